Source: an optimization exercise on an open RTL-to-GDS flow (aim: small area). Production flows keep margins and buffers that such runs may drop.
RTL that was checked went through simulation tests only; none was proved equivalent to the original.
Order is by start time. A run may have started before the one above it ended, and the first run may already hold edits.
Some runs may be left out. An edit can pass the tests and still lose a function that they never use.
No functional check of the RTL was part of runs 2, 4, 7, 9, 15, 18 and 22.
Power and IR drop assume default switching activity.

==> flow/design.v <==
module alu(OPA, OPB, CIN,INP_VALID, CLK, RST, CMD, CE, MODE, COUT, OFLOW, RES, G, E, L, ERR);
    input ['d8-1:0] OPA, OPB;
    input CLK, RST, CE, MODE, CIN;
    input [1:0] INP_VALID;
    input ['d4-1:0] CMD;
    output reg ['d16-1:0] RES;
    output reg COUT;
    output reg OFLOW;
    output reg G;
    output reg E;
    output reg L;
    output reg ERR;
    reg ['d16-1:0] RES_next;
    reg COUT_next, OFLOW_next, G_next, E_next, L_next, ERR_next;
    reg ['d16-1:0] res_t;
    reg cout_t, oflow_t, g_t, e_t, l_t, err_t;
    always @(posedge CLK or posedge RST) begin
        if (RST) begin
            RES <= {'d16{1'b0}};
            COUT <= 1'b0;
            OFLOW <= 1'b0;
            G <= 1'b0;
            E <= 1'b0;
            L <= 1'b0;
            ERR <= 1'b0;
        end
        else begin
                RES <= RES_next;
                COUT <= COUT_next;
                OFLOW <= OFLOW_next;
                G <= G_next;
                E <= E_next;
                L <= L_next;
                ERR <= ERR_next;
        end
    end
    always @(posedge CLK) begin
        res_t = {'d16{1'b0}};
        cout_t = 1'b0;
        oflow_t = 1'b0;
        g_t = 1'b0;
        e_t = 1'b0;
        l_t = 1'b0;
        err_t = 1'b0;
        if (CE) begin
            if (MODE) begin
                case (CMD)
                   'd0: begin
                        if (INP_VALID == 'b11) begin
                            res_t = OPA+ OPB;
                            cout_t = res_t[8]; 
                        end
                   end
                   'd1: begin
                        if (INP_VALID == 'b11) begin
                            oflow_t = (OPA < OPB);
                            res_t = OPA - OPB;
                        end
                   end
                   'd2: begin
                        if (INP_VALID == 'b11) begin
                            res_t = OPA + OPB + CIN;
                            cout_t = res_t[8];
                        end
                   end
                   'd3: begin
                        if (INP_VALID == 'b11) begin
                            oflow_t = (OPA < (OPB + CIN));
                            res_t = OPA - OPB - CIN;
                        end
                   end
                   'd4:  begin
                        if (INP_VALID[0] == 'b1) begin
                            res_t = OPA + 1;
                        end
                   end
                   'd5: begin
                        if (INP_VALID[0] == 'b1) begin
                            res_t = OPA - 1;
                            if (OPA == {'d8{1'b0}}) oflow_t = 1;
                        end
                   end
                   'd6: begin
                        if (INP_VALID[1] == 'b1) begin
                            res_t = OPB + 1;
                        end
                   end
                   'd7: begin
                        if (INP_VALID[1] == 'b1) begin
                            res_t = OPB - 1;
                            if (OPB == {'d8{1'b0}}) oflow_t = 1;
                        end
                   end
                   'd8: begin
                        if (INP_VALID == 'b11) begin
                            if (OPA == OPB) begin
                                e_t = 1'b1;
                                g_t = 1'b0;
                                l_t = 1'b0;
                            end
                            else if (OPA > OPB) begin
                                e_t = 1'b0;
                                g_t = 1'b1;
                                l_t = 1'b0;
                            end
                            else begin
                                e_t = 1'b0;
                                g_t = 1'b0;
                                l_t = 1'b1;
                            end
                        end
                   end
                   'd9: begin
                        if (INP_VALID == 'b11) begin
                            res_t = (OPA + 1) * (OPB + 1);
                        end
                   end
                   'd10: begin
                        if (INP_VALID == 'b11) begin
                            res_t = (OPA << 1) * (OPB);
                        end
                   end
                   'd11: begin
                        if (INP_VALID == 'b11) begin
                            res_t = $signed(OPA) + $signed(OPB);
                            oflow_t =((OPA[7] == OPB[7]) && (res_t[7] != OPA[7]));
                            cout_t = res_t[8];
                            if ($signed(res_t) < 0) l_t = 1'b1;
                            else if ($signed(res_t) > 0) g_t = 1'b1;
                            else e_t = 1'b1;
                        end
                   end
                   'd12: begin
                        if (INP_VALID == 'b11) begin
                            res_t = $signed(OPA) - $signed(OPB);
                            oflow_t = ((OPA[7] != OPB[7]) && (res_t[7] != OPA[7]));
                            cout_t = res_t[8];
                            if ($signed(res_t) < 0) l_t = 1'b1;
                            else if ($signed(res_t) > 0) g_t = 1'b1;
                            else e_t = 1'b1;
                        end
                   end
                   default:;
               endcase
            end
            else begin
                case (CMD)
                    'd0:begin
                        if (INP_VALID == 'b11) res_t = {1'b0, OPA & OPB};
                    end
                    'd1:begin
                        if (INP_VALID == 'b11) res_t = {1'b0, ~(OPA & OPB)};
                    end
                    'd2:begin
                        if (INP_VALID == 'b11)res_t = {1'b0, OPA | OPB};
                    end
                    'd3:begin
                        if (INP_VALID == 'b11)res_t = {1'b0, ~(OPA | OPB)};
                    end
                    'd4:begin
                        if (INP_VALID == 'b11) res_t = {1'b0, OPA ^ OPB};
                    end
                    'd5:begin
                        if (INP_VALID == 'b11) res_t = {1'b0, ~(OPA ^ OPB)};
                    end
                    'd6:begin
                        if (INP_VALID[0] == 'b1)
                            res_t = ~OPA &{'d8 {1'b1}};
                    end
                    'd7:begin
                        if (INP_VALID[1] == 'b1)
                            res_t =  ~OPB&{'d8{1'b1}};
                    end
                    'd8:begin
                        if (INP_VALID[0] == 'b1)
                            res_t = (OPA >> 1) &{'d8{1'b1}} ;
                    end
                    'd9:begin
                        if (INP_VALID[0] == 'b1)
                            res_t = (OPA << 1)&{'d8{1'b1}};
                    end
                    'd10:begin
                        if (INP_VALID[1] == 'b1)
                            res_t = (OPB >> 1)&{'d8{1'b1}};
                    end
                    'd11:begin
                        if (INP_VALID[1] == 'b1)
                            res_t = (OPB << 1)&{'d8{1'b1}};
                    end
                    'd12:begin
                        if (INP_VALID == 'b11) begin
                            if (!(|OPB['d8-1:'d2+1])) begin
                                res_t = ((OPA <<  OPB['d2:0]) | (OPA >> ('d8 -  OPB['d2:0])))&{'d8{1'b1}};
                            end
                            else err_t = 1'b1;
                        end
                    end
                    'd13:begin
                        if (INP_VALID == 'b11) begin
                            if (!(|OPB['d8-1:'d2+1])) begin
                                res_t = ((OPA >> OPB['d2:0]) | (OPA << ('d8 - OPB['d2:0]))) &{'d8{1'b1}};
                            end
                            else err_t = 1'b1;
                        end
                    end
                    default: ;
                endcase
            end
            if(!(MODE == 1 && (CMD == 'd10 || CMD == 'd9 || CMD == 'd12 || CMD == 'd11)))
                res_t = res_t & {'d8{1'b1}};
        end
        RES_next <= res_t;
        COUT_next <= cout_t;
        OFLOW_next <= oflow_t;
        G_next <= g_t;
        E_next <= e_t;
        L_next <= l_t;
        ERR_next <= err_t;
    end
endmodule
==> flow/run.sh <==
#!/bin/bash
# synth_recipe.tcl (not shown) runs the flow's synth.tcl, then flattens the netlist and writes it again
# the make line also repeats each setting of config.mk as NAME=value (left out here)
make -C /OpenROAD-flow-scripts/flow DESIGN_CONFIG=/design/flow/config.mk WORK_HOME=/design/flow/orfs CLKGATE_MAP_FILE= SYNTH_SCRIPT=/design/flow/synth_recipe.tcl finish
==> flow/config.mk <==
export PLATFORM = sky130hd
export DESIGN_NAME = alu
export DESIGN_NICKNAME = alu
export VERILOG_FILES = /design/flow/design.v
export SDC_FILE = /design/flow/constraint.sdc
export NUM_CORES = 4
export LEC_CHECK = 0
export CAP_MARGIN = 20
export CORE_MARGIN = 2
export CORE_UTILIZATION = 40
export SLEW_MARGIN = 20
==> flow/constraint.sdc <==
create_clock -name core_clock -period 8.0 [get_ports {CLK}]
set_input_delay 1.6000 -clock core_clock [delete_from_list [all_inputs] [get_ports {CLK}]]
set_output_delay 1.6000 -clock core_clock [all_outputs]
set_load 0.01 [all_outputs]
==> run_results.csv, run 1 <==
group,metric,value,unit
synth,synth_ff_type,"dfxtp_1",
synth,syn_area,10200,µm²
floorplan,start_util,0.407,
critical_path,critical_path_class,"in2reg",
finish,fin_nets,1537,
synth,netlist_top_cells_count,"150 x inv_1, 143 x nor2_1, 108 x ha_1",
critical_path,crit_chain,"clkdlybuf4s50_1, ha_1, xor2_1, nand2_1, fa_1, inv_1, ha_1, ha_1, inv_1, fa_1, inv_1, ha_1, fa_1, a21o_1, a211o_1, a2111oi_0, or3_1, o21ai_0, xor2_1, a22oi_1, a21oi_1",
synth,synth.avg_cell_area,7.97,µm²
power_and_ir_drop,leakagePower,0.00510,µW
clock_tree,clock-root-buffer,"clkbuf_16",
clock_tree,cts_inserted_buffers,5,
floorplan,fp.dieW,164,µm
placed_design,port_buffers,48,
detailed_routing,drt_pass1_iterations,8,
flow_run,maxCapViolations,0,
placed_design,place_congestion,1.01,
floorplan,die-area,26800,µm²
critical_path,crit_path_top_delay_cell,"clkdlybuf4s50_1",
global_routing,grt_usage,0.281,
synth,synthArstFlopShare,0.500,
sta,rsz0062_at_grt,"false",
finish,drive_above_1_share,0.0858,
critical_path,cp_max_fo,7,
power_and_ir_drop,ir_drop,0.000200,V
detailed_routing,drc,0,
sta,slew_headroom,0.238,
finish,areaGrowthSynthToFinish,10.7,%
placed_design,place_area,11100,µm²
global_routing,overflow,0,
floorplan,core,25100,µm²
sta,worstMarginPinSlew,1.13,ns
sta,maxSlewViolCount,0,
sta,fmax,0.137,GHz
critical_path,start_kind,"primary input",
floorplan,die_y,164,µm
detailed_routing,wl_per_cell,22.4,µm
clock_tree,cts_tree,"yes",
clock_tree,clk_pin_slew_worst_paths,0.05,ns
synth,synth-seq-cells,44,
sta,setup_violations,0,
clock_tree,clock_sinks,44,
synth,synth_edf_count,0,
detailed_routing,via_per_inst,6.03,
floorplan,rows,58,
critical_path,worst_ep_required_time,8.16,ns
finish,fin_area,11300,µm²
global_routing,grt_pass1_vias,9815,
detailed_routing,drt_iter0_drc,1015,
global_routing,grt_antenna_before_repair,1,
detailed_routing,wl,36.9,mm
synth,synth_warnings,1,
synth,syn_inst,1281,
sta,timing.final.crit_period,7.31,ns
synth,synth_top_area_frac,0.169,
clock_tree,hold_buffers,0,
clock_tree,post_cts_resized,0,
detailed_routing,ant_nets,0,
clock_tree,postCtsSetupRepairBufs,0,
floorplan,io_pins,49,
critical_path,cp_common_cell,"ha_1",
synth,ys_seq_area_frac,0.0970,
status,status,"complete, no violations",
global_routing,grt_pass1_wl,57.4,mm
synth,synth_top_cell_by_area,"fa_1",
detailed_routing,num_vias,9933,
clock_tree,cts_max_level,2,
critical_path,cp.arrival,7.46,ns
global_routing,grt_max_degree,40,
clock_tree,clock_path_buffers,2,
min_path,hold_class,"reg2reg",
placed_design,hpwl,29.7,mm
synth,synth_most_common_cell,"inv_1",
critical_path,end_kind,"flop",
sta,tns,0,ns
critical_path,cp_slowest_stage_delay,0.68,ns
sta,finalCritPeriodShare,0.913,
sta,finalHoldViolations,0,
finish,n_fill_cell,2586,
synth,ys_top_cells_by_area,"fa_1 17%, ha_1 13%, inv_1 5.5%, dfrtp_1 5.4%, nor2_1 5.3%",
power_and_ir_drop,cellPowerDensity,169,nW/µm²
sta,fin_worst_skew,0.00223,ns
synth,yosysUniqueCellTypes,94,
clock_tree,insertion_delay,0.27,ns
## worst max-delay path, delay by kind of cell
family,cells,cell delay [ns]
adder cells (fa/ha/maj),7,2.64
AO/OA/AOI/OAI,6,1.32
buffers and inverters,4,0.81
XOR/XNOR,2,0.69
AND/OR/NAND/NOR,2,0.38
## logic make-up (layout without fill, tap and decap cells)
group,Yosys count,count (layout),share of synthesized area
xor+xnor,99,99,0.0915
buf+inv,222,258,0.0894
mux,31,31,0.0357
flops,44,44,0.0970
other cells,0,1,0
simple gates,424,424,0.196
fa+ha+maj,194,194,0.301
compound gates,267,267,0.189
## metal layers
metal / vias to the layer above / track usage / share of wire
li1: 4503 / - / -
met1: 4804 / 0.382 / 0.42
met2: 519 / 0.447 / 0.44
met3: 107 / 0.0303 / 0.082
met4: 0 / 0.133 / 0.052
met5: - / 0 / 0
## flip-flops by register name, indices dropped and copies added (netlist names)
| name | count |
|---|---|
| COUT | 1 |
| L | 1 |
| ERR_next | 1 |
| COUT_next | 1 |
| RES_next | 16 |
| OFLOW | 1 |
| RES | 16 |
| OFLOW_next | 1 |
| L_next | 1 |
| E | 1 |
| E_next | 1 |
| G | 1 |
| ERR | 1 |
| G_next | 1 |
## metrics by stage
step | total power, µW | std cells | worst slack, ns | hold slack, ns | util
finish | 1910 | 1648 | 0.693 | 0.324 | 0.450
floorplan | 1250 | 1281 | 0.901 | 0.316 | -
global placement | 1660 | 1639 | 0.592 | 0.316 | 0.443
global route | 2090 | 1647 | 0.386 | 0.331 | 0.450
detailed placement | 1670 | 1639 | 0.465 | 0.320 | 0.443
CTS | 1910 | 1647 | 0.719 | 0.325 | 0.450
## final cells by class
cell class / instances / area, µm² / share of cell area
antenna: 1 / 2.50 / 0.000221
clock buffer: 7 / 153 / 0.0135
clock inverter: 1 / 30.0 / 0.00266
inverter: 158 / 596 / 0.0527
multi-input combinational: 1015 / 8310 / 0.735
sequential: 44 / 991 / 0.0877
tap: 330 / 413 / 0.0365
timing repair buffer: 92 / 811 / 0.0717
## layout by cell type, fill, tap and decap left out, types with 8 or more instances in the layout
cell type,n
inv_1,150
nor2_1,143
ha_1,108
nand2_1,106
fa_1,86
a21oi_1,61
xnor2_1,53
clkdlybuf4s50_1,48
buf_4,44
xor2_1,37
nor3_1,36
nand3_1,35
o22ai_1,30
o21ai_0,29
mux2i_1,24
dfrtp_1,22
dfxtp_1,22
nand2b_1,15
or2_2,14
a22oi_1,14
a31oi_1,13
nor4_1,11
a221oi_1,10
nand4_1,9
a21o_1,9
nor2b_1,8
a211oi_1,8
## worst paths after layout
| check | start | end | slack (ns) | cells past startpoint |
|---|---|---|---|---|
| min in group asynchronous | RST | RES[9] | 1.76 | 2 |
| worst max register to register | RES_next[15] | RES[15] | 7.58 | 0 |
| worst min register to register | RES_next[8] | RES[8] | 0.32 | 0 |
| max in group asynchronous | RST | ERR | 5.75 | 2 |
| worst max-delay path | OPB[0] | RES_next[14] | 0.69 | 21 |
| worst min-delay path | RES_next[8] | RES[8] | 0.32 | 0 |
## power breakdown
| part | internal (µW) | total (µW) | switching (µW) |
|---|---|---|---|
| combinational | 554 | 1450 | 898 |
| sequential | 226 | 227 | 1.08 |
| clock | 164 | 236 | 71.7 |
| total | 943 | 1910 | 971 |
==> inputs of run 2 (changes only) <==
==> flow/design.v (replaced) <==
module alu(OPA, OPB, CIN, INP_VALID, CLK, RST, CMD, CE, MODE, COUT, OFLOW, RES, G, E, L, ERR);
    input [7:0] OPA, OPB;
    input CLK, RST, CE, MODE, CIN;
    input [1:0] INP_VALID;
    input [3:0] CMD;
    output reg [15:0] RES;
    output reg COUT;
    output reg OFLOW;
    output reg G;
    output reg E;
    output reg L;
    output reg ERR;
    wire [3:0] fam_d;
    wire [7:0] xa_d, yb_d;
    wire       c_d;
    alu_dec u_dec (.OPA(OPA), .OPB(OPB), .CIN(CIN), .INP_VALID(INP_VALID), .CMD(CMD), .CE(CE), .MODE(MODE),
                   .fam_d(fam_d), .xa_d(xa_d), .yb_d(yb_d), .c_d(c_d));
    reg [3:0] fam;
    reg [7:0] xan, ybn;
    reg       cn;
    always @(posedge CLK) begin
        fam <= fam_d;
        xan <= ~xa_d;
        ybn <= ~yb_d;
        cn  <= ~c_d;
    end
    wire s_alu = ~fam[3] & ~fam[2];                  
    wire s_add = ~fam[3] & ~fam[2] & ~fam[1] & fam[0];
    wire s_sub = ~fam[3] & fam[1] & ~fam[0];
    wire s_sgn = ~fam[3] & fam[1] & fam[0];
    wire s_cmp = ~fam[3] & fam[2] & ~fam[0];
    wire s_err = ~fam[3] & fam[2] & fam[0];
    wire s_lo  = fam[3] & fam[1];                    
    wire s_hi  = fam[3] & fam[0];                    
    wire s_mul = fam[2] & fam[1];                    
    wire s_sft = fam[3] & fam[2] & ~fam[1];          
    wire [8:0] Sn;
    wire [8:0] cyn;
    assign cyn[0] = cn;
    genvar k;
    generate for (k = 0; k < 8; k = k + 1) begin : add
        alu_fa u_fa (.a(xan[k]), .b(ybn[k]), .c(cyn[k]), .s(Sn[k]), .co(cyn[k+1]));
    end endgenerate
    assign Sn[8] = cyn[8];
    wire [8:0] S = ~Sn;
    wire [15:0] P;
    alu_mul u_mul (.xa(~xan), .yb(~ybn), .sg(S & {9{s_mul}}), .P(P));
    wire xa7 = ~xan[7];
    wire yb7 = ~ybn[7];
    wire z8  = ~|S[7:0];
    wire r8  = xa7 ^ yb7 ^ S[8];
    wire neg = s_cmp ? ~S[8] : r8;
    wire gel = s_cmp | s_sgn;
    wire [15:0] res_d;
    assign res_d[7:0]  = ({8{s_alu}} & S[7:0]) | ({8{s_lo}} & P[7:0]) | ({8{s_hi}} & P[15:8]) |
                         ({8{s_sft}} & {P[6:0], 1'b0});
    assign res_d[15:8] = ({8{s_mul}} & P[15:8]) | ({8{s_sft}} & P[14:7]) | {8{s_sgn & r8}};
    wire cout_d  = (s_add & S[8]) | (s_sgn & r8);
    wire oflow_d = (s_sub & ~S[8]) | (s_sgn & ~(xa7 ^ yb7) & (S[7] ^ xa7));
    wire g_d     = gel & ~neg & ~z8;
    wire e_d     = gel & ~neg & z8;
    wire l_d     = gel & neg;
    always @(posedge CLK or posedge RST) begin
        if (RST) begin
            RES <= 16'd0;
            COUT <= 1'b0;
            OFLOW <= 1'b0;
            G <= 1'b0;
            E <= 1'b0;
            L <= 1'b0;
            ERR <= 1'b0;
        end else begin
            RES <= res_d;
            COUT <= cout_d;
            OFLOW <= oflow_d;
            G <= g_d;
            E <= e_d;
            L <= l_d;
            ERR <= s_err;
        end
    end
endmodule
module alu_dec(OPA, OPB, CIN, INP_VALID, CMD, CE, MODE, fam_d, xa_d, yb_d, c_d);
    input [7:0] OPA, OPB;
    input CE, MODE, CIN;
    input [1:0] INP_VALID;
    input [3:0] CMD;
    output reg [3:0] fam_d;
    output [7:0] xa_d, yb_d;
    output reg c_d;
    localparam F_PASS = 4'b0000,  
               F_ADD  = 4'b0001,  
               F_SUB  = 4'b0010,  
               F_SGN  = 4'b0011,  
               F_CMP  = 4'b0100,  
               F_ERR  = 4'b0101,  
               F_NULL = 4'b1000,  
               F_HI   = 4'b1001,  
               F_LO   = 4'b1010,  
               F_ROT  = 4'b1011,  
               F_SFT  = 4'b1100,  
               F_MUL  = 4'b1110;  
    localparam T_A = 4'b1100, T_B = 4'b1010;  
    wire vab = INP_VALID[0] & INP_VALID[1];
    wire va  = INP_VALID[0];
    wire vb  = INP_VALID[1];
    wire rot_err = |OPB[7:3];
    wire quirk = CIN & (&OPB);
    reg [3:0] t;        
    reg yinv, yen, yff, ohen;
    reg [1:0] rsel;     
    always @* begin
        fam_d = F_NULL; t = T_A; yinv = 1'b0; yen = 1'b1; yff = 1'b0; ohen = 1'b0;
        rsel = 2'd0; c_d = 1'b0;
        if (CE) begin
            if (MODE) begin
                case (CMD)
                    4'd0:  if (vab) fam_d = F_ADD;
                    4'd1:  if (vab) begin fam_d = F_SUB; yinv = 1'b1; c_d = 1'b1; end
                    4'd2:  if (vab) begin fam_d = F_ADD; c_d = CIN; end
                    4'd3:  if (vab) begin
                               yinv = 1'b1;
                               if (quirk) fam_d = F_ADD;       
                               else begin fam_d = F_SUB; c_d = ~CIN; end
                           end
                    4'd4:  if (va) begin fam_d = F_PASS; yen = 1'b0; c_d = 1'b1; end
                    4'd5:  if (va) begin fam_d = F_SUB; yen = 1'b0; yff = 1'b1; end
                    4'd6:  if (vb) begin fam_d = F_PASS; t = T_B; yen = 1'b0; c_d = 1'b1; end
                    4'd7:  if (vb) begin fam_d = F_SUB; t = T_B; yen = 1'b0; yff = 1'b1; end
                    4'd8:  if (vab) begin fam_d = F_CMP; yinv = 1'b1; c_d = 1'b1; end
                    4'd9:  if (vab) begin fam_d = F_MUL; c_d = 1'b1; end
                    4'd10: if (vab) fam_d = F_SFT;
                    4'd11: if (vab) fam_d = F_SGN;
                    4'd12: if (vab) begin fam_d = F_SGN; yinv = 1'b1; c_d = 1'b1; end
                    default: ;
                endcase
            end else begin
                case (CMD)
                    4'd0:  if (vab) begin fam_d = F_PASS; t = 4'b1000; yen = 1'b0; end
                    4'd1:  if (vab) begin fam_d = F_PASS; t = 4'b0111; yen = 1'b0; end
                    4'd2:  if (vab) begin fam_d = F_PASS; t = 4'b1110; yen = 1'b0; end
                    4'd3:  if (vab) begin fam_d = F_PASS; t = 4'b0001; yen = 1'b0; end
                    4'd4:  if (vab) begin fam_d = F_PASS; t = 4'b0110; yen = 1'b0; end
                    4'd5:  if (vab) begin fam_d = F_PASS; t = 4'b1001; yen = 1'b0; end
                    4'd6:  if (va)  begin fam_d = F_PASS; t = 4'b0011; yen = 1'b0; end
                    4'd7:  if (vb)  begin fam_d = F_PASS; t = 4'b0101; yen = 1'b0; end
                    4'd8:  if (va)  begin fam_d = F_HI; yen = 1'b0; ohen = 1'b1; rsel = 2'd3; end
                    4'd9:  if (va)  begin fam_d = F_LO; yen = 1'b0; ohen = 1'b1; rsel = 2'd2; end
                    4'd10: if (vb)  begin fam_d = F_HI; t = T_B; yen = 1'b0; ohen = 1'b1; rsel = 2'd3; end
                    4'd11: if (vb)  begin fam_d = F_LO; t = T_B; yen = 1'b0; ohen = 1'b1; rsel = 2'd2; end
                    4'd12: if (vab) begin
                               if (rot_err) fam_d = F_ERR;
                               else begin fam_d = F_ROT; yen = 1'b0; ohen = 1'b1; rsel = 2'd0; end
                           end
                    4'd13: if (vab) begin
                               if (rot_err) fam_d = F_ERR;
                               else begin fam_d = F_ROT; yen = 1'b0; ohen = 1'b1; rsel = 2'd1; end
                           end
                    default: ;
                endcase
            end
        end
    end
    wire [2:0] s = OPB[2:0];
    wire [2:0] r = (rsel == 2'd0) ? s : (rsel == 2'd1) ? (3'd0 - s) : (rsel == 2'd2) ? 3'd1 : 3'd7;
    wire [7:0] oh = 8'd1 << r;
    genvar k;
    generate for (k = 0; k < 8; k = k + 1) begin : bitk
        wire a = OPA[k];
        wire b = OPB[k];
        assign xa_d[k] = (a & b & t[3]) | (a & ~b & t[2]) | (~a & b & t[1]) | (~a & ~b & t[0]);
        assign yb_d[k] = ((b ^ yinv) & yen) | yff | (oh[k] & ohen);
    end endgenerate
endmodule
module alu_mul(xa, yb, sg, P);
    input [7:0] xa, yb;
    input [8:0] sg;
    output [15:0] P;
    wire [7:0] pp [0:7];
    genvar k;
    generate for (k = 0; k < 8; k = k + 1) begin : ppg
        assign pp[k] = {8{xa[k]}} & yb;
    end endgenerate
    wire hs1, hc2;
    wire fs3, fc4;
    wire hs5, hc6;
    wire fs7, fc8;
    wire fs9, fc10;
    wire hs11, hc12;
    wire fs13, fc14;
    wire fs15, fc16;
    wire hs17, hc18;
    wire fs19, fc20;
    wire hs21, hc22;
    wire hs23, hc24;
    wire hs25, hc26;
    wire fs27, fc28;
    wire hs29, hc30;
    wire fs31, fc32;
    wire fs33, fc34;
    wire fs35, fc36;
    wire fs37, fc38;
    wire fs39, fc40;
    wire fs41, fc42;
    wire fs43, fc44;
    wire fs45, fc46;
    wire fs47, fc48;
    wire fs49, fc50;
    wire fs51, fc52;
    wire fs53, fc54;
    wire fs55, fc56;
    wire hs57, hc58;
    wire hs59, hc60;
    wire hs61, hc62;
    wire fs63, fc64;
    wire fs65, fc66;
    wire fs67, fc68;
    wire fs69, fc70;
    wire fs71, fc72;
    wire fs73, fc74;
    wire fs75, fc76;
    wire fs77, fc78;
    wire fs79, fc80;
    wire fs81, fc82;
    wire hs83, hc84;
    wire hs85, hc86;
    wire fs87, fc88;
    wire fs89, fc90;
    wire fs91, fc92;
    wire fs93, fc94;
    wire fs95, fc96;
    wire fs97, fc98;
    wire fs99, fc100;
    wire fs101, fc102;
    wire fs103, fc104;
    wire fs105, fc106;
    wire fs107, fc108;
    wire fs109, fc110;
    wire hs111, hc112;
    wire hs113, hc114;
    wire fs115, fc116;
    wire fs117, fc118;
    wire fs119, fc120;
    wire fs121, fc122;
    wire fs123, fc124;
    wire fs125, fc126;
    wire fs127, fc128;
    wire fs129, fc130;
    wire fs131, fc132;
    wire fs133, fc134;
    wire fs135, fc136;
    wire fs137, fc138;
    wire fs139, fc140;
    wire fs141, fc142;
    wire xs143;
    alu_ha u_hs1 (.a(pp[0][5]), .b(pp[1][4]), .s(hs1), .co(hc2));
    alu_fa u_fs3 (.a(pp[0][6]), .b(pp[1][5]), .c(pp[2][4]), .s(fs3), .co(fc4));
    alu_ha u_hs5 (.a(pp[3][3]), .b(pp[4][2]), .s(hs5), .co(hc6));
    alu_fa u_fs7 (.a(pp[0][7]), .b(pp[1][6]), .c(pp[2][5]), .s(fs7), .co(fc8));
    alu_fa u_fs9 (.a(pp[3][4]), .b(pp[4][3]), .c(pp[5][2]), .s(fs9), .co(fc10));
    alu_ha u_hs11 (.a(pp[6][1]), .b(pp[7][0]), .s(hs11), .co(hc12));
    alu_fa u_fs13 (.a(pp[1][7]), .b(pp[2][6]), .c(pp[3][5]), .s(fs13), .co(fc14));
    alu_fa u_fs15 (.a(pp[4][4]), .b(pp[5][3]), .c(pp[6][2]), .s(fs15), .co(fc16));
    alu_ha u_hs17 (.a(pp[7][1]), .b(sg[8]), .s(hs17), .co(hc18));
    alu_fa u_fs19 (.a(pp[2][7]), .b(pp[3][6]), .c(pp[4][5]), .s(fs19), .co(fc20));
    alu_ha u_hs21 (.a(pp[5][4]), .b(pp[6][3]), .s(hs21), .co(hc22));
    alu_ha u_hs23 (.a(pp[3][7]), .b(pp[4][6]), .s(hs23), .co(hc24));
    alu_ha u_hs25 (.a(pp[0][3]), .b(pp[1][2]), .s(hs25), .co(hc26));
    alu_fa u_fs27 (.a(pp[0][4]), .b(pp[1][3]), .c(pp[2][2]), .s(fs27), .co(fc28));
    alu_ha u_hs29 (.a(pp[3][1]), .b(pp[4][0]), .s(hs29), .co(hc30));
    alu_fa u_fs31 (.a(hs1), .b(pp[2][3]), .c(pp[3][2]), .s(fs31), .co(fc32));
    alu_fa u_fs33 (.a(pp[4][1]), .b(pp[5][0]), .c(sg[5]), .s(fs33), .co(fc34));
    alu_fa u_fs35 (.a(hc2), .b(fs3), .c(hs5), .s(fs35), .co(fc36));
    alu_fa u_fs37 (.a(pp[5][1]), .b(pp[6][0]), .c(sg[6]), .s(fs37), .co(fc38));
    alu_fa u_fs39 (.a(fc4), .b(hc6), .c(fs7), .s(fs39), .co(fc40));
    alu_fa u_fs41 (.a(fs9), .b(hs11), .c(sg[7]), .s(fs41), .co(fc42));
    alu_fa u_fs43 (.a(fc8), .b(fc10), .c(hc12), .s(fs43), .co(fc44));
    alu_fa u_fs45 (.a(fs13), .b(fs15), .c(hs17), .s(fs45), .co(fc46));
    alu_fa u_fs47 (.a(fc14), .b(fc16), .c(hc18), .s(fs47), .co(fc48));
    alu_fa u_fs49 (.a(fs19), .b(hs21), .c(pp[7][2]), .s(fs49), .co(fc50));
    alu_fa u_fs51 (.a(fc20), .b(hc22), .c(hs23), .s(fs51), .co(fc52));
    alu_fa u_fs53 (.a(pp[5][5]), .b(pp[6][4]), .c(pp[7][3]), .s(fs53), .co(fc54));
    alu_fa u_fs55 (.a(hc24), .b(pp[4][7]), .c(pp[5][6]), .s(fs55), .co(fc56));
    alu_ha u_hs57 (.a(pp[6][5]), .b(pp[7][4]), .s(hs57), .co(hc58));
    alu_ha u_hs59 (.a(pp[5][7]), .b(pp[6][6]), .s(hs59), .co(hc60));
    alu_ha u_hs61 (.a(pp[0][2]), .b(pp[1][1]), .s(hs61), .co(hc62));
    alu_fa u_fs63 (.a(hs25), .b(pp[2][1]), .c(pp[3][0]), .s(fs63), .co(fc64));
    alu_fa u_fs65 (.a(hc26), .b(fs27), .c(hs29), .s(fs65), .co(fc66));
    alu_fa u_fs67 (.a(fc28), .b(hc30), .c(fs31), .s(fs67), .co(fc68));
    alu_fa u_fs69 (.a(fc32), .b(fc34), .c(fs35), .s(fs69), .co(fc70));
    alu_fa u_fs71 (.a(fc36), .b(fc38), .c(fs39), .s(fs71), .co(fc72));
    alu_fa u_fs73 (.a(fc40), .b(fc42), .c(fs43), .s(fs73), .co(fc74));
    alu_fa u_fs75 (.a(fc44), .b(fc46), .c(fs47), .s(fs75), .co(fc76));
    alu_fa u_fs77 (.a(fc48), .b(fc50), .c(fs51), .s(fs77), .co(fc78));
    alu_fa u_fs79 (.a(fc52), .b(fc54), .c(fs55), .s(fs79), .co(fc80));
    alu_fa u_fs81 (.a(fc56), .b(hc58), .c(hs59), .s(fs81), .co(fc82));
    alu_ha u_hs83 (.a(hc60), .b(pp[6][7]), .s(hs83), .co(hc84));
    alu_ha u_hs85 (.a(pp[0][1]), .b(pp[1][0]), .s(hs85), .co(hc86));
    alu_fa u_fs87 (.a(hs61), .b(pp[2][0]), .c(sg[2]), .s(fs87), .co(fc88));
    alu_fa u_fs89 (.a(hc62), .b(fs63), .c(sg[3]), .s(fs89), .co(fc90));
    alu_fa u_fs91 (.a(fc64), .b(fs65), .c(sg[4]), .s(fs91), .co(fc92));
    alu_fa u_fs93 (.a(fc66), .b(fs67), .c(fs33), .s(fs93), .co(fc94));
    alu_fa u_fs95 (.a(fc68), .b(fs69), .c(fs37), .s(fs95), .co(fc96));
    alu_fa u_fs97 (.a(fc70), .b(fs71), .c(fs41), .s(fs97), .co(fc98));
    alu_fa u_fs99 (.a(fc72), .b(fs73), .c(fs45), .s(fs99), .co(fc100));
    alu_fa u_fs101 (.a(fc74), .b(fs75), .c(fs49), .s(fs101), .co(fc102));
    alu_fa u_fs103 (.a(fc76), .b(fs77), .c(fs53), .s(fs103), .co(fc104));
    alu_fa u_fs105 (.a(fc78), .b(fs79), .c(hs57), .s(fs105), .co(fc106));
    alu_fa u_fs107 (.a(fc80), .b(fs81), .c(pp[7][5]), .s(fs107), .co(fc108));
    alu_fa u_fs109 (.a(fc82), .b(hs83), .c(pp[7][6]), .s(fs109), .co(fc110));
    alu_ha u_hs111 (.a(hc84), .b(pp[7][7]), .s(hs111), .co(hc112));
    alu_ha u_hs113 (.a(pp[0][0]), .b(sg[0]), .s(hs113), .co(hc114));
    alu_fa u_fs115 (.a(hs85), .b(sg[1]), .c(hc114), .s(fs115), .co(fc116));
    alu_fa u_fs117 (.a(hc86), .b(fs87), .c(fc116), .s(fs117), .co(fc118));
    alu_fa u_fs119 (.a(fc88), .b(fs89), .c(fc118), .s(fs119), .co(fc120));
    alu_fa u_fs121 (.a(fc90), .b(fs91), .c(fc120), .s(fs121), .co(fc122));
    alu_fa u_fs123 (.a(fc92), .b(fs93), .c(fc122), .s(fs123), .co(fc124));
    alu_fa u_fs125 (.a(fc94), .b(fs95), .c(fc124), .s(fs125), .co(fc126));
    alu_fa u_fs127 (.a(fc96), .b(fs97), .c(fc126), .s(fs127), .co(fc128));
    alu_fa u_fs129 (.a(fc98), .b(fs99), .c(fc128), .s(fs129), .co(fc130));
    alu_fa u_fs131 (.a(fc100), .b(fs101), .c(fc130), .s(fs131), .co(fc132));
    alu_fa u_fs133 (.a(fc102), .b(fs103), .c(fc132), .s(fs133), .co(fc134));
    alu_fa u_fs135 (.a(fc104), .b(fs105), .c(fc134), .s(fs135), .co(fc136));
    alu_fa u_fs137 (.a(fc106), .b(fs107), .c(fc136), .s(fs137), .co(fc138));
    alu_fa u_fs139 (.a(fc108), .b(fs109), .c(fc138), .s(fs139), .co(fc140));
    alu_fa u_fs141 (.a(fc110), .b(hs111), .c(fc140), .s(fs141), .co(fc142));
    assign xs143 = hc112 ^ fc142;
    assign P = {xs143, fs141, fs139, fs137, fs135, fs133, fs131, fs129, fs127, fs125, fs123, fs121, fs119, fs117, fs115, hs113};
endmodule
module alu_fa(a, b, c, s, co);
    input a, b, c;
    output s, co;
    assign s  = a ^ b ^ c;
    assign co = (a & b) | (a & c) | (b & c);
endmodule
module alu_ha(a, b, s, co);
    input a, b;
    output s, co;
    assign s  = a ^ b;
    assign co = a & b;
endmodule
--- a/flow/config.mk
+++ b/flow/config.mk
@@ -11 +11,2 @@
 export SLEW_MARGIN = 20
+export SYNTH_HIERARCHICAL = 1
==> run_results.csv, run 2 <==
group,metric,value,unit
critical_path,worst_ep_required_time,8.16,ns
synth,syn_inst,494,
detailed_routing,wl,11.6,mm
global_routing,grt_pass1_wl,19.3,mm
sta,setup_violations,0,
sta,finalCritPeriodShare,0.988,
critical_path,cp_slowest_stage_delay,0.56,ns
synth,synth-seq-cells,43,
critical_path,end_kind,"flop",
synth,synth_warnings,9,
power_and_ir_drop,leakagePower,0.00242,µW
synth,netlist_top_cells_count,"67 x and2_1, 64 x fa_1, 41 x inv_1",
clock_tree,clock_path_buffers,2,
sta,fin_ws,0.0947,ns
synth,yosysUniqueCellTypes,71,
floorplan,fp.dieW,115,µm
sta,fin_worst_skew,0.00393,ns
detailed_routing,wl_per_cell,16.8,µm
synth,synth_most_common_cell,"and2_1",
finish,largest_registers,"RES (16), xan (8), ybn (8)",
clock_tree,clock-root-buffer,"clkbuf_16",
synth,ys_top_cells_by_area,"fa_1 26%, dfrtp_1 11%, dfxtp_1 8.5%, and2_1 8.5%, ha_1 4.3%",
synth,synth_top_cell_by_area,"fa_1",
synth,synthArstFlopShare,0.512,
placed_design,place_congestion,0.911,
clock_tree,insertion_delay,0.28,ns
synth,synth.avg_cell_area,10.0,µm²
finish,largest_reg_flops,16,
finish,fin_nets,626,
placed_design,hpwl,9.24,mm
synth,synth_ff_type,"dfrtp_1",
power_and_ir_drop,ir_drop,0.000117,V
finish,multiInputGateArea,3610,µm²
critical_path,cp_common_cell,"fa_2",
critical_path,path_buf_inv,0,
finish,drive_above_1_share,0.116,
finish,layout.cells.non_filler,687,
floorplan,core,12100,µm²
detailed_routing,drc,0,
global_routing,overflow,0,
global_routing,grt_usage,0.185,
global_routing,grt_max_degree,30,
flow_run,maxCapViolations,0,
detailed_routing,ant_nets,0,
min_path,hold_class,"reg2reg",
critical_path,cp.arrival,8.07,ns
critical_path,crit_chain,"fa_2, fa_2, fa_2, fa_2, fa_2, fa_2, fa_2, nor2_2, fa_2, fa_1, fa_2, fa_2, fa_2, fa_2, fa_2, fa_2, fa_2, fa_2, fa_2, xor2_1, a22oi_1, o21ai_1, o2bb2ai_1",
finish,final_cell_mix,"67 x and2_1, 48 x clkdlybuf4s50_1, 44 x fa_1, 41 x inv_1, 25 x o21ai_0",
clock_tree,cts_tree,"yes",
sta,timing.final.crit_period,7.91,ns
floorplan,die_y,115,µm
power_and_ir_drop,cellPowerDensity,214,nW/µm²
global_routing,grt_antenna_before_repair,0,
synth,syn_area,4950,µm²
sta,slew_headroom,0.434,
sta,timing.hold.ws,0.688,ns
finish,regArea,972,µm²
critical_path,path_delay_family,"adder cells",
clock_tree,cts_inserted_buffers,5,
detailed_routing,via_per_inst,5.35,
finish,areaGrowthSynthToFinish,14.2,%
sta,fmax,0.126,GHz
global_routing,busiest_layer,"met2",
floorplan,rows,40,
critical_path,cp_max_fo,2,
sta,finalHoldViolations,0,
floorplan,io_pins,49,
global_routing,gr-usage-met3,0.0221,
placed_design,dp_slack,-0.114,ns
synth,synth_top_area_frac,0.259,
placed_design,dp_cells,677,
finish,n_fill_cell,1128,
critical_path,start_kind,"flop",
critical_path,critical_path_class,"reg2reg",
clock_tree,clk_pin_slew_worst_paths,0.06,ns
finish,n_antenna_cell,0,
floorplan,start_util,0.410,
synth,ys_seq_area_frac,0.196,
floorplan,die-area,13300,µm²
placed_design,port_buffers,48,
finish,layout_commonest_cell,"and2_1",
synth,synth_edf_count,0,
sta,rsz0062_at_grt,"true",
global_routing,met2_usage,0.326,
status,status,"complete, no violations",
detailed_routing,drt_iter0_drc,144,
global_routing,grt_pass1_vias,3694,
critical_path,crit_path_top_delay_cell,"fa_2",
detailed_routing,drt_pass1_iterations,5,
clock_tree,clock_sinks,43,
finish,largest_register,"RES",
clock_tree,cts_max_level,2,
detailed_routing,num_vias,3678,
sta,maxSlewViolCount,0,
global_routing,use_met1,0.250,
sta,worstMarginPinSlew,0.846,ns
## run 2: cell types whose count changed after synthesis, sizes merged, moves of 36 or more
| cell | change |
|---|---|
| nand2 | -85 |
| a21oi | -53 |
| inv | -114 |
| ha | -91 |
| and2 | +60 |
| xnor2 | -52 |
| nor2 | -124 |
| xor2 | -36 |
## run 2: final cells by class
type,count,area share
clock buffer,8,0.0316
inverter,41,0.0272
multi-input combinational,372,0.638
sequential,43,0.172
tap,168,0.0372
timing repair buffer,55,0.0943
## run 2: worst min-delay path, cell delays in order (launching register included)
cell and delay (ns):
dfxtp_1 0.46, nand2_1 0.10, o21ai_0 0.08
## run 2: where the power goes
part / internal [µW] / switching [µW]
logic: 342 / 378
registers: 240 / 15.7
clock network: 154 / 79.2
## run 2: logic make-up (layout without fill, tap and decap cells)
family	after synthesis	count (layout)	synth area share
simple gates	162	162	0.198
compound gates	108	108	0.150
fa+ha+maj	81	81	0.302
buf+inv	79	104	0.0882
flops	43	43	0.196
xor+xnor	12	12	0.0243
mux	9	9	0.0414
## run 2: what timing repair did
| item | 4_1_cts | 5_1_grt |
|---|---|---|
| setup buffers | 0 | 2 |
| hold buffers | 0 | 0 |
| resized for setup | 4 | 10 |
| pin swaps | 3 | 12 |
| hold endpoints to repair | 0 | 0 |
| setup endpoints to repair | 3 | 4 |
## run 2: per-module statistics from Yosys, one instance, submodules excluded
module   flip-flops and latches  times used  cell area, µm²  cells
alu_ha                        0          15            12.5      1
alu                          43           1            1680    167
alu_mul                       0           1             529     81
alu_fa                        0          64            20.0      1
alu_dec                       0           1            1270    167
## run 2: per-layer routing
layer	wire [µm]	part of all wire	up-vias
li1	-	-	1739
met1	5280	0.46	1826
met2	5770	0.50	104
met3	408	0.035	9
met4	100	0.0086	0
met5	0	0	-
## run 2: final timing paths
| check | start | endpoint | slack (ns) | cells after the start |
|---|---|---|---|---|
| worst max register to register | xan[0] | RES[7] | 0.09 | 23 |
| min in group asynchronous | RST | ERR | 1.77 | 2 |
| worst max-delay path | xan[0] | RES[7] | 0.09 | 23 |
| max in group asynchronous | RST | G | 5.75 | 2 |
| worst min register to register | fam[3] | RES[0] | 0.69 | 2 |
| worst min-delay path | fam[3] | RES[0] | 0.69 | 2 |
## run 2: per-stage QoR
step | utilization | setup TNS (ns) | instance area, µm² | power, µW
6_report | 0.469 | 0 | 5650 | 1210
4_1_cts | 0.466 | 0 | 5620 | 1210
3_3_place_gp | 0.450 | -0.0541 | 5430 | 954
5_1_grt | 0.469 | -0.291 | 5650 | 1300
2_1_floorplan | - | 0 | 4980 | 835
3_5_place_dp | 0.450 | -0.152 | 5430 | 966
==> inputs of run 3 (changes only) <==
--- a/flow/design.v
+++ b/flow/design.v
@@ -13,6 +13,6 @@
     wire [3:0] fam_d;
-    wire [7:0] xa_d, yb_d;
-    wire       c_d;
+    wire [7:0] xan_d, ybn_d;
+    wire       cn_d;
     alu_dec u_dec (.OPA(OPA), .OPB(OPB), .CIN(CIN), .INP_VALID(INP_VALID), .CMD(CMD), .CE(CE), .MODE(MODE),
-                   .fam_d(fam_d), .xa_d(xa_d), .yb_d(yb_d), .c_d(c_d));
+                   .fam_d(fam_d), .xan_d(xan_d), .ybn_d(ybn_d), .cn_d(cn_d));
     reg [3:0] fam;
@@ -22,5 +22,5 @@
         fam <= fam_d;
-        xan <= ~xa_d;
-        ybn <= ~yb_d;
-        cn  <= ~c_d;
+        xan <= xan_d;
+        ybn <= ybn_d;
+        cn  <= cn_d;
     end
@@ -46,3 +46,3 @@
     wire [15:0] P;
-    alu_mul u_mul (.xa(~xan), .yb(~ybn), .sg(S & {9{s_mul}}), .P(P));
+    alu_mul u_mul (.xan(xan), .ybn(ybn), .sg(S & {9{s_mul}}), .P(P));
     wire xa7 = ~xan[7];
@@ -82,3 +82,3 @@
 endmodule
-module alu_dec(OPA, OPB, CIN, INP_VALID, CMD, CE, MODE, fam_d, xa_d, yb_d, c_d);
+module alu_dec(OPA, OPB, CIN, INP_VALID, CMD, CE, MODE, fam_d, xan_d, ybn_d, cn_d);
     input [7:0] OPA, OPB;
@@ -87,5 +87,37 @@
     input [3:0] CMD;
+    output [3:0] fam_d;
+    output [7:0] xan_d, ybn_d;
+    output cn_d;
+    wire [3:0] t;
+    wire yinv, yen;
+    wire [7:0] oh;
+    alu_ctl u_ctl (.OPB(OPB), .CIN(CIN), .INP_VALID(INP_VALID), .CMD(CMD), .CE(CE), .MODE(MODE),
+                   .fam_d(fam_d), .t(t), .yinv(yinv), .yen(yen), .oh(oh), .cn_d(cn_d));
+    genvar k;
+    generate for (k = 0; k < 8; k = k + 1) begin : bitk
+        alu_xbit u_x (.a(OPA[k]), .b(OPB[k]), .t(t), .xn(xan_d[k]));
+        alu_ybit u_y (.b(OPB[k]), .yinv(yinv), .yen(yen), .oh(oh[k]), .yn(ybn_d[k]));
+    end endgenerate
+endmodule
+module alu_xbit(a, b, t, xn);
+    input a, b;
+    input [3:0] t;
+    output xn;
+    assign xn = ~(a ? (b ? t[3] : t[2]) : (b ? t[1] : t[0]));
+endmodule
+module alu_ybit(b, yinv, yen, oh, yn);
+    input b, yinv, yen, oh;
+    output yn;
+    assign yn = ~(((b ^ yinv) & yen) | oh);
+endmodule
+module alu_ctl(OPB, CIN, INP_VALID, CMD, CE, MODE, fam_d, t, yinv, yen, oh, cn_d);
+    input [7:0] OPB;
+    input CE, MODE, CIN;
+    input [1:0] INP_VALID;
+    input [3:0] CMD;
     output reg [3:0] fam_d;
-    output [7:0] xa_d, yb_d;
-    output reg c_d;
+    output reg [3:0] t;
+    output yinv, yen;
+    output [7:0] oh;
+    output cn_d;
     localparam F_PASS = 4'b0000,  
@@ -102,76 +134,75 @@
                F_MUL  = 4'b1110;  
-    localparam T_A = 4'b1100, T_B = 4'b1010;  
-    wire vab = INP_VALID[0] & INP_VALID[1];
-    wire va  = INP_VALID[0];
-    wire vb  = INP_VALID[1];
-    wire rot_err = |OPB[7:3];
+    wire [4:0] mc = {MODE, CMD};
+    wire M = MODE;
+    wire [3:0] C = CMD;
+    wire [2:0] s = OPB[2:0];
     wire quirk = CIN & (&OPB);
-    reg [3:0] t;        
-    reg yinv, yen, yff, ohen;
-    reg [1:0] rsel;     
+    wire rot_err = |OPB[7:3];
+    reg needa, needb, exists;
     always @* begin
-        fam_d = F_NULL; t = T_A; yinv = 1'b0; yen = 1'b1; yff = 1'b0; ohen = 1'b0;
-        rsel = 2'd0; c_d = 1'b0;
-        if (CE) begin
-            if (MODE) begin
-                case (CMD)
-                    4'd0:  if (vab) fam_d = F_ADD;
-                    4'd1:  if (vab) begin fam_d = F_SUB; yinv = 1'b1; c_d = 1'b1; end
-                    4'd2:  if (vab) begin fam_d = F_ADD; c_d = CIN; end
-                    4'd3:  if (vab) begin
-                               yinv = 1'b1;
-                               if (quirk) fam_d = F_ADD;       
-                               else begin fam_d = F_SUB; c_d = ~CIN; end
-                           end
-                    4'd4:  if (va) begin fam_d = F_PASS; yen = 1'b0; c_d = 1'b1; end
-                    4'd5:  if (va) begin fam_d = F_SUB; yen = 1'b0; yff = 1'b1; end
-                    4'd6:  if (vb) begin fam_d = F_PASS; t = T_B; yen = 1'b0; c_d = 1'b1; end
-                    4'd7:  if (vb) begin fam_d = F_SUB; t = T_B; yen = 1'b0; yff = 1'b1; end
-                    4'd8:  if (vab) begin fam_d = F_CMP; yinv = 1'b1; c_d = 1'b1; end
-                    4'd9:  if (vab) begin fam_d = F_MUL; c_d = 1'b1; end
-                    4'd10: if (vab) fam_d = F_SFT;
-                    4'd11: if (vab) fam_d = F_SGN;
-                    4'd12: if (vab) begin fam_d = F_SGN; yinv = 1'b1; c_d = 1'b1; end
-                    default: ;
-                endcase
-            end else begin
-                case (CMD)
-                    4'd0:  if (vab) begin fam_d = F_PASS; t = 4'b1000; yen = 1'b0; end
-                    4'd1:  if (vab) begin fam_d = F_PASS; t = 4'b0111; yen = 1'b0; end
-                    4'd2:  if (vab) begin fam_d = F_PASS; t = 4'b1110; yen = 1'b0; end
-                    4'd3:  if (vab) begin fam_d = F_PASS; t = 4'b0001; yen = 1'b0; end
-                    4'd4:  if (vab) begin fam_d = F_PASS; t = 4'b0110; yen = 1'b0; end
-                    4'd5:  if (vab) begin fam_d = F_PASS; t = 4'b1001; yen = 1'b0; end
-                    4'd6:  if (va)  begin fam_d = F_PASS; t = 4'b0011; yen = 1'b0; end
-                    4'd7:  if (vb)  begin fam_d = F_PASS; t = 4'b0101; yen = 1'b0; end
-                    4'd8:  if (va)  begin fam_d = F_HI; yen = 1'b0; ohen = 1'b1; rsel = 2'd3; end
-                    4'd9:  if (va)  begin fam_d = F_LO; yen = 1'b0; ohen = 1'b1; rsel = 2'd2; end
-                    4'd10: if (vb)  begin fam_d = F_HI; t = T_B; yen = 1'b0; ohen = 1'b1; rsel = 2'd3; end
-                    4'd11: if (vb)  begin fam_d = F_LO; t = T_B; yen = 1'b0; ohen = 1'b1; rsel = 2'd2; end
-                    4'd12: if (vab) begin
-                               if (rot_err) fam_d = F_ERR;
-                               else begin fam_d = F_ROT; yen = 1'b0; ohen = 1'b1; rsel = 2'd0; end
-                           end
-                    4'd13: if (vab) begin
-                               if (rot_err) fam_d = F_ERR;
-                               else begin fam_d = F_ROT; yen = 1'b0; ohen = 1'b1; rsel = 2'd1; end
-                           end
-                    default: ;
-                endcase
-            end
-        end
+        needa = 1'b1; needb = 1'b1; exists = 1'b1;
+        case (mc)
+            5'h14, 5'h15, 5'h06, 5'h08, 5'h09: needb = 1'b0;   
+            5'h16, 5'h17, 5'h07, 5'h0A, 5'h0B: needa = 1'b0;   
+            5'h1D, 5'h1E, 5'h1F, 5'h0E, 5'h0F: exists = 1'b0;
+            default: ;
+        endcase
     end
-    wire [2:0] s = OPB[2:0];
-    wire [2:0] r = (rsel == 2'd0) ? s : (rsel == 2'd1) ? (3'd0 - s) : (rsel == 2'd2) ? 3'd1 : 3'd7;
-    wire [7:0] oh = 8'd1 << r;
-    genvar k;
-    generate for (k = 0; k < 8; k = k + 1) begin : bitk
-        wire a = OPA[k];
-        wire b = OPB[k];
-        assign xa_d[k] = (a & b & t[3]) | (a & ~b & t[2]) | (~a & b & t[1]) | (~a & ~b & t[0]);
-        assign yb_d[k] = ((b ^ yinv) & yen) | yff | (oh[k] & ohen);
+    wire ok = CE & exists & (INP_VALID[0] | ~needa) & (INP_VALID[1] | ~needb);
+    reg [3:0] fam_t;
+    always @* begin
+        case (mc)
+            5'h10, 5'h12: fam_t = F_ADD;
+            5'h13:        fam_t = quirk ? F_ADD : F_SUB;
+            5'h11, 5'h15, 5'h17: fam_t = F_SUB;
+            5'h14, 5'h16: fam_t = F_PASS;
+            5'h18:        fam_t = F_CMP;
+            5'h19:        fam_t = F_MUL;
+            5'h1A:        fam_t = F_SFT;
+            5'h1B, 5'h1C: fam_t = F_SGN;
+            5'h08, 5'h0A: fam_t = F_HI;
+            5'h09, 5'h0B: fam_t = F_LO;
+            5'h0C, 5'h0D: fam_t = rot_err ? F_ERR : F_ROT;
+            default:      fam_t = F_PASS;    
+        endcase
+        fam_d = ok ? fam_t : F_NULL;
+    end
+    assign yen  = M & (C[3] | ~C[2]);
+    assign yinv = C[3] ? (~C[1] & ~C[0]) : C[0];
+    wire yff  = M & ~C[3] & C[2] & C[0];
+    wire ohen = ~M & C[3];
+    wire [2:0] u = {s[2] & C[2], s[1] & C[2], s[0] | ~C[2]};
+    wire dir = C[0] ^ ~C[2];
+    wire [7:0] d;
+    genvar j;
+    generate for (j = 0; j < 8; j = j + 1) begin : dec
+        assign d[j] = ohen & (u == j);
     end endgenerate
+    wire [7:0] dm = {d[1], d[2], d[3], d[4], d[5], d[6], d[7], d[0]};
+    assign oh = (dir ? dm : d) | {8{yff}};
+    reg c_d;
+    always @* begin
+        if (M) begin
+            if (~C[3]) c_d = C[2] ? ~C[0] : (C[1] ? (CIN ^ C[0]) : C[0]);
+            else       c_d = ~(C[1] & C[0]);
+        end else c_d = 1'b0;
+    end
+    assign cn_d = ~c_d;
+    always @* begin
+        case (mc)
+            5'h00: t = 4'b1000;   
+            5'h01: t = 4'b0111;   
+            5'h02: t = 4'b1110;   
+            5'h03: t = 4'b0001;   
+            5'h04: t = 4'b0110;   
+            5'h05: t = 4'b1001;   
+            5'h06: t = 4'b0011;   
+            5'h07: t = 4'b0101;   
+            5'h0A, 5'h0B, 5'h16, 5'h17: t = 4'b1010;  
+            default: t = 4'b1100;   
+        endcase
+    end
 endmodule
-module alu_mul(xa, yb, sg, P);
-    input [7:0] xa, yb;
+module alu_mul(xan, ybn, sg, P);
+    input [7:0] xan, ybn;
     input [8:0] sg;
@@ -181,3 +212,3 @@
     generate for (k = 0; k < 8; k = k + 1) begin : ppg
-        assign pp[k] = {8{xa[k]}} & yb;
+        assign pp[k] = ~({8{xan[k]}} | ybn);
     end endgenerate
==> run_results.csv, run 3 <==
group,metric,value,unit
detailed_routing,wl_per_cell,16.0,µm
clock_tree,clock_path_buffers,2,
detailed_routing,via_per_inst,5.36,
synth,synth_ff_type,"dfrtp_1",
finish,n_antenna_cell,0,
detailed_routing,drt_pass1_iterations,4,
status,status,"complete, no violations",
sta,finalHoldViolations,0,
synth,ys_seq_area_frac,0.208,
flow_run,maxCapViolations,0,
min_path,hold_class,"reg2reg",
finish,finalCoreUtilization,0.461,
detailed_routing,top_layer,"met4",
detailed_routing,num_vias,3358,
clock_tree,clock-root-buffer,"clkbuf_16",
synth,syn_inst,465,
global_routing,grt_usage,0.172,
sta,finalCritPeriodShare,0.987,
sta,tns,0,ns
synth,ys_top_cells_by_area,"fa_1 27%, dfrtp_1 12%, dfxtp_1 9.0%, nor2_1 6.5%, ha_1 5.3%",
critical_path,start_kind,"flop",
sta,worstMarginPinSlew,0.956,ns
finish,n_fill_cell,1101,
sta,timing.hold.ws,0.672,ns
synth,synth_warnings,9,
synth,synth.avg_cell_area,10.1,µm²
power_and_ir_drop,leakagePower,0.00228,µW
sta,timing.final.crit_period,7.90,ns
floorplan,fp.dieW,112,µm
synth,syn_area,4680,µm²
detailed_routing,drt-met1-wl,4.66,mm
clock_tree,clk_pin_slew_worst_paths,0.06,ns
critical_path,cp_max_fo,2,
min_path,min_from,"fam[3]",
critical_path,worst_ep_required_time,8.17,ns
critical_path,r2r_cells,23,
finish,multiInputGateArea,3310,µm²
synth,synth_top_area_frac,0.274,
power_and_ir_drop,cellPowerDensity,193,nW/µm²
synth,netlist_top_cells_count,"81 x nor2_1, 64 x fa_1, 24 x a21oi_1",
placed_design,port_buffers,48,
synth,synthArstFlopShare,0.512,
sta,setup_violations,0,
critical_path,end_kind,"flop",
detailed_routing,drt_iter0_drc,179,
detailed_routing,route.met3.wl,529,µm
critical_path,r2r_slack,0.10,ns
finish,layout_commonest_cell,"nor2_1",
detailed_routing,drc,0,
finish,fin_nets,594,
sta,slew_headroom,0.361,
clock_tree,cts_max_level,2,
sta,fin_ws,0.103,ns
clock_tree,cts_inserted_buffers,5,
critical_path,reg2reg_to,"RES[7]",
synth,synth-seq-cells,43,
min_path,holdPathEnd,"RES[5]",
finish,areaGrowthSynthToFinish,12.4,%
floorplan,io_pins,49,
finish,final_cell_mix,"80 x nor2_1, 48 x clkdlybuf4s50_1, 44 x fa_1, 24 x a21oi_1, 22 x dfrtp_1",
global_routing,grt_pass1_vias,3498,
global_routing,grt_max_degree,31,
critical_path,r2r-start,"xan[0]",
detailed_routing,ant_nets,0,
placed_design,dp_slack,-0.0752,ns
global_routing,grt_antenna_before_repair,0,
sta,fin_worst_skew,0.00446,ns
finish,drive_above_1_share,0.128,
critical_path,critical_path_class,"reg2reg",
synth,synth_most_common_cell,"nor2_1",
critical_path,cp.arrival,8.06,ns
synth,synth_edf_count,0,
synth,synth_top_cell_by_area,"fa_1",
floorplan,die-area,12600,µm²
finish,largest_registers,"RES (16), xan (8), ybn (8)",
placed_design,place_congestion,0.878,
sta,fmax,0.127,GHz
floorplan,start_util,0.410,
power_and_ir_drop,power.total,1020,µW
floorplan,core,11400,µm²
detailed_routing,wl,10.0,mm
clock_tree,clock_sinks,43,
clock_tree,hold_buffers,0,
clock_tree,insertion_delay,0.28,ns
floorplan,die_y,112,µm
finish,largest_reg_flops,16,
floorplan,rows,39,
placed_design,hpwl,8.14,mm
detailed_routing,met2_length,4.71,mm
finish,regArea,972,µm²
sta,rsz0062_at_grt,"true",
synth,yosysUniqueCellTypes,65,
finish,largest_register,"RES",
clock_tree,cts_tree,"yes",
global_routing,overflow,0,
global_routing,grt_pass1_wl,17.7,mm
sta,maxSlewViolCount,0,
min_path,whs_path_depth,1,
power_and_ir_drop,ir_drop,0.0000996,V
[run 3: modules after synthesis (local to each module, per instance), excerpt]
module,flip-flops and latches,cells inside,copies in the design,cell area (µm²)
alu_ybit,0,2,8,13.8
alu_ctl,0,122,1,778
alu_xbit,0,2,8,26.3
alu_mul,0,97,1,554
alu_ha,0,1,15,12.5
alu,43,135,1,1560
alu_fa,0,1,64,20.0
[run 3: cell families (layout without fill, tap and decap cells)]
family	Yosys count	count (layout)	synth area share
AND/OR/NAND/NOR	150	150	0.158
AO/OA/AOI/OAI	102	102	0.144
adder cells (fa/ha/maj)	84	84	0.327
buffers and inverters	64	83	0.0957
flip-flops	43	43	0.208
XOR/XNOR	13	13	0.0275
multiplexers	9	9	0.0407
[run 3: report_power, final]
group          switching, µW  internal (µW)  total [µW]
Clock                   80.2            155         235
Combinational            273            246         519
Sequential              30.7            231         262
[run 3: worst max path at each step]
stage / start / to / slack (ns) / depth (start not counted)
after global routing: xan[0] / RES[7] / -0.15 / 23
after global placement: xan[0] / RES[7] / 0.003 / 23
after floorplan: xan[0] / RES[7] / 0.004 / 24
after detailed placement: xan[0] / RES[7] / -0.08 / 23
final: xan[0] / RES[7] / 0.10 / 23
after CTS: xan[0] / RES[7] / 0.004 / 23
[run 3: final cells by class]
| cell class | count | share of cell area |
|---|---|---|
| Multi-Input combinational cell | 358 | 0.630 |
| Clock buffer | 6 | 0.0264 |
| Sequential cell | 43 | 0.185 |
| Inverter | 16 | 0.0114 |
| Timing Repair Buffer | 59 | 0.107 |
| Tap cell | 143 | 0.0340 |
| Clock inverter | 2 | 0.00666 |
[run 3: what timing repair did]
| action | in CTS | in global routing |
|---|---|---|
| buffers inserted | 1 | 0 |
| pin swaps | 3 | 6 |
| endpoints found under the setup margin | 2 | 4 |
| gates resized for setup | 3 | 5 |
[run 3: critical path, stage by stage, from the launching register on]
cell and delay, ns:
dfxtp_2 0.33, fa_2 0.38, fa_2 0.35, fa_2 0.35, fa_2 0.35, fa_2 0.34
fa_2 0.35, fa_2 0.35, fa_1 0.57, nor2_2 0.05, fa_2 0.54, fa_1 0.44
fa_2 0.37, fa_2 0.34, fa_2 0.35, fa_2 0.35, fa_2 0.35, fa_2 0.35
fa_2 0.35, fa_2 0.34, xor2_1 0.18, a22oi_1 0.17, o21ai_1 0.09, o2bb2ai_1 0.12
[run 3: through the flow]
stage	instance area [µm²]	std cells
floorplan	4720	465
global placement	5060	618
detailed placement	5060	618
CTS	5250	627
global route	5260	627
finish	5260	627
[run 3: layer usage]
metal,GRT usage,up-vias
met5,0,-
met4,0.0366,0
met3,0.0313,9
met2,0.275,94
met1,0.246,1648
li1,-,1607
==> inputs of run 4 (changes only) <==
--- a/flow/design.v
+++ b/flow/design.v
@@ -117,3 +117,3 @@
     input [3:0] CMD;
-    output reg [3:0] fam_d;
+    output [3:0] fam_d;
     output reg [3:0] t;
@@ -122,15 +122,2 @@
     output cn_d;
-    localparam F_PASS = 4'b0000,  
-               F_ADD  = 4'b0001,  
-               F_SUB  = 4'b0010,  
-               F_SGN  = 4'b0011,  
-               F_CMP  = 4'b0100,  
-               F_ERR  = 4'b0101,  
-               F_NULL = 4'b1000,  
-               F_HI   = 4'b1001,  
-               F_LO   = 4'b1010,  
-               F_ROT  = 4'b1011,  
-               F_SFT  = 4'b1100,  
-               F_MUL  = 4'b1110;  
-    wire [4:0] mc = {MODE, CMD};
     wire M = MODE;
@@ -138,46 +125,41 @@
     wire [2:0] s = OPB[2:0];
-    wire quirk = CIN & (&OPB);
-    wire rot_err = |OPB[7:3];
-    reg needa, needb, exists;
+    wire q = CIN & (&OPB);        
+    wire e = |OPB[7:3];           
+    wire unA1 = M & ~C[3] & C[2] & ~C[1];    
+    wire unB1 = M & ~C[3] & C[2] & C[1];     
+    wire unA0 = ~M & ((~C[3] & C[2] & C[1] & ~C[0]) | (C[3] & ~C[2] & ~C[1]));   
+    wire unB0 = ~M & ((~C[3] & C[2] & C[1] & C[0]) | (C[3] & ~C[2] & C[1]));     
+    wire exists = M ? ~(C[3] & C[2] & (C[1] | C[0])) : ~(C[3] & C[2] & C[1]);
+    wire vok = ((unA1 | unA0) & INP_VALID[0]) | ((unB1 | unB0) & INP_VALID[1]) |
+               (~(unA1 | unA0 | unB1 | unB0) & INP_VALID[0] & INP_VALID[1]);
+    wire ok = CE & exists & vok;
+    reg [3:0] f;
     always @* begin
-        needa = 1'b1; needb = 1'b1; exists = 1'b1;
-        case (mc)
-            5'h14, 5'h15, 5'h06, 5'h08, 5'h09: needb = 1'b0;   
-            5'h16, 5'h17, 5'h07, 5'h0A, 5'h0B: needa = 1'b0;   
-            5'h1D, 5'h1E, 5'h1F, 5'h0E, 5'h0F: exists = 1'b0;
-            default: ;
-        endcase
-    end
-    wire ok = CE & exists & (INP_VALID[0] | ~needa) & (INP_VALID[1] | ~needb);
-    reg [3:0] fam_t;
-    always @* begin
-        case (mc)
-            5'h10, 5'h12: fam_t = F_ADD;
-            5'h13:        fam_t = quirk ? F_ADD : F_SUB;
-            5'h11, 5'h15, 5'h17: fam_t = F_SUB;
-            5'h14, 5'h16: fam_t = F_PASS;
-            5'h18:        fam_t = F_CMP;
-            5'h19:        fam_t = F_MUL;
-            5'h1A:        fam_t = F_SFT;
-            5'h1B, 5'h1C: fam_t = F_SGN;
-            5'h08, 5'h0A: fam_t = F_HI;
-            5'h09, 5'h0B: fam_t = F_LO;
-            5'h0C, 5'h0D: fam_t = rot_err ? F_ERR : F_ROT;
-            default:      fam_t = F_PASS;    
-        endcase
-        fam_d = ok ? fam_t : F_NULL;
+        if (M) begin
+            if (~C[3]) f = {2'b00, C[0] & ~(C[1] & ~C[2] & q), ~C[2] & (~C[0] | (C[1] & q))};
+            else case (C[2:0])
+                3'd0: f = 4'b0100;
+                3'd1: f = 4'b1110;
+                3'd2: f = 4'b1100;
+                default: f = 4'b0011;
+            endcase
+        end else begin
+            if (~C[3]) f = 4'b0000;
+            else if (~C[2]) f = {2'b10, C[0], ~C[0]};
+            else f = e ? 4'b0101 : 4'b1011;
+        end
     end
-    assign yen  = M & (C[3] | ~C[2]);
-    assign yinv = C[3] ? (~C[1] & ~C[0]) : C[0];
-    wire yff  = M & ~C[3] & C[2] & C[0];
+    assign fam_d = ok ? f : 4'b1000;
+    assign yen  = M & ~(~C[3] & C[2] & ~C[1]);
+    assign yinv = C[3] ? (~C[1] & ~C[0]) : (C[0] & ~C[2]);
+    wire yff  = M & ~C[3] & C[2] & ~C[1] & C[0];    
     wire ohen = ~M & C[3];
-    wire [2:0] u = {s[2] & C[2], s[1] & C[2], s[0] | ~C[2]};
     wire dir = C[0] ^ ~C[2];
-    wire [7:0] d;
-    genvar j;
-    generate for (j = 0; j < 8; j = j + 1) begin : dec
-        assign d[j] = ohen & (u == j);
-    end endgenerate
-    wire [7:0] dm = {d[1], d[2], d[3], d[4], d[5], d[6], d[7], d[0]};
-    assign oh = (dir ? dm : d) | {8{yff}};
+    wire [2:0] r;
+    assign r[0] = s[0] | ~C[2];
+    assign r[1] = C[2] ? (s[1] ^ (dir & s[0])) : dir;
+    assign r[2] = C[2] ? (s[2] ^ (dir & (s[1] | s[0]))) : dir;
+    wire [3:0] lo = {r[1] & r[0], r[1] & ~r[0], ~r[1] & r[0], ~r[1] & ~r[0]} | {4{yff}};
+    wire [1:0] hi = ({r[2], ~r[2]} & {2{ohen}}) | {2{yff}};
+    assign oh = {lo & {4{hi[1]}}, lo & {4{hi[0]}}};
     reg c_d;
@@ -191,12 +173,13 @@
     always @* begin
-        case (mc)
-            5'h00: t = 4'b1000;   
-            5'h01: t = 4'b0111;   
-            5'h02: t = 4'b1110;   
-            5'h03: t = 4'b0001;   
-            5'h04: t = 4'b0110;   
-            5'h05: t = 4'b1001;   
-            5'h06: t = 4'b0011;   
-            5'h07: t = 4'b0101;   
-            5'h0A, 5'h0B, 5'h16, 5'h17: t = 4'b1010;  
+        if (M) t = C[3] ? 4'b1100 : (C[2] & C[1]) ? {4{C[0]}} : 4'b1100;
+        else case (C)
+            4'd0: t = 4'b1000;   
+            4'd1: t = 4'b0111;   
+            4'd2: t = 4'b1110;   
+            4'd3: t = 4'b0001;   
+            4'd4: t = 4'b0110;   
+            4'd5: t = 4'b1001;   
+            4'd6: t = 4'b0011;   
+            4'd7: t = 4'b0101;   
+            4'd10, 4'd11: t = 4'b1010;  
             default: t = 4'b1100;   
--- a/flow/config.mk
+++ b/flow/config.mk
@@ -10,2 +10,3 @@
 export CORE_UTILIZATION = 40
+export CTS_BUF_LIST = sky130_fd_sc_hd__clkbuf_4
 export SLEW_MARGIN = 20
==> run_results.csv, run 4 <==
group,metric,value,unit
detailed_routing,num_vias,3229,
placed_design,dp_slack,-0.0471,ns
finish,n_antenna_cell,0,
synth,netlist_top_cells_count,"91 x nor2_1, 64 x fa_1, 22 x dfrtp_1",
sta,fin_ws,0.105,ns
detailed_routing,drt_pass1_iterations,4,
flow_run,maxCapViolations,0,
critical_path,r2r-start,"xan[0]",
clock_tree,cts_tree,"yes",
sta,finalHoldViolations,0,
synth,synth.avg_cell_area,10.2,µm²
synth,ys_seq_area_frac,0.211,
sta,maxSlewViolCount,0,
critical_path,r2r_cells,23,
power_and_ir_drop,comb_power_share,0.578,
sta,fmax,0.127,GHz
min_path,min_from,"fam[3]",
critical_path,start_kind,"flop",
power_and_ir_drop,p_sw,357,µW
global_routing,grt_pass1_vias,3413,
sta,worstMarginPinSlew,0.958,ns
critical_path,end_kind,"flop",
detailed_routing,ant_nets,0,
critical_path,reg2reg_to,"RES[7]",
power_and_ir_drop,p_sw_frac,0.408,
finish,n_fill_cell,1095,
placed_design,port_buffers,48,
power_and_ir_drop,leakagePower,0.00223,µW
floorplan,core,11300,µm²
synth,syn_area,4600,µm²
synth,synth_top_area_frac,0.278,
clock_tree,clock_path_buffers,2,
clock_tree,clk_pin_slew_worst_paths,0.11,ns
finish,largest_reg_flops,16,
clock_tree,cts_inserted_buffers,5,
finish,largest_registers,"RES (16), xan (8), ybn (8)",
global_routing,grt_max_degree,29,
power_and_ir_drop,clkPwrFrac,0.118,
power_and_ir_drop,ir_drop,0.0000862,V
sta,rsz0062_at_grt,"true",
critical_path,cp.arrival,8.14,ns
placed_design,place_area,4990,µm²
floorplan,start_util,0.407,
sta,timing.final.crit_period,7.90,ns
global_routing,grt_usage,0.165,
global_routing,overflow,0,
global_routing,grt_antenna_before_repair,0,
power_and_ir_drop,seqPwrFrac,0.304,
floorplan,die-area,12400,µm²
synth,synth_most_common_cell,"nor2_1",
min_path,holdPathEnd,"RES[0]",
detailed_routing,drc,0,
floorplan,die_y,111,µm
sta,finalCritPeriodShare,0.987,
finish,regArea,972,µm²
status,status,"complete, no violations",
clock_tree,clock-root-buffer,"clkbuf_4",
sta,fin_worst_skew,0.00883,ns
finish,areaGrowthSynthToFinish,10.4,%
power_and_ir_drop,cellPowerDensity,172,nW/µm²
synth,synth_ff_type,"dfrtp_1",
sta,slew_headroom,0.356,
critical_path,critical_path_class,"reg2reg",
finish,multiInputGateArea,3250,µm²
sta,timing.hold.ws,0.672,ns
finish,final_cell_mix,"89 x nor2_1, 48 x clkdlybuf4s50_1, 44 x fa_1, 22 x dfrtp_1, 21 x ha_1",
synth,synth_top_cell_by_area,"fa_1",
finish,layout_commonest_cell,"nor2_1",
synth,synth_warnings,9,
clock_tree,insertion_delay,0.34,ns
sta,setup_violations,0,
finish,drive_above_1_share,0.140,
placed_design,place_congestion,0.854,
finish,largest_register,"RES",
finish,fin_area,5080,µm²
detailed_routing,via_per_inst,5.27,
synth,synth-seq-cells,43,
sta,tns,0,ns
floorplan,fp.dieW,111,µm
placed_design,dp_cells,604,
floorplan,rows,39,
synth,ys_top_cells_by_area,"fa_1 28%, dfrtp_1 12%, dfxtp_1 9.1%, nor2_1 7.4%, ha_1 5.7%",
clock_tree,clock_sinks,43,
critical_path,cp_max_fo,2,
finish,layout.cells.non_filler,613,
clock_tree,hold_buffers,0,
synth,synth_edf_count,0,
placed_design,hpwl,8.03,mm
detailed_routing,wl_per_cell,16.0,µm
critical_path,r2r_slack,0.10,ns
detailed_routing,drt_iter0_drc,147,
finish,fin_nets,581,
synth,syn_inst,450,
detailed_routing,wl,9.81,mm
min_path,whs_path_depth,2,
synth,yosysUniqueCellTypes,63,
floorplan,io_pins,49,
power_and_ir_drop,p_int,517,µW
synth,synthArstFlopShare,0.512,
min_path,hold_class,"reg2reg",
critical_path,worst_ep_required_time,8.24,ns
global_routing,grt_pass1_wl,16.8,mm
clock_tree,cts_max_level,2,
run 4: logic make-up after synthesis:
| family | synth area share |
|---|---|
| buf+inv | 0.0970 |
| flops | 0.211 |
| xor+xnor | 0.0299 |
| simple gates | 0.152 |
| fa+ha+maj | 0.335 |
| mux | 0.0435 |
| compound gates | 0.131 |
run 4: worst max path at each step:
stage,from,endpoint
after global placement,xan[0],RES[7]
after detailed placement,xan[0],RES[7]
final,xan[0],RES[7]
after floorplan,xan[0],RES[7]
after global routing,xan[0],RES[7]
after CTS,xan[0],RES[7]
run 4: final cells by class:
class	count	area share
tap	143	0.0352
sequential	43	0.191
clock inverter	1	0.000985
timing repair buffer	60	0.112
clock buffer	7	0.0103
multi-input combinational	344	0.639
inverter	15	0.0111
run 4: repair_timing:
item,CTS,global route
pin swaps,2,6
setup buffers,0,1
resized for setup,4,7
setup endpoints to repair,2,4
run 4: modules after synthesis (local to each module, per instance), excerpt:
module	copies in the design	cells	flip-flops and latches	cell area, µm²
alu	1	135	43	1560
alu_ctl	1	107	0	703
alu_mul	1	97	0	554
alu_xbit	8	2	0	26.3
alu_fa	64	1	0	20.0
alu_ybit	8	2	0	13.8
alu_ha	15	1	0	12.5
run 4: metrics by stage:
stage,power (µW),util
floorplan,680,-
global placement,747,0.441
detailed placement,762,0.441
CTS,868,0.447
global route,943,0.449
finish,874,0.449
run 4: critical path, stage by stage (launching register included):
cell       delay, ns
dfxtp_2         0.34
fa_2            0.38
fa_2            0.34
fa_2            0.36
fa_2            0.36
fa_2            0.34
fa_2            0.35
fa_2            0.55
nor2_1          0.07
fa_2            0.56
fa_1            0.44
fa_2            0.37
fa_2            0.35
fa_2            0.34
fa_2            0.35
fa_2            0.35
fa_2            0.35
fa_2            0.35
fa_2            0.35
fa_2            0.34
xor2_1          0.18
a22oi_1         0.17
o21ai_1         0.09
o2bb2ai_1       0.12
run 4: metal layers:
metal | track usage | part of all wire
met3 | 0.0224 | 0.033
met5 | 0 | 0
met1 | 0.224 | 0.47
met4 | 0.0461 | 0.017
met2 | 0.278 | 0.48
run 4: power by group through the flow:
| stage | combinational [µW] | clock [µW] | sequential [µW] |
|---|---|---|---|
| 5_1_grt | 558 | 116 | 269 |
| 3_5_place_dp | 492 | 0 | 270 |
| 4_1_cts | 494 | 108 | 266 |
| 6_report | 505 | 103 | 266 |
| 2_1_floorplan | 424 | 0 | 256 |
| 3_3_place_gp | 478 | 0 | 269 |
==> inputs of run 5 (changes only) <==
--- a/flow/design.v
+++ b/flow/design.v
@@ -197,17 +197,17 @@
     end endgenerate
-    wire hs1, hc2;
+    wire fs1, fc2;
     wire fs3, fc4;
-    wire hs5, hc6;
+    wire fs5, fc6;
     wire fs7, fc8;
     wire fs9, fc10;
-    wire hs11, hc12;
+    wire fs11, fc12;
     wire fs13, fc14;
     wire fs15, fc16;
-    wire hs17, hc18;
+    wire fs17, fc18;
     wire fs19, fc20;
-    wire hs21, hc22;
-    wire hs23, hc24;
-    wire hs25, hc26;
+    wire fs21, fc22;
+    wire fs23, fc24;
+    wire fs25, fc26;
     wire fs27, fc28;
-    wire hs29, hc30;
+    wire fs29, fc30;
     wire fs31, fc32;
@@ -225,5 +225,5 @@
     wire fs55, fc56;
-    wire hs57, hc58;
-    wire hs59, hc60;
-    wire hs61, hc62;
+    wire fs57, fc58;
+    wire fs59, fc60;
+    wire fs61, fc62;
     wire fs63, fc64;
@@ -238,4 +238,4 @@
     wire fs81, fc82;
-    wire hs83, hc84;
-    wire hs85, hc86;
+    wire fs83, fc84;
+    wire fs85, fc86;
     wire fs87, fc88;
@@ -252,92 +252,92 @@
     wire fs109, fc110;
-    wire hs111, hc112;
+    wire fs111, fc112;
     wire hs113, hc114;
-    wire fs115, fc116;
-    wire fs117, fc118;
-    wire fs119, fc120;
-    wire fs121, fc122;
-    wire fs123, fc124;
-    wire fs125, fc126;
-    wire fs127, fc128;
-    wire fs129, fc130;
-    wire fs131, fc132;
-    wire fs133, fc134;
-    wire fs135, fc136;
-    wire fs137, fc138;
-    wire fs139, fc140;
-    wire fs141, fc142;
+    wire hs115, hc116;
+    wire hs117, hc118;
+    wire hs119, hc120;
+    wire hs121, hc122;
+    wire hs123, hc124;
+    wire hs125, hc126;
+    wire hs127, hc128;
+    wire hs129, hc130;
+    wire hs131, hc132;
+    wire hs133, hc134;
+    wire hs135, hc136;
+    wire hs137, hc138;
+    wire hs139, hc140;
+    wire hs141, hc142;
     wire xs143;
-    alu_ha u_hs1 (.a(pp[0][5]), .b(pp[1][4]), .s(hs1), .co(hc2));
-    alu_fa u_fs3 (.a(pp[0][6]), .b(pp[1][5]), .c(pp[2][4]), .s(fs3), .co(fc4));
-    alu_ha u_hs5 (.a(pp[3][3]), .b(pp[4][2]), .s(hs5), .co(hc6));
-    alu_fa u_fs7 (.a(pp[0][7]), .b(pp[1][6]), .c(pp[2][5]), .s(fs7), .co(fc8));
-    alu_fa u_fs9 (.a(pp[3][4]), .b(pp[4][3]), .c(pp[5][2]), .s(fs9), .co(fc10));
-    alu_ha u_hs11 (.a(pp[6][1]), .b(pp[7][0]), .s(hs11), .co(hc12));
-    alu_fa u_fs13 (.a(pp[1][7]), .b(pp[2][6]), .c(pp[3][5]), .s(fs13), .co(fc14));
-    alu_fa u_fs15 (.a(pp[4][4]), .b(pp[5][3]), .c(pp[6][2]), .s(fs15), .co(fc16));
-    alu_ha u_hs17 (.a(pp[7][1]), .b(sg[8]), .s(hs17), .co(hc18));
-    alu_fa u_fs19 (.a(pp[2][7]), .b(pp[3][6]), .c(pp[4][5]), .s(fs19), .co(fc20));
-    alu_ha u_hs21 (.a(pp[5][4]), .b(pp[6][3]), .s(hs21), .co(hc22));
-    alu_ha u_hs23 (.a(pp[3][7]), .b(pp[4][6]), .s(hs23), .co(hc24));
-    alu_ha u_hs25 (.a(pp[0][3]), .b(pp[1][2]), .s(hs25), .co(hc26));
-    alu_fa u_fs27 (.a(pp[0][4]), .b(pp[1][3]), .c(pp[2][2]), .s(fs27), .co(fc28));
-    alu_ha u_hs29 (.a(pp[3][1]), .b(pp[4][0]), .s(hs29), .co(hc30));
-    alu_fa u_fs31 (.a(hs1), .b(pp[2][3]), .c(pp[3][2]), .s(fs31), .co(fc32));
-    alu_fa u_fs33 (.a(pp[4][1]), .b(pp[5][0]), .c(sg[5]), .s(fs33), .co(fc34));
-    alu_fa u_fs35 (.a(hc2), .b(fs3), .c(hs5), .s(fs35), .co(fc36));
-    alu_fa u_fs37 (.a(pp[5][1]), .b(pp[6][0]), .c(sg[6]), .s(fs37), .co(fc38));
-    alu_fa u_fs39 (.a(fc4), .b(hc6), .c(fs7), .s(fs39), .co(fc40));
-    alu_fa u_fs41 (.a(fs9), .b(hs11), .c(sg[7]), .s(fs41), .co(fc42));
-    alu_fa u_fs43 (.a(fc8), .b(fc10), .c(hc12), .s(fs43), .co(fc44));
-    alu_fa u_fs45 (.a(fs13), .b(fs15), .c(hs17), .s(fs45), .co(fc46));
-    alu_fa u_fs47 (.a(fc14), .b(fc16), .c(hc18), .s(fs47), .co(fc48));
-    alu_fa u_fs49 (.a(fs19), .b(hs21), .c(pp[7][2]), .s(fs49), .co(fc50));
-    alu_fa u_fs51 (.a(fc20), .b(hc22), .c(hs23), .s(fs51), .co(fc52));
-    alu_fa u_fs53 (.a(pp[5][5]), .b(pp[6][4]), .c(pp[7][3]), .s(fs53), .co(fc54));
-    alu_fa u_fs55 (.a(hc24), .b(pp[4][7]), .c(pp[5][6]), .s(fs55), .co(fc56));
-    alu_ha u_hs57 (.a(pp[6][5]), .b(pp[7][4]), .s(hs57), .co(hc58));
-    alu_ha u_hs59 (.a(pp[5][7]), .b(pp[6][6]), .s(hs59), .co(hc60));
-    alu_ha u_hs61 (.a(pp[0][2]), .b(pp[1][1]), .s(hs61), .co(hc62));
-    alu_fa u_fs63 (.a(hs25), .b(pp[2][1]), .c(pp[3][0]), .s(fs63), .co(fc64));
-    alu_fa u_fs65 (.a(hc26), .b(fs27), .c(hs29), .s(fs65), .co(fc66));
-    alu_fa u_fs67 (.a(fc28), .b(hc30), .c(fs31), .s(fs67), .co(fc68));
-    alu_fa u_fs69 (.a(fc32), .b(fc34), .c(fs35), .s(fs69), .co(fc70));
-    alu_fa u_fs71 (.a(fc36), .b(fc38), .c(fs39), .s(fs71), .co(fc72));
-    alu_fa u_fs73 (.a(fc40), .b(fc42), .c(fs43), .s(fs73), .co(fc74));
-    alu_fa u_fs75 (.a(fc44), .b(fc46), .c(fs47), .s(fs75), .co(fc76));
-    alu_fa u_fs77 (.a(fc48), .b(fc50), .c(fs51), .s(fs77), .co(fc78));
-    alu_fa u_fs79 (.a(fc52), .b(fc54), .c(fs55), .s(fs79), .co(fc80));
-    alu_fa u_fs81 (.a(fc56), .b(hc58), .c(hs59), .s(fs81), .co(fc82));
-    alu_ha u_hs83 (.a(hc60), .b(pp[6][7]), .s(hs83), .co(hc84));
-    alu_ha u_hs85 (.a(pp[0][1]), .b(pp[1][0]), .s(hs85), .co(hc86));
-    alu_fa u_fs87 (.a(hs61), .b(pp[2][0]), .c(sg[2]), .s(fs87), .co(fc88));
-    alu_fa u_fs89 (.a(hc62), .b(fs63), .c(sg[3]), .s(fs89), .co(fc90));
-    alu_fa u_fs91 (.a(fc64), .b(fs65), .c(sg[4]), .s(fs91), .co(fc92));
-    alu_fa u_fs93 (.a(fc66), .b(fs67), .c(fs33), .s(fs93), .co(fc94));
-    alu_fa u_fs95 (.a(fc68), .b(fs69), .c(fs37), .s(fs95), .co(fc96));
-    alu_fa u_fs97 (.a(fc70), .b(fs71), .c(fs41), .s(fs97), .co(fc98));
-    alu_fa u_fs99 (.a(fc72), .b(fs73), .c(fs45), .s(fs99), .co(fc100));
-    alu_fa u_fs101 (.a(fc74), .b(fs75), .c(fs49), .s(fs101), .co(fc102));
-    alu_fa u_fs103 (.a(fc76), .b(fs77), .c(fs53), .s(fs103), .co(fc104));
-    alu_fa u_fs105 (.a(fc78), .b(fs79), .c(hs57), .s(fs105), .co(fc106));
-    alu_fa u_fs107 (.a(fc80), .b(fs81), .c(pp[7][5]), .s(fs107), .co(fc108));
-    alu_fa u_fs109 (.a(fc82), .b(hs83), .c(pp[7][6]), .s(fs109), .co(fc110));
-    alu_ha u_hs111 (.a(hc84), .b(pp[7][7]), .s(hs111), .co(hc112));
+    alu_fa u_fs1 (.a(pp[0][1]), .b(pp[1][0]), .c(sg[1]), .s(fs1), .co(fc2));
+    alu_fa u_fs3 (.a(pp[0][2]), .b(pp[1][1]), .c(pp[2][0]), .s(fs3), .co(fc4));
+    alu_fa u_fs5 (.a(fs3), .b(fc2), .c(sg[2]), .s(fs5), .co(fc6));
+    alu_fa u_fs7 (.a(pp[0][3]), .b(pp[1][2]), .c(pp[2][1]), .s(fs7), .co(fc8));
+    alu_fa u_fs9 (.a(pp[3][0]), .b(fc4), .c(fs7), .s(fs9), .co(fc10));
+    alu_fa u_fs11 (.a(fs9), .b(sg[3]), .c(fc6), .s(fs11), .co(fc12));
+    alu_fa u_fs13 (.a(pp[0][4]), .b(pp[1][3]), .c(pp[2][2]), .s(fs13), .co(fc14));
+    alu_fa u_fs15 (.a(pp[3][1]), .b(pp[4][0]), .c(fc8), .s(fs15), .co(fc16));
+    alu_fa u_fs17 (.a(fs13), .b(fc10), .c(fs15), .s(fs17), .co(fc18));
+    alu_fa u_fs19 (.a(fs17), .b(sg[4]), .c(fc12), .s(fs19), .co(fc20));
+    alu_fa u_fs21 (.a(pp[0][5]), .b(pp[1][4]), .c(pp[2][3]), .s(fs21), .co(fc22));
+    alu_fa u_fs23 (.a(pp[3][2]), .b(pp[4][1]), .c(pp[5][0]), .s(fs23), .co(fc24));
+    alu_fa u_fs25 (.a(fc14), .b(fs21), .c(fs23), .s(fs25), .co(fc26));
+    alu_fa u_fs27 (.a(fc16), .b(fs25), .c(fc18), .s(fs27), .co(fc28));
+    alu_fa u_fs29 (.a(fs27), .b(fc20), .c(sg[5]), .s(fs29), .co(fc30));
+    alu_fa u_fs31 (.a(pp[0][6]), .b(pp[1][5]), .c(pp[2][4]), .s(fs31), .co(fc32));
+    alu_fa u_fs33 (.a(pp[3][3]), .b(pp[4][2]), .c(pp[5][1]), .s(fs33), .co(fc34));
+    alu_fa u_fs35 (.a(pp[6][0]), .b(fc22), .c(fc24), .s(fs35), .co(fc36));
+    alu_fa u_fs37 (.a(fs31), .b(fs33), .c(fc26), .s(fs37), .co(fc38));
+    alu_fa u_fs39 (.a(fs35), .b(fs37), .c(fc28), .s(fs39), .co(fc40));
+    alu_fa u_fs41 (.a(fs39), .b(sg[6]), .c(fc30), .s(fs41), .co(fc42));
+    alu_fa u_fs43 (.a(pp[0][7]), .b(pp[1][6]), .c(pp[2][5]), .s(fs43), .co(fc44));
+    alu_fa u_fs45 (.a(pp[3][4]), .b(pp[4][3]), .c(pp[5][2]), .s(fs45), .co(fc46));
+    alu_fa u_fs47 (.a(pp[6][1]), .b(pp[7][0]), .c(fc32), .s(fs47), .co(fc48));
+    alu_fa u_fs49 (.a(fc34), .b(fs43), .c(fs45), .s(fs49), .co(fc50));
+    alu_fa u_fs51 (.a(fc36), .b(fs47), .c(fs49), .s(fs51), .co(fc52));
+    alu_fa u_fs53 (.a(fc38), .b(fs51), .c(fc40), .s(fs53), .co(fc54));
+    alu_fa u_fs55 (.a(fs53), .b(sg[7]), .c(fc42), .s(fs55), .co(fc56));
+    alu_fa u_fs57 (.a(pp[1][7]), .b(pp[2][6]), .c(pp[3][5]), .s(fs57), .co(fc58));
+    alu_fa u_fs59 (.a(pp[4][4]), .b(pp[5][3]), .c(pp[6][2]), .s(fs59), .co(fc60));
+    alu_fa u_fs61 (.a(pp[7][1]), .b(fc44), .c(fc46), .s(fs61), .co(fc62));
+    alu_fa u_fs63 (.a(fs57), .b(fs59), .c(fc48), .s(fs63), .co(fc64));
+    alu_fa u_fs65 (.a(fc50), .b(fs61), .c(fs63), .s(fs65), .co(fc66));
+    alu_fa u_fs67 (.a(fc52), .b(fs65), .c(fc54), .s(fs67), .co(fc68));
+    alu_fa u_fs69 (.a(fs67), .b(sg[8]), .c(fc56), .s(fs69), .co(fc70));
+    alu_fa u_fs71 (.a(pp[2][7]), .b(pp[3][6]), .c(pp[4][5]), .s(fs71), .co(fc72));
+    alu_fa u_fs73 (.a(pp[5][4]), .b(pp[6][3]), .c(pp[7][2]), .s(fs73), .co(fc74));
+    alu_fa u_fs75 (.a(fc58), .b(fc60), .c(fs71), .s(fs75), .co(fc76));
+    alu_fa u_fs77 (.a(fs73), .b(fc62), .c(fs75), .s(fs77), .co(fc78));
+    alu_fa u_fs79 (.a(fc64), .b(fs77), .c(fc66), .s(fs79), .co(fc80));
+    alu_fa u_fs81 (.a(fs79), .b(fc68), .c(fc70), .s(fs81), .co(fc82));
+    alu_fa u_fs83 (.a(pp[3][7]), .b(pp[4][6]), .c(pp[5][5]), .s(fs83), .co(fc84));
+    alu_fa u_fs85 (.a(pp[6][4]), .b(pp[7][3]), .c(fc72), .s(fs85), .co(fc86));
+    alu_fa u_fs87 (.a(fc74), .b(fs83), .c(fc76), .s(fs87), .co(fc88));
+    alu_fa u_fs89 (.a(fs85), .b(fc78), .c(fs87), .s(fs89), .co(fc90));
+    alu_fa u_fs91 (.a(fs89), .b(fc80), .c(fc82), .s(fs91), .co(fc92));
+    alu_fa u_fs93 (.a(pp[4][7]), .b(pp[5][6]), .c(pp[6][5]), .s(fs93), .co(fc94));
+    alu_fa u_fs95 (.a(pp[7][4]), .b(fc84), .c(fs93), .s(fs95), .co(fc96));
+    alu_fa u_fs97 (.a(fc86), .b(fs95), .c(fc88), .s(fs97), .co(fc98));
+    alu_fa u_fs99 (.a(fc90), .b(fs97), .c(fc92), .s(fs99), .co(fc100));
+    alu_fa u_fs101 (.a(pp[5][7]), .b(pp[6][6]), .c(pp[7][5]), .s(fs101), .co(fc102));
+    alu_fa u_fs103 (.a(fc94), .b(fs101), .c(fc96), .s(fs103), .co(fc104));
+    alu_fa u_fs105 (.a(fs103), .b(fc98), .c(fc100), .s(fs105), .co(fc106));
+    alu_fa u_fs107 (.a(pp[6][7]), .b(pp[7][6]), .c(fc102), .s(fs107), .co(fc108));
+    alu_fa u_fs109 (.a(fs107), .b(fc104), .c(fc106), .s(fs109), .co(fc110));
+    alu_fa u_fs111 (.a(pp[7][7]), .b(fc108), .c(fc110), .s(fs111), .co(fc112));
     alu_ha u_hs113 (.a(pp[0][0]), .b(sg[0]), .s(hs113), .co(hc114));
-    alu_fa u_fs115 (.a(hs85), .b(sg[1]), .c(hc114), .s(fs115), .co(fc116));
-    alu_fa u_fs117 (.a(hc86), .b(fs87), .c(fc116), .s(fs117), .co(fc118));
-    alu_fa u_fs119 (.a(fc88), .b(fs89), .c(fc118), .s(fs119), .co(fc120));
-    alu_fa u_fs121 (.a(fc90), .b(fs91), .c(fc120), .s(fs121), .co(fc122));
-    alu_fa u_fs123 (.a(fc92), .b(fs93), .c(fc122), .s(fs123), .co(fc124));
-    alu_fa u_fs125 (.a(fc94), .b(fs95), .c(fc124), .s(fs125), .co(fc126));
-    alu_fa u_fs127 (.a(fc96), .b(fs97), .c(fc126), .s(fs127), .co(fc128));
-    alu_fa u_fs129 (.a(fc98), .b(fs99), .c(fc128), .s(fs129), .co(fc130));
-    alu_fa u_fs131 (.a(fc100), .b(fs101), .c(fc130), .s(fs131), .co(fc132));
-    alu_fa u_fs133 (.a(fc102), .b(fs103), .c(fc132), .s(fs133), .co(fc134));
-    alu_fa u_fs135 (.a(fc104), .b(fs105), .c(fc134), .s(fs135), .co(fc136));
-    alu_fa u_fs137 (.a(fc106), .b(fs107), .c(fc136), .s(fs137), .co(fc138));
-    alu_fa u_fs139 (.a(fc108), .b(fs109), .c(fc138), .s(fs139), .co(fc140));
-    alu_fa u_fs141 (.a(fc110), .b(hs111), .c(fc140), .s(fs141), .co(fc142));
-    assign xs143 = hc112 ^ fc142;
-    assign P = {xs143, fs141, fs139, fs137, fs135, fs133, fs131, fs129, fs127, fs125, fs123, fs121, fs119, fs117, fs115, hs113};
+    alu_ha u_hs115 (.a(fs1), .b(hc114), .s(hs115), .co(hc116));
+    alu_ha u_hs117 (.a(fs5), .b(hc116), .s(hs117), .co(hc118));
+    alu_ha u_hs119 (.a(fs11), .b(hc118), .s(hs119), .co(hc120));
+    alu_ha u_hs121 (.a(fs19), .b(hc120), .s(hs121), .co(hc122));
+    alu_ha u_hs123 (.a(fs29), .b(hc122), .s(hs123), .co(hc124));
+    alu_ha u_hs125 (.a(fs41), .b(hc124), .s(hs125), .co(hc126));
+    alu_ha u_hs127 (.a(fs55), .b(hc126), .s(hs127), .co(hc128));
+    alu_ha u_hs129 (.a(fs69), .b(hc128), .s(hs129), .co(hc130));
+    alu_ha u_hs131 (.a(fs81), .b(hc130), .s(hs131), .co(hc132));
+    alu_ha u_hs133 (.a(fs91), .b(hc132), .s(hs133), .co(hc134));
+    alu_ha u_hs135 (.a(fs99), .b(hc134), .s(hs135), .co(hc136));
+    alu_ha u_hs137 (.a(fs105), .b(hc136), .s(hs137), .co(hc138));
+    alu_ha u_hs139 (.a(fs109), .b(hc138), .s(hs139), .co(hc140));
+    alu_ha u_hs141 (.a(fs111), .b(hc140), .s(hs141), .co(hc142));
+    assign xs143 = fc112 ^ hc142;
+    assign P = {xs143, hs141, hs139, hs137, hs135, hs133, hs131, hs129, hs127, hs125, hs123, hs121, hs119, hs117, hs115, hs113};
 endmodule
==> flow/flow/run.sh (new file) <==
#!/bin/bash
# Standard ORFS flow, with the port buffers made from the smallest buffer cell
# and no dummy loads in the clock tree. make's full output goes to flow.log.
set -eo pipefail
export BUFFER_PORTS_ARGS="-buffer_cell sky130_fd_sc_hd__buf_1"
export CTS_ARGS="-sink_clustering_enable -repair_clock_nets -buf_list \"sky130_fd_sc_hd__clkbuf_4 sky130_fd_sc_hd__clkbuf_8\" -dont_use_dummy_load"
bash standard.sh > flow.log 2>&1
==> flow/standard.sh (new file) <==
#!/bin/bash
# synth_recipe.tcl (not shown) runs the flow's synth.tcl, then flattens the netlist and writes it again
# the make line also repeats each setting of config.mk as NAME=value (left out here)
make -C /OpenROAD-flow-scripts/flow DESIGN_CONFIG=/design/flow/config.mk WORK_HOME=/design/flow/orfs CLKGATE_MAP_FILE= SYNTH_SCRIPT=/design/flow/synth_recipe.tcl "${@:-finish}"
--- a/flow/config.mk
+++ b/flow/config.mk
@@ -10,3 +10,2 @@
 export CORE_UTILIZATION = 40
-export CTS_BUF_LIST = sky130_fd_sc_hd__clkbuf_4
 export SLEW_MARGIN = 20
removed: flow/run.sh
==> run_results.csv, run 5 <==
group,metric,value,unit
global_routing,grt_pass1_wl,16.5,mm
clock_tree,insertion_delay,0.30,ns
synth,synth.avg_cell_area,10.2,µm²
finish,final_cell_mix,"91 x nor2_1, 55 x fa_1, 48 x buf_1, 22 x dfrtp_1",
placed_design,hpwl,7.50,mm
placed_design,dp_slack,0.117,ns
power_and_ir_drop,ir_drop,0.000101,V
detailed_routing,wl,9.67,mm
clock_tree,clock_path_buffers,2,
synth,syn_inst,450,
critical_path,cp_max_fo,3,
placed_design,place_area,4630,µm²
synth,netlist_top_cells_count,"91 x nor2_1, 64 x fa_1, 22 x dfrtp_1",
power_and_ir_drop,cellPowerDensity,188,nW/µm²
clock_tree,clk_pin_slew_worst_paths,0.08,ns
synth,synth_top_area_frac,0.278,
detailed_routing,num_vias,3312,
synth,ys_seq_area_frac,0.211,
sta,maxSlewViolCount,0,
power_and_ir_drop,leakagePower,0.00211,µW
detailed_routing,drc,0,
sta,fin_ws,0.327,ns
synth,synth_ff_type,"dfrtp_1",
sta,finalCritPeriodShare,0.959,
synth,synthArstFlopShare,0.512,
finish,n_antenna_cell,0,
power_and_ir_drop,p_sw_frac,0.421,
clock_tree,cts_max_level,2,
sta,fmax,0.130,GHz
finish,largest_reg_flops,16,
clock_tree,cts_inserted_buffers,5,
critical_path,start_kind,"flop",
sta,slew_headroom,0.364,
critical_path,r2r_cells,22,
synth,syn_area,4600,µm²
detailed_routing,drt_iter0_drc,154,
critical_path,endpoint,"RES[7]",
synth,synth_edf_count,0,
power_and_ir_drop,p_int,516,µW
floorplan,core,11300,µm²
floorplan,die_y,111,µm
critical_path,startpoint,"xan[0]",
critical_path,end_kind,"flop",
clock_tree,cts_tree,"yes",
detailed_routing,drt_pass1_iterations,5,
critical_path,worst_ep_required_time,8.19,ns
synth,synth_most_common_cell,"nor2_1",
finish,largest_registers,"RES (16), xan (8), ybn (8)",
finish,finalCoreUtilization,0.419,
min_path,min_from,"fam[3]",
power_and_ir_drop,p_sw,374,µW
finish,fin_area,4740,µm²
critical_path,critical_path_class,"reg2reg",
clock_tree,clock_sinks,43,
detailed_routing,ant_nets,0,
detailed_routing,wl_per_cell,15.9,µm
power_and_ir_drop,seqPwrFrac,0.299,
finish,areaGrowthSynthToFinish,3.04,%
critical_path,r2r-start,"xan[0]",
floorplan,io_pins,49,
finish,drive_above_1_share,0.101,
sta,rsz0062_at_grt,"false",
flow_run,maxCapViolations,0,
placed_design,place_congestion,0.897,
floorplan,die-area,12400,µm²
floorplan,fp.dieW,111,µm
detailed_routing,via_per_inst,5.44,
floorplan,start_util,0.407,
synth,yosysUniqueCellTypes,63,
critical_path,r2r_slack,0.33,ns
global_routing,grt_pass1_vias,3385,
power_and_ir_drop,clkPwrFrac,0.135,
sta,setup_violations,0,
finish,layout_commonest_cell,"nor2_1",
sta,worstMarginPinSlew,0.955,ns
status,status,"complete, no violations",
finish,fin_nets,580,
sta,fin_worst_skew,0.0224,ns
sta,finalHoldViolations,0,
min_path,hold_class,"reg2reg",
global_routing,grt_max_degree,29,
sta,tns,0,ns
floorplan,rows,39,
finish,largest_register,"RES",
placed_design,port_buffers,48,
synth,synth-seq-cells,43,
synth,synth_top_cell_by_area,"fa_1",
global_routing,overflow,0,
sta,timing.final.crit_period,7.67,ns
synth,synth_warnings,9,
global_routing,grt_usage,0.162,
critical_path,cp.arrival,7.87,ns
clock_tree,clock-root-buffer,"clkbuf_8",
finish,n_fill_cell,1097,
global_routing,grt_antenna_before_repair,0,
critical_path,reg2reg_to,"RES[7]",
power_and_ir_drop,comb_power_share,0.566,
synth,ys_top_cells_by_area,"fa_1 28%, dfrtp_1 12%, dfxtp_1 9.1%, nor2_1 7.4%, ha_1 5.7%",
[run 5: cell counts after synthesis]
No cell type changed its count.
[run 5: worst min path at each step]
stage / end / slack, ns / cells past startpoint
2_1_floorplan: OFLOW / 0.53 / 3
3_3_place_gp: RES[7] / 0.68 / 1
3_5_place_dp: RES[7] / 0.69 / 1
4_1_cts: RES[7] / 0.67 / 1
5_1_grt: RES[5] / 0.72 / 1
6_report: RES[7] / 0.68 / 1
[run 5: cell families (layout without fill, tap and decap cells)]
| logic type | count (synthesis) | after routing | synth area share |
|---|---|---|---|
| adders and majority gates | 85 | 85 | 0.335 |
| AOI/OAI and AO/OA | 86 | 86 | 0.131 |
| muxes | 10 | 10 | 0.0435 |
| buffers and inverters | 63 | 79 | 0.0970 |
| xor gates and xnor gates | 14 | 14 | 0.0299 |
| DFF | 43 | 43 | 0.211 |
| and+or+nand+nor | 149 | 149 | 0.152 |
[run 5: repair_timing]
| action | 4_1_cts | 5_1_grt |
|---|---|---|
| hold buffers | 0 | 0 |
| gates resized for setup | 0 | 9 |
| buffers inserted | 0 | 2 |
| endpoints found under the setup margin | 0 | 4 |
[run 5: cell type report]
class | count | area, µm² | area share
multi-input combinational | 344 | 3210 | 0.676
inverter | 15 | 56.3 | 0.0119
clock buffer | 5 | 68.8 | 0.0145
sequential | 43 | 971 | 0.205
tap | 143 | 179 | 0.0377
timing repair buffer | 59 | 260 | 0.0549
[run 5: worst max-delay path: stages (launching register included)]
cell and delay (ns):
dfxtp_1 0.33, fa_2 0.40, fa_2 0.57, nor2_1 0.07, fa_1 0.41, fa_1 0.43, fa_2 0.36, fa_2 0.35
fa_2 0.38, fa_1 0.39, fa_1 0.39, fa_1 0.39, fa_2 0.35, fa_1 0.38, fa_1 0.41, fa_1 0.40
fa_1 0.39, fa_1 0.44, ha_1 0.21, xor2_1 0.18, a22oi_1 0.14, o21ai_0 0.11, o2bb2ai_1 0.13
[run 5: power groups by stage]
stage | logic, µW | registers (µW) | clock network (µW)
floorplan | 454 | 255 | 0
global placement | 484 | 270 | 0
detailed placement | 489 | 270 | 0
CTS | 495 | 265 | 126
global route | 569 | 270 | 134
finish | 504 | 266 | 120
[run 5: per-module statistics from Yosys, one instance, submodules excluded, a selection]
module,flops+latches,cells
alu_xbit,0,2
alu_ctl,0,107
alu_mul,0,97
alu,43,135
alu_fa,0,1
alu_ha,0,1
alu_ybit,0,2
[run 5: per-layer routing]
layer | part of all wire | GRT usage | vias to the layer above
li1 | - | - | 1544
met4 | 0.018 | 0.0486 | 0
met5 | 0 | 0 | -
met1 | 0.47 | 0.234 | 1638
met2 | 0.45 | 0.250 | 116
met3 | 0.059 | 0.0279 | 14
[run 5: metrics by stage]
step	power, µW	hold WS (ns)	std cells
after floorplan	709	0.533	450
after global routing	973	0.719	609
after global placement	754	0.683	601
after CTS	886	0.671	606
final	890	0.679	609
after detailed placement	759	0.687	601
==> inputs of run 6 (changes only) <==
==> flow/flow/run.sh (replaced) <==
#!/bin/bash
# Standard ORFS flow, with the port buffers made from the smallest buffer cell
# and no dummy loads in the clock tree. make's full output goes to flow.log.
set -eo pipefail
export BUFFER_PORTS_ARGS="-buffer_cell sky130_fd_sc_hd__buf_1"
export CTS_ARGS="-sink_clustering_enable -repair_clock_nets -buf_list sky130_fd_sc_hd__clkbuf_8 -dont_use_dummy_load"
bash standard.sh > flow.log 2>&1
==> run_results.csv, run 6 <==
group,metric,value,unit
synth,yosysUniqueCellTypes,63,
placed_design,place_area,4630,µm²
placed_design,place_congestion,0.897,
critical_path,end_kind,"flop",
clock_tree,cts_tree,"yes",
sta,rsz0062_at_grt,"false",
clock_tree,cts_inserted_buffers,5,
global_routing,grt_pass1_wl,16.5,mm
synth,syn_inst,450,
placed_design,dp_slack,0.117,ns
finish,areaGrowthSynthToFinish,3.04,%
synth,synth.avg_cell_area,10.2,µm²
status,status,"complete, no violations",
floorplan,die_y,111,µm
synth,synth_ff_type,"dfrtp_1",
clock_tree,clk_pin_slew_worst_paths,0.08,ns
synth,synth_edf_count,0,
synth,synthArstFlopShare,0.512,
finish,fin_nets,580,
sta,fin_ws,0.327,ns
synth,synth_top_family_by_area,"adder cells",
critical_path,critical_path_class,"reg2reg",
synth,synth_most_common_cell,"nor2_1",
critical_path,start_kind,"flop",
global_routing,grt_antenna_before_repair,0,
detailed_routing,drc,0,
floorplan,core,11300,µm²
synth,synth_adder_area_share,0.335,
sta,fin_worst_skew,0.0224,ns
detailed_routing,wl,9.67,mm
synth,synth_warnings,9,
clock_tree,clock-root-buffer,"clkbuf_8",
global_routing,grt_usage,0.162,
placed_design,port_buffers,48,
finish,fin_area,4740,µm²
finish,multiInputGateArea,3210,µm²
sta,tns,0,ns
sta,timing.final.crit_period,7.67,ns
synth,synth_top_area_frac,0.278,
detailed_routing,ant_nets,0,
synth,ys_seq_area_frac,0.211,
synth,synthSimpleGateAreaFrac,0.152,
finish,largest_reg_flops,16,
clock_tree,cts_max_level,2,
sta,worstMarginPinSlew,0.955,ns
finish,largest_register,"RES",
sta,setup_violations,0,
detailed_routing,via_per_inst,5.44,
min_path,hold_class,"reg2reg",
power_and_ir_drop,cellPowerDensity,188,nW/µm²
critical_path,cp_slowest_stage_delay,0.57,ns
synth,synth-seq-cells,43,
detailed_routing,num_vias,3312,
sta,fmax,0.130,GHz
floorplan,fp.dieW,111,µm
critical_path,crit_chain,"fa_2, fa_2, nor2_1, fa_1, fa_1, fa_2, fa_2, fa_2, fa_1, fa_1, fa_1, fa_2, fa_1, fa_1, fa_1, fa_1, fa_1, ha_1, xor2_1, a22oi_1, o21ai_0, o2bb2ai_1",
clock_tree,clock_sinks,43,
global_routing,overflow,0,
global_routing,grt_pass1_vias,3385,
synth,netlist_top_cells_count,"91 x nor2_1, 64 x fa_1, 22 x dfrtp_1",
synth,muxShareOfSynthArea,0.0435,
detailed_routing,drt_iter0_drc,154,
floorplan,start_util,0.407,
finish,layout_commonest_cell,"nor2_1",
floorplan,io_pins,49,
synth,ys_top_cells_by_area,"fa_1 28%, dfrtp_1 12%, dfxtp_1 9.1%, nor2_1 7.4%, ha_1 5.7%",
critical_path,crit_path_top_delay_cell,"fa_2",
finish,drive_above_1_share,0.101,
critical_path,cp_common_cell,"fa_1",
synth,synth_top_cell_by_area,"fa_1",
power_and_ir_drop,ir_drop,0.000101,V
finish,regArea,971,µm²
clock_tree,insertion_delay,0.30,ns
critical_path,cp.arrival,7.87,ns
flow_run,maxCapViolations,0,
synth,syn_area,4600,µm²
sta,finalHoldViolations,0,
sta,maxSlewViolCount,0,
finish,layout.cells.non_filler,609,
finish,n_antenna_cell,0,
sta,slew_headroom,0.364,
detailed_routing,wl_per_cell,15.9,µm
synth,synth_compound_area_frac,0.131,
synth,synth-xor-area-share,0.0299,
finish,largest_registers,"RES (16), xan (8), ybn (8)",
critical_path,worst_ep_required_time,8.19,ns
critical_path,cp_max_fo,3,
detailed_routing,drt_pass1_iterations,5,
power_and_ir_drop,leakagePower,0.00211,µW
floorplan,rows,39,
global_routing,grt_max_degree,29,
finish,final_cell_mix,"91 x nor2_1, 55 x fa_1, 48 x buf_1, 22 x dfrtp_1",
clock_tree,clock_path_buffers,2,
placed_design,dp_cells,601,
placed_design,hpwl,7.50,mm
finish,n_fill_cell,1097,
sta,finalCritPeriodShare,0.959,
floorplan,die-area,12400,µm²
-- run 6: area by class of cell --
cell class	instances	share of cell area
Multi-Input combinational cell	344	0.676
Clock buffer	5	0.0145
Inverter	15	0.0119
Sequential cell	43	0.205
Tap cell	143	0.0377
Timing Repair Buffer	59	0.0549
-- run 6: kinds of logic after synthesis --
kind of cell / after synthesis
compound gates: 86
mux: 10
simple gates: 149
flops: 43
fa+ha+maj: 85
buf+inv: 63
xor+xnor: 14
-- run 6: per-layer routing --
layer | wire (µm) | GRT usage
met1 | 4590 | 0.234
met2 | 4340 | 0.250
met3 | 572 | 0.0279
met4 | 173 | 0.0486
met5 | 0 | 0
-- run 6: what timing repair did --
item | CTS | global route
hold buffers | 0 | 0
gates resized for setup | 0 | 9
setup buffers | 0 | 2
setup endpoints to repair | 0 | 4
-- run 6: stage by stage --
step,hold WS (ns),utilization,total power [µW]
finish,0.679,0.419,890
floorplan,0.533,-,709
global placement,0.683,0.409,754
CTS,0.671,0.415,886
detailed placement,0.687,0.409,759
global route,0.719,0.419,973
-- run 6: Yosys stat by module, one instance, submodules excluded, excerpt --
module	flops+latches	cells	cell area [µm²]	copies in the design
alu_ybit	0	2	13.8	8
alu_ctl	0	107	703	1
alu_mul	0	97	554	1
alu_fa	0	1	20.0	64
alu	43	135	1560	1
alu_ha	0	1	12.5	15
alu_xbit	0	2	26.3	8
-- run 6: worst paths after layout --
path	start	end	slack [ns]	depth (start not counted)
max in group asynchronous	RST	RES[4]	6.08	2
min in group asynchronous	RST	RES[3]	1.41	2
worst min register to register	fam[3]	RES[7]	0.68	1
worst max-delay path	xan[0]	RES[7]	0.33	22
worst max register to register	xan[0]	RES[7]	0.33	22
worst min-delay path	fam[3]	RES[7]	0.68	1
-- run 6: report_power, final --
group / switching, µW / total (µW) / internal [µW]
Clock: 63.9 / 120 / 56.2
Sequential: 32.2 / 266 / 234
Combinational: 278 / 504 / 225
Total: 374 / 890 / 516
-- run 6: worst max-delay path, delay by kind of cell, from the launching register on --
kind | cells | cell delay [ns]
compound gates | 3 | 0.38
xor+xnor | 1 | 0.18
fa+ha+maj | 17 | 6.65
flops | 1 | 0.33
simple gates | 1 | 0.07
==> inputs of run 7 (changes only) <==
--- a/flow/design.v
+++ b/flow/design.v
@@ -26,12 +26,14 @@
     end
-    wire s_alu = ~fam[3] & ~fam[2];                  
+    wire s_pos = ~fam[3] & ~fam[2] & ~(fam[1] & fam[0]);   
+    wire s_neg = ~fam[3] & fam[2] & ~fam[0];              
     wire s_add = ~fam[3] & ~fam[2] & ~fam[1] & fam[0];
-    wire s_sub = ~fam[3] & fam[1] & ~fam[0];
-    wire s_sgn = ~fam[3] & fam[1] & fam[0];
-    wire s_cmp = ~fam[3] & fam[2] & ~fam[0];
-    wire s_err = ~fam[3] & fam[2] & fam[0];
-    wire s_lo  = fam[3] & fam[1];                    
-    wire s_hi  = fam[3] & fam[0];                    
-    wire s_mul = fam[2] & fam[1];                    
-    wire s_sft = fam[3] & fam[2] & ~fam[1];          
+    wire s_sub = ~fam[3] & fam[2] & ~fam[1] & ~fam[0];
+    wire s_sgn = ~fam[3] & fam[1] & ~fam[0];
+    wire s_cmp = ~fam[3] & fam[2] & fam[0];
+    wire s_err = ~fam[3] & ~fam[2] & fam[1] & fam[0];
+    wire s_inv = fam[2];                                  
+    wire s_lo  = fam[3] & fam[1];                         
+    wire s_hi  = fam[3] & fam[0];                         
+    wire s_mul = fam[2] & fam[1] & ~fam[0] & fam[3];      
+    wire s_sft = fam[3] & fam[2] & ~fam[1];               
     wire [8:0] Sn;
@@ -49,8 +51,10 @@
     wire yb7 = ~ybn[7];
-    wire z8  = ~|S[7:0];
-    wire r8  = xa7 ^ yb7 ^ S[8];
-    wire neg = s_cmp ? ~S[8] : r8;
+    wire zdet = s_inv ? (&S[7:0]) : ~|S[7:0];             
+    wire r8  = xa7 ^ yb7 ^ S[8] ^ s_inv;
+    wire ovf = ~(xa7 ^ yb7) & (S[7] ^ xa7);
+    wire neg = s_cmp ? S[8] : r8;
     wire gel = s_cmp | s_sgn;
     wire [15:0] res_d;
-    assign res_d[7:0]  = ({8{s_alu}} & S[7:0]) | ({8{s_lo}} & P[7:0]) | ({8{s_hi}} & P[15:8]) |
+    assign res_d[7:0]  = ({8{s_pos}} & S[7:0]) | ({8{s_neg}} & Sn[7:0]) |
+                         ({8{s_lo}} & P[7:0]) | ({8{s_hi}} & P[15:8]) |
                          ({8{s_sft}} & {P[6:0], 1'b0});
@@ -58,5 +62,5 @@
     wire cout_d  = (s_add & S[8]) | (s_sgn & r8);
-    wire oflow_d = (s_sub & ~S[8]) | (s_sgn & ~(xa7 ^ yb7) & (S[7] ^ xa7));
-    wire g_d     = gel & ~neg & ~z8;
-    wire e_d     = gel & ~neg & z8;
+    wire oflow_d = (s_sub & S[8]) | (s_sgn & ovf);
+    wire g_d     = gel & ~neg & ~zdet;
+    wire e_d     = gel & ~neg & zdet;
     wire l_d     = gel & neg;
@@ -91,6 +95,6 @@
     wire [3:0] t;
-    wire yinv, yen;
+    wire yen;
     wire [7:0] oh;
     alu_ctl u_ctl (.OPB(OPB), .CIN(CIN), .INP_VALID(INP_VALID), .CMD(CMD), .CE(CE), .MODE(MODE),
-                   .fam_d(fam_d), .t(t), .yinv(yinv), .yen(yen), .oh(oh), .cn_d(cn_d));
+                   .fam_d(fam_d), .t(t), .yen(yen), .oh(oh), .cn_d(cn_d));
     genvar k;
@@ -98,3 +102,3 @@
         alu_xbit u_x (.a(OPA[k]), .b(OPB[k]), .t(t), .xn(xan_d[k]));
-        alu_ybit u_y (.b(OPB[k]), .yinv(yinv), .yen(yen), .oh(oh[k]), .yn(ybn_d[k]));
+        alu_ybit u_y (.b(OPB[k]), .yen(yen), .oh(oh[k]), .yn(ybn_d[k]));
     end endgenerate
@@ -107,8 +111,8 @@
 endmodule
-module alu_ybit(b, yinv, yen, oh, yn);
-    input b, yinv, yen, oh;
+module alu_ybit(b, yen, oh, yn);
+    input b, yen, oh;
     output yn;
-    assign yn = ~(((b ^ yinv) & yen) | oh);
+    assign yn = ~((b & yen) | oh);
 endmodule
-module alu_ctl(OPB, CIN, INP_VALID, CMD, CE, MODE, fam_d, t, yinv, yen, oh, cn_d);
+module alu_ctl(OPB, CIN, INP_VALID, CMD, CE, MODE, fam_d, t, yen, oh, cn_d);
     input [7:0] OPB;
@@ -119,3 +123,3 @@
     output reg [3:0] t;
-    output yinv, yen;
+    output yen;
     output [7:0] oh;
@@ -138,8 +142,11 @@
         if (M) begin
-            if (~C[3]) f = {2'b00, C[0] & ~(C[1] & ~C[2] & q), ~C[2] & (~C[0] | (C[1] & q))};
-            else case (C[2:0])
-                3'd0: f = 4'b0100;
-                3'd1: f = 4'b1110;
-                3'd2: f = 4'b1100;
-                default: f = 4'b0011;
+            case (C)
+                4'd0, 4'd2:  f = 4'b0001;
+                4'd1, 4'd3, 4'd5, 4'd7: f = 4'b0100;
+                4'd4, 4'd6:  f = 4'b0000;
+                4'd8:        f = 4'b0101;
+                4'd9:        f = 4'b1110;
+                4'd10:       f = 4'b1100;
+                4'd11:       f = 4'b0010;
+                default:     f = 4'b0110;
             endcase
@@ -148,3 +155,3 @@
             else if (~C[2]) f = {2'b10, C[0], ~C[0]};
-            else f = e ? 4'b0101 : 4'b1011;
+            else f = e ? 4'b0011 : 4'b1011;
         end
@@ -152,5 +159,3 @@
     assign fam_d = ok ? f : 4'b1000;
-    assign yen  = M & ~(~C[3] & C[2] & ~C[1]);
-    assign yinv = C[3] ? (~C[1] & ~C[0]) : (C[0] & ~C[2]);
-    wire yff  = M & ~C[3] & C[2] & ~C[1] & C[0];    
+    assign yen = M & (C[3] | ~C[2]) & ~(~C[3] & ~C[2] & C[1] & C[0] & q);
     wire ohen = ~M & C[3];
@@ -161,15 +166,12 @@
     assign r[2] = C[2] ? (s[2] ^ (dir & (s[1] | s[0]))) : dir;
-    wire [3:0] lo = {r[1] & r[0], r[1] & ~r[0], ~r[1] & r[0], ~r[1] & ~r[0]} | {4{yff}};
-    wire [1:0] hi = ({r[2], ~r[2]} & {2{ohen}}) | {2{yff}};
+    wire [3:0] lo = {r[1] & r[0], r[1] & ~r[0], ~r[1] & r[0], ~r[1] & ~r[0]};
+    wire [1:0] hi = {r[2], ~r[2]} & {2{ohen}};
     assign oh = {lo & {4{hi[1]}}, lo & {4{hi[0]}}};
-    reg c_d;
-    always @* begin
-        if (M) begin
-            if (~C[3]) c_d = C[2] ? ~C[0] : (C[1] ? (CIN ^ C[0]) : C[0]);
-            else       c_d = ~(C[1] & C[0]);
-        end else c_d = 1'b0;
-    end
+    wire c_d = M & ((~C[3] & C[2]) | (~C[3] & ~C[2] & C[1] & CIN & ~(C[0] & q)) |
+                    (C[3] & ~C[2] & ~C[1] & C[0]));
     assign cn_d = ~c_d;
+    wire inv = C[3] ? (~C[1] & ~C[0]) : C[0];
+    wire opb = ~C[3] & C[2] & C[1];
     always @* begin
-        if (M) t = C[3] ? 4'b1100 : (C[2] & C[1]) ? {4{C[0]}} : 4'b1100;
+        if (M) t = opb ? (inv ? 4'b0101 : 4'b1010) : (inv ? 4'b0011 : 4'b1100);
         else case (C)
==> run_results.csv, run 7 <==
group,metric,value,unit
clock_tree,cts_inserted_buffers,5,
clock_tree,hold_buffers,0,
sta,finalHoldViolations,0,
sta,fin_worst_skew,0.0162,ns
finish,finalCoreUtilization,0.423,
clock_tree,clock-root-buffer,"clkbuf_8",
clock_tree,cts_tree,"yes",
synth,synth_top_area_frac,0.278,
sta,finalCritPeriodShare,0.973,
critical_path,critical_path_class,"reg2reg",
critical_path,crit_chain,"fa_1, fa_1, fa_1, fa_2, nor2_1, fa_1, fa_2, fa_2, fa_1, fa_1, fa_1, fa_1, fa_2, fa_2, fa_1, fa_2, fa_1, ha_4, xor2_1, a22o_1, a221o_1",
clock_tree,cts_max_level,2,
sta,worstMarginPinSlew,0.921,ns
detailed_routing,num_vias,3316,
finish,largest_registers,"RES (16), xan (8), ybn (8)",
detailed_routing,drc,0,
critical_path,cp.arrival,7.97,ns
floorplan,fp.dieW,111,µm
clock_tree,post_cts_resized,0,
detailed_routing,ant_nets,0,
critical_path,endpoint,"RES[7]",
synth,synth_most_common_cell,"nor2_1",
global_routing,grt_pass1_vias,3241,
power_and_ir_drop,ir_drop,0.0000961,V
critical_path,cp_max_fo,2,
placed_design,dp_cells,612,
finish,largest_register,"RES",
critical_path,r2r-start,"xan[0]",
finish,regArea,971,µm²
min_path,hold_class,"reg2reg",
synth,synth-seq-cells,43,
finish,layout.cells.non_filler,617,
critical_path,cp_slowest_stage_delay,0.55,ns
global_routing,grt_max_degree,24,
detailed_routing,wl,9.61,mm
power_and_ir_drop,power.total,856,µW
global_routing,grt_pass1_wl,16.1,mm
finish,largest_reg_flops,16,
global_routing,grt_usage,0.157,
clock_tree,postCtsSetupRepairBufs,0,
finish,fin_nets,589,
finish,layout_commonest_cell,"nor2_1",
sta,slew_headroom,0.386,
critical_path,r2r_cells,21,
synth,syn_area,4600,µm²
global_routing,grt_antenna_before_repair,0,
placed_design,place_congestion,0.847,
finish,areaGrowthSynthToFinish,4.11,%
sta,timing.final.crit_period,7.78,ns
synth,synth_ff_type,"dfrtp_1",
sta,maxSlewViolCount,0,
synth,synth_top_cell_by_area,"fa_1",
synth,synthArstFlopShare,0.512,
synth,netlist_top_cells_count,"103 x nor2_1, 64 x fa_1, 22 x dfrtp_1, 22 x ha_1, 21 x dfxtp_1",
placed_design,port_buffers,48,
power_and_ir_drop,leakagePower,0.00212,µW
finish,drive_above_1_share,0.108,
sta,rsz0062_at_grt,"false",
finish,n_antenna_cell,0,
sta,setup_violations,0,
placed_design,hpwl,7.60,mm
global_routing,busiest_layer,"met2",
floorplan,die-area,12400,µm²
detailed_routing,drt_pass1_iterations,4,
synth,ys_seq_area_frac,0.211,
clock_tree,clock_sinks,43,
global_routing,overflow,0,
finish,multiInputGateArea,3210,µm²
detailed_routing,drt_iter0_drc,177,
floorplan,rows,39,
synth,syn_inst,453,
global_routing,use_met1,0.229,
floorplan,start_util,0.406,
floorplan,die_y,111,µm
critical_path,startpoint,"xan[0]",
synth,yosysUniqueCellTypes,60,
critical_path,r2r_slack,0.22,ns
critical_path,crit_path_top_delay_cell,"fa_2",
clock_tree,insertion_delay,0.30,ns
critical_path,start_kind,"flop",
global_routing,gr-usage-met3,0.0301,
finish,final_cell_mix,"103 x nor2_1, 58 x fa_1, 48 x buf_1, 22 x dfrtp_1",
critical_path,worst_ep_required_time,8.19,ns
synth,synth_edf_count,0,
floorplan,core,11300,µm²
detailed_routing,wl_per_cell,15.6,µm
power_and_ir_drop,cellPowerDensity,179,nW/µm²
sta,tns,0,ns
synth,synth.avg_cell_area,10.2,µm²
status,status,"complete, no violations",
critical_path,reg2reg_to,"RES[7]",
critical_path,cp_common_cell,"fa_1",
clock_tree,clk_pin_slew_worst_paths,0.08,ns
sta,timing.hold.ws,0.632,ns
flow_run,maxCapViolations,0,
synth,ys_top_cells_by_area,"fa_1 28%, dfrtp_1 12%, dfxtp_1 9.1%, nor2_1 8.4%, ha_1 6.0%",
global_routing,met2_usage,0.241,
critical_path,end_kind,"flop",
floorplan,io_pins,49,
finish,n_fill_cell,1139,
synth,synth_warnings,9,
detailed_routing,via_per_inst,5.37,
sta,fmax,0.129,GHz
clock_tree,clock_path_buffers,2,
-- run 7: changes by cell type after synthesis, moves of 8 or more --
cell     before  now
o21ai_1      11    1
a22oi_1      15    1
nor2_1       91  103
a221o_1       0   15
a21oi_2       0    8
xor2_1       12    4
-- run 7: per-layer routing --
metal	wire length, µm	share of wire	up-vias
met5	0	0	-
met4	93	0.0097	0
met3	579	0.060	7
met2	4420	0.46	113
met1	4510	0.47	1624
li1	-	-	1572
-- run 7: logic make-up after synthesis --
group	Yosys count	synth area share
xor+xnor	7	0.0174
mux	10	0.0457
buf+inv	64	0.0971
fa+ha+maj	86	0.338
compound gates	76	0.126
simple gates	167	0.164
flops	43	0.211
-- run 7: report_power, final --
part,internal [µW],leakage (µW),total [µW],switching [µW]
Clock,56.2,0.0000359,120,63.7
Combinational,205,0.00162,457,252
Sequential,246,0.000471,279,33.2
-- run 7: stage by stage --
stage | worst slack, ns | instance area (µm²)
after CTS | 0.0392 | 4760
after global routing | 0.00858 | 4790
after floorplan | 0.137 | 4600
after global placement | 0.114 | 4690
after detailed placement | 0.0382 | 4690
final | 0.218 | 4790
-- run 7: modules after synthesis (local to each module, per instance), excerpt --
module / cells / copies in the design / area (µm²)
alu_fa: 1 / 64 / 20.0
alu_ctl: 98 / 1 / 614
alu_mul: 97 / 1 / 554
alu_xbit: 2 / 8 / 26.3
alu_ha: 1 / 15 / 12.5
alu: 155 / 1 / 1680
alu_ybit: 1 / 8 / 8.76
-- run 7: worst min path at each step --
stage,start,end,slack (ns),depth (start not counted)
finish,fam[0],L,0.63,3
global route,fam[0],L,0.66,3
CTS,fam[0],L,0.63,3
detailed placement,fam[0],L,0.63,3
global placement,fam[0],L,0.62,3
floorplan,fam[3],OFLOW,0.57,2
-- run 7: critical path: cells and delay by family, from the launching register on --
| kind | cells | cell delay, ns |
|---|---|---|
| fa+ha+maj | 17 | 6.69 |
| simple gates | 1 | 0.06 |
| compound gates | 2 | 0.46 |
| xor+xnor | 1 | 0.16 |
| flops | 1 | 0.32 |
-- run 7: cell type report --
cell class | count | share of cell area
timing repair buffer | 64 | 0.0627
inverter | 16 | 0.0125
tap | 143 | 0.0373
clock buffer | 5 | 0.0144
sequential | 43 | 0.203
multi-input combinational | 346 | 0.670
==> inputs of run 8 (changes only) <==
==> flow/design.v: back to that of run 5 <==
--- a/flow/flow/run.sh
+++ b/flow/flow/run.sh
@@ -5,2 +5,3 @@
 export BUFFER_PORTS_ARGS="-buffer_cell sky130_fd_sc_hd__buf_1"
+export REMOVE_ABC_BUFFERS=1
 export CTS_ARGS="-sink_clustering_enable -repair_clock_nets -buf_list sky130_fd_sc_hd__clkbuf_8 -dont_use_dummy_load"
--- a/flow/config.mk
+++ b/flow/config.mk
@@ -10,2 +10,3 @@
 export CORE_UTILIZATION = 40
+export GPL_TIMING_DRIVEN = 0
 export SLEW_MARGIN = 20
==> run_results.csv, run 8 <==
group,metric,value,unit
status,status,"complete, no violations",
floorplan,io_pins,49,
detailed_routing,drc,0,
sta,timing.hold.ws,0.710,ns
synth,synth-seq-cells,43,
floorplan,core,11300,µm²
sta,timing.final.crit_period,7.73,ns
critical_path,end_kind,"flop",
finish,largest_registers,"RES (16), xan (8), ybn (8)",
min_path,hold_class,"reg2reg",
critical_path,worst_ep_required_time,8.14,ns
synth,ys_seq_area_frac,0.211,
finish,layout_commonest_cell,"nor2_1",
detailed_routing,num_vias,3252,
synth,synthSimpleGateAreaFrac,0.152,
sta,slew_headroom,0.348,
critical_path,cp.arrival,7.87,ns
clock_tree,cts_max_level,2,
power_and_ir_drop,leakagePower,0.00209,µW
critical_path,critical_path_class,"reg2reg",
finish,n_fill_cell,1101,
sta,tns,0,ns
synth,synth.avg_cell_area,10.2,µm²
critical_path,r2r_slack,0.27,ns
finish,final_cell_mix,"91 x nor2_1, 51 x fa_1, 48 x buf_1, 22 x dfrtp_1, 21 x ha_1",
clock_tree,insertion_delay,0.28,ns
clock_tree,clock_path_buffers,2,
placed_design,place_area,4570,µm²
floorplan,fp.dieW,111,µm
global_routing,grt_pass1_wl,16.6,mm
synth,syn_inst,450,
finish,areaGrowthSynthToFinish,2.77,%
floorplan,rows,39,
finish,layout.cells.non_filler,603,
synth,synth_most_common_cell,"nor2_1",
clock_tree,clock-root-buffer,"clkbuf_8",
global_routing,grt_pass1_vias,3403,
finish,largest_reg_flops,16,
floorplan,die-area,12400,µm²
clock_tree,clk_pin_slew_worst_paths,0.07,ns
critical_path,crit_chain,"fa_2, fa_2, fa_2, fa_2, fa_2, nor2_1, fa_1, fa_2, fa_1, fa_1, fa_2, fa_1, fa_1, fa_2, fa_1, fa_1, fa_1, ha_1, xor2_1, a22oi_1, o21ai_1, o2bb2ai_1",
critical_path,path_buf_inv,0,
clock_tree,cts_tree,"yes",
floorplan,die_y,111,µm
synth,synth-xor-area-share,0.0299,
placed_design,dp_cells,593,
power_and_ir_drop,cellPowerDensity,189,nW/µm²
placed_design,port_buffers,48,
detailed_routing,drt_pass1_iterations,4,
synth,synth_top_family_by_area,"adder cells",
power_and_ir_drop,ir_drop,0.000137,V
detailed_routing,wl_per_cell,16.1,µm
critical_path,start_kind,"flop",
placed_design,hpwl,7.53,mm
critical_path,cp_slowest_stage_delay,0.59,ns
global_routing,grt_antenna_before_repair,0,
sta,maxSlewViolCount,0,
clock_tree,clock_sinks,43,
global_routing,grt_usage,0.161,
floorplan,start_util,0.407,
clock_tree,cts_inserted_buffers,5,
detailed_routing,drt_iter0_drc,151,
detailed_routing,via_per_inst,5.39,
synth,muxShareOfSynthArea,0.0435,
synth,yosysUniqueCellTypes,63,
finish,largest_register,"RES",
sta,setup_violations,0,
synth,synth_edf_count,0,
synth,synth_compound_area_frac,0.131,
synth,synthArstFlopShare,0.512,
synth,synth_top_cell_by_area,"fa_1",
finish,fin_area,4730,µm²
sta,fin_worst_skew,0.0148,ns
synth,ys_top_cells_by_area,"fa_1 28%, dfrtp_1 12%, dfxtp_1 9.1%, nor2_1 7.4%, ha_1 5.7%",
sta,fmax,0.129,GHz
sta,worstMarginPinSlew,0.978,ns
placed_design,place_congestion,0.831,
synth,netlist_top_cells_count,"91 x nor2_1, 64 x fa_1, 22 x dfrtp_1",
critical_path,cp_max_fo,6,
synth,syn_area,4600,µm²
sta,finalHoldViolations,0,
finish,n_antenna_cell,0,
finish,drive_above_1_share,0.107,
detailed_routing,wl,9.69,mm
synth,synth_ff_type,"dfrtp_1",
flow_run,maxCapViolations,0,
critical_path,path_delay_family,"adder cells",
finish,fin_nets,574,
synth,synth_adder_area_share,0.335,
global_routing,grt_max_degree,30,
global_routing,overflow,0,
synth,synth_warnings,9,
sta,finalCritPeriodShare,0.966,
critical_path,crit_path_top_delay_cell,"fa_2",
synth,synth_top_area_frac,0.278,
detailed_routing,ant_nets,0,
[run 8: changes by cell type in the layout (fill, tap and decap cells not counted), sizes merged, moves of 8 or more]
cell / delta
a21oi: -10
a221o: -15
a22oi: +14
buf: -11
nor2: -12
o21ai: +16
xor2: +8
[run 8: power breakdown]
part | internal, µW | total, µW | switching [µW]
Combinational | 230 | 503 | 273
Clock | 56.2 | 117 | 60.6
Sequential | 234 | 275 | 40.6
[run 8: metal layers]
layer / up-vias / share of wire / global-route usage
met5: - / 0 / 0
met4: 0 / 0.014 / 0.0288
met3: 12 / 0.058 / 0.0273
met2: 113 / 0.49 / 0.265
met1: 1596 / 0.44 / 0.226
li1: 1531 / - / -
[run 8: cell families after synthesis]
family                     after synthesis
adders and majority gates               85
muxes                                   10
xor gates and xnor gates                14
buffers and inverters                   63
and+or+nand+nor                        149
DFF                                     43
AOI/OAI and AO/OA                       86
[run 8: stage by stage]
stage / total power (µW) / setup WS [ns] / utilization
CTS: 892 / 0.0210 / 0.413
global placement: 752 / -0.0996 / 0.404
finish: 895 / 0.271 / 0.418
global route: 980 / -0.00616 / 0.418
floorplan: 611 / 0.320 / -
detailed placement: 763 / -0.135 / 0.404
[run 8: repair_timing]
action                                  CTS  global route
hold buffers                              0             0
resized for setup                         7            12
endpoints found under the setup margin    3             4
buffers inserted                          2             3
pin swaps                                 2             2
[run 8: cell type report]
class / instances / area, µm² / area share
repair buffers: 53 / 218 / 0.0460
clock buffers: 5 / 68.8 / 0.0145
well taps: 143 / 179 / 0.0378
inverters: 15 / 56.3 / 0.0119
flip-flops and latches: 43 / 978 / 0.207
multi-input cells: 344 / 3230 / 0.683
[run 8: worst paths after layout]
| kind | startpoint | cells past startpoint | end |
|---|---|---|---|
| max | xan[0] | 22 | RES[7] |
| min | fam[3] | 1 | RES[1] |
| max reg2reg | xan[0] | 22 | RES[7] |
| min reg2reg | fam[3] | 1 | RES[1] |
| max in group asynchronous | RST | 2 | RES[4] |
| min in group asynchronous | RST | 2 | COUT |
[run 8: modules after synthesis, one instance, submodules excluded, a selection]
| module | flops+latches | cells |
|---|---|---|
| alu | 43 | 135 |
| alu_ctl | 0 | 107 |
| alu_fa | 0 | 1 |
| alu_ha | 0 | 1 |
| alu_mul | 0 | 97 |
| alu_xbit | 0 | 2 |
| alu_ybit | 0 | 2 |
==> inputs of run 9 (changes only) <==
==> flow/design.v: back to that of run 7 <==
==> run_results.csv, run 9 <==
group,metric,value,unit
detailed_routing,wl,9.66,mm
global_routing,grt_pass1_wl,16.4,mm
flow_run,maxCapViolations,0,
finish,largest_registers,"RES (16), xan (8), ybn (8)",
critical_path,crit_cells,21,
finish,multiInputGateArea,3240,µm²
synth,synth_top_area_frac,0.278,
clock_tree,insertion_delay,0.30,ns
global_routing,busiest_layer,"met2",
synth,ys_top_cells_by_area,"fa_1 28%, dfrtp_1 12%, dfxtp_1 9.1%, nor2_1 8.4%, ha_1 6.0%",
sta,fin_worst_skew,0.0223,ns
floorplan,start_util,0.406,
sta,finalHoldViolations,0,
synth,synthArstFlopShare,0.512,
power_and_ir_drop,p_sw,357,µW
sta,slew_headroom,0.372,
finish,largest_register,"RES",
power_and_ir_drop,p_int,508,µW
synth,muxShareOfSynthArea,0.0457,
global_routing,grt_usage,0.160,
critical_path,cp.arrival,7.95,ns
finish,largest_reg_flops,16,
synth,netlist_top_cells_count,"103 x nor2_1, 64 x fa_1, 22 x dfrtp_1, 22 x ha_1, 21 x dfxtp_1",
detailed_routing,drc,0,
floorplan,die-area,12400,µm²
critical_path,endpoint,"RES[7]",
synth,synth.avg_cell_area,10.2,µm²
floorplan,io_pins,49,
critical_path,startpoint,"ybn[0]",
power_and_ir_drop,comb_power_share,0.528,
critical_path,cp_common_cell,"fa_2",
global_routing,met2_usage,0.263,
finish,final_cell_mix,"103 x nor2_1, 48 x fa_1, 48 x buf_1, 22 x dfrtp_1, 21 x ha_1",
clock_tree,clk_pin_slew_worst_paths,0.08,ns
sta,tns,0,ns
global_routing,use_met1,0.219,
synth,synth_top_family_by_area,"adder cells",
min_path,hold_class,"reg2reg",
synth,synth_most_common_cell,"nor2_1",
sta,finalCritPeriodShare,0.974,
floorplan,die_y,111,µm
placed_design,dp_cells,596,
detailed_routing,drt_pass1_iterations,5,
power_and_ir_drop,power.total,865,µW
synth,synth_edf_count,0,
synth,synth_compound_area_frac,0.126,
critical_path,crit_path_top_delay_cell,"fa_2",
detailed_routing,ant_nets,0,
critical_path,cp_slowest_stage_delay,0.58,ns
sta,fmax,0.128,GHz
sta,setup_violations,0,
placed_design,dp_slack,-0.374,ns
global_routing,grt_antenna_before_repair,0,
placed_design,port_buffers,48,
synth,synth-seq-cells,43,
power_and_ir_drop,clkPwrFrac,0.137,
min_path,whs_path_depth,2,
synth,yosysUniqueCellTypes,60,
clock_tree,cts_tree,"yes",
synth,syn_area,4600,µm²
sta,timing.final.crit_period,7.79,ns
finish,layout_commonest_cell,"nor2_1",
clock_tree,cts_inserted_buffers,5,
critical_path,start_kind,"flop",
critical_path,end_kind,"flop",
power_and_ir_drop,p_sw_frac,0.412,
finish,n_fill_cell,1127,
placed_design,hpwl,7.62,mm
global_routing,overflow,0,
synth,synth_top_cell_by_area,"fa_1",
critical_path,path_buf_inv,0,
critical_path,r2r_cells,21,
synth,synth_warnings,9,
global_routing,grt_pass1_vias,3401,
floorplan,fp.dieW,111,µm
power_and_ir_drop,ir_drop,0.000111,V
critical_path,reg2reg_to,"RES[7]",
detailed_routing,wl_per_cell,15.9,µm
synth,synthSimpleGateAreaFrac,0.164,
detailed_routing,via_per_inst,5.46,
clock_tree,cts_max_level,2,
critical_path,worst_ep_required_time,8.16,ns
synth,synth_ff_type,"dfrtp_1",
power_and_ir_drop,seqPwrFrac,0.335,
clock_tree,hold_buffers,0,
critical_path,critical_path_class,"reg2reg",
power_and_ir_drop,cellPowerDensity,182,nW/µm²
sta,maxSlewViolCount,0,
status,status,"complete, no violations",
sta,rsz0062_at_grt,"false",
critical_path,cp_max_fo,9,
clock_tree,clock_path_buffers,2,
global_routing,grt_max_degree,24,
finish,layout.cells.non_filler,607,
finish,finalCoreUtilization,0.419,
placed_design,place_congestion,0.884,
clock_tree,clock_sinks,43,
detailed_routing,drt_iter0_drc,159,
finish,regArea,978,µm²
critical_path,crit_chain,"fa_2, fa_2, fa_2, fa_2, fa_2, fa_2, fa_2, fa_2, nor2_1, fa_2, fa_1, fa_2, fa_2, fa_2, fa_2, fa_2, fa_1, ha_4, xor2_1, a22o_1, a221o_1",
sta,fin_ws,0.207,ns
global_routing,gr-usage-met3,0.0273,
sta,worstMarginPinSlew,0.939,ns
floorplan,rows,39,
critical_path,r2r_slack,0.21,ns
synth,synth-xor-area-share,0.0174,
finish,n_antenna_cell,0,
finish,drive_above_1_share,0.114,
power_and_ir_drop,leakagePower,0.00207,µW
floorplan,core,11300,µm²
finish,areaGrowthSynthToFinish,3.18,%
critical_path,r2r-start,"ybn[0]",
critical_path,path_delay_family,"adder cells",
synth,ys_seq_area_frac,0.211,
synth,synth_adder_area_share,0.338,
detailed_routing,num_vias,3317,
finish,fin_nets,579,
clock_tree,clock-root-buffer,"clkbuf_8",
synth,syn_inst,453,
==> run 9: cell count changes after synthesis, sizes merged, moves of 6 or more <==
cell | before | now
xor2 | 12 | 4
o2bb2ai | 7 | 0
nand3 | 0 | 6
a21oi | 14 | 24
a22oi | 15 | 1
a221o | 0 | 15
nor2 | 93 | 105
a22o | 1 | 8
o21ai | 23 | 7
==> run 9: layer usage <==
metal,share of wire,vias to the layer above,wire [µm]
li1,-,1548,-
met1,0.44,1645,4260
met2,0.49,107,4720
met3,0.052,17,499
met4,0.018,0,176
met5,0,-,0
==> run 9: tightest hold or removal path, stage by stage (launching register included) <==
cell and delay (ns):
dfxtp_1 0.50, nand2_1 0.13, nor3_1 0.05
==> run 9: logic make-up (layout without fill, tap and decap cells) <==
kind of cell             count (synthesis)  after routing
buffers and inverters                   64             75
AND/OR/NAND/NOR                        167            167
adder cells (fa/ha/maj)                 86             86
AO/OA/AOI/OAI                           76             76
multiplexers                            10             10
flip-flops                              43             43
XOR/XNOR                                 7              7
==> run 9: area by class of cell <==
cell class	count	area share
multi-input cells	346	0.682
flip-flops and latches	43	0.206
repair buffers	54	0.0474
well taps	143	0.0377
clock buffers	5	0.0145
inverters	16	0.0126
==> run 9: worst min path at each step <==
stage / startpoint / to / slack, ns
5_1_grt: fam[0] / ERR / 0.72
4_1_cts: fam[0] / ERR / 0.68
3_3_place_gp: fam[0] / ERR / 0.69
2_1_floorplan: fam[0] / ERR / 0.59
3_5_place_dp: fam[0] / ERR / 0.70
6_report: fam[0] / ERR / 0.69
==> run 9: per-stage QoR <==
step	hold WS, ns	instance area [µm²]
final	0.688	4750
after floorplan	0.590	4220
after CTS	0.676	4740
after global placement	0.694	4570
after detailed placement	0.700	4570
after global routing	0.721	4750
==> run 9: repair_timing <==
action / 4_1_cts / 5_1_grt
buffers inserted: 6 / 0
gates resized for setup: 16 / 5
pin swaps: 9 / 2
setup endpoints to repair: 5 / 3
==> run 9: power groups by stage <==
stage	registers (µW)	clock network, µW	logic (µW)
detailed placement	295	0	428
CTS	290	122	452
finish	290	118	457
global route	296	133	505
floorplan	291	0	295
global placement	293	0	418
==> run 9: per-module statistics from Yosys, one instance, submodules excluded, a selection <==
module | cells | times used
alu_fa | 1 | 64
alu_ctl | 98 | 1
alu | 155 | 1
alu_ybit | 1 | 8
alu_mul | 97 | 1
alu_ha | 1 | 15
alu_xbit | 2 | 8
==> inputs of run 10 (changes only) <==
==> flow/design.v: back to that of run 5 <==
--- a/flow/flow/run.sh
+++ b/flow/flow/run.sh
@@ -6,3 +6,3 @@
 export REMOVE_ABC_BUFFERS=1
-export CTS_ARGS="-sink_clustering_enable -repair_clock_nets -buf_list sky130_fd_sc_hd__clkbuf_8 -dont_use_dummy_load"
+export CTS_ARGS="-sink_clustering_enable -repair_clock_nets -buf_list sky130_fd_sc_hd__clkbuf_8 -sink_clustering_size 30 -sink_clustering_max_diameter 150 -dont_use_dummy_load"
 bash standard.sh > flow.log 2>&1
==> run_results.csv, run 10 <==
group,metric,value,unit
status,status,"complete, no violations",
global_routing,grt_usage,0.161,
sta,finalHoldViolations,0,
sta,setup_violations,0,
finish,largest_reg_flops,16,
critical_path,start_kind,"flop",
detailed_routing,drc,0,
finish,drive_above_1_share,0.107,
detailed_routing,drt_iter0_drc,151,
finish,final_cell_mix,"91 x nor2_1, 51 x fa_1, 48 x buf_1, 22 x dfrtp_1, 21 x ha_1",
clock_tree,clock-root-buffer,"clkbuf_8",
critical_path,crit_path_top_delay_cell,"fa_2",
critical_path,crit_chain,"fa_2, fa_2, fa_2, fa_2, fa_2, nor2_1, fa_1, fa_2, fa_1, fa_1, fa_2, fa_1, fa_1, fa_2, fa_1, fa_1, fa_1, ha_1, xor2_1, a22oi_1, o21ai_1, o2bb2ai_1",
detailed_routing,via_per_inst,5.39,
detailed_routing,wl,9.69,mm
synth,muxShareOfSynthArea,0.0435,
floorplan,io_pins,49,
flow_run,maxCapViolations,0,
sta,finalCritPeriodShare,0.966,
synth,ys_seq_area_frac,0.211,
global_routing,grt_max_degree,30,
clock_tree,cts_max_level,2,
power_and_ir_drop,power.total,895,µW
clock_tree,insertion_delay,0.28,ns
synth,synthArstFlopShare,0.512,
global_routing,gr-usage-met3,0.0273,
placed_design,place_congestion,0.831,
critical_path,path_buf_inv,0,
critical_path,path_delay_family,"adder cells",
synth,synth_compound_area_frac,0.131,
global_routing,busiest_layer,"met2",
synth,synth_ff_type,"dfrtp_1",
detailed_routing,wl_per_cell,16.1,µm
clock_tree,cts_inserted_buffers,5,
finish,n_fill_cell,1101,
placed_design,port_buffers,48,
synth,syn_area,4600,µm²
finish,areaGrowthSynthToFinish,2.77,%
global_routing,grt_pass1_wl,16.6,mm
synth,synth_top_area_frac,0.278,
finish,layout_commonest_cell,"nor2_1",
global_routing,met2_usage,0.265,
detailed_routing,num_vias,3252,
synth,synth_top_family_by_area,"adder cells",
synth,netlist_top_cells_count,"91 x nor2_1, 64 x fa_1, 22 x dfrtp_1",
clock_tree,cts_tree,"yes",
synth,synth.avg_cell_area,10.2,µm²
global_routing,grt_pass1_vias,3403,
synth,synth-xor-area-share,0.0299,
finish,largest_registers,"RES (16), xan (8), ybn (8)",
sta,maxSlewViolCount,0,
sta,worstMarginPinSlew,0.978,ns
sta,slew_headroom,0.348,
clock_tree,clk_pin_slew_worst_paths,0.07,ns
synth,synth_top_cell_by_area,"fa_1",
global_routing,use_met1,0.226,
synth,synth_adder_area_share,0.335,
critical_path,critical_path_class,"reg2reg",
synth,synth_warnings,9,
floorplan,rows,39,
synth,yosysUniqueCellTypes,63,
floorplan,die_y,111,µm
floorplan,fp.dieW,111,µm
finish,fin_nets,574,
floorplan,core,11300,µm²
detailed_routing,ant_nets,0,
power_and_ir_drop,ir_drop,0.000137,V
floorplan,die-area,12400,µm²
clock_tree,clock_path_buffers,2,
finish,n_antenna_cell,0,
critical_path,cp.arrival,7.87,ns
placed_design,dp_slack,-0.135,ns
min_path,hold_class,"reg2reg",
critical_path,cp_max_fo,6,
detailed_routing,drt_pass1_iterations,4,
sta,fmax,0.129,GHz
synth,synthSimpleGateAreaFrac,0.152,
synth,ys_top_cells_by_area,"fa_1 28%, dfrtp_1 12%, dfxtp_1 9.1%, nor2_1 7.4%, ha_1 5.7%",
power_and_ir_drop,leakagePower,0.00209,µW
critical_path,worst_ep_required_time,8.14,ns
finish,largest_register,"RES",
sta,fin_ws,0.271,ns
synth,syn_inst,450,
clock_tree,clock_sinks,43,
synth,synth_most_common_cell,"nor2_1",
power_and_ir_drop,cellPowerDensity,189,nW/µm²
synth,synth-seq-cells,43,
sta,fin_worst_skew,0.0148,ns
sta,timing.final.crit_period,7.73,ns
floorplan,start_util,0.407,
global_routing,overflow,0,
synth,synth_edf_count,0,
placed_design,hpwl,7.53,mm
critical_path,cp_slowest_stage_delay,0.59,ns
critical_path,end_kind,"flop",
global_routing,grt_antenna_before_repair,0,
==> run 10: cell count changes after synthesis, sizes merged, moves of 6 or more <==
cell	before	now
a21oi	24	14
nor2	105	93
a22o	8	1
nand3	6	0
o21ai	7	23
a221o	15	0
a22oi	1	15
o2bb2ai	0	7
xor2	4	12
==> run 10: repair_timing <==
action,4_1_cts,5_1_grt
resized for setup,7,12
hold endpoints to repair,0,0
buffers inserted,2,3
setup endpoints to repair,3,4
pin swaps,2,2
hold buffers,0,0
==> run 10: worst reg2reg max path: cells and delay by family, from the launching register on <==
family          cells  cell delay (ns)
simple gates        1             0.06
fa+ha+maj          17             6.57
flops               1             0.38
compound gates      3             0.40
xor+xnor            1             0.17
==> run 10: cell families (layout without fill, tap and decap cells) <==
kind of cell,count (synthesis),in the layout
AND/OR/NAND/NOR,149,149
AO/OA/AOI/OAI,86,86
adder cells (fa/ha/maj),85,85
flip-flops,43,43
multiplexers,10,10
XOR/XNOR,14,14
buffers and inverters,63,73
==> run 10: cell type report <==
type / instances / area (µm²) / share of cell area
Multi-Input combinational cell: 344 / 3230 / 0.683
Clock buffer: 5 / 68.8 / 0.0145
Sequential cell: 43 / 978 / 0.207
Inverter: 15 / 56.3 / 0.0119
Timing Repair Buffer: 53 / 218 / 0.0460
Tap cell: 143 / 179 / 0.0378
==> run 10: modules after synthesis, one instance, submodules excluded, excerpt <==
module | flops+latches | times used | cells
alu_ybit | 0 | 8 | 2
alu | 43 | 1 | 135
alu_xbit | 0 | 8 | 2
alu_ctl | 0 | 1 | 107
alu_mul | 0 | 1 | 97
alu_ha | 0 | 15 | 1
alu_fa | 0 | 64 | 1
==> run 10: routing by layer <==
layer | up-vias | part of all wire
met5 | - | 0
met4 | 0 | 0.014
met3 | 12 | 0.058
met2 | 113 | 0.49
met1 | 1596 | 0.44
li1 | 1531 | -
==> run 10: through the flow <==
stage / instance area (µm²) / hold slack (ns) / cells / util / setup TNS [ns]
6_report: 4730 / 0.710 / 603 / 0.418 / 0
5_1_grt: 4730 / 0.762 / 603 / 0.418 / -0.00616
4_1_cts: 4670 / 0.712 / 600 / 0.413 / 0
3_5_place_dp: 4570 / 0.698 / 593 / 0.404 / -0.266
3_3_place_gp: 4570 / 0.681 / 593 / 0.404 / -0.192
2_1_floorplan: 4210 / 0.571 / 402 / - / 0
==> run 10: final timing paths <==
path / startpoint / end / slack, ns / cells after the start
worst max-delay path: xan[0] / RES[7] / 0.27 / 22
max in group asynchronous: RST / RES[4] / 6.07 / 2
worst max register to register: xan[0] / RES[7] / 0.27 / 22
worst min register to register: fam[3] / RES[1] / 0.71 / 1
min in group asynchronous: RST / COUT / 1.42 / 2
worst min-delay path: fam[3] / RES[1] / 0.71 / 1
==> run 10: power breakdown <==
group	switching [µW]	internal [µW]
Combinational	273	230
Sequential	40.6	234
Clock	60.6	56.2
Total	375	521
==> inputs of run 11 (changes only) <==
--- a/flow/flow/run.sh
+++ b/flow/flow/run.sh
@@ -6,3 +6,3 @@
 export REMOVE_ABC_BUFFERS=1
-export CTS_ARGS="-sink_clustering_enable -repair_clock_nets -buf_list sky130_fd_sc_hd__clkbuf_8 -sink_clustering_size 30 -sink_clustering_max_diameter 150 -dont_use_dummy_load"
+export CTS_ARGS="-sink_clustering_enable -repair_clock_nets -buf_list sky130_fd_sc_hd__clkbuf_16 -dont_use_dummy_load"
 bash standard.sh > flow.log 2>&1
==> run_results.csv, run 11 <==
group,metric,value,unit
status,status,"complete, no violations",
finish,areaGrowthSynthToFinish,3.62,%
critical_path,critical_path_class,"reg2reg",
synth,syn_inst,450,
critical_path,end_kind,"flop",
synth,synth_top_area_frac,0.278,
finish,n_fill_cell,1098,
finish,multiInputGateArea,3230,µm²
floorplan,fp.dieW,111,µm
placed_design,hpwl,7.53,mm
critical_path,crit_path_top_delay_cell,"fa_2",
clock_tree,cts_max_level,2,
sta,maxSlewViolCount,0,
synth,synth_edf_count,0,
clock_tree,cts_inserted_buffers,5,
synth,synth-seq-cells,43,
detailed_routing,wl,9.83,mm
global_routing,overflow,0,
critical_path,worst_ep_required_time,8.14,ns
floorplan,die-area,12400,µm²
clock_tree,cts_tree,"yes",
floorplan,rows,39,
global_routing,grt_pass1_wl,16.6,mm
synth,netlist_top_cells_count,"91 x nor2_1, 64 x fa_1, 22 x dfrtp_1",
detailed_routing,drt_pass1_iterations,4,
placed_design,port_buffers,48,
sta,timing.final.crit_period,7.79,ns
power_and_ir_drop,cellPowerDensity,201,nW/µm²
finish,n_antenna_cell,0,
floorplan,start_util,0.407,
clock_tree,clock_sinks,43,
finish,largest_register,"RES",
finish,layout_commonest_cell,"nor2_1",
finish,largest_reg_flops,16,
critical_path,cp.arrival,7.93,ns
finish,fin_nets,572,
detailed_routing,ant_nets,0,
critical_path,cp_common_cell,"fa_1",
detailed_routing,wl_per_cell,16.4,µm
min_path,hold_class,"reg2reg",
clock_tree,clock_path_buffers,2,
critical_path,start_kind,"flop",
global_routing,grt_pass1_vias,3416,
finish,largest_registers,"RES (16), xan (8), ybn (8)",
sta,fin_worst_skew,0.0137,ns
finish,final_cell_mix,"91 x nor2_1, 51 x fa_1, 48 x buf_1, 22 x dfrtp_1, 21 x ha_1",
critical_path,crit_chain,"fa_2, fa_2, nor2_1, fa_1, fa_1, fa_2, fa_2, fa_2, fa_1, fa_1, fa_2, fa_1, fa_1, fa_2, fa_1, fa_1, fa_1, ha_1, xor2_1, a22oi_1, o21ai_1, o2bb2ai_1",
synth,yosysUniqueCellTypes,63,
synth,synth.avg_cell_area,10.2,µm²
floorplan,core,11300,µm²
clock_tree,insertion_delay,0.28,ns
floorplan,die_y,111,µm
finish,finalCoreUtilization,0.421,
synth,syn_area,4600,µm²
critical_path,cp_max_fo,9,
placed_design,place_congestion,0.831,
synth,synthArstFlopShare,0.512,
floorplan,io_pins,49,
finish,regArea,976,µm²
detailed_routing,via_per_inst,5.40,
detailed_routing,num_vias,3244,
detailed_routing,drc,0,
synth,synth_top_cell_by_area,"fa_1",
synth,synth_most_common_cell,"nor2_1",
global_routing,grt_max_degree,30,
detailed_routing,drt_iter0_drc,143,
global_routing,grt_usage,0.162,
sta,slew_headroom,0.320,
finish,drive_above_1_share,0.103,
sta,fmax,0.128,GHz
synth,synth_ff_type,"dfrtp_1",
synth,synth_warnings,9,
sta,setup_violations,0,
critical_path,cp_slowest_stage_delay,0.58,ns
sta,finalHoldViolations,0,
clock_tree,clock-root-buffer,"clkbuf_16",
clock_tree,clk_pin_slew_worst_paths,0.06,ns
sta,finalCritPeriodShare,0.974,
synth,ys_seq_area_frac,0.211,
flow_run,maxCapViolations,0,
power_and_ir_drop,ir_drop,0.000133,V
sta,worstMarginPinSlew,1.02,ns
synth,ys_top_cells_by_area,"fa_1 28%, dfrtp_1 12%, dfxtp_1 9.1%, nor2_1 7.4%, ha_1 5.7%",
global_routing,grt_antenna_before_repair,0,
power_and_ir_drop,leakagePower,0.00210,µW
sta,timing.hold.ws,0.701,ns
-- run 11: cell counts after synthesis --
No cell type changed its count.
-- run 11: through the flow --
step | setup slack [ns] | instances | power, µW | setup TNS [ns] | area (µm²)
after floorplan | 0.320 | 402 | 611 | 0 | 4210
after global placement | -0.0996 | 593 | 752 | -0.192 | 4570
after detailed placement | -0.135 | 593 | 763 | -0.266 | 4570
after CTS | 0.0263 | 600 | 958 | 0 | 4730
after global routing | -0.00550 | 601 | 1040 | -0.00550 | 4770
final | 0.212 | 601 | 958 | 0 | 4770
-- run 11: logic make-up (layout without fill, tap and decap cells) --
| kind of cell | after synthesis | after routing | share of synthesized area |
|---|---|---|---|
| AOI/OAI and AO/OA | 86 | 86 | 0.131 |
| xor gates and xnor gates | 14 | 14 | 0.0299 |
| adders and majority gates | 85 | 85 | 0.335 |
| buffers and inverters | 63 | 71 | 0.0970 |
| DFF | 43 | 43 | 0.211 |
| muxes | 10 | 10 | 0.0435 |
| and+or+nand+nor | 149 | 149 | 0.152 |
-- run 11: final timing paths --
path	startpoint	endpoint	slack [ns]	depth (start not counted)
worst max-delay path	xan[0]	RES[7]	0.21	22
max in group asynchronous	RST	RES[4]	6.07	2
worst max register to register	xan[0]	RES[7]	0.21	22
worst min-delay path	fam[3]	RES[0]	0.70	2
worst min register to register	fam[3]	RES[0]	0.70	2
min in group asynchronous	RST	COUT	1.44	2
-- run 11: cell type report --
class                           instances  area share
Sequential cell                        43       0.205
Inverter                               15      0.0118
Tap cell                              143      0.0375
Multi-Input combinational cell        344       0.677
Timing Repair Buffer                   51      0.0425
Clock buffer                            5      0.0262
-- run 11: critical path, delay by kind of cell, from the launching register on --
family,cells,cell delay (ns)
DFF,1,0.39
adders and majority gates,17,6.63
xor gates and xnor gates,1,0.17
and+or+nand+nor,1,0.06
AOI/OAI and AO/OA,3,0.41
-- run 11: per-module statistics from Yosys, one instance, submodules excluded, excerpt --
module    cell area [µm²]  cells inside
alu                  1560           135
alu_ctl               703           107
alu_fa               20.0             1
alu_ha               12.5             1
alu_mul               554            97
alu_xbit             26.3             2
alu_ybit             13.8             2
-- run 11: report_power, final --
group	internal, µW	switching [µW]
clock	110	68.4
sequential	235	41.2
combinational	229	275
total	574	384
-- run 11: metal layers --
| metal | vias up | part of all wire | global-route usage |
|---|---|---|---|
| li1 | 1527 | - | - |
| met1 | 1604 | 0.45 | 0.226 |
| met2 | 102 | 0.49 | 0.270 |
| met3 | 11 | 0.046 | 0.0252 |
| met4 | 0 | 0.011 | 0.0321 |
| met5 | - | 0 | 0 |
-- run 11: repair_timing --
item / 4_1_cts / 5_1_grt
gates resized for setup: 7 / 11
buffers inserted: 2 / 1
pin swaps: 2 / 2
hold buffers: 0 / 0
setup endpoints to repair: 4 / 4
==> inputs of run 12 (changes only) <==
--- a/flow/flow/run.sh
+++ b/flow/flow/run.sh
@@ -6,3 +6,3 @@
 export REMOVE_ABC_BUFFERS=1
-export CTS_ARGS="-sink_clustering_enable -repair_clock_nets -buf_list sky130_fd_sc_hd__clkbuf_16 -dont_use_dummy_load"
+export CTS_ARGS="-sink_clustering_enable -repair_clock_nets -buf_list sky130_fd_sc_hd__clkbuf_4 -sink_clustering_size 10 -dont_use_dummy_load"
 bash standard.sh > flow.log 2>&1
==> run_results.csv, run 12 <==
group,metric,value,unit
finish,largest_reg_flops,16,
synth,synthArstFlopShare,0.512,
finish,n_fill_cell,1107,
detailed_routing,via_per_inst,5.39,
global_routing,grt_pass1_vias,3419,
floorplan,fp.dieW,111,µm
floorplan,rows,39,
detailed_routing,wl_per_cell,16.0,µm
synth,synth_most_common_cell,"nor2_1",
power_and_ir_drop,leakagePower,0.00208,µW
critical_path,end_kind,"flop",
floorplan,die-area,12400,µm²
detailed_routing,drt_pass1_iterations,4,
flow_run,maxCapViolations,0,
synth,ys_seq_area_frac,0.211,
global_routing,gr-usage-met3,0.0252,
sta,fin_worst_skew,0.0245,ns
finish,areaGrowthSynthToFinish,2.26,%
detailed_routing,drc,0,
synth,synth_warnings,9,
global_routing,use_met1,0.227,
finish,multiInputGateArea,3230,µm²
floorplan,die_y,111,µm
sta,slew_headroom,0.331,
placed_design,hpwl,7.53,mm
status,status,"complete, no violations",
sta,fin_ws,0.276,ns
clock_tree,cts_max_level,2,
synth,synth_top_area_frac,0.278,
sta,finalHoldViolations,0,
sta,fmax,0.129,GHz
floorplan,io_pins,49,
sta,timing.hold.ws,0.726,ns
sta,timing.final.crit_period,7.72,ns
finish,drive_above_1_share,0.108,
sta,finalCritPeriodShare,0.965,
synth,syn_inst,450,
floorplan,start_util,0.407,
global_routing,overflow,0,
critical_path,worst_ep_required_time,8.20,ns
synth,synth_edf_count,0,
clock_tree,clk_pin_slew_worst_paths,0.11,ns
detailed_routing,num_vias,3257,
finish,finalCoreUtilization,0.416,
finish,regArea,978,µm²
critical_path,cp_max_fo,2,
min_path,hold_class,"reg2reg",
global_routing,grt_usage,0.161,
placed_design,port_buffers,48,
power_and_ir_drop,cellPowerDensity,184,nW/µm²
finish,n_antenna_cell,0,
power_and_ir_drop,p_sw,371,µW
finish,final_cell_mix,"91 x nor2_1, 51 x fa_1, 48 x buf_1, 22 x dfrtp_1, 21 x ha_1",
synth,synth_top_cell_by_area,"fa_1",
detailed_routing,drt_iter0_drc,151,
floorplan,core,11300,µm²
clock_tree,clock_sinks,43,
power_and_ir_drop,p_sw_frac,0.429,
placed_design,dp_slack,-0.135,ns
detailed_routing,wl,9.68,mm
synth,synth_ff_type,"dfrtp_1",
clock_tree,insertion_delay,0.34,ns
critical_path,start_kind,"flop",
power_and_ir_drop,p_int,494,µW
sta,setup_violations,0,
critical_path,critical_path_class,"reg2reg",
synth,synth.avg_cell_area,10.2,µm²
finish,largest_register,"RES",
clock_tree,clock-root-buffer,"clkbuf_4",
global_routing,busiest_layer,"met2",
synth,netlist_top_cells_count,"91 x nor2_1, 64 x fa_1, 22 x dfrtp_1",
finish,fin_nets,575,
power_and_ir_drop,clkPwrFrac,0.101,
finish,largest_registers,"RES (16), xan (8), ybn (8)",
clock_tree,clock_path_buffers,2,
synth,synth-seq-cells,43,
power_and_ir_drop,ir_drop,0.0000948,V
power_and_ir_drop,seqPwrFrac,0.315,
synth,syn_area,4600,µm²
finish,layout_commonest_cell,"nor2_1",
sta,worstMarginPinSlew,1.00,ns
global_routing,grt_max_degree,30,
clock_tree,cts_tree,"yes",
clock_tree,cts_inserted_buffers,5,
global_routing,met2_usage,0.267,
synth,yosysUniqueCellTypes,63,
global_routing,grt_pass1_wl,16.6,mm
global_routing,grt_antenna_before_repair,0,
power_and_ir_drop,comb_power_share,0.584,
critical_path,cp.arrival,7.93,ns
synth,ys_top_cells_by_area,"fa_1 28%, dfrtp_1 12%, dfxtp_1 9.1%, nor2_1 7.4%, ha_1 5.7%",
detailed_routing,ant_nets,0,
placed_design,place_congestion,0.831,
sta,maxSlewViolCount,0,
## run 12: cell counts after synthesis
Identical to the previous run, type by type.
## run 12: path summary, 6_finish.rpt
| check | startpoint | end | slack [ns] | depth (start not counted) |
|---|---|---|---|---|
| max in group asynchronous | RST | RES[4] | 6.13 | 2 |
| hold / removal | fam[3] | RES[0] | 0.73 | 2 |
| hold reg to reg | fam[3] | RES[0] | 0.73 | 2 |
| min in group asynchronous | RST | COUT | 1.36 | 2 |
| setup reg to reg | xan[0] | RES[7] | 0.28 | 22 |
| setup / recovery | xan[0] | RES[7] | 0.28 | 22 |
## run 12: worst max-delay path, stage by stage, from the launching register on
cell and delay, ns:
dfxtp_4 0.38, fa_2 0.39, fa_2 0.58, nor2_1 0.06, fa_1 0.41, fa_2 0.38, fa_2 0.35, fa_1 0.40
fa_2 0.37, fa_1 0.38, fa_1 0.39, fa_2 0.35, fa_1 0.38, fa_1 0.39, fa_2 0.35, fa_1 0.38
fa_1 0.39, fa_1 0.45, ha_1 0.22, xor2_1 0.17, a22oi_1 0.15, o21ai_1 0.09, o2bb2ai_1 0.17
## run 12: layer usage
layer | routed length (µm) | share of wire | up-vias
met3 | 423 | 0.044 | 13
li1 | - | - | 1532
met4 | 123 | 0.013 | 0
met1 | 4370 | 0.45 | 1613
met2 | 4760 | 0.49 | 99
met5 | 0 | 0 | -
## run 12: stage by stage
| stage | std cells | setup TNS [ns] | cell area [µm²] | power, µW |
|---|---|---|---|---|
| after floorplan | 402 | 0 | 4210 | 611 |
| after global placement | 593 | -0.192 | 4570 | 752 |
| after detailed placement | 593 | -0.266 | 4570 | 763 |
| after CTS | 603 | 0 | 4670 | 868 |
| after global routing | 604 | -0.0144 | 4710 | 950 |
| final | 604 | 0 | 4710 | 865 |
## run 12: layout make-up
cell class | count | area share
inverters | 15 | 0.0120
repair buffers | 54 | 0.0478
well taps | 143 | 0.0380
clock buffers | 5 | 0.00797
multi-input cells | 344 | 0.686
flip-flops and latches | 43 | 0.208
## run 12: repair_timing
action,4_1_cts,5_1_grt
setup endpoints to repair,3,4
resized for setup,10,9
pin swaps,3,1
gates cloned,0,0
setup buffers,5,1
hold buffers,0,0
## run 12: power by group through the flow
stage | clock, µW | sequential, µW | combinational [µW]
after global routing | 104 | 277 | 569
after CTS | 93.0 | 272 | 503
after floorplan | 0 | 268 | 343
after global placement | 0 | 279 | 474
after detailed placement | 0 | 279 | 484
final | 87.3 | 273 | 505
## run 12: logic make-up after synthesis
group,count (synthesis),share of synthesized area
adders and majority gates,85,0.335
xor gates and xnor gates,14,0.0299
AOI/OAI and AO/OA,86,0.131
DFF,43,0.211
muxes,10,0.0435
and+or+nand+nor,149,0.152
buffers and inverters,63,0.0970
## run 12: per-module statistics from Yosys (local to each module, per instance), a selection
module | cell area, µm² | times used | flops+latches
alu | 1560 | 1 | 43
alu_ctl | 703 | 1 | 0
alu_ybit | 13.8 | 8 | 0
alu_xbit | 26.3 | 8 | 0
alu_ha | 12.5 | 15 | 0
alu_mul | 554 | 1 | 0
alu_fa | 20.0 | 64 | 0
==> inputs of run 13 (changes only) <==
--- a/flow/flow/run.sh
+++ b/flow/flow/run.sh
@@ -6,3 +6,3 @@
 export REMOVE_ABC_BUFFERS=1
-export CTS_ARGS="-sink_clustering_enable -repair_clock_nets -buf_list sky130_fd_sc_hd__clkbuf_4 -sink_clustering_size 10 -dont_use_dummy_load"
+export CTS_ARGS="-sink_clustering_enable -repair_clock_nets -buf_list sky130_fd_sc_hd__clkbuf_4 -sink_clustering_size 8 -sink_clustering_max_diameter 50 -dont_use_dummy_load"
 bash standard.sh > flow.log 2>&1
==> run_results.csv, run 13 <==
group,metric,value,unit
finish,final_cell_mix,"91 x nor2_1, 51 x fa_1, 48 x buf_1, 22 x dfrtp_1, 21 x ha_1",
detailed_routing,wl_per_cell,16.0,µm
synth,synth_most_common_cell,"nor2_1",
critical_path,endpoint,"RES[7]",
min_path,hold_class,"reg2reg",
global_routing,overflow,0,
global_routing,grt_max_degree,30,
clock_tree,cts_tree,"yes",
detailed_routing,ant_nets,0,
finish,largest_register,"RES",
floorplan,core,11300,µm²
critical_path,cp_common_cell,"fa_1",
finish,finalCoreUtilization,0.416,
placed_design,dp_cells,593,
finish,n_antenna_cell,0,
synth,ys_seq_area_frac,0.211,
synth,syn_area,4600,µm²
critical_path,r2r-start,"xan[0]",
critical_path,startpoint,"xan[0]",
clock_tree,insertion_delay,0.34,ns
sta,worstMarginPinSlew,1.00,ns
clock_tree,clock-root-buffer,"clkbuf_4",
finish,layout.cells.non_filler,604,
finish,layout_commonest_cell,"nor2_1",
finish,n_fill_cell,1107,
finish,areaGrowthSynthToFinish,2.26,%
synth,synthArstFlopShare,0.512,
finish,largest_reg_flops,16,
synth,synth-seq-cells,43,
critical_path,r2r_cells,22,
placed_design,place_area,4570,µm²
finish,fin_area,4710,µm²
clock_tree,clock_sinks,43,
floorplan,fp.dieW,111,µm
finish,largest_registers,"RES (16), xan (8), ybn (8)",
finish,multiInputGateArea,3230,µm²
global_routing,grt_pass1_vias,3419,
critical_path,crit_chain,"fa_2, fa_2, nor2_1, fa_1, fa_2, fa_2, fa_1, fa_2, fa_1, fa_1, fa_2, fa_1, fa_1, fa_2, fa_1, fa_1, fa_1, ha_1, xor2_1, a22oi_1, o21ai_1, o2bb2ai_1",
critical_path,crit_path_top_delay_cell,"fa_2",
sta,timing.final.crit_period,7.72,ns
finish,fin_nets,575,
floorplan,die_y,111,µm
synth,syn_inst,450,
critical_path,worst_ep_required_time,8.20,ns
status,status,"complete, no violations",
detailed_routing,drc,0,
power_and_ir_drop,cellPowerDensity,184,nW/µm²
clock_tree,cts_max_level,2,
clock_tree,clock_path_buffers,2,
placed_design,dp_slack,-0.135,ns
critical_path,reg2reg_to,"RES[7]",
critical_path,critical_path_class,"reg2reg",
critical_path,end_kind,"flop",
sta,maxSlewViolCount,0,
floorplan,die-area,12400,µm²
global_routing,grt_pass1_wl,16.6,mm
sta,fmax,0.129,GHz
power_and_ir_drop,leakagePower,0.00208,µW
detailed_routing,drt_iter0_drc,151,
critical_path,cp_max_fo,2,
synth,synth_ff_type,"dfrtp_1",
detailed_routing,via_per_inst,5.39,
synth,ys_top_cells_by_area,"fa_1 28%, dfrtp_1 12%, dfxtp_1 9.1%, nor2_1 7.4%, ha_1 5.7%",
critical_path,cp.arrival,7.93,ns
synth,yosysUniqueCellTypes,63,
placed_design,place_congestion,0.831,
critical_path,cp_slowest_stage_delay,0.58,ns
finish,regArea,978,µm²
min_path,whs_path_depth,2,
flow_run,maxCapViolations,0,
synth,synth_top_area_frac,0.278,
floorplan,io_pins,49,
synth,synth_top_cell_by_area,"fa_1",
sta,finalCritPeriodShare,0.965,
floorplan,rows,39,
synth,synth_warnings,9,
critical_path,start_kind,"flop",
sta,setup_violations,0,
detailed_routing,num_vias,3257,
global_routing,grt_antenna_before_repair,0,
placed_design,hpwl,7.53,mm
synth,netlist_top_cells_count,"91 x nor2_1, 64 x fa_1, 22 x dfrtp_1",
clock_tree,clk_pin_slew_worst_paths,0.11,ns
placed_design,port_buffers,48,
synth,synth.avg_cell_area,10.2,µm²
floorplan,start_util,0.407,
detailed_routing,drt_pass1_iterations,4,
sta,fin_ws,0.276,ns
critical_path,r2r_slack,0.28,ns
synth,synth_edf_count,0,
clock_tree,cts_inserted_buffers,5,
global_routing,grt_usage,0.161,
sta,fin_worst_skew,0.0245,ns
sta,finalHoldViolations,0,
finish,drive_above_1_share,0.108,
power_and_ir_drop,ir_drop,0.0000948,V
detailed_routing,wl,9.68,mm
sta,slew_headroom,0.331,
## run 13: cell families after synthesis
group,count (synthesis),share of synthesized area
compound gates,86,0.131
xor+xnor,14,0.0299
fa+ha+maj,85,0.335
buf+inv,63,0.0970
mux,10,0.0435
flops,43,0.211
simple gates,149,0.152
## run 13: timing repair
| action | 4_1_cts | 5_1_grt |
|---|---|---|
| setup buffers | 5 | 1 |
| endpoints found under the setup margin | 3 | 4 |
| resized for setup | 10 | 9 |
| pin swaps | 3 | 1 |
| hold buffers | 0 | 0 |
## run 13: final cells by class
| cell class | count | share of cell area |
|---|---|---|
| clock buffers | 5 | 0.00797 |
| inverters | 15 | 0.0120 |
| multi-input cells | 344 | 0.686 |
| flip-flops and latches | 43 | 0.208 |
| well taps | 143 | 0.0380 |
| repair buffers | 54 | 0.0478 |
## run 13: worst max-delay path, delay by kind of cell (launching register included)
kind                       cells  cell delay (ns)
xor gates and xnor gates       1             0.17
DFF                            1             0.38
adders and majority gates     17             6.56
and+or+nand+nor                1             0.06
AOI/OAI and AO/OA              3             0.41
## run 13: worst min path at each step
stage / from / end / slack (ns)
6_report: fam[3] / RES[0] / 0.73
5_1_grt: fam[3] / RES[1] / 0.78
4_1_cts: fam[3] / RES[1] / 0.72
3_5_place_dp: fam[3] / RES[0] / 0.70
3_3_place_gp: fam[3] / RES[0] / 0.68
2_1_floorplan: fam[3] / RES[0] / 0.57
## run 13: power breakdown
part	total, µW	internal (µW)	switching [µW]	leakage [µW]
sequential	273	234	38.5	0.000480
combinational	505	230	275	0.00157
clock	87.3	29.4	57.9	0.0000230
total	865	494	371	0.00208
## run 13: routing by layer
metal | wire length, µm | GRT usage | up-vias
li1 | - | - | 1532
met1 | 4370 | 0.227 | 1613
met2 | 4760 | 0.267 | 99
met3 | 423 | 0.0252 | 13
met4 | 123 | 0.0321 | 0
met5 | 0 | 0 | -
## run 13: through the flow
stage	TNS (ns)	hold WS, ns	power (µW)
floorplan	0	0.571	611
global placement	-0.192	0.681	752
finish	0	0.726	865
CTS	0	0.723	868
detailed placement	-0.266	0.698	763
global route	-0.0144	0.776	950
## run 13: Yosys stat by module (local to each module, per instance), a selection
module,cell area (µm²),cells,times used
alu_ybit,13.8,2,8
alu_fa,20.0,1,64
alu_xbit,26.3,2,8
alu_ctl,703,107,1
alu,1560,135,1
alu_mul,554,97,1
alu_ha,12.5,1,15
==> inputs of run 14 (changes only) <==
--- a/flow/design.v
+++ b/flow/design.v
@@ -46,3 +46,3 @@
     wire [15:0] P;
-    alu_mul u_mul (.xan(xan), .ybn(ybn), .sg(S & {9{s_mul}}), .P(P));
+    alu_mul u_mul (.xan(xan), .ybn(ybn), .mul(s_mul), .P(P));
     wire xa7 = ~xan[7];
@@ -188,11 +188,77 @@
 endmodule
-module alu_mul(xan, ybn, sg, P);
+module alu_mul(xan, ybn, mul, P);
     input [7:0] xan, ybn;
-    input [8:0] sg;
+    input mul;
     output [15:0] P;
-    wire [7:0] pp [0:7];
-    genvar k;
-    generate for (k = 0; k < 8; k = k + 1) begin : ppg
-        assign pp[k] = ~({8{xan[k]}} | ybn);
-    end endgenerate
+    wire [7:0] xa = ~xan;
+    wire [7:0] yb = ~ybn;
+    wire pp_1_1 = ~(xan[1] | ybn[1]);
+    wire pp_1_2 = ~(xan[1] | ybn[2]);
+    wire pp_1_3 = ~(xan[1] | ybn[3]);
+    wire pp_1_4 = ~(xan[1] | ybn[4]);
+    wire pp_1_5 = ~(xan[1] | ybn[5]);
+    wire pp_1_6 = ~(xan[1] | ybn[6]);
+    wire pp_1_7 = ~(xan[1] | ybn[7]);
+    wire pp_2_1 = ~(xan[2] | ybn[1]);
+    wire pp_2_2 = ~(xan[2] | ybn[2]);
+    wire pp_2_3 = ~(xan[2] | ybn[3]);
+    wire pp_2_4 = ~(xan[2] | ybn[4]);
+    wire pp_2_5 = ~(xan[2] | ybn[5]);
+    wire pp_2_6 = ~(xan[2] | ybn[6]);
+    wire pp_2_7 = ~(xan[2] | ybn[7]);
+    wire pp_3_1 = ~(xan[3] | ybn[1]);
+    wire pp_3_2 = ~(xan[3] | ybn[2]);
+    wire pp_3_3 = ~(xan[3] | ybn[3]);
+    wire pp_3_4 = ~(xan[3] | ybn[4]);
+    wire pp_3_5 = ~(xan[3] | ybn[5]);
+    wire pp_3_6 = ~(xan[3] | ybn[6]);
+    wire pp_3_7 = ~(xan[3] | ybn[7]);
+    wire pp_4_1 = ~(xan[4] | ybn[1]);
+    wire pp_4_2 = ~(xan[4] | ybn[2]);
+    wire pp_4_3 = ~(xan[4] | ybn[3]);
+    wire pp_4_4 = ~(xan[4] | ybn[4]);
+    wire pp_4_5 = ~(xan[4] | ybn[5]);
+    wire pp_4_6 = ~(xan[4] | ybn[6]);
+    wire pp_4_7 = ~(xan[4] | ybn[7]);
+    wire pp_5_1 = ~(xan[5] | ybn[1]);
+    wire pp_5_2 = ~(xan[5] | ybn[2]);
+    wire pp_5_3 = ~(xan[5] | ybn[3]);
+    wire pp_5_4 = ~(xan[5] | ybn[4]);
+    wire pp_5_5 = ~(xan[5] | ybn[5]);
+    wire pp_5_6 = ~(xan[5] | ybn[6]);
+    wire pp_5_7 = ~(xan[5] | ybn[7]);
+    wire pp_6_1 = ~(xan[6] | ybn[1]);
+    wire pp_6_2 = ~(xan[6] | ybn[2]);
+    wire pp_6_3 = ~(xan[6] | ybn[3]);
+    wire pp_6_4 = ~(xan[6] | ybn[4]);
+    wire pp_6_5 = ~(xan[6] | ybn[5]);
+    wire pp_6_6 = ~(xan[6] | ybn[6]);
+    wire pp_6_7 = ~(xan[6] | ybn[7]);
+    wire pp_7_1 = ~(xan[7] | ybn[1]);
+    wire pp_7_2 = ~(xan[7] | ybn[2]);
+    wire pp_7_3 = ~(xan[7] | ybn[3]);
+    wire pp_7_4 = ~(xan[7] | ybn[4]);
+    wire pp_7_5 = ~(xan[7] | ybn[5]);
+    wire pp_7_6 = ~(xan[7] | ybn[6]);
+    wire pp_7_7 = ~(xan[7] | ybn[7]);
+    wire m1 = yb[0] & mul, m0 = mul ^ yb[0];
+    wire n1 = xa[0] & mul, n0 = mul ^ xa[0];
+    wire r0_0 = (xa[0] & m0);
+    wire r0_1 = (xa[0] & m1) | (xa[1] & m0);
+    wire r0_2 = (xa[1] & m1) | (xa[2] & m0);
+    wire r0_3 = (xa[2] & m1) | (xa[3] & m0);
+    wire r0_4 = (xa[3] & m1) | (xa[4] & m0);
+    wire r0_5 = (xa[4] & m1) | (xa[5] & m0);
+    wire r0_6 = (xa[5] & m1) | (xa[6] & m0);
+    wire r0_7 = (xa[6] & m1) | (xa[7] & m0);
+    wire r0_8 = (xa[7] & m1);
+    wire c0_1 = (yb[1] & n0);
+    wire c0_2 = (yb[1] & n1) | (yb[2] & n0);
+    wire c0_3 = (yb[2] & n1) | (yb[3] & n0);
+    wire c0_4 = (yb[3] & n1) | (yb[4] & n0);
+    wire c0_5 = (yb[4] & n1) | (yb[5] & n0);
+    wire c0_6 = (yb[5] & n1) | (yb[6] & n0);
+    wire c0_7 = (yb[6] & n1) | (yb[7] & n0);
+    wire c0_8 = (yb[7] & n1);
+    wire b0m = yb[0] & mul;
     wire fs1, fc2;
@@ -248,7 +314,7 @@
     wire fs101, fc102;
-    wire fs103, fc104;
-    wire fs105, fc106;
-    wire fs107, fc108;
-    wire fs109, fc110;
-    wire fs111, fc112;
+    wire hs103, hc104;
+    wire hs105, hc106;
+    wire hs107, hc108;
+    wire hs109, hc110;
+    wire hs111, hc112;
     wire hs113, hc114;
@@ -261,83 +327,69 @@
     wire hs127, hc128;
-    wire hs129, hc130;
-    wire hs131, hc132;
-    wire hs133, hc134;
-    wire hs135, hc136;
-    wire hs137, hc138;
-    wire hs139, hc140;
-    wire hs141, hc142;
-    wire xs143;
-    alu_fa u_fs1 (.a(pp[0][1]), .b(pp[1][0]), .c(sg[1]), .s(fs1), .co(fc2));
-    alu_fa u_fs3 (.a(pp[0][2]), .b(pp[1][1]), .c(pp[2][0]), .s(fs3), .co(fc4));
-    alu_fa u_fs5 (.a(fs3), .b(fc2), .c(sg[2]), .s(fs5), .co(fc6));
-    alu_fa u_fs7 (.a(pp[0][3]), .b(pp[1][2]), .c(pp[2][1]), .s(fs7), .co(fc8));
-    alu_fa u_fs9 (.a(pp[3][0]), .b(fc4), .c(fs7), .s(fs9), .co(fc10));
-    alu_fa u_fs11 (.a(fs9), .b(sg[3]), .c(fc6), .s(fs11), .co(fc12));
-    alu_fa u_fs13 (.a(pp[0][4]), .b(pp[1][3]), .c(pp[2][2]), .s(fs13), .co(fc14));
-    alu_fa u_fs15 (.a(pp[3][1]), .b(pp[4][0]), .c(fc8), .s(fs15), .co(fc16));
-    alu_fa u_fs17 (.a(fs13), .b(fc10), .c(fs15), .s(fs17), .co(fc18));
-    alu_fa u_fs19 (.a(fs17), .b(sg[4]), .c(fc12), .s(fs19), .co(fc20));
-    alu_fa u_fs21 (.a(pp[0][5]), .b(pp[1][4]), .c(pp[2][3]), .s(fs21), .co(fc22));
-    alu_fa u_fs23 (.a(pp[3][2]), .b(pp[4][1]), .c(pp[5][0]), .s(fs23), .co(fc24));
-    alu_fa u_fs25 (.a(fc14), .b(fs21), .c(fs23), .s(fs25), .co(fc26));
-    alu_fa u_fs27 (.a(fc16), .b(fs25), .c(fc18), .s(fs27), .co(fc28));
-    alu_fa u_fs29 (.a(fs27), .b(fc20), .c(sg[5]), .s(fs29), .co(fc30));
-    alu_fa u_fs31 (.a(pp[0][6]), .b(pp[1][5]), .c(pp[2][4]), .s(fs31), .co(fc32));
-    alu_fa u_fs33 (.a(pp[3][3]), .b(pp[4][2]), .c(pp[5][1]), .s(fs33), .co(fc34));
-    alu_fa u_fs35 (.a(pp[6][0]), .b(fc22), .c(fc24), .s(fs35), .co(fc36));
-    alu_fa u_fs37 (.a(fs31), .b(fs33), .c(fc26), .s(fs37), .co(fc38));
-    alu_fa u_fs39 (.a(fs35), .b(fs37), .c(fc28), .s(fs39), .co(fc40));
-    alu_fa u_fs41 (.a(fs39), .b(sg[6]), .c(fc30), .s(fs41), .co(fc42));
-    alu_fa u_fs43 (.a(pp[0][7]), .b(pp[1][6]), .c(pp[2][5]), .s(fs43), .co(fc44));
-    alu_fa u_fs45 (.a(pp[3][4]), .b(pp[4][3]), .c(pp[5][2]), .s(fs45), .co(fc46));
-    alu_fa u_fs47 (.a(pp[6][1]), .b(pp[7][0]), .c(fc32), .s(fs47), .co(fc48));
-    alu_fa u_fs49 (.a(fc34), .b(fs43), .c(fs45), .s(fs49), .co(fc50));
-    alu_fa u_fs51 (.a(fc36), .b(fs47), .c(fs49), .s(fs51), .co(fc52));
-    alu_fa u_fs53 (.a(fc38), .b(fs51), .c(fc40), .s(fs53), .co(fc54));
-    alu_fa u_fs55 (.a(fs53), .b(sg[7]), .c(fc42), .s(fs55), .co(fc56));
-    alu_fa u_fs57 (.a(pp[1][7]), .b(pp[2][6]), .c(pp[3][5]), .s(fs57), .co(fc58));
-    alu_fa u_fs59 (.a(pp[4][4]), .b(pp[5][3]), .c(pp[6][2]), .s(fs59), .co(fc60));
-    alu_fa u_fs61 (.a(pp[7][1]), .b(fc44), .c(fc46), .s(fs61), .co(fc62));
-    alu_fa u_fs63 (.a(fs57), .b(fs59), .c(fc48), .s(fs63), .co(fc64));
-    alu_fa u_fs65 (.a(fc50), .b(fs61), .c(fs63), .s(fs65), .co(fc66));
-    alu_fa u_fs67 (.a(fc52), .b(fs65), .c(fc54), .s(fs67), .co(fc68));
-    alu_fa u_fs69 (.a(fs67), .b(sg[8]), .c(fc56), .s(fs69), .co(fc70));
-    alu_fa u_fs71 (.a(pp[2][7]), .b(pp[3][6]), .c(pp[4][5]), .s(fs71), .co(fc72));
-    alu_fa u_fs73 (.a(pp[5][4]), .b(pp[6][3]), .c(pp[7][2]), .s(fs73), .co(fc74));
-    alu_fa u_fs75 (.a(fc58), .b(fc60), .c(fs71), .s(fs75), .co(fc76));
-    alu_fa u_fs77 (.a(fs73), .b(fc62), .c(fs75), .s(fs77), .co(fc78));
-    alu_fa u_fs79 (.a(fc64), .b(fs77), .c(fc66), .s(fs79), .co(fc80));
-    alu_fa u_fs81 (.a(fs79), .b(fc68), .c(fc70), .s(fs81), .co(fc82));
-    alu_fa u_fs83 (.a(pp[3][7]), .b(pp[4][6]), .c(pp[5][5]), .s(fs83), .co(fc84));
-    alu_fa u_fs85 (.a(pp[6][4]), .b(pp[7][3]), .c(fc72), .s(fs85), .co(fc86));
-    alu_fa u_fs87 (.a(fc74), .b(fs83), .c(fc76), .s(fs87), .co(fc88));
-    alu_fa u_fs89 (.a(fs85), .b(fc78), .c(fs87), .s(fs89), .co(fc90));
-    alu_fa u_fs91 (.a(fs89), .b(fc80), .c(fc82), .s(fs91), .co(fc92));
-    alu_fa u_fs93 (.a(pp[4][7]), .b(pp[5][6]), .c(pp[6][5]), .s(fs93), .co(fc94));
-    alu_fa u_fs95 (.a(pp[7][4]), .b(fc84), .c(fs93), .s(fs95), .co(fc96));
-    alu_fa u_fs97 (.a(fc86), .b(fs95), .c(fc88), .s(fs97), .co(fc98));
-    alu_fa u_fs99 (.a(fc90), .b(fs97), .c(fc92), .s(fs99), .co(fc100));
-    alu_fa u_fs101 (.a(pp[5][7]), .b(pp[6][6]), .c(pp[7][5]), .s(fs101), .co(fc102));
-    alu_fa u_fs103 (.a(fc94), .b(fs101), .c(fc96), .s(fs103), .co(fc104));
-    alu_fa u_fs105 (.a(fs103), .b(fc98), .c(fc100), .s(fs105), .co(fc106));
-    alu_fa u_fs107 (.a(pp[6][7]), .b(pp[7][6]), .c(fc102), .s(fs107), .co(fc108));
-    alu_fa u_fs109 (.a(fs107), .b(fc104), .c(fc106), .s(fs109), .co(fc110));
-    alu_fa u_fs111 (.a(pp[7][7]), .b(fc108), .c(fc110), .s(fs111), .co(fc112));
-    alu_ha u_hs113 (.a(pp[0][0]), .b(sg[0]), .s(hs113), .co(hc114));
-    alu_ha u_hs115 (.a(fs1), .b(hc114), .s(hs115), .co(hc116));
-    alu_ha u_hs117 (.a(fs5), .b(hc116), .s(hs117), .co(hc118));
-    alu_ha u_hs119 (.a(fs11), .b(hc118), .s(hs119), .co(hc120));
-    alu_ha u_hs121 (.a(fs19), .b(hc120), .s(hs121), .co(hc122));
-    alu_ha u_hs123 (.a(fs29), .b(hc122), .s(hs123), .co(hc124));
-    alu_ha u_hs125 (.a(fs41), .b(hc124), .s(hs125), .co(hc126));
-    alu_ha u_hs127 (.a(fs55), .b(hc126), .s(hs127), .co(hc128));
-    alu_ha u_hs129 (.a(fs69), .b(hc128), .s(hs129), .co(hc130));
-    alu_ha u_hs131 (.a(fs81), .b(hc130), .s(hs131), .co(hc132));
-    alu_ha u_hs133 (.a(fs91), .b(hc132), .s(hs133), .co(hc134));
-    alu_ha u_hs135 (.a(fs99), .b(hc134), .s(hs135), .co(hc136));
-    alu_ha u_hs137 (.a(fs105), .b(hc136), .s(hs137), .co(hc138));
-    alu_ha u_hs139 (.a(fs109), .b(hc138), .s(hs139), .co(hc140));
-    alu_ha u_hs141 (.a(fs111), .b(hc140), .s(hs141), .co(hc142));
-    assign xs143 = fc112 ^ hc142;
-    assign P = {xs143, hs141, hs139, hs137, hs135, hs133, hs131, hs129, hs127, hs125, hs123, hs121, hs119, hs117, hs115, hs113};
+    wire xs129;
+    alu_fa u_fs1 (.a(r0_0), .b(b0m), .c(mul), .s(fs1), .co(fc2));
+    alu_fa u_fs3 (.a(r0_1), .b(c0_1), .c(fc2), .s(fs3), .co(fc4));
+    alu_fa u_fs5 (.a(pp_1_1), .b(r0_2), .c(c0_2), .s(fs5), .co(fc6));
+    alu_fa u_fs7 (.a(pp_1_2), .b(pp_2_1), .c(r0_3), .s(fs7), .co(fc8));
+    alu_fa u_fs9 (.a(c0_3), .b(fc6), .c(fs7), .s(fs9), .co(fc10));
+    alu_fa u_fs11 (.a(pp_1_3), .b(pp_2_2), .c(pp_3_1), .s(fs11), .co(fc12));
+    alu_fa u_fs13 (.a(r0_4), .b(c0_4), .c(fs11), .s(fs13), .co(fc14));
+    alu_fa u_fs15 (.a(fc8), .b(fs13), .c(fc10), .s(fs15), .co(fc16));
+    alu_fa u_fs17 (.a(pp_1_4), .b(pp_2_3), .c(pp_3_2), .s(fs17), .co(fc18));
+    alu_fa u_fs19 (.a(pp_4_1), .b(r0_5), .c(c0_5), .s(fs19), .co(fc20));
+    alu_fa u_fs21 (.a(fc12), .b(fs17), .c(fs19), .s(fs21), .co(fc22));
+    alu_fa u_fs23 (.a(fc14), .b(fs21), .c(fc16), .s(fs23), .co(fc24));
+    alu_fa u_fs25 (.a(pp_1_5), .b(pp_2_4), .c(pp_3_3), .s(fs25), .co(fc26));
+    alu_fa u_fs27 (.a(pp_4_2), .b(pp_5_1), .c(r0_6), .s(fs27), .co(fc28));
+    alu_fa u_fs29 (.a(c0_6), .b(fc18), .c(fs25), .s(fs29), .co(fc30));
+    alu_fa u_fs31 (.a(fc20), .b(fs27), .c(fs29), .s(fs31), .co(fc32));
+    alu_fa u_fs33 (.a(fc22), .b(fs31), .c(fc24), .s(fs33), .co(fc34));
+    alu_fa u_fs35 (.a(pp_1_6), .b(pp_2_5), .c(pp_3_4), .s(fs35), .co(fc36));
+    alu_fa u_fs37 (.a(pp_4_3), .b(pp_5_2), .c(pp_6_1), .s(fs37), .co(fc38));
+    alu_fa u_fs39 (.a(r0_7), .b(c0_7), .c(fc26), .s(fs39), .co(fc40));
+    alu_fa u_fs41 (.a(fs35), .b(fs37), .c(fc28), .s(fs41), .co(fc42));
+    alu_fa u_fs43 (.a(fc30), .b(fs39), .c(fs41), .s(fs43), .co(fc44));
+    alu_fa u_fs45 (.a(fc32), .b(fs43), .c(fc34), .s(fs45), .co(fc46));
+    alu_fa u_fs47 (.a(pp_1_7), .b(pp_2_6), .c(pp_3_5), .s(fs47), .co(fc48));
+    alu_fa u_fs49 (.a(pp_4_4), .b(pp_5_3), .c(pp_6_2), .s(fs49), .co(fc50));
+    alu_fa u_fs51 (.a(pp_7_1), .b(r0_8), .c(c0_8), .s(fs51), .co(fc52));
+    alu_fa u_fs53 (.a(fc36), .b(fc38), .c(fs47), .s(fs53), .co(fc54));
+    alu_fa u_fs55 (.a(fs49), .b(fs51), .c(fc40), .s(fs55), .co(fc56));
+    alu_fa u_fs57 (.a(fs53), .b(fc42), .c(fs55), .s(fs57), .co(fc58));
+    alu_fa u_fs59 (.a(fc44), .b(fs57), .c(fc46), .s(fs59), .co(fc60));
+    alu_fa u_fs61 (.a(pp_2_7), .b(pp_3_6), .c(pp_4_5), .s(fs61), .co(fc62));
+    alu_fa u_fs63 (.a(pp_5_4), .b(pp_6_3), .c(pp_7_2), .s(fs63), .co(fc64));
+    alu_fa u_fs65 (.a(fc48), .b(fc50), .c(fs61), .s(fs65), .co(fc66));
+    alu_fa u_fs67 (.a(fs63), .b(fc52), .c(fc54), .s(fs67), .co(fc68));
+    alu_fa u_fs69 (.a(fs65), .b(fc56), .c(fs67), .s(fs69), .co(fc70));
+    alu_fa u_fs71 (.a(fc58), .b(fs69), .c(fc60), .s(fs71), .co(fc72));
+    alu_fa u_fs73 (.a(pp_3_7), .b(pp_4_6), .c(pp_5_5), .s(fs73), .co(fc74));
+    alu_fa u_fs75 (.a(pp_6_4), .b(pp_7_3), .c(fc62), .s(fs75), .co(fc76));
+    alu_fa u_fs77 (.a(fc64), .b(fs73), .c(fc66), .s(fs77), .co(fc78));
+    alu_fa u_fs79 (.a(fs75), .b(fc68), .c(fs77), .s(fs79), .co(fc80));
+    alu_fa u_fs81 (.a(fc70), .b(fs79), .c(fc72), .s(fs81), .co(fc82));
+    alu_fa u_fs83 (.a(pp_4_7), .b(pp_5_6), .c(pp_6_5), .s(fs83), .co(fc84));
+    alu_fa u_fs85 (.a(pp_7_4), .b(fc74), .c(fs83), .s(fs85), .co(fc86));
+    alu_fa u_fs87 (.a(fc76), .b(fs85), .c(fc78), .s(fs87), .co(fc88));
+    alu_fa u_fs89 (.a(fc80), .b(fs87), .c(fc82), .s(fs89), .co(fc90));
+    alu_fa u_fs91 (.a(pp_5_7), .b(pp_6_6), .c(pp_7_5), .s(fs91), .co(fc92));
+    alu_fa u_fs93 (.a(fc84), .b(fs91), .c(fc86), .s(fs93), .co(fc94));
+    alu_fa u_fs95 (.a(fs93), .b(fc88), .c(fc90), .s(fs95), .co(fc96));
+    alu_fa u_fs97 (.a(pp_6_7), .b(pp_7_6), .c(fc92), .s(fs97), .co(fc98));
+    alu_fa u_fs99 (.a(fs97), .b(fc94), .c(fc96), .s(fs99), .co(fc100));
+    alu_fa u_fs101 (.a(pp_7_7), .b(fc98), .c(fc100), .s(fs101), .co(fc102));
+    alu_ha u_hs103 (.a(fc4), .b(fs5), .s(hs103), .co(hc104));
+    alu_ha u_hs105 (.a(fs9), .b(hc104), .s(hs105), .co(hc106));
+    alu_ha u_hs107 (.a(fs15), .b(hc106), .s(hs107), .co(hc108));
+    alu_ha u_hs109 (.a(fs23), .b(hc108), .s(hs109), .co(hc110));
+    alu_ha u_hs111 (.a(fs33), .b(hc110), .s(hs111), .co(hc112));
+    alu_ha u_hs113 (.a(fs45), .b(hc112), .s(hs113), .co(hc114));
+    alu_ha u_hs115 (.a(fs59), .b(hc114), .s(hs115), .co(hc116));
+    alu_ha u_hs117 (.a(fs71), .b(hc116), .s(hs117), .co(hc118));
+    alu_ha u_hs119 (.a(fs81), .b(hc118), .s(hs119), .co(hc120));
+    alu_ha u_hs121 (.a(fs89), .b(hc120), .s(hs121), .co(hc122));
+    alu_ha u_hs123 (.a(fs95), .b(hc122), .s(hs123), .co(hc124));
+    alu_ha u_hs125 (.a(fs99), .b(hc124), .s(hs125), .co(hc126));
+    alu_ha u_hs127 (.a(fs101), .b(hc126), .s(hs127), .co(hc128));
+    assign xs129 = fc102 ^ hc128;
+    assign P = {xs129, hs127, hs125, hs123, hs121, hs119, hs117, hs115, hs113, hs111, hs109, hs107, hs105, hs103, fs3, fs1};
 endmodule
--- a/flow/flow/run.sh
+++ b/flow/flow/run.sh
@@ -6,3 +6,3 @@
 export REMOVE_ABC_BUFFERS=1
-export CTS_ARGS="-sink_clustering_enable -repair_clock_nets -buf_list sky130_fd_sc_hd__clkbuf_4 -sink_clustering_size 8 -sink_clustering_max_diameter 50 -dont_use_dummy_load"
+export CTS_ARGS="-sink_clustering_enable -repair_clock_nets -buf_list sky130_fd_sc_hd__clkbuf_8 -dont_use_dummy_load"
 bash standard.sh > flow.log 2>&1
==> run_results.csv, run 14 <==
group,metric,value,unit
synth,synth.avg_cell_area,10.2,µm²
global_routing,grt_pass1_vias,3215,
synth,synthSimpleGateAreaFrac,0.137,
detailed_routing,num_vias,3224,
sta,fmax,0.133,GHz
critical_path,end_kind,"flop",
synth,synth_top_area_frac,0.262,
sta,finalHoldViolations,0,
synth,netlist_top_cells_count,"73 x nor2_1, 59 x fa_1, 22 x dfrtp_1",
sta,finalCritPeriodShare,0.937,
flow_run,maxCapViolations,0,
floorplan,fp.dieW,110,µm
global_routing,grt_max_degree,30,
global_routing,overflow,0,
synth,synth-seq-cells,43,
critical_path,cp_slowest_stage_delay,0.51,ns
clock_tree,hold_buffers,0,
sta,fin_ws,0.505,ns
critical_path,path_delay_family,"adder cells",
synth,ys_seq_area_frac,0.216,
min_path,hold_class,"reg2reg",
detailed_routing,wl,9.41,mm
clock_tree,clk_pin_slew_worst_paths,0.08,ns
critical_path,path_buf_inv,1,
floorplan,die_y,110,µm
critical_path,start_kind,"flop",
sta,tns,0,ns
synth,syn_area,4500,µm²
placed_design,dp_slack,0.0723,ns
synth,synth_warnings,8,
critical_path,cp.arrival,7.68,ns
sta,fin_worst_skew,0.0150,ns
floorplan,die-area,12100,µm²
finish,layout_commonest_cell,"nor2_1",
sta,timing.final.crit_period,7.49,ns
detailed_routing,wl_per_cell,16.0,µm
clock_tree,clock-root-buffer,"clkbuf_8",
sta,rsz0062_at_grt,"false",
finish,n_antenna_cell,0,
detailed_routing,drt_iter0_drc,183,
finish,fin_nets,558,
finish,drive_above_1_share,0.0735,
critical_path,worst_ep_required_time,8.19,ns
synth,synthArstFlopShare,0.512,
sta,worstMarginPinSlew,0.954,ns
sta,setup_violations,0,
critical_path,critical_path_class,"reg2reg",
finish,largest_reg_flops,16,
finish,largest_register,"RES",
floorplan,start_util,0.413,
finish,areaGrowthSynthToFinish,1.78,%
status,status,"complete, no violations",
power_and_ir_drop,leakagePower,0.00202,µW
synth,synth_compound_area_frac,0.155,
power_and_ir_drop,cellPowerDensity,179,nW/µm²
synth,synth_top_cell_by_area,"fa_1",
placed_design,place_area,4500,µm²
detailed_routing,via_per_inst,5.47,
synth,yosysUniqueCellTypes,65,
critical_path,crit_path_top_delay_cell,"dfxtp_4",
clock_tree,clock_path_buffers,2,
placed_design,hpwl,7.30,mm
synth,synth-xor-area-share,0.0303,
synth,synth_edf_count,0,
sta,slew_headroom,0.364,
detailed_routing,drt_pass1_iterations,4,
global_routing,grt_pass1_wl,15.9,mm
floorplan,core,10900,µm²
critical_path,r2r_slack,0.51,ns
floorplan,io_pins,49,
finish,fin_area,4580,µm²
global_routing,grt_antenna_before_repair,0,
global_routing,grt_usage,0.169,
clock_tree,insertion_delay,0.30,ns
critical_path,cp_max_fo,29,
finish,final_cell_mix,"73 x nor2_1, 59 x fa_1, 48 x buf_1, 22 x dfrtp_1, 21 x ha_1",
clock_tree,cts_tree,"yes",
power_and_ir_drop,ir_drop,0.0000911,V
synth,synth_top_family_by_area,"adder cells",
clock_tree,cts_max_level,2,
placed_design,port_buffers,48,
synth,synth_most_common_cell,"nor2_1",
critical_path,cp_common_cell,"fa_1",
clock_tree,postCtsSetupRepairBufs,0,
placed_design,place_congestion,0.857,
floorplan,rows,38,
sta,maxSlewViolCount,0,
synth,syn_inst,442,
clock_tree,cts_inserted_buffers,5,
clock_tree,clock_sinks,43,
finish,largest_registers,"RES (16), xan (8), ybn (8)",
synth,synth_adder_area_share,0.321,
detailed_routing,ant_nets,0,
critical_path,crit_chain,"and2_2, ha_1, inv_2, o22ai_1, fa_1, fa_1, fa_1, fa_1, fa_1, fa_1, fa_1, fa_1, fa_1, fa_1, fa_1, fa_1, fa_1, ha_1, xor2_1, a22oi_1, o21ai_0, o2bb2ai_1",
detailed_routing,drc,0,
synth,synth_ff_type,"dfrtp_1",
synth,ys_top_cells_by_area,"fa_1 26%, dfrtp_1 12%, dfxtp_1 9.3%, nor2_1 6.1%, ha_1 5.8%",
synth,muxShareOfSynthArea,0.0445,
run 14: changes by cell type after synthesis, sizes merged:
cell,before,now
and2,2,3
buf,45,42
clkbuf,3,4
fa,64,59
inv,14,20
nand2,18,17
nor2,93,73
o22ai,0,13
run 14: report_power, final:
group | leakage [µW] | switching [µW] | internal (µW) | total [µW]
Combinational | 0.00150 | 236 | 190 | 426
Clock | 0.0000359 | 65.0 | 56.2 | 121
Sequential | 0.000481 | 40.1 | 234 | 274
run 14: tightest hold or removal path, stage by stage, from the launching register on:
cell	delay (ns)
dfxtp_1	0.33
fa_1	0.21
o21ai_0	0.11
run 14: path summary, 6_finish.rpt:
kind / cells past startpoint / to / start
max: 22 / RES[7] / fam[1]
min: 2 / RES[0] / cn
max reg2reg: 22 / RES[7] / fam[1]
min reg2reg: 2 / RES[0] / cn
max in group asynchronous: 2 / RES[11] / RST
min in group asynchronous: 2 / E / RST
run 14: area by class of cell:
cell class	instances	area, µm²
clock buffers	5	68.8
fillers	1044	6310
multi-input cells	332	3100
flip-flops and latches	43	976
inverters	21	78.8
well taps	140	175
repair buffers	48	180
run 14: repair_timing:
action                                  4_1_cts  5_1_grt
hold endpoints to repair                      0        0
resized for setup                             0        3
endpoints found under the setup margin        0        5
run 14: Yosys stat by module (local to each module, per instance), a selection:
module,flops+latches,cells inside,times used
alu_ybit,0,2,8
alu_xbit,0,2,8
alu_fa,0,1,59
alu_mul,0,105,1
alu,43,126,1
alu_ha,0,1,13
alu_ctl,0,107,1
run 14: per-layer routing:
metal	GRT usage	wire (µm)	vias to the layer above
met5	0	0	-
met4	0.0298	68	0
met3	0.0353	628	8
met2	0.265	4260	109
met1	0.243	4450	1583
li1	-	-	1524
run 14: cell families (layout without fill, tap and decap cells):
family                   count (synthesis)  count (layout)
flip-flops                              43              43
AO/OA/AOI/OAI                           99              99
adder cells (fa/ha/maj)                 80              80
XOR/XNOR                                14              14
multiplexers                            10              10
buffers and inverters                   67              74
AND/OR/NAND/NOR                        129             129
run 14: metrics by stage:
step	std cells	util	total power, µW	hold WS [ns]
global route	589	0.421	903	0.731
finish	589	0.421	821	0.678
global placement	584	0.413	695	0.664
detailed placement	584	0.413	704	0.674
floorplan	396	-	574	0.567
CTS	589	0.420	827	0.681
==> inputs of run 15 (changes only) <==
--- a/flow/design.v
+++ b/flow/design.v
@@ -156,7 +156,8 @@
     wire ohen = ~M & C[3];
-    wire dir = C[0] ^ ~C[2];
+    wire dir = C[2] & C[0];
+    wire [2:0] u = C[2] ? s : {~C[0], ~C[0], 1'b1};
     wire [2:0] r;
-    assign r[0] = s[0] | ~C[2];
-    assign r[1] = C[2] ? (s[1] ^ (dir & s[0])) : dir;
-    assign r[2] = C[2] ? (s[2] ^ (dir & (s[1] | s[0]))) : dir;
+    assign r[0] = u[0];
+    assign r[1] = u[1] ^ (dir & u[0]);
+    assign r[2] = u[2] ^ (dir & (u[1] | u[0]));
     wire [3:0] lo = {r[1] & r[0], r[1] & ~r[0], ~r[1] & r[0], ~r[1] & ~r[0]} | {4{yff}};
==> run_results.csv, run 15 <==
group,metric,value,unit
status,status,"complete, no violations",
clock_tree,clock_path_buffers,2,
synth,syn_area,4440,µm²
sta,tns,0,ns
critical_path,worst_ep_required_time,8.18,ns
sta,finalCritPeriodShare,0.954,
sta,fmax,0.131,GHz
synth,synth_compound_area_frac,0.154,
floorplan,start_util,0.410,
finish,multiInputGateArea,3060,µm²
detailed_routing,drt_pass1_iterations,5,
global_routing,overflow,0,
sta,worstMarginPinSlew,0.897,ns
synth,synth.avg_cell_area,10.2,µm²
synth,yosysUniqueCellTypes,65,
clock_tree,cts_tree,"yes",
synth,synth_edf_count,0,
power_and_ir_drop,ir_drop,0.0000744,V
flow_run,maxCapViolations,0,
sta,timing.hold.ws,0.676,ns
sta,slew_headroom,0.397,
sta,timing.final.crit_period,7.63,ns
synth,synth_top_cell_by_area,"fa_1",
detailed_routing,drc,0,
synth,synth-xor-area-share,0.0287,
finish,fin_area,4530,µm²
floorplan,io_pins,49,
synth,synthSimpleGateAreaFrac,0.144,
clock_tree,cts_inserted_buffers,5,
synth,synth_top_family_by_area,"adder cells",
sta,rsz0062_at_grt,"false",
sta,fin_ws,0.366,ns
global_routing,grt_max_degree,30,
sta,setup_violations,0,
sta,finalHoldViolations,0,
clock_tree,postCtsSetupRepairBufs,0,
floorplan,fp.dieW,109,µm
finish,final_cell_mix,"67 x nor2_1, 59 x fa_1, 48 x buf_1, 22 x dfrtp_1, 20 x dfxtp_1",
finish,layout_commonest_cell,"nor2_1",
floorplan,die_y,109,µm
finish,largest_registers,"RES (16), xan (8), ybn (8)",
critical_path,cp_max_fo,12,
synth,ys_top_cells_by_area,"fa_1 27%, dfrtp_1 12%, dfxtp_1 9.5%, nor2_1 5.7%, ha_1 5.4%",
finish,drive_above_1_share,0.0652,
critical_path,end_kind,"flop",
global_routing,grt_pass1_vias,3204,
floorplan,core,10800,µm²
detailed_routing,drt_iter0_drc,241,
detailed_routing,wl_per_cell,15.8,µm
synth,muxShareOfSynthArea,0.0428,
synth,synthArstFlopShare,0.512,
synth,synth_ff_type,"dfrtp_1",
detailed_routing,ant_nets,0,
clock_tree,clk_pin_slew_worst_paths,0.08,ns
synth,syn_inst,437,
detailed_routing,wl,9.22,mm
clock_tree,clock-root-buffer,"clkbuf_8",
synth,synth_warnings,8,
clock_tree,hold_buffers,0,
finish,areaGrowthSynthToFinish,2.03,%
detailed_routing,via_per_inst,5.47,
floorplan,rows,38,
synth,synth_most_common_cell,"nor2_1",
synth,synth_adder_area_share,0.319,
global_routing,grt_usage,0.167,
finish,largest_register,"RES",
finish,n_antenna_cell,0,
finish,fin_nets,552,
synth,synth_top_area_frac,0.266,
placed_design,port_buffers,48,
synth,ys_seq_area_frac,0.219,
sta,maxSlewViolCount,0,
min_path,hold_class,"reg2reg",
critical_path,critical_path_class,"reg2reg",
clock_tree,post_cts_resized,0,
placed_design,place_area,4460,µm²
power_and_ir_drop,cellPowerDensity,179,nW/µm²
finish,n_fill_cell,1075,
detailed_routing,num_vias,3201,
clock_tree,clock_sinks,43,
synth,netlist_top_cells_count,"67 x nor2_1, 59 x fa_1, 22 x dfrtp_1",
critical_path,cp.arrival,7.81,ns
clock_tree,insertion_delay,0.29,ns
placed_design,place_congestion,0.821,
sta,fin_worst_skew,0.0190,ns
clock_tree,cts_max_level,2,
placed_design,dp_slack,0.0447,ns
global_routing,grt_antenna_before_repair,0,
global_routing,grt_pass1_wl,15.8,mm
finish,largest_reg_flops,16,
critical_path,start_kind,"flop",
floorplan,die-area,12000,µm²
finish,regArea,975,µm²
power_and_ir_drop,power.total,809,µW
placed_design,hpwl,7.33,mm
power_and_ir_drop,leakagePower,0.00202,µW
synth,synth-seq-cells,43,
-- run 15: cell count changes after synthesis, moves of 3 or more --
cell | before | now
nor3_1 | 8 | 2
nor3b_1 | 1 | 4
clkbuf_1 | 4 | 7
nor2_1 | 73 | 67
buf_2 | 9 | 6
a21oi_1 | 14 | 19
a211oi_1 | 0 | 3
o32a_1 | 3 | 0
-- run 15: final timing paths --
check                      startpoint      end  slack [ns]  cells past startpoint
max                            fam[2]   RES[7]        0.37                     22
min                                cn   RES[0]        0.68                      2
max reg2reg                    fam[2]   RES[7]        0.37                     22
min reg2reg                        cn   RES[0]        0.68                      2
max in group asynchronous         RST  RES[14]        6.12                      2
min in group asynchronous         RST    OFLOW        1.40                      2
-- run 15: area by class of cell --
class | count | area share
Clock buffer | 5 | 0.0152
Sequential cell | 43 | 0.215
Timing Repair Buffer | 48 | 0.0397
Inverter | 20 | 0.0166
Multi-Input combinational cell | 329 | 0.675
Tap cell | 140 | 0.0386
-- run 15: per-layer routing --
| metal | part of all wire | track usage | routed length [µm] |
|---|---|---|---|
| met4 | 0.0056 | 0.0253 | 52 |
| met2 | 0.45 | 0.269 | 4170 |
| met3 | 0.067 | 0.0279 | 619 |
| met1 | 0.47 | 0.241 | 4380 |
| met5 | 0 | 0 | 0 |
-- run 15: power breakdown --
part	switching, µW	internal [µW]
clock network	59.2	56.1
registers	39.6	234
logic	233	188
total	332	477
-- run 15: modules after synthesis (local to each module, per instance), excerpt --
module / cell area, µm² / cells
alu_ybit: 13.8 / 2
alu_xbit: 26.3 / 2
alu_ctl: 644 / 102
alu: 1510 / 126
alu_mul: 623 / 105
alu_ha: 12.5 / 1
alu_fa: 20.0 / 1
-- run 15: kinds of logic (layout without fill, tap and decap cells) --
kind of cell	Yosys count	count (layout)
mux	9	9
fa+ha+maj	78	78
compound gates	101	101
buf+inv	65	73
xor+xnor	13	13
simple gates	128	128
flops	43	43
-- run 15: stage by stage --
step	instances	util
final	585	0.418
after floorplan	392	-
after global routing	585	0.418
after detailed placement	580	0.411
after CTS	585	0.418
after global placement	580	0.411
-- run 15: critical path, cell delays in order (launching register included) --
cell and delay (ns):
dfxtp_1 0.56, and2_2 0.27, ha_1 0.22, inv_2 0.11
o22ai_1 0.23, fa_1 0.47, fa_1 0.40, fa_1 0.42
fa_1 0.40, fa_1 0.40, fa_1 0.39, fa_1 0.39
fa_1 0.39, fa_1 0.39, fa_1 0.41, fa_1 0.41
fa_1 0.39, fa_1 0.45, ha_1 0.22, xor2_1 0.18
a22oi_1 0.16, o21ai_0 0.14, o2bb2ai_1 0.15
==> inputs of run 16 (changes only) <==
--- a/flow/design.v
+++ b/flow/design.v
@@ -36,13 +36,5 @@
     wire s_sft = fam[3] & fam[2] & ~fam[1];          
-    wire [8:0] Sn;
-    wire [8:0] cyn;
-    assign cyn[0] = cn;
-    genvar k;
-    generate for (k = 0; k < 8; k = k + 1) begin : add
-        alu_fa u_fa (.a(xan[k]), .b(ybn[k]), .c(cyn[k]), .s(Sn[k]), .co(cyn[k+1]));
-    end endgenerate
-    assign Sn[8] = cyn[8];
-    wire [8:0] S = ~Sn;
     wire [15:0] P;
-    alu_mul u_mul (.xan(xan), .ybn(ybn), .mul(s_mul), .P(P));
+    alu_mul u_mul (.xan(xan), .ybn(ybn), .cn(cn), .add(~fam[3]), .mul(s_mul), .P(P));
+    wire [8:0] S = P[8:0];
     wire xa7 = ~xan[7];
@@ -54,3 +46,3 @@
     wire [15:0] res_d;
-    assign res_d[7:0]  = ({8{s_alu}} & S[7:0]) | ({8{s_lo}} & P[7:0]) | ({8{s_hi}} & P[15:8]) |
+    assign res_d[7:0]  = ({8{s_alu | s_lo}} & P[7:0]) | ({8{s_hi}} & P[15:8]) |
                          ({8{s_sft}} & {P[6:0], 1'b0});
@@ -189,5 +181,5 @@
 endmodule
-module alu_mul(xan, ybn, mul, P);
+module alu_mul(xan, ybn, cn, add, mul, P);
     input [7:0] xan, ybn;
-    input mul;
+    input cn, add, mul;
     output [15:0] P;
@@ -195,53 +187,53 @@
     wire [7:0] yb = ~ybn;
-    wire pp_1_1 = ~(xan[1] | ybn[1]);
-    wire pp_1_2 = ~(xan[1] | ybn[2]);
-    wire pp_1_3 = ~(xan[1] | ybn[3]);
-    wire pp_1_4 = ~(xan[1] | ybn[4]);
-    wire pp_1_5 = ~(xan[1] | ybn[5]);
-    wire pp_1_6 = ~(xan[1] | ybn[6]);
-    wire pp_1_7 = ~(xan[1] | ybn[7]);
-    wire pp_2_1 = ~(xan[2] | ybn[1]);
-    wire pp_2_2 = ~(xan[2] | ybn[2]);
-    wire pp_2_3 = ~(xan[2] | ybn[3]);
-    wire pp_2_4 = ~(xan[2] | ybn[4]);
-    wire pp_2_5 = ~(xan[2] | ybn[5]);
-    wire pp_2_6 = ~(xan[2] | ybn[6]);
-    wire pp_2_7 = ~(xan[2] | ybn[7]);
-    wire pp_3_1 = ~(xan[3] | ybn[1]);
-    wire pp_3_2 = ~(xan[3] | ybn[2]);
-    wire pp_3_3 = ~(xan[3] | ybn[3]);
-    wire pp_3_4 = ~(xan[3] | ybn[4]);
-    wire pp_3_5 = ~(xan[3] | ybn[5]);
-    wire pp_3_6 = ~(xan[3] | ybn[6]);
-    wire pp_3_7 = ~(xan[3] | ybn[7]);
-    wire pp_4_1 = ~(xan[4] | ybn[1]);
-    wire pp_4_2 = ~(xan[4] | ybn[2]);
-    wire pp_4_3 = ~(xan[4] | ybn[3]);
-    wire pp_4_4 = ~(xan[4] | ybn[4]);
-    wire pp_4_5 = ~(xan[4] | ybn[5]);
-    wire pp_4_6 = ~(xan[4] | ybn[6]);
-    wire pp_4_7 = ~(xan[4] | ybn[7]);
-    wire pp_5_1 = ~(xan[5] | ybn[1]);
-    wire pp_5_2 = ~(xan[5] | ybn[2]);
-    wire pp_5_3 = ~(xan[5] | ybn[3]);
-    wire pp_5_4 = ~(xan[5] | ybn[4]);
-    wire pp_5_5 = ~(xan[5] | ybn[5]);
-    wire pp_5_6 = ~(xan[5] | ybn[6]);
-    wire pp_5_7 = ~(xan[5] | ybn[7]);
-    wire pp_6_1 = ~(xan[6] | ybn[1]);
-    wire pp_6_2 = ~(xan[6] | ybn[2]);
-    wire pp_6_3 = ~(xan[6] | ybn[3]);
-    wire pp_6_4 = ~(xan[6] | ybn[4]);
-    wire pp_6_5 = ~(xan[6] | ybn[5]);
-    wire pp_6_6 = ~(xan[6] | ybn[6]);
-    wire pp_6_7 = ~(xan[6] | ybn[7]);
-    wire pp_7_1 = ~(xan[7] | ybn[1]);
-    wire pp_7_2 = ~(xan[7] | ybn[2]);
-    wire pp_7_3 = ~(xan[7] | ybn[3]);
-    wire pp_7_4 = ~(xan[7] | ybn[4]);
-    wire pp_7_5 = ~(xan[7] | ybn[5]);
-    wire pp_7_6 = ~(xan[7] | ybn[6]);
-    wire pp_7_7 = ~(xan[7] | ybn[7]);
-    wire m1 = yb[0] & mul, m0 = mul ^ yb[0];
-    wire n1 = xa[0] & mul, n0 = mul ^ xa[0];
+    wire pp_1_1 = ~(xan[1] | ybn[1] | add);
+    wire pp_1_2 = ~(xan[1] | ybn[2] | add);
+    wire pp_1_3 = ~(xan[1] | ybn[3] | add);
+    wire pp_1_4 = ~(xan[1] | ybn[4] | add);
+    wire pp_1_5 = ~(xan[1] | ybn[5] | add);
+    wire pp_1_6 = ~(xan[1] | ybn[6] | add);
+    wire pp_1_7 = ~(xan[1] | ybn[7] | add);
+    wire pp_2_1 = ~(xan[2] | ybn[1] | add);
+    wire pp_2_2 = ~(xan[2] | ybn[2] | add);
+    wire pp_2_3 = ~(xan[2] | ybn[3] | add);
+    wire pp_2_4 = ~(xan[2] | ybn[4] | add);
+    wire pp_2_5 = ~(xan[2] | ybn[5] | add);
+    wire pp_2_6 = ~(xan[2] | ybn[6] | add);
+    wire pp_2_7 = ~(xan[2] | ybn[7] | add);
+    wire pp_3_1 = ~(xan[3] | ybn[1] | add);
+    wire pp_3_2 = ~(xan[3] | ybn[2] | add);
+    wire pp_3_3 = ~(xan[3] | ybn[3] | add);
+    wire pp_3_4 = ~(xan[3] | ybn[4] | add);
+    wire pp_3_5 = ~(xan[3] | ybn[5] | add);
+    wire pp_3_6 = ~(xan[3] | ybn[6] | add);
+    wire pp_3_7 = ~(xan[3] | ybn[7] | add);
+    wire pp_4_1 = ~(xan[4] | ybn[1] | add);
+    wire pp_4_2 = ~(xan[4] | ybn[2] | add);
+    wire pp_4_3 = ~(xan[4] | ybn[3] | add);
+    wire pp_4_4 = ~(xan[4] | ybn[4] | add);
+    wire pp_4_5 = ~(xan[4] | ybn[5] | add);
+    wire pp_4_6 = ~(xan[4] | ybn[6] | add);
+    wire pp_4_7 = ~(xan[4] | ybn[7] | add);
+    wire pp_5_1 = ~(xan[5] | ybn[1] | add);
+    wire pp_5_2 = ~(xan[5] | ybn[2] | add);
+    wire pp_5_3 = ~(xan[5] | ybn[3] | add);
+    wire pp_5_4 = ~(xan[5] | ybn[4] | add);
+    wire pp_5_5 = ~(xan[5] | ybn[5] | add);
+    wire pp_5_6 = ~(xan[5] | ybn[6] | add);
+    wire pp_5_7 = ~(xan[5] | ybn[7] | add);
+    wire pp_6_1 = ~(xan[6] | ybn[1] | add);
+    wire pp_6_2 = ~(xan[6] | ybn[2] | add);
+    wire pp_6_3 = ~(xan[6] | ybn[3] | add);
+    wire pp_6_4 = ~(xan[6] | ybn[4] | add);
+    wire pp_6_5 = ~(xan[6] | ybn[5] | add);
+    wire pp_6_6 = ~(xan[6] | ybn[6] | add);
+    wire pp_6_7 = ~(xan[6] | ybn[7] | add);
+    wire pp_7_1 = ~(xan[7] | ybn[1] | add);
+    wire pp_7_2 = ~(xan[7] | ybn[2] | add);
+    wire pp_7_3 = ~(xan[7] | ybn[3] | add);
+    wire pp_7_4 = ~(xan[7] | ybn[4] | add);
+    wire pp_7_5 = ~(xan[7] | ybn[5] | add);
+    wire pp_7_6 = ~(xan[7] | ybn[6] | add);
+    wire pp_7_7 = ~(xan[7] | ybn[7] | add);
+    wire m1 = yb[0] & mul, m0 = add | (mul ^ yb[0]);
+    wire n1 = xa[0] & mul, n0 = add | (mul ^ xa[0]);
     wire r0_0 = (xa[0] & m0);
@@ -263,3 +255,4 @@
     wire c0_8 = (yb[7] & n1);
-    wire b0m = yb[0] & mul;
+    wire b0m = yb[0] & (mul | add);
+    wire c0 = mul | (add & ~cn);
     wire fs1, fc2;
@@ -329,3 +322,3 @@
     wire xs129;
-    alu_fa u_fs1 (.a(r0_0), .b(b0m), .c(mul), .s(fs1), .co(fc2));
+    alu_fa u_fs1 (.a(r0_0), .b(b0m), .c(c0), .s(fs1), .co(fc2));
     alu_fa u_fs3 (.a(r0_1), .b(c0_1), .c(fc2), .s(fs3), .co(fc4));
--- a/flow/flow/run.sh
+++ b/flow/flow/run.sh
@@ -6,2 +6,3 @@
 export REMOVE_ABC_BUFFERS=1
+export RECOVER_POWER=100
 export CTS_ARGS="-sink_clustering_enable -repair_clock_nets -buf_list sky130_fd_sc_hd__clkbuf_8 -dont_use_dummy_load"
==> run_results.csv, run 16 <==
group,metric,value,unit
flow_run,maxCapViolations,0,
placed_design,port_buffers,48,
power_and_ir_drop,ir_drop,0.000126,V
critical_path,cp_max_fo,12,
detailed_routing,wl_per_cell,16.4,µm
sta,slew_headroom,0.0791,
synth,synth_top_area_frac,0.240,
critical_path,worst_ep_required_time,8.17,ns
placed_design,dp_slack,0.209,ns
clock_tree,cts_inserted_buffers,5,
placed_design,hpwl,7.19,mm
synth,netlist_top_cells_count,"51 x fa_1, 31 x nor3_1, 22 x dfrtp_1",
floorplan,io_pins,49,
critical_path,end_kind,"flop",
sta,setup_violations,0,
global_routing,grt_pass1_vias,3013,
clock_tree,clock_sinks,43,
placed_design,dp_cells,553,
finish,layout_commonest_cell,"fa_1",
floorplan,die-area,11500,µm²
synth,synthArstFlopShare,0.512,
synth,yosysUniqueCellTypes,64,
clock_tree,post_cts_resized,0,
finish,fin_nets,521,
sta,timing.final.crit_period,7.68,ns
global_routing,grt_antenna_before_repair,0,
synth,synth.avg_cell_area,10.3,µm²
sta,fin_worst_skew,0.0103,ns
clock_tree,insertion_delay,0.29,ns
synth,syn_area,4260,µm²
finish,n_fill_cell,1005,
floorplan,fp.dieW,107,µm
finish,largest_registers,"RES (16), xan (8), ybn (8)",
finish,layout.cells.non_filler,558,
finish,regArea,971,µm²
critical_path,r2r_cells,21,
power_and_ir_drop,cellPowerDensity,184,nW/µm²
detailed_routing,drt_iter0_drc,135,
detailed_routing,via_per_inst,5.64,
floorplan,core,10300,µm²
synth,synth_top_cell_by_area,"fa_1",
clock_tree,cts_tree,"yes",
critical_path,cp.arrival,7.86,ns
sta,fin_ws,0.315,ns
sta,maxSlewViolCount,0,
clock_tree,cts_max_level,2,
sta,rsz0062_at_grt,"false",
status,status,"complete, no violations",
clock_tree,hold_buffers,0,
finish,areaGrowthSynthToFinish,3.08,%
detailed_routing,drc,0,
synth,syn_inst,415,
synth,muxShareOfSynthArea,0.0446,
synth,ys_seq_area_frac,0.228,
floorplan,start_util,0.413,
power_and_ir_drop,p_sw,331,µW
detailed_routing,ant_nets,0,
global_routing,grt_max_degree,31,
finish,n_antenna_cell,0,
clock_tree,clock-root-buffer,"clkbuf_8",
synth,synth_adder_area_share,0.295,
floorplan,die_y,107,µm
finish,fin_area,4390,µm²
placed_design,place_congestion,0.836,
clock_tree,postCtsSetupRepairBufs,0,
global_routing,grt_usage,0.168,
power_and_ir_drop,clkPwrFrac,0.149,
sta,fmax,0.130,GHz
finish,drive_above_1_share,0.104,
synth,synth_most_common_cell,"fa_1",
synth,synth-seq-cells,43,
global_routing,overflow,0,
min_path,whs_path_depth,1,
synth,ys_top_cells_by_area,"fa_1 24%, dfrtp_1 13%, dfxtp_1 9.9%, ha_1 5.6%, mux4_2 4.2%",
finish,largest_reg_flops,16,
power_and_ir_drop,p_int,477,µW
min_path,hold_class,"reg2reg",
power_and_ir_drop,comb_power_share,0.522,
synth,synth_ff_type,"dfrtp_1",
placed_design,place_area,4340,µm²
finish,largest_register,"RES",
floorplan,rows,37,
power_and_ir_drop,leakagePower,0.00199,µW
critical_path,critical_path_class,"reg2reg",
sta,finalHoldViolations,0,
power_and_ir_drop,seqPwrFrac,0.329,
finish,finalCoreUtilization,0.426,
power_and_ir_drop,p_sw_frac,0.410,
synth,synth_top_family_by_area,"adder cells",
synth,synth-xor-area-share,0.0302,
global_routing,grt_pass1_wl,15.3,mm
finish,multiInputGateArea,2920,µm²
critical_path,start_kind,"flop",
clock_tree,clock_path_buffers,2,
clock_tree,clk_pin_slew_worst_paths,0.07,ns
detailed_routing,wl,9.13,mm
synth,synth_edf_count,0,
sta,finalCritPeriodShare,0.961,
power_and_ir_drop,power.total,808,µW
synth,synth_compound_area_frac,0.135,
detailed_routing,num_vias,3145,
synth,synthSimpleGateAreaFrac,0.181,
sta,worstMarginPinSlew,1.37,ns
synth,synth_warnings,8,
finish,final_cell_mix,"51 x fa_1, 46 x buf_1, 31 x nor3_1, 22 x dfrtp_1",
detailed_routing,drt_pass1_iterations,4,
## run 16: area by class of cell
type                    count  share of cell area
flip-flops and latches     43               0.221
well taps                 136              0.0387
clock buffers               5              0.0157
repair buffers             49              0.0444
inverters                  19              0.0162
multi-input cells         306               0.664
## run 16: critical path: stages, from the launching register on
cell	delay, ns
dfxtp_1	0.45
and2_2	0.33
ha_1	0.28
nor2_2	0.29
o22ai_1	0.14
fa_1	0.45
fa_1	0.43
fa_1	0.39
fa_1	0.39
fa_1	0.39
fa_1	0.38
fa_1	0.39
fa_1	0.39
fa_1	0.38
fa_1	0.39
fa_1	0.40
fa_1	0.41
fa_1	0.45
ha_1	0.22
xor2_1	0.17
and3_1	0.19
a221o_1	0.26
## run 16: kinds of logic after synthesis
| kind of cell | count (synthesis) |
|---|---|
| compound gates | 79 |
| mux | 9 |
| simple gates | 135 |
| xor+xnor | 13 |
| flops | 43 |
| buf+inv | 66 |
| fa+ha+maj | 70 |
## run 16: path summary, 6_finish.rpt
kind	startpoint	end	slack (ns)
worst max-delay path	fam[1]	RES[7]	0.32
worst min-delay path	fam[2]	ERR	0.53
worst max register to register	fam[1]	RES[7]	0.32
worst min register to register	fam[2]	ERR	0.53
max in group asynchronous	RST	COUT	6.09
min in group asynchronous	RST	RES[6]	1.42
## run 16: through the flow
stage | hold slack, ns | setup TNS, ns
after global placement | 0.530 | -0.114
after global routing | 0.555 | 0
final | 0.533 | 0
after floorplan | 0.487 | 0
after CTS | 0.540 | 0
after detailed placement | 0.536 | 0
## run 16: modules after synthesis (local to each module, per instance), excerpt
module,copies in the design,cells,flip-flops and latches
alu_ctl,1,102,0
alu_xbit,8,2,0
alu_ha,13,1,0
alu,1,101,43
alu_fa,51,1,0
alu_mul,1,116,0
alu_ybit,8,2,0
## run 16: power groups by stage
stage	clock (µW)	combinational (µW)	sequential, µW
2_1_floorplan	0	309	263
3_3_place_gp	0	426	270
3_5_place_dp	0	436	270
4_1_cts	125	437	265
5_1_grt	137	479	269
6_report	120	422	266
## run 16: metal layers
metal / up-vias / track usage / share of wire
met3: 10 / 0.0316 / 0.055
li1: 1481 / - / -
met1: 1556 / 0.236 / 0.46
met5: - / 0 / 0
met4: 0 / 0.0353 / 0.012
met2: 98 / 0.271 / 0.48
==> inputs of run 17 (changes only) <==
--- a/flow/flow/run.sh
+++ b/flow/flow/run.sh
@@ -6,3 +6,2 @@
 export REMOVE_ABC_BUFFERS=1
-export RECOVER_POWER=100
 export CTS_ARGS="-sink_clustering_enable -repair_clock_nets -buf_list sky130_fd_sc_hd__clkbuf_8 -dont_use_dummy_load"
==> run_results.csv, run 17 <==
group,metric,value,unit
clock_tree,cts_tree,"yes",
power_and_ir_drop,cellPowerDensity,185,nW/µm²
clock_tree,cts_inserted_buffers,5,
detailed_routing,drc,0,
detailed_routing,ant_nets,0,
synth,netlist_top_cells_count,"51 x fa_1, 31 x nor3_1, 22 x dfrtp_1",
finish,multiInputGateArea,2930,µm²
synth,synth_warnings,8,
sta,timing.hold.ws,0.533,ns
synth,yosysUniqueCellTypes,64,
global_routing,grt_pass1_vias,3013,
finish,largest_register,"RES",
critical_path,critical_path_class,"reg2reg",
floorplan,io_pins,49,
floorplan,fp.dieW,107,µm
synth,synthArstFlopShare,0.512,
finish,layout_commonest_cell,"fa_1",
synth,synth_top_area_frac,0.240,
critical_path,cp_slowest_stage_delay,0.45,ns
sta,slew_headroom,0.373,
flow_run,maxCapViolations,0,
sta,fin_worst_skew,0.00947,ns
sta,worstMarginPinSlew,0.941,ns
finish,drive_above_1_share,0.111,
clock_tree,clock_sinks,43,
critical_path,cp_common_cell,"fa_1",
critical_path,cp_max_fo,12,
sta,rsz0062_at_grt,"false",
finish,fin_nets,521,
synth,synth_edf_count,0,
finish,n_antenna_cell,0,
finish,largest_registers,"RES (16), xan (8), ybn (8)",
sta,finalHoldViolations,0,
power_and_ir_drop,leakagePower,0.00199,µW
power_and_ir_drop,power.total,814,µW
floorplan,die_y,107,µm
detailed_routing,wl_per_cell,16.4,µm
clock_tree,clock-root-buffer,"clkbuf_8",
global_routing,grt_usage,0.168,
status,status,"complete, no violations",
finish,fin_area,4410,µm²
critical_path,start_kind,"flop",
floorplan,core,10300,µm²
detailed_routing,drt_iter0_drc,130,
detailed_routing,via_per_inst,5.65,
finish,n_fill_cell,1004,
synth,syn_area,4260,µm²
finish,finalCoreUtilization,0.427,
floorplan,die-area,11500,µm²
power_and_ir_drop,ir_drop,0.000126,V
synth,synth.avg_cell_area,10.3,µm²
synth,ys_seq_area_frac,0.228,
clock_tree,hold_buffers,0,
synth,synth_ff_type,"dfrtp_1",
min_path,hold_class,"reg2reg",
detailed_routing,drt_pass1_iterations,5,
sta,tns,0,ns
global_routing,grt_antenna_before_repair,0,
synth,ys_top_cells_by_area,"fa_1 24%, dfrtp_1 13%, dfxtp_1 9.9%, ha_1 5.6%, mux4_2 4.2%",
detailed_routing,wl,9.13,mm
placed_design,place_congestion,0.836,
detailed_routing,num_vias,3154,
synth,synth_top_cell_by_area,"fa_1",
floorplan,start_util,0.413,
synth,synth_most_common_cell,"fa_1",
critical_path,crit_chain,"and2_2, ha_1, nor2_2, o22ai_1, fa_1, fa_1, fa_1, fa_1, fa_1, fa_1, fa_1, fa_1, fa_1, fa_1, fa_1, fa_1, fa_1, ha_1, xor2_1, and3_1, a221o_1",
critical_path,cp.arrival,7.87,ns
finish,largest_reg_flops,16,
clock_tree,clk_pin_slew_worst_paths,0.07,ns
clock_tree,clock_path_buffers,2,
placed_design,port_buffers,48,
sta,setup_violations,0,
synth,syn_inst,415,
clock_tree,insertion_delay,0.29,ns
placed_design,hpwl,7.19,mm
global_routing,grt_max_degree,31,
global_routing,grt_pass1_wl,15.3,mm
critical_path,crit_path_top_delay_cell,"dfxtp_1",
sta,fmax,0.130,GHz
clock_tree,postCtsSetupRepairBufs,0,
clock_tree,cts_max_level,2,
sta,finalCritPeriodShare,0.961,
critical_path,end_kind,"flop",
floorplan,rows,37,
synth,synth-seq-cells,43,
global_routing,overflow,0,
critical_path,worst_ep_required_time,8.18,ns
finish,regArea,971,µm²
placed_design,place_area,4340,µm²
finish,areaGrowthSynthToFinish,3.35,%
sta,timing.final.crit_period,7.69,ns
sta,maxSlewViolCount,0,
finish,final_cell_mix,"51 x fa_1, 48 x buf_1, 31 x nor3_1, 22 x dfrtp_1",
[run 17: cells by family (layout without fill, tap and decap cells)]
family          after synthesis  after routing  share of synthesized area
xor+xnor                     13             13                     0.0302
mux                           9              9                     0.0446
flops                        43             43                      0.228
buf+inv                      66             73                     0.0854
fa+ha+maj                    70             70                      0.295
simple gates                135            135                      0.181
compound gates               79             79                      0.135
[run 17: Yosys stat by module (local to each module, per instance), a selection]
| module | times used | cells |
|---|---|---|
| alu_ybit | 8 | 2 |
| alu_ha | 13 | 1 |
| alu | 1 | 101 |
| alu_xbit | 8 | 2 |
| alu_mul | 1 | 116 |
| alu_ctl | 1 | 102 |
| alu_fa | 51 | 1 |
[run 17: what timing repair did]
action | 4_1_cts | 5_1_grt
setup endpoints to repair | 0 | 3
gates resized for setup | 0 | 1
endpoints found under the hold margin | 0 | 0
[run 17: power breakdown]
| group | internal [µW] | leakage (µW) | switching, µW |
|---|---|---|---|
| logic | 187 | 0.00147 | 240 |
| clock network | 56.2 | 0.0000359 | 64.2 |
| registers | 234 | 0.000480 | 32.1 |
[run 17: through the flow]
step,instances,setup WS (ns)
after CTS,558,0.168
after floorplan,368,0.510
final,558,0.309
after global routing,558,0.00778
after detailed placement,553,0.209
after global placement,552,-0.0776
[run 17: cell type report]
cell class	count	share of cell area
Multi-Input combinational cell	306	0.665
Clock buffer	5	0.0156
Sequential cell	43	0.220
Timing Repair Buffer	49	0.0443
Inverter	19	0.0162
Tap cell	136	0.0386
[run 17: final timing paths]
kind,slack (ns),to,depth (start not counted),from
min reg2reg,0.53,ERR,1,fam[2]
min,0.53,ERR,1,fam[2]
max in group asynchronous,6.09,COUT,2,RST
max,0.31,RES[7],21,fam[1]
min in group asynchronous,1.42,RES[6],2,RST
max reg2reg,0.31,RES[7],21,fam[1]
[run 17: layer usage]
metal	GRT usage	up-vias	wire (µm)
met5	0	-	0
met4	0.0353	0	121
met3	0.0316	12	488
met2	0.271	101	4330
met1	0.236	1560	4190
li1	-	1481	-
[run 17: worst max-delay path: cells and delay by family, from the launching register on]
kind / cells / cell delay (ns)
adders and majority gates: 15 / 5.74
DFF: 1 / 0.45
and+or+nand+nor: 3 / 0.82
AOI/OAI and AO/OA: 2 / 0.40
xor gates and xnor gates: 1 / 0.17
==> inputs of run 18 (changes only) <==
--- a/flow/design.v
+++ b/flow/design.v
@@ -26,17 +26,18 @@
     end
-    wire s_alu = ~fam[3] & ~fam[2];                  
+    wire s_alu = ~fam[3] & (~fam[2] | (fam[1] & ~fam[0]));    
     wire s_add = ~fam[3] & ~fam[2] & ~fam[1] & fam[0];
-    wire s_sub = ~fam[3] & fam[1] & ~fam[0];
-    wire s_sgn = ~fam[3] & fam[1] & fam[0];
-    wire s_cmp = ~fam[3] & fam[2] & ~fam[0];
-    wire s_err = ~fam[3] & fam[2] & fam[0];
+    wire s_sub = ~fam[3] & ~fam[2] & fam[1] & ~fam[0];
+    wire s_sgn = ~fam[3] & fam[1] & (fam[2] ^ fam[0]);
+    wire s_cmp = ~fam[3] & fam[2] & ~fam[1] & ~fam[0];
+    wire s_err = ~fam[3] & fam[2] & ~fam[1] & fam[0];
+    wire s_inv = ~fam[3] & ~fam[0] & (fam[2] | fam[1]);      
     wire s_lo  = fam[3] & fam[1];                    
     wire s_hi  = fam[3] & fam[0];                    
-    wire s_mul = fam[2] & fam[1];                    
+    wire s_mul = fam[3] & fam[2] & fam[1];                  
     wire s_sft = fam[3] & fam[2] & ~fam[1];          
     wire [15:0] P;
-    alu_mul u_mul (.xan(xan), .ybn(ybn), .cn(cn), .add(~fam[3]), .mul(s_mul), .P(P));
+    alu_mul u_mul (.xan(xan), .ybn(ybn), .cn(cn), .add(~fam[3]), .inv(s_inv), .mul(s_mul), .P(P));
     wire [8:0] S = P[8:0];
     wire xa7 = ~xan[7];
-    wire yb7 = ~ybn[7];
+    wire yb7 = ~ybn[7] ^ s_inv;
     wire z8  = ~|S[7:0];
@@ -83,6 +84,6 @@
     wire [3:0] t;
-    wire yinv, yen;
+    wire yen;
     wire [7:0] oh;
     alu_ctl u_ctl (.OPB(OPB), .CIN(CIN), .INP_VALID(INP_VALID), .CMD(CMD), .CE(CE), .MODE(MODE),
-                   .fam_d(fam_d), .t(t), .yinv(yinv), .yen(yen), .oh(oh), .cn_d(cn_d));
+                   .fam_d(fam_d), .t(t), .yen(yen), .oh(oh), .cn_d(cn_d));
     genvar k;
@@ -90,3 +91,3 @@
         alu_xbit u_x (.a(OPA[k]), .b(OPB[k]), .t(t), .xn(xan_d[k]));
-        alu_ybit u_y (.b(OPB[k]), .yinv(yinv), .yen(yen), .oh(oh[k]), .yn(ybn_d[k]));
+        alu_ybit u_y (.b(OPB[k]), .yen(yen), .oh(oh[k]), .yn(ybn_d[k]));
     end endgenerate
@@ -99,8 +100,8 @@
 endmodule
-module alu_ybit(b, yinv, yen, oh, yn);
-    input b, yinv, yen, oh;
+module alu_ybit(b, yen, oh, yn);
+    input b, yen, oh;
     output yn;
-    assign yn = ~(((b ^ yinv) & yen) | oh);
+    assign yn = ~((b & yen) | oh);
 endmodule
-module alu_ctl(OPB, CIN, INP_VALID, CMD, CE, MODE, fam_d, t, yinv, yen, oh, cn_d);
+module alu_ctl(OPB, CIN, INP_VALID, CMD, CE, MODE, fam_d, t, yen, oh, cn_d);
     input [7:0] OPB;
@@ -111,3 +112,3 @@
     output reg [3:0] t;
-    output yinv, yen;
+    output yen;
     output [7:0] oh;
@@ -130,3 +131,3 @@
         if (M) begin
-            if (~C[3]) f = {2'b00, C[0] & ~(C[1] & ~C[2] & q), ~C[2] & (~C[0] | (C[1] & q))};
+            if (~C[3]) f = {2'b00, C[0] & ~(C[1] & ~C[2] & q), ~C[2] & ~C[0]};
             else case (C[2:0])
@@ -135,3 +136,4 @@
                 3'd2: f = 4'b1100;
-                default: f = 4'b0011;
+                3'd3: f = 4'b0011;
+                default: f = 4'b0110;
             endcase
@@ -144,5 +146,3 @@
     assign fam_d = ok ? f : 4'b1000;
-    assign yen  = M & ~(~C[3] & C[2] & ~C[1]);
-    assign yinv = C[3] ? (~C[1] & ~C[0]) : (C[0] & ~C[2]);
-    wire yff  = M & ~C[3] & C[2] & ~C[1] & C[0];    
+    assign yen  = M & (C[3] | ~C[2]) & ~(~C[3] & C[1] & C[0] & q);
     wire ohen = ~M & C[3];
@@ -154,4 +154,4 @@
     assign r[2] = u[2] ^ (dir & (u[1] | u[0]));
-    wire [3:0] lo = {r[1] & r[0], r[1] & ~r[0], ~r[1] & r[0], ~r[1] & ~r[0]} | {4{yff}};
-    wire [1:0] hi = ({r[2], ~r[2]} & {2{ohen}}) | {2{yff}};
+    wire [3:0] lo = {r[1] & r[0], r[1] & ~r[0], ~r[1] & r[0], ~r[1] & ~r[0]};
+    wire [1:0] hi = {r[2], ~r[2]} & {2{ohen}};
     assign oh = {lo & {4{hi[1]}}, lo & {4{hi[0]}}};
@@ -166,3 +166,3 @@
     always @* begin
-        if (M) t = C[3] ? 4'b1100 : (C[2] & C[1]) ? {4{C[0]}} : 4'b1100;
+        if (M) t = (~C[3] & C[2] & C[1]) ? 4'b1010 : 4'b1100;
         else case (C)
@@ -181,5 +181,5 @@
 endmodule
-module alu_mul(xan, ybn, cn, add, mul, P);
+module alu_mul(xan, ybn, cn, add, inv, mul, P);
     input [7:0] xan, ybn;
-    input cn, add, mul;
+    input cn, add, inv, mul;
     output [15:0] P;
@@ -237,3 +237,3 @@
     wire m1 = yb[0] & mul, m0 = add | (mul ^ yb[0]);
-    wire n1 = xa[0] & mul, n0 = add | (mul ^ xa[0]);
+    wire n1 = xa[0] & mul, n0 = (add & ~inv) | (~add & (mul ^ xa[0])), ni = add & inv;
     wire r0_0 = (xa[0] & m0);
@@ -247,11 +247,11 @@
     wire r0_8 = (xa[7] & m1);
-    wire c0_1 = (yb[1] & n0);
-    wire c0_2 = (yb[1] & n1) | (yb[2] & n0);
-    wire c0_3 = (yb[2] & n1) | (yb[3] & n0);
-    wire c0_4 = (yb[3] & n1) | (yb[4] & n0);
-    wire c0_5 = (yb[4] & n1) | (yb[5] & n0);
-    wire c0_6 = (yb[5] & n1) | (yb[6] & n0);
-    wire c0_7 = (yb[6] & n1) | (yb[7] & n0);
+    wire c0_1 = (yb[1] & n0) | (ybn[1] & ni);
+    wire c0_2 = (yb[1] & n1) | (yb[2] & n0) | (ybn[2] & ni);
+    wire c0_3 = (yb[2] & n1) | (yb[3] & n0) | (ybn[3] & ni);
+    wire c0_4 = (yb[3] & n1) | (yb[4] & n0) | (ybn[4] & ni);
+    wire c0_5 = (yb[4] & n1) | (yb[5] & n0) | (ybn[5] & ni);
+    wire c0_6 = (yb[5] & n1) | (yb[6] & n0) | (ybn[6] & ni);
+    wire c0_7 = (yb[6] & n1) | (yb[7] & n0) | (ybn[7] & ni);
     wire c0_8 = (yb[7] & n1);
-    wire b0m = yb[0] & (mul | add);
+    wire b0m = (yb[0] ^ inv) & (mul | add);
     wire c0 = mul | (add & ~cn);
==> flow/flow/run.sh (replaced) <==
#!/bin/bash
# Standard ORFS flow with three changes to how the layout is made:
#  - after synthesis, every combinational cell gets its smallest footprint
#    (flow/downsize.tcl); the flow's timing repair upsizes where needed;
#  - the port buffers use the smallest buffer cell;
#  - the clock tree uses clkbuf_8 and no dummy loads.
# Each tool's full output goes to a log file in this folder.
set -eo pipefail
export BUFFER_PORTS_ARGS="-buffer_cell sky130_fd_sc_hd__buf_1"
export REMOVE_ABC_BUFFERS=1
export CTS_ARGS="-sink_clustering_enable -repair_clock_nets -buf_list sky130_fd_sc_hd__clkbuf_8 -dont_use_dummy_load"
bash standard.sh synth > synth.log 2>&1
export DOWNSIZE_ODB=$(ls orfs/results/*/*/*/1_synth.odb)
openroad -no_init -no_splash -exit flow/downsize.tcl > downsize.log 2>&1
touch orfs/results/*/*/*/1_synth.sdc
bash standard.sh > flow.log 2>&1
==> flow/flow/downsize.tcl (new file) <==
# Give every combinational cell of the synthesized netlist the smallest
# footprint of its function; timing repair later in the flow upsizes the
# cells that need it. Registers, clock cells, buffers and inverters are kept.
set odb $::env(DOWNSIZE_ODB)
read_db $odb
set db [ord::get_db]
set block [ord::get_db_block]
set n 0
foreach inst [$block getInsts] {
  set m [$inst getMaster]
  set name [$m getName]
  if {![regexp {^sky130_fd_sc_hd__(\w+)_(\d+)$} $name -> base sz]} { continue }
  if {[regexp {^(df|dl|sdf|edf|sedf|clk|buf|conb|tap|fill|decap|diode|lpflow|probe)} $base]} { continue }
  set best $m
  foreach cand {0 1 2 4 6 8 12 16} {
    set cm [$db findMaster sky130_fd_sc_hd__${base}_$cand]
    if {$cm == "NULL"} { continue }
    if {[$cm getWidth] < [$best getWidth] || ([$cm getWidth] == [$best getWidth] && [$best getName] ne $name && $cand > 0)} {
      set best $cm
    }
  }
  if {[$best getWidth] < [$m getWidth]} {
    puts "[$inst getName]: $name -> [$best getName]"
    $inst swapMaster $best
    incr n
  }
}
puts "downsized $n cells"
write_db $odb
==> run_results.csv, run 18 <==
group,metric,value,unit
status,status,"complete, no violations",
global_routing,grt_pass1_wl,15.8,mm
floorplan,die-area,11800,µm²
global_routing,grt_usage,0.168,
sta,worstMarginPinSlew,1.06,ns
critical_path,cp.arrival,7.82,ns
critical_path,r2r_cells,21,
power_and_ir_drop,leakagePower,0.00200,µW
detailed_routing,wl_per_cell,15.6,µm
min_path,holdPathEnd,"ERR",
detailed_routing,drt_pass1_iterations,5,
detailed_routing,drc,0,
sta,slew_headroom,0.297,
finish,drive_above_1_share,0.0626,
detailed_routing,drt_iter0_drc,165,
sta,fmax,0.130,GHz
floorplan,rows,38,
floorplan,start_util,0.406,
clock_tree,cts_max_level,2,
sta,rsz0062_at_grt,"false",
power_and_ir_drop,seqPwrFrac,0.364,
floorplan,fp.dieW,108,µm
sta,finalCritPeriodShare,0.959,
critical_path,r2r-start,"fam[3]",
detailed_routing,via_per_inst,5.64,
floorplan,die_y,108,µm
detailed_routing,ant_nets,0,
placed_design,place_congestion,0.840,
critical_path,cp_max_fo,13,
critical_path,end_kind,"flop",
critical_path,reg2reg_to,"RES[7]",
sta,timing.final.crit_period,7.67,ns
synth,syn_area,4370,µm²
clock_tree,hold_buffers,0,
placed_design,port_buffers,48,
critical_path,r2r_slack,0.33,ns
power_and_ir_drop,comb_power_share,0.471,
critical_path,start_kind,"flop",
global_routing,grt_antenna_before_repair,0,
critical_path,worst_ep_required_time,8.15,ns
power_and_ir_drop,p_int,425,µW
sta,timing.hold.ws,0.579,ns
clock_tree,clock_path_buffers,2,
finish,largest_reg_flops,16,
placed_design,hpwl,7.29,mm
clock_tree,cts_tree,"yes",
synth,syn_inst,453,
power_and_ir_drop,p_sw,282,µW
sta,tns,0,ns
finish,finalCoreUtilization,0.418,
floorplan,core,10700,µm²
synth,synth.avg_cell_area,9.64,µm²
finish,layout_commonest_cell,"fa_1",
min_path,min_from,"fam[2]",
floorplan,io_pins,49,
clock_tree,insertion_delay,0.29,ns
power_and_ir_drop,clkPwrFrac,0.165,
finish,layout.cells.non_filler,603,
min_path,whs_path_depth,2,
power_and_ir_drop,power.total,707,µW
finish,largest_register,"RES",
detailed_routing,wl,9.43,mm
finish,n_antenna_cell,0,
min_path,hold_class,"reg2reg",
sta,maxSlewViolCount,0,
critical_path,critical_path_class,"reg2reg",
detailed_routing,num_vias,3402,
power_and_ir_drop,ir_drop,0.0000849,V
sta,fin_worst_skew,0.0204,ns
finish,areaGrowthSynthToFinish,2.87,%
global_routing,grt_pass1_vias,3233,
clock_tree,clock_sinks,43,
synth,synth_warnings,8,
finish,fin_nets,562,
finish,final_cell_mix,"51 x fa_1, 48 x buf_1, 47 x nor2_1, 30 x nor3_1, 28 x inv_1",
sta,setup_violations,0,
power_and_ir_drop,cellPowerDensity,157,nW/µm²
clock_tree,cts_inserted_buffers,5,
sta,finalHoldViolations,0,
finish,largest_registers,"RES (16), xan (8), ybn (8)",
global_routing,grt_max_degree,27,
flow_run,maxCapViolations,0,
clock_tree,clock-root-buffer,"clkbuf_8",
global_routing,overflow,0,
clock_tree,clk_pin_slew_worst_paths,0.08,ns
placed_design,dp_cells,593,
power_and_ir_drop,p_sw_frac,0.399,
-- run 18: power by group through the flow --
| stage | Clock [µW] | Combinational [µW] | Sequential [µW] |
|---|---|---|---|
| after CTS | 121 | 332 | 257 |
| after global placement | 0 | 324 | 260 |
| after detailed placement | 0 | 328 | 261 |
| after global routing | 128 | 373 | 260 |
| after floorplan | 0 | 229 | 256 |
| final | 117 | 333 | 257 |
-- run 18: metal layers --
metal | track usage | share of wire
met4 | 0.0293 | 0.0055
met2 | 0.281 | 0.48
met3 | 0.0229 | 0.065
met5 | 0 | 0
met1 | 0.235 | 0.45
-- run 18: what timing repair did --
action,CTS,global route
resized for setup,4,4
endpoints found under the setup margin,4,4
buffers inserted,0,3
endpoints found under the hold margin,0,0
cloned,2,0
-- run 18: metrics by stage --
stage	worst slack (ns)	area [µm²]
after global routing	0.0451	4490
after CTS	0.0167	4450
after global placement	-0.227	4360
after detailed placement	-0.307	4360
after floorplan	0.432	4010
final	0.326	4490
-- run 18: cell type report --
cell class | count | area (µm²)
sequential | 43 | 977
fill | 1086 | 6250
clock buffer | 5 | 68.8
timing repair buffer | 51 | 203
inverter | 31 | 120
multi-input combinational | 331 | 2940
timing repair inverter | 2 | 10.0
tap | 140 | 175
-- run 18: how the worst max path moves through the flow --
stage               startpoint      to  slack (ns)  depth (start not counted)
finish                  fam[3]  RES[7]        0.33                         21
global placement        fam[1]  RES[7]       -0.23                         21
global route            fam[1]  RES[7]        0.05                         21
floorplan               fam[1]  RES[7]        0.43                         21
detailed placement      fam[1]  RES[7]       -0.31                         21
CTS                     fam[3]  RES[7]        0.02                         21
-- run 18: critical path: stages, from the launching register on --
cell and delay [ns]:
dfxtp_2 0.53, and3_1 0.30, ha_1 0.29, nor2_4 0.22, o22ai_1 0.13, fa_1 0.46, fa_1 0.44, fa_1 0.39
fa_1 0.39, fa_1 0.39, fa_1 0.38, fa_1 0.39, fa_1 0.38, fa_1 0.38, fa_1 0.39, fa_1 0.41
fa_1 0.40, fa_1 0.48, ha_1 0.23, xor2_1 0.18, a222oi_1 0.31, inv_1 0.08
==> inputs of run 19 (changes only) <==
==> flow/design.v: back to that of run 16 <==
==> run_results.csv, run 19 <==
group,metric,value,unit
power_and_ir_drop,cellPowerDensity,187,nW/µm²
clock_tree,clk_pin_slew_worst_paths,0.09,ns
placed_design,place_congestion,0.817,
finish,fin_nets,523,
sta,finalHoldViolations,0,
clock_tree,clock_path_buffers,2,
critical_path,path_delay_family,"adder cells",
placed_design,hpwl,7.32,mm
detailed_routing,via_per_inst,5.71,
sta,slew_headroom,0.384,
finish,n_fill_cell,1040,
clock_tree,hold_buffers,0,
critical_path,cp.arrival,7.82,ns
global_routing,grt_antenna_before_repair,0,
global_routing,met2_usage,0.294,
finish,largest_registers,"RES (16), xan (8), ybn (8)",
detailed_routing,wl,9.52,mm
critical_path,cp_slowest_stage_delay,0.51,ns
sta,tns,0,ns
floorplan,fp.dieW,106,µm
critical_path,critical_path_class,"reg2reg",
sta,fmax,0.131,GHz
clock_tree,clock-root-buffer,"clkbuf_8",
placed_design,dp_slack,-0.135,ns
floorplan,die-area,11300,µm²
min_path,hold_class,"reg2reg",
power_and_ir_drop,leakagePower,0.00198,µW
clock_tree,clock_sinks,43,
synth,synth.avg_cell_area,10.1,µm²
critical_path,path_buf_inv,1,
detailed_routing,drt_pass1_iterations,4,
critical_path,cp_max_fo,14,
global_routing,overflow,0,
sta,maxSlewViolCount,0,
clock_tree,cts_inserted_buffers,5,
global_routing,gr-usage-met3,0.0270,
global_routing,grt_pass1_vias,3097,
sta,timing.hold.ws,0.552,ns
finish,layout_commonest_cell,"fa_1",
sta,fin_ws,0.369,ns
clock_tree,postCtsSetupRepairBufs,0,
sta,timing.final.crit_period,7.63,ns
detailed_routing,drc,0,
finish,areaGrowthSynthToFinish,3.94,%
detailed_routing,wl_per_cell,17.0,µm
sta,worstMarginPinSlew,0.916,ns
finish,regArea,972,µm²
clock_tree,cts_max_level,2,
critical_path,crit_chain,"clkinvlp_4, or2_1, nor2_1, fa_1, fa_1, fa_1, fa_1, fa_1, fa_1, fa_1, fa_1, fa_1, fa_1, fa_1, fa_1, fa_1, ha_1, xor2_1, and3_1, a221o_1",
detailed_routing,num_vias,3196,
sta,fin_worst_skew,0.0236,ns
global_routing,grt_max_degree,25,
synth,syn_area,4190,µm²
power_and_ir_drop,ir_drop,0.000127,V
critical_path,worst_ep_required_time,8.19,ns
critical_path,end_kind,"flop",
detailed_routing,drt_iter0_drc,187,
floorplan,core,10200,µm²
critical_path,start_kind,"flop",
finish,multiInputGateArea,2870,µm²
critical_path,cp_common_cell,"fa_1",
clock_tree,insertion_delay,0.29,ns
synth,syn_inst,415,
global_routing,use_met1,0.233,
floorplan,rows,37,
status,status,"complete, no violations",
finish,final_cell_mix,"51 x fa_1, 48 x buf_1, 40 x nor2_1, 31 x nor3_1, 22 x dfrtp_1",
clock_tree,cts_tree,"yes",
sta,rsz0062_at_grt,"false",
finish,finalCoreUtilization,0.425,
sta,setup_violations,0,
floorplan,die_y,106,µm
finish,drive_above_1_share,0.0637,
floorplan,start_util,0.409,
sta,finalCritPeriodShare,0.954,
global_routing,grt_pass1_wl,15.5,mm
floorplan,io_pins,49,
detailed_routing,ant_nets,0,
finish,n_antenna_cell,0,
flow_run,maxCapViolations,0,
finish,largest_register,"RES",
placed_design,port_buffers,48,
critical_path,crit_path_top_delay_cell,"dfxtp_2",
synth,synth_warnings,8,
global_routing,busiest_layer,"met2",
finish,largest_reg_flops,16,
global_routing,grt_usage,0.174,
==> run 19: per-layer routing <==
metal | wire (µm) | vias to the layer above
met4 | 135 | 0
met1 | 4050 | 1584
met2 | 4740 | 115
li1 | - | 1485
met5 | 0 | -
met3 | 598 | 12
==> run 19: area by class of cell <==
type / count / share of cell area
multi-input cells: 306 / 0.659
flip-flops and latches: 43 / 0.223
repair buffers: 49 / 0.0431
well taps: 136 / 0.0391
inverters: 19 / 0.0173
clock buffers: 5 / 0.0158
repair inverters: 2 / 0.00230
==> run 19: path summary, 6_finish.rpt <==
check	from	end	slack, ns	cells past startpoint
max reg2reg	fam[3]	RES[7]	0.37	20
max	fam[3]	RES[7]	0.37	20
min reg2reg	fam[2]	ERR	0.55	1
max in group asynchronous	RST	RES[14]	6.09	2
min	fam[2]	ERR	0.55	1
min in group asynchronous	RST	L	1.41	2
==> run 19: per-stage QoR <==
| step | std cells | total power [µW] | instance area [µm²] |
|---|---|---|---|
| 2_1_floorplan | 368 | 561 | 3890 |
| 6_report | 560 | 815 | 4350 |
| 3_3_place_gp | 552 | 680 | 4240 |
| 5_1_grt | 560 | 878 | 4350 |
| 4_1_cts | 560 | 825 | 4340 |
| 3_5_place_dp | 553 | 701 | 4260 |
==> run 19: timing repair <==
item	CTS	global route
endpoints found under the setup margin	3	4
resized for setup	2	4
cloned	2	0
pin swaps	0	0
hold endpoints to repair	0	0
==> run 19: power by group <==
group / switching (µW) / leakage [µW] / internal (µW) / total [µW]
sequential: 31.5 / 0.000480 / 235 / 266
combinational: 240 / 0.00147 / 186 / 426
clock: 66.3 / 0.0000359 / 56.3 / 123
==> run 19: worst reg2reg max path, delay by kind of cell, from the launching register on <==
| family | cells | cell delay [ns] |
|---|---|---|
| and+or+nand+nor | 3 | 0.74 |
| buffers and inverters | 1 | 0.32 |
| DFF | 1 | 0.51 |
| xor gates and xnor gates | 1 | 0.18 |
| AOI/OAI and AO/OA | 1 | 0.25 |
| adders and majority gates | 14 | 5.52 |
==> inputs of run 20 (changes only) <==
--- a/flow/config.mk
+++ b/flow/config.mk
@@ -9,3 +9,3 @@
 export CORE_MARGIN = 2
-export CORE_UTILIZATION = 40
+export CORE_UTILIZATION = 60
 export GPL_TIMING_DRIVEN = 0
==> run_results.csv, run 20 <==
group,metric,value,unit
status,status,"complete, no violations",
finish,regArea,971,µm²
clock_tree,cts_tree,"yes",
placed_design,dp_cells,498,
finish,multiInputGateArea,2870,µm²
global_routing,grt_max_degree,25,
finish,n_fill_cell,582,
floorplan,start_util,0.620,
finish,n_antenna_cell,0,
floorplan,die_y,87.5,µm
power_and_ir_drop,leakagePower,0.00201,µW
global_routing,overflow,0,
floorplan,rows,30,
placed_design,dp_slack,-0.128,ns
detailed_routing,num_vias,3172,
flow_run,maxCapViolations,0,
detailed_routing,wl_per_cell,17.4,µm
finish,drive_above_1_share,0.0657,
critical_path,worst_ep_required_time,8.18,ns
sta,worstMarginPinSlew,0.949,ns
global_routing,grt_pass1_wl,14.8,mm
power_and_ir_drop,ir_drop,0.0000834,V
critical_path,critical_path_class,"reg2reg",
sta,fin_ws,0.290,ns
min_path,hold_class,"reg2reg",
min_path,min_from,"fam[2]",
finish,final_cell_mix,"51 x fa_1, 48 x buf_1, 40 x nor2_1, 31 x nor3_1, 22 x dfrtp_1",
finish,layout_commonest_cell,"fa_1",
placed_design,hpwl,6.88,mm
critical_path,r2r_slack,0.29,ns
clock_tree,insertion_delay,0.29,ns
clock_tree,clock_path_buffers,2,
min_path,whs_path_depth,1,
min_path,holdPathEnd,"ERR",
finish,areaGrowthSynthToFinish,2.90,%
detailed_routing,drt_iter0_drc,174,
global_routing,grt_antenna_before_repair,0,
sta,maxSlewViolCount,0,
clock_tree,clock-root-buffer,"clkbuf_8",
finish,largest_reg_flops,16,
floorplan,core,6760,µm²
synth,syn_area,4190,µm²
critical_path,cp_max_fo,12,
power_and_ir_drop,cellPowerDensity,188,nW/µm²
clock_tree,cts_max_level,2,
critical_path,r2r-start,"fam[3]",
synth,syn_inst,415,
critical_path,start_kind,"flop",
sta,fmax,0.130,GHz
sta,finalHoldViolations,0,
global_routing,grt_pass1_vias,3071,
finish,layout.cells.non_filler,506,
finish,largest_register,"RES",
floorplan,io_pins,49,
global_routing,grt_usage,0.246,
sta,fin_worst_skew,0.0243,ns
floorplan,fp.dieW,87.5,µm
finish,fin_nets,525,
sta,slew_headroom,0.362,
power_and_ir_drop,power.total,809,µW
sta,rsz0062_at_grt,"false",
sta,timing.hold.ws,0.544,ns
detailed_routing,drt_pass1_iterations,5,
clock_tree,clock_sinks,43,
detailed_routing,ant_nets,0,
clock_tree,cts_inserted_buffers,5,
synth,synth.avg_cell_area,10.1,µm²
sta,timing.final.crit_period,7.71,ns
sta,setup_violations,0,
detailed_routing,drc,0,
detailed_routing,wl,8.78,mm
placed_design,port_buffers,48,
finish,finalCoreUtilization,0.638,
critical_path,cp.arrival,7.89,ns
finish,largest_registers,"RES (16), xan (8), ybn (8)",
sta,finalCritPeriodShare,0.964,
placed_design,place_congestion,0.857,
critical_path,end_kind,"flop",
synth,synth_warnings,8,
critical_path,r2r_cells,20,
clock_tree,clk_pin_slew_worst_paths,0.08,ns
floorplan,die-area,7660,µm²
critical_path,reg2reg_to,"RES[7]",
detailed_routing,via_per_inst,6.27,
[run 20: cell types whose count changed in the layout (fill, tap and decap cells not counted), sizes merged]
cell / previous run / this run
buf: 49 / 53
clkinvlp: 3 / 1
[run 20: report_power, final]
| part | switching [µW] | internal [µW] |
|---|---|---|
| combinational | 238 | 189 |
| clock | 62.8 | 56.2 |
| sequential | 28.5 | 234 |
[run 20: layout make-up]
cell class / count / share of cell area
clock buffers: 5 / 0.0160
inverters: 19 / 0.0174
multi-input cells: 306 / 0.666
flip-flops and latches: 43 / 0.225
well taps: 80 / 0.0232
repair buffers: 53 / 0.0523
[run 20: timing repair]
item | in CTS | in global routing
resized for setup | 1 | 4
hold buffers | 0 | 0
setup endpoints to repair | 2 | 4
setup buffers | 0 | 3
pin swaps | 0 | 0
[run 20: worst max path at each step]
stage / start / end / slack (ns) / depth (start not counted)
2_1_floorplan: fam[1] / RES[7] / 0.59 / 21
6_report: fam[3] / RES[7] / 0.29 / 20
5_1_grt: fam[3] / RES[7] / 0.01 / 20
3_5_place_dp: fam[1] / RES[7] / -0.13 / 21
3_3_place_gp: fam[3] / RES[7] / -0.07 / 20
4_1_cts: fam[1] / RES[7] / 0.02 / 21
[run 20: metal layers]
layer / up-vias / GRT usage / share of wire
li1: 1488 / - / -
met5: - / 0 / 0
met4: 0 / 0.0503 / 0.0093
met1: 1567 / 0.340 / 0.43
met2: 109 / 0.425 / 0.51
met3: 8 / 0.0283 / 0.051
[run 20: worst max-delay path, cell delays in order, from the launching register on]
cell and delay [ns]:
dfxtp_1 0.54, clkinvlp_4 0.31, buf_4 0.24, nor3_1 0.27, fa_1 0.48, fa_1 0.47
fa_1 0.42, fa_1 0.40, fa_1 0.40, fa_1 0.39, fa_1 0.38, fa_1 0.39
fa_1 0.40, fa_1 0.39, fa_1 0.39, fa_1 0.41, fa_1 0.45, ha_1 0.22
xor2_1 0.18, and3_1 0.20, a221o_1 0.26
[run 20: through the flow]
step	area [µm²]	TNS, ns
4_1_cts	4270	0
6_report	4310	0
5_1_grt	4310	0
3_3_place_gp	4170	-0.0971
2_1_floorplan	3890	0
3_5_place_dp	4200	-0.210
==> inputs of run 21 (changes only) <==
--- a/flow/design.v
+++ b/flow/design.v
@@ -83,6 +83,6 @@
     wire [3:0] t;
-    wire yinv, yen;
+    wire yena, yenb;
     wire [7:0] oh;
     alu_ctl u_ctl (.OPB(OPB), .CIN(CIN), .INP_VALID(INP_VALID), .CMD(CMD), .CE(CE), .MODE(MODE),
-                   .fam_d(fam_d), .t(t), .yinv(yinv), .yen(yen), .oh(oh), .cn_d(cn_d));
+                   .fam_d(fam_d), .t(t), .yena(yena), .yenb(yenb), .oh(oh), .cn_d(cn_d));
     genvar k;
@@ -90,3 +90,3 @@
         alu_xbit u_x (.a(OPA[k]), .b(OPB[k]), .t(t), .xn(xan_d[k]));
-        alu_ybit u_y (.b(OPB[k]), .yinv(yinv), .yen(yen), .oh(oh[k]), .yn(ybn_d[k]));
+        alu_ybit u_y (.a(OPA[k]), .b(OPB[k]), .yena(yena), .yenb(yenb), .oh(oh[k]), .yn(ybn_d[k]));
     end endgenerate
@@ -99,8 +99,8 @@
 endmodule
-module alu_ybit(b, yinv, yen, oh, yn);
-    input b, yinv, yen, oh;
+module alu_ybit(a, b, yena, yenb, oh, yn);
+    input a, b, yena, yenb, oh;
     output yn;
-    assign yn = ~(((b ^ yinv) & yen) | oh);
+    assign yn = ~((a & yena) | (b & yenb) | oh);
 endmodule
-module alu_ctl(OPB, CIN, INP_VALID, CMD, CE, MODE, fam_d, t, yinv, yen, oh, cn_d);
+module alu_ctl(OPB, CIN, INP_VALID, CMD, CE, MODE, fam_d, t, yena, yenb, oh, cn_d);
     input [7:0] OPB;
@@ -111,3 +111,3 @@
     output reg [3:0] t;
-    output yinv, yen;
+    output yena, yenb;
     output [7:0] oh;
@@ -144,4 +144,6 @@
     assign fam_d = ok ? f : 4'b1000;
-    assign yen  = M & ~(~C[3] & C[2] & ~C[1]);
-    assign yinv = C[3] ? (~C[1] & ~C[0]) : (C[0] & ~C[2]);
+    wire yen  = M & ~(~C[3] & C[2] & ~C[1]);
+    wire yinv = C[3] ? (~C[1] & ~C[0]) : (C[0] & ~C[2]);
+    assign yena = yen & yinv;
+    assign yenb = yen & ~yinv;
     wire yff  = M & ~C[3] & C[2] & ~C[1] & C[0];    
@@ -166,3 +168,3 @@
     always @* begin
-        if (M) t = C[3] ? 4'b1100 : (C[2] & C[1]) ? {4{C[0]}} : 4'b1100;
+        if (M) t = yinv ? 4'b0101 : C[3] ? 4'b1100 : (C[2] & C[1]) ? {4{C[0]}} : 4'b1100;
         else case (C)
--- a/flow/config.mk
+++ b/flow/config.mk
@@ -9,3 +9,3 @@
 export CORE_MARGIN = 2
-export CORE_UTILIZATION = 60
+export CORE_UTILIZATION = 40
 export GPL_TIMING_DRIVEN = 0
==> run_results.csv, run 21 <==
group,metric,value,unit
power_and_ir_drop,leakagePower,0.00193,µW
finish,n_antenna_cell,0,
critical_path,crit_path_top_delay_cell,"fa_1",
clock_tree,cts_tree,"yes",
clock_tree,cts_max_level,2,
detailed_routing,drt_iter0_drc,157,
global_routing,grt_max_degree,28,
detailed_routing,wl,9.50,mm
clock_tree,clk_pin_slew_worst_paths,0.08,ns
synth,synth_warnings,8,
finish,fin_nets,519,
sta,timing.final.crit_period,7.71,ns
critical_path,worst_ep_required_time,8.18,ns
floorplan,start_util,0.408,
finish,largest_registers,"RES (16), xan (8), ybn (8)",
placed_design,port_buffers,48,
clock_tree,clock-root-buffer,"clkbuf_8",
finish,areaGrowthSynthToFinish,3.33,%
floorplan,io_pins,49,
critical_path,path_buf_inv,0,
critical_path,crit_chain,"and2_2, ha_1, nor2_2, o22ai_1, fa_1, fa_1, fa_1, fa_1, fa_1, fa_1, fa_1, fa_1, fa_1, fa_1, fa_1, fa_1, fa_1, ha_1, xor2_1, and3_1, a221o_1",
finish,largest_reg_flops,16,
critical_path,critical_path_class,"reg2reg",
critical_path,cp.arrival,7.89,ns
critical_path,reg2reg_to,"RES[7]",
sta,finalCritPeriodShare,0.964,
finish,layout_commonest_cell,"fa_1",
floorplan,die_y,106,µm
detailed_routing,ant_nets,0,
detailed_routing,drt_pass1_iterations,4,
finish,layout.cells.non_filler,556,
min_path,min_from,"fam[2]",
critical_path,cp_common_cell,"fa_1",
global_routing,grt_pass1_wl,15.6,mm
sta,rsz0062_at_grt,"false",
global_routing,grt_antenna_before_repair,0,
clock_tree,clock_path_buffers,2,
global_routing,overflow,0,
floorplan,die-area,11300,µm²
clock_tree,insertion_delay,0.29,ns
finish,drive_above_1_share,0.0619,
critical_path,r2r-start,"fam[1]",
synth,syn_area,4170,µm²
sta,tns,0,ns
power_and_ir_drop,ir_drop,0.0000884,V
detailed_routing,via_per_inst,5.75,
finish,multiInputGateArea,2830,µm²
floorplan,rows,37,
critical_path,start_kind,"flop",
power_and_ir_drop,cellPowerDensity,178,nW/µm²
sta,setup_violations,0,
placed_design,place_congestion,0.925,
critical_path,r2r_slack,0.29,ns
critical_path,path_delay_family,"adder cells",
finish,largest_register,"RES",
detailed_routing,wl_per_cell,17.1,µm
sta,fmax,0.130,GHz
placed_design,place_area,4220,µm²
global_routing,grt_pass1_vias,3201,
finish,n_fill_cell,1004,
clock_tree,cts_inserted_buffers,5,
critical_path,r2r_cells,21,
global_routing,grt_usage,0.174,
placed_design,hpwl,7.30,mm
sta,finalHoldViolations,0,
sta,timing.hold.ws,0.501,ns
finish,final_cell_mix,"51 x fa_1, 48 x buf_1, 35 x nor2_1, 32 x nor3_1, 22 x dfrtp_1",
sta,worstMarginPinSlew,1.05,ns
sta,slew_headroom,0.302,
min_path,whs_path_depth,1,
finish,regArea,972,µm²
critical_path,end_kind,"flop",
flow_run,maxCapViolations,0,
floorplan,core,10200,µm²
placed_design,dp_cells,549,
sta,maxSlewViolCount,0,
synth,synth.avg_cell_area,10.1,µm²
status,status,"complete, no violations",
detailed_routing,drc,0,
sta,fin_worst_skew,0.0214,ns
clock_tree,clock_sinks,43,
critical_path,cp_slowest_stage_delay,0.47,ns
critical_path,cp_max_fo,12,
detailed_routing,num_vias,3195,
finish,fin_area,4310,µm²
synth,syn_inst,414,
floorplan,fp.dieW,106,µm
min_path,holdPathEnd,"ERR",
min_path,hold_class,"reg2reg",
finish,finalCoreUtilization,0.421,
run 21: area by class of cell:
class / count / share of cell area
inverter: 20 / 0.0183
tap: 136 / 0.0395
multi-input combinational: 302 / 0.657
timing repair inverter: 2 / 0.00232
sequential: 43 / 0.226
timing repair buffer: 48 / 0.0418
clock buffer: 5 / 0.0160
run 21: power breakdown:
part           internal, µW  switching [µW]  leakage (µW)
sequential              233            29.7      0.000480
combinational           169             219       0.00142
clock                  56.1            59.8     0.0000359
total                   458             308       0.00193
run 21: metal layers:
metal | up-vias | wire length [µm] | track usage
met5 | - | 0 | 0
li1 | 1484 | - | -
met1 | 1586 | 4320 | 0.239
met4 | 0 | 145 | 0.0489
met2 | 111 | 4570 | 0.287
met3 | 14 | 453 | 0.0239
run 21: worst reg2reg max path, cell delays in order (launching register included):
cell     delay [ns]
dfxtp_1        0.43
and2_2         0.32
ha_1           0.28
nor2_2         0.30
o22ai_1        0.15
fa_1           0.46
fa_1           0.43
fa_1           0.40
fa_1           0.39
fa_1           0.39
fa_1           0.38
fa_1           0.38
fa_1           0.38
fa_1           0.38
fa_1           0.39
fa_1           0.41
fa_1           0.40
fa_1           0.47
ha_1           0.23
xor2_1         0.18
and3_1         0.19
a221o_1        0.26
run 21: metrics by stage:
step / power [µW] / setup WS, ns
after floorplan: 530 / 0.593
after global placement: 644 / -0.0453
after detailed placement: 654 / -0.121
after CTS: 775 / 0.0406
after global routing: 832 / 0.0306
final: 766 / 0.292
run 21: worst max path at each step:
stage           start      to  slack [ns]  cells past startpoint
6_report       fam[1]  RES[7]        0.29                     21
4_1_cts        fam[3]  RES[7]        0.04                     20
3_5_place_dp   fam[3]  RES[7]       -0.12                     20
5_1_grt        fam[1]  RES[7]        0.03                     21
2_1_floorplan  fam[1]  RES[7]        0.59                     21
3_3_place_gp   fam[3]  RES[7]       -0.05                     20
run 21: timing repair:
action,4_1_cts,5_1_grt
gates resized for setup,2,3
endpoints found under the hold margin,0,0
buffers inserted,0,0
hold buffers,0,0
setup endpoints to repair,2,4
gates cloned,1,1
==> inputs of run 22 (changes only) <==
--- a/flow/design.v
+++ b/flow/design.v
@@ -189,51 +189,53 @@
     wire [7:0] yb = ~ybn;
-    wire pp_1_1 = ~(xan[1] | ybn[1] | add);
-    wire pp_1_2 = ~(xan[1] | ybn[2] | add);
-    wire pp_1_3 = ~(xan[1] | ybn[3] | add);
-    wire pp_1_4 = ~(xan[1] | ybn[4] | add);
-    wire pp_1_5 = ~(xan[1] | ybn[5] | add);
-    wire pp_1_6 = ~(xan[1] | ybn[6] | add);
-    wire pp_1_7 = ~(xan[1] | ybn[7] | add);
-    wire pp_2_1 = ~(xan[2] | ybn[1] | add);
-    wire pp_2_2 = ~(xan[2] | ybn[2] | add);
-    wire pp_2_3 = ~(xan[2] | ybn[3] | add);
-    wire pp_2_4 = ~(xan[2] | ybn[4] | add);
-    wire pp_2_5 = ~(xan[2] | ybn[5] | add);
-    wire pp_2_6 = ~(xan[2] | ybn[6] | add);
-    wire pp_2_7 = ~(xan[2] | ybn[7] | add);
-    wire pp_3_1 = ~(xan[3] | ybn[1] | add);
-    wire pp_3_2 = ~(xan[3] | ybn[2] | add);
-    wire pp_3_3 = ~(xan[3] | ybn[3] | add);
-    wire pp_3_4 = ~(xan[3] | ybn[4] | add);
-    wire pp_3_5 = ~(xan[3] | ybn[5] | add);
-    wire pp_3_6 = ~(xan[3] | ybn[6] | add);
-    wire pp_3_7 = ~(xan[3] | ybn[7] | add);
-    wire pp_4_1 = ~(xan[4] | ybn[1] | add);
-    wire pp_4_2 = ~(xan[4] | ybn[2] | add);
-    wire pp_4_3 = ~(xan[4] | ybn[3] | add);
-    wire pp_4_4 = ~(xan[4] | ybn[4] | add);
-    wire pp_4_5 = ~(xan[4] | ybn[5] | add);
-    wire pp_4_6 = ~(xan[4] | ybn[6] | add);
-    wire pp_4_7 = ~(xan[4] | ybn[7] | add);
-    wire pp_5_1 = ~(xan[5] | ybn[1] | add);
-    wire pp_5_2 = ~(xan[5] | ybn[2] | add);
-    wire pp_5_3 = ~(xan[5] | ybn[3] | add);
-    wire pp_5_4 = ~(xan[5] | ybn[4] | add);
-    wire pp_5_5 = ~(xan[5] | ybn[5] | add);
-    wire pp_5_6 = ~(xan[5] | ybn[6] | add);
-    wire pp_5_7 = ~(xan[5] | ybn[7] | add);
-    wire pp_6_1 = ~(xan[6] | ybn[1] | add);
-    wire pp_6_2 = ~(xan[6] | ybn[2] | add);
-    wire pp_6_3 = ~(xan[6] | ybn[3] | add);
-    wire pp_6_4 = ~(xan[6] | ybn[4] | add);
-    wire pp_6_5 = ~(xan[6] | ybn[5] | add);
-    wire pp_6_6 = ~(xan[6] | ybn[6] | add);
-    wire pp_6_7 = ~(xan[6] | ybn[7] | add);
-    wire pp_7_1 = ~(xan[7] | ybn[1] | add);
-    wire pp_7_2 = ~(xan[7] | ybn[2] | add);
-    wire pp_7_3 = ~(xan[7] | ybn[3] | add);
-    wire pp_7_4 = ~(xan[7] | ybn[4] | add);
-    wire pp_7_5 = ~(xan[7] | ybn[5] | add);
-    wire pp_7_6 = ~(xan[7] | ybn[6] | add);
-    wire pp_7_7 = ~(xan[7] | ybn[7] | add);
+    wire [7:1] xgn;
+    alu_gate u_gate (.xan(xan[7:1]), .add(add), .xgn(xgn));
+    wire pp_1_1 = ~(xgn[1] | ybn[1]);
+    wire pp_1_2 = ~(xgn[1] | ybn[2]);
+    wire pp_1_3 = ~(xgn[1] | ybn[3]);
+    wire pp_1_4 = ~(xgn[1] | ybn[4]);
+    wire pp_1_5 = ~(xgn[1] | ybn[5]);
+    wire pp_1_6 = ~(xgn[1] | ybn[6]);
+    wire pp_1_7 = ~(xgn[1] | ybn[7]);
+    wire pp_2_1 = ~(xgn[2] | ybn[1]);
+    wire pp_2_2 = ~(xgn[2] | ybn[2]);
+    wire pp_2_3 = ~(xgn[2] | ybn[3]);
+    wire pp_2_4 = ~(xgn[2] | ybn[4]);
+    wire pp_2_5 = ~(xgn[2] | ybn[5]);
+    wire pp_2_6 = ~(xgn[2] | ybn[6]);
+    wire pp_2_7 = ~(xgn[2] | ybn[7]);
+    wire pp_3_1 = ~(xgn[3] | ybn[1]);
+    wire pp_3_2 = ~(xgn[3] | ybn[2]);
+    wire pp_3_3 = ~(xgn[3] | ybn[3]);
+    wire pp_3_4 = ~(xgn[3] | ybn[4]);
+    wire pp_3_5 = ~(xgn[3] | ybn[5]);
+    wire pp_3_6 = ~(xgn[3] | ybn[6]);
+    wire pp_3_7 = ~(xgn[3] | ybn[7]);
+    wire pp_4_1 = ~(xgn[4] | ybn[1]);
+    wire pp_4_2 = ~(xgn[4] | ybn[2]);
+    wire pp_4_3 = ~(xgn[4] | ybn[3]);
+    wire pp_4_4 = ~(xgn[4] | ybn[4]);
+    wire pp_4_5 = ~(xgn[4] | ybn[5]);
+    wire pp_4_6 = ~(xgn[4] | ybn[6]);
+    wire pp_4_7 = ~(xgn[4] | ybn[7]);
+    wire pp_5_1 = ~(xgn[5] | ybn[1]);
+    wire pp_5_2 = ~(xgn[5] | ybn[2]);
+    wire pp_5_3 = ~(xgn[5] | ybn[3]);
+    wire pp_5_4 = ~(xgn[5] | ybn[4]);
+    wire pp_5_5 = ~(xgn[5] | ybn[5]);
+    wire pp_5_6 = ~(xgn[5] | ybn[6]);
+    wire pp_5_7 = ~(xgn[5] | ybn[7]);
+    wire pp_6_1 = ~(xgn[6] | ybn[1]);
+    wire pp_6_2 = ~(xgn[6] | ybn[2]);
+    wire pp_6_3 = ~(xgn[6] | ybn[3]);
+    wire pp_6_4 = ~(xgn[6] | ybn[4]);
+    wire pp_6_5 = ~(xgn[6] | ybn[5]);
+    wire pp_6_6 = ~(xgn[6] | ybn[6]);
+    wire pp_6_7 = ~(xgn[6] | ybn[7]);
+    wire pp_7_1 = ~(xgn[7] | ybn[1]);
+    wire pp_7_2 = ~(xgn[7] | ybn[2]);
+    wire pp_7_3 = ~(xgn[7] | ybn[3]);
+    wire pp_7_4 = ~(xgn[7] | ybn[4]);
+    wire pp_7_5 = ~(xgn[7] | ybn[5]);
+    wire pp_7_6 = ~(xgn[7] | ybn[6]);
+    wire pp_7_7 = ~(xgn[7] | ybn[7]);
     wire m1 = yb[0] & mul, m0 = add | (mul ^ yb[0]);
@@ -391,2 +393,8 @@
 endmodule
+module alu_gate(xan, add, xgn);
+    input [7:1] xan;
+    input add;
+    output [7:1] xgn;
+    assign xgn = xan | {7{add}};
+endmodule
 module alu_fa(a, b, c, s, co);
==> run_results.csv, run 22 <==
group,metric,value,unit
detailed_routing,drt_iter0_drc,170,
global_routing,grt_max_degree,28,
finish,drive_above_1_share,0.0701,
critical_path,cp_slowest_stage_delay,0.45,ns
placed_design,hpwl,6.93,mm
power_and_ir_drop,p_int,454,µW
detailed_routing,wl_per_cell,15.5,µm
min_path,hold_class,"reg2reg",
power_and_ir_drop,p_sw,297,µW
floorplan,core,9860,µm²
finish,largest_registers,"RES (16), xan (8), ybn (8)",
floorplan,io_pins,49,
sta,rsz0062_at_grt,"false",
synth,syn_area,4090,µm²
finish,layout_commonest_cell,"nor2_1",
sta,worstMarginPinSlew,0.835,ns
sta,tns,0,ns
critical_path,end_kind,"flop",
power_and_ir_drop,p_sw_frac,0.396,
finish,largest_register,"RES",
clock_tree,hold_buffers,0,
finish,fin_area,4330,µm²
critical_path,path_buf_inv,0,
finish,fin_nets,527,
critical_path,cp_max_fo,12,
detailed_routing,via_per_inst,5.51,
global_routing,grt_pass1_wl,15.1,mm
critical_path,critical_path_class,"reg2reg",
detailed_routing,ant_nets,0,
sta,fmax,0.131,GHz
power_and_ir_drop,power.total,751,µW
clock_tree,clock-root-buffer,"clkbuf_8",
global_routing,overflow,0,
power_and_ir_drop,ir_drop,0.0000861,V
floorplan,rows,36,
power_and_ir_drop,comb_power_share,0.508,
critical_path,start_kind,"flop",
power_and_ir_drop,leakagePower,0.00200,µW
detailed_routing,drc,0,
sta,fin_worst_skew,0.0125,ns
synth,synth_warnings,8,
finish,n_fill_cell,988,
critical_path,cp_common_cell,"fa_1",
finish,regArea,972,µm²
floorplan,die_y,105,µm
sta,maxSlewViolCount,0,
sta,finalHoldViolations,0,
floorplan,die-area,11100,µm²
detailed_routing,wl,8.68,mm
power_and_ir_drop,clkPwrFrac,0.154,
global_routing,grt_usage,0.166,
global_routing,grt_pass1_vias,3136,
floorplan,fp.dieW,105,µm
status,status,"complete, no violations",
global_routing,grt_antenna_before_repair,0,
clock_tree,clock_sinks,43,
sta,slew_headroom,0.441,
clock_tree,insertion_delay,0.28,ns
sta,setup_violations,0,
clock_tree,cts_max_level,2,
finish,areaGrowthSynthToFinish,5.90,%
power_and_ir_drop,cellPowerDensity,173,nW/µm²
synth,synth.avg_cell_area,10.1,µm²
placed_design,port_buffers,48,
sta,fin_ws,0.347,ns
finish,final_cell_mix,"65 x nor2_1, 51 x fa_1, 48 x buf_1, 22 x dfrtp_1, 20 x dfxtp_1",
detailed_routing,drt_pass1_iterations,4,
clock_tree,clock_path_buffers,2,
critical_path,worst_ep_required_time,8.17,ns
flow_run,maxCapViolations,0,
finish,n_antenna_cell,0,
detailed_routing,num_vias,3092,
finish,multiInputGateArea,2820,µm²
sta,timing.hold.ws,0.530,ns
critical_path,path_delay_family,"adder cells",
placed_design,place_congestion,0.888,
critical_path,cp.arrival,7.82,ns
clock_tree,cts_inserted_buffers,5,
sta,timing.final.crit_period,7.65,ns
sta,finalCritPeriodShare,0.957,
placed_design,place_area,4200,µm²
clock_tree,clk_pin_slew_worst_paths,0.07,ns
placed_design,dp_slack,-0.0262,ns
clock_tree,cts_tree,"yes",
power_and_ir_drop,seqPwrFrac,0.338,
critical_path,crit_path_top_delay_cell,"fa_1",
finish,largest_reg_flops,16,
floorplan,start_util,0.415,
synth,syn_inst,407,
critical_path,crit_chain,"and2_4, ha_1, nor2_2, o22ai_1, fa_1, fa_1, fa_1, fa_1, fa_1, fa_1, fa_1, fa_1, fa_1, fa_1, fa_1, fa_1, fa_1, ha_1, xor2_1, and3_1, a221o_1",
## run 22: cell types whose count changed in the layout (fill, tap and decap cells not counted), sizes merged
cell,delta
or2,+4
buf,+6
clkinvlp,-2
nor3,-30
nor2,+30
## run 22: through the flow
step,cells,utilization
final,561,0.439
after global routing,561,0.439
after CTS,555,0.433
after detailed placement,550,0.426
after global placement,550,0.426
after floorplan,369,-
## run 22: metal layers
| layer | vias to the layer above | part of all wire | global-route usage |
|---|---|---|---|
| li1 | 1466 | - | - |
| met1 | 1502 | 0.48 | 0.231 |
| met2 | 111 | 0.46 | 0.272 |
| met3 | 13 | 0.054 | 0.0324 |
| met4 | 0 | 0.013 | 0.0333 |
| met5 | - | 0 | 0 |
## run 22: power groups by stage
stage               Combinational [µW]  Clock, µW  Sequential (µW)
floorplan                          277          0              253
global placement                   378          0              256
detailed placement                 381          0              257
CTS                                384        122              253
global route                       436        132              256
finish                             382        116              254
## run 22: worst paths after layout
path	start	endpoint	slack, ns	cells after the start
min in group asynchronous	RST	E	1.41	2
max in group asynchronous	RST	RES[10]	6.12	2
max	fam[1]	RES[7]	0.35	21
min reg2reg	fam[2]	ERR	0.53	1
min	fam[2]	ERR	0.53	1
max reg2reg	fam[1]	RES[7]	0.35	21
## run 22: cell type report
| class | count | share of cell area |
|---|---|---|
| Clock buffer | 5 | 0.0159 |
| Tap cell | 133 | 0.0384 |
| Sequential cell | 43 | 0.224 |
| Timing Repair Buffer | 54 | 0.0528 |
| Multi-Input combinational cell | 306 | 0.650 |
| Inverter | 20 | 0.0182 |
## run 22: timing repair
action | CTS | global route
gates resized for setup | 1 | 5
endpoints found under the setup margin | 1 | 4
buffers inserted | 0 | 5

-- port drivers added, routing unchanged --
No port has a modelled driver above. Below, the same layouts with a new extraction and two added sets of constraints. Step 1 sets driving cells, clkbuf_16 on the clock port and buf_2 on the other inputs (assumed; they add their load-dependent delay and slew). Step 2 adds t to the input delays and takes it off the output delays; t is the mean of the earliest and latest rising clock arrival at the registers after step 1. Input paths then give back, and output paths get back, about the clock's delay inside the block. a / b / c = ideal / step 1 / step 2; a / b = the first two.
run	t, ns	setup slack, ns	cell pins on the clock port's net
run 1	0.306	0.693 / 0.693 / 0.387	1
run 2	0.316	0.095 / 0.095 / 0.095	1
run 3	0.315	0.103 / 0.103 / 0.103	1
run 4	0.367	0.105 / 0.105 / 0.105	1
run 5	0.323	0.327 / 0.327 / 0.327	1
run 6	0.323	0.327 / 0.327 / 0.327	1
run 7	0.322	0.218 / 0.218 / 0.218	1
run 8	0.305	0.271 / 0.271 / 0.271	1
run 9	0.316	0.207 / 0.207 / 0.207	1
run 10	0.305	0.271 / 0.271 / 0.271	1
run 11	0.308	0.212 / 0.212 / 0.212	1
run 12	0.357	0.276 / 0.276 / 0.276	1
run 13	0.357	0.276 / 0.276 / 0.276	1
run 14	0.321	0.505 / 0.505 / 0.505	1
run 15	0.309	0.366 / 0.366 / 0.366	1
run 16	0.317	0.315 / 0.315 / 0.315	1
run 17	0.318	0.309 / 0.309 / 0.309	1
run 18	0.309	0.326 / 0.326 / 0.326	1
run 19	0.311	0.369 / 0.369 / 0.369	1
run 20	0.306	0.290 / 0.290 / 0.290	1
run 21	0.306	0.292 / 0.292 / 0.292	1
run 22	0.306	0.347 / 0.347 / 0.347	1
After both steps setup and hold are still met in every run listed. The setup slack of run 1, which loses most, moves by 0.000 ns with the drivers and by -0.306 ns with both steps.
